This design comes from an exercise in tuning for small area on the open sky130 flow, not from production work. At most, simulation tests tie the RTL to the original design; equivalence was not proved. The runs stand in the order in which they began. Some may have run side by side, so a run need not build on the results above it, and the first need not be the original design. The series may have gaps, and a smaller design here may also do less where the tests do not look. Only the layout flow was run in runs 2 and 4; the RTL was not checked for function there. The flow treats the clock pin as an ideal source, which a real chip does not have. No activity file was given, so power comes from the tool's default toggle rates.

==> design.v <==
`timescale 1ns / 1ps
module address_decoder(
    input we_i, req_i,
    input [31:0] addr_i,
    output reg req_m, we_m, 
    output reg [5:0] req,  
    output reg we_d, 
    output reg [2:0] RDsel_o       
    );
  always @(*) begin
  {req_m, we_m, req, we_d, RDsel_o} = 'b0;
  if (req_i)
    case(addr_i[31:12])
      20'h80000: begin  
        req = 6'h01;
        RDsel_o = 3'd1;
        we_d = we_i;
      end
      20'h80001: begin  
        req = 6'h02;
        RDsel_o = 3'd2;
        we_d = we_i;
      end
      20'h80002: begin  
        req = 6'h04;
        RDsel_o = 3'd3;
        we_d = we_i;
      end
      20'h80003: begin  
        req = 6'h08;
        RDsel_o = 3'd4;
        we_d = we_i;
      end
      20'h80004: begin  
        req = 6'h10;
        RDsel_o = 3'd5;
        we_d = we_i;
      end
      20'h80005: begin  
        req = 6'h20;
        RDsel_o = 3'd6;
        we_d = we_i;
      end
      default: begin
        req_m = 'b1;
        we_m = we_i;
        RDsel_o = 3'b0;
      end
    endcase
  end
endmodule
`timescale 1ns / 1ps
module regs_leds(
    input req_i, we_i, CLK100, resetn,
    input [31:0] wdata, addr_i,
    output reg [31:0] out,
    output [15:0] LED
  );
  reg        clk_strb;
  reg [31:0] strb_buf;
  reg [15:0] data_strb;
  reg [15:0] LED_reg;
  assign LED = clk_strb? LED_reg | data_strb: LED_reg & ~data_strb;
  always @(posedge CLK100) begin
    if(!resetn) begin
      strb_buf  <= 'b0;
      clk_strb  <= 'b0;
      data_strb <= 'b0;
      LED_reg   <= 'b0;
      out       <= 'b0;
    end else begin
      if (strb_buf == 10**6) begin 
        clk_strb <= ~clk_strb;
        strb_buf <= 'b0;
      end else 
        strb_buf <= strb_buf + 1'b1;
      if(req_i) begin
        if(addr_i[11:0] == 12'h800) begin
          if(we_i) LED_reg <= wdata[31:16]? LED_reg: wdata[15:0];
          out <= 'b0 | LED_reg;
        end
        if(addr_i[11:0] == 12'hf00) begin
          if(we_i) data_strb <= wdata[31:16]? data_strb: wdata[15:0];
          out <= 'b0 | data_strb;
        end
      end
    end
  end
endmodule
`timescale 1ns / 1ps
module regs_semseg(
    input req_i, we_i, CLK100, resetn,
    input [31:0] wdata_i, addr_i,
    output reg [31:0] out,  
    output CA, CB, CC, CD, CE, CF, CG, 
    output [7:0] AN
  );
  reg [9:0] counter;
  reg [7:0] semseg;
  reg [7:0] ANreg;
  reg CAr, CBr, CCr, CDr, CEr, CFr, CGr;
  reg [31:0] wdata_seg;
  reg [7:0]  select_seg;
  reg        clk_strb;
  reg [31:0] strb_buf;
  reg [7:0]  strb_sel;
  assign AN = ANreg | ~(select_seg | (strb_sel & {8{clk_strb}}));
  assign {CA, CB, CC, CD, CE, CF, CG} = {CAr, CBr, CCr, CDr, CEr, CFr, CGr};
  always @(posedge CLK100) begin
    if (!resetn) begin
      counter <= 'b0;
      ANreg[7:0] <= 8'b11111111;
      {CAr, CBr, CCr, CDr, CEr, CFr, CGr} <= 7'b1111111;
      select_seg <= 'b0;
      clk_strb <= 'b0;
      strb_buf <= 'b0;
      strb_sel <= 'b0;
      out      <= 'b0;
      wdata_seg <= 'b0;
      semseg   <= 'b0;
    end
    else begin
      if(req_i)
        case (addr_i[11:0])
          12'h000: begin
            if(we_i) wdata_seg[3:0] <= wdata_i[31:4]? wdata_seg[3:0]: wdata_i[3:0];
            out <= wdata_seg;
          end
          12'h004: begin
            if(we_i) wdata_seg[7:4] <= wdata_i[31:4]? wdata_seg[7:4]: wdata_i[3:0];
            out <= wdata_seg;
          end
          12'h008: begin
            if(we_i) wdata_seg[11:8] <= wdata_i[31:4]? wdata_seg[11:8]: wdata_i[3:0];
            out <= wdata_seg;
          end
          12'h00C: begin
            if(we_i) wdata_seg[15:12] <= wdata_i[31:4]? wdata_seg[15:12]: wdata_i[3:0];
            out <= wdata_seg;
          end
          12'h010: begin
            if(we_i) wdata_seg[19:16] <= wdata_i[31:4]? wdata_seg[19:16]: wdata_i[3:0];
            out <= wdata_seg;
          end
          12'h014: begin
            if(we_i) wdata_seg[23:20] <= wdata_i[31:4]? wdata_seg[23:20]: wdata_i[3:0];
            out <= wdata_seg;
          end
          12'h018: begin
            if(we_i) wdata_seg[27:24] <= wdata_i[31:4]? wdata_seg[27:24]: wdata_i[3:0];
            out <= wdata_seg;
          end
          12'h01C: begin
            if(we_i) wdata_seg[31:28] <= wdata_i[31:4]? wdata_seg[31:28]: wdata_i[3:0];
            out <= wdata_seg;
          end
          12'h020: begin
            if(we_i) select_seg <= wdata_i[31:8]? select_seg: wdata_i[7:0];
            out <= 'b0 | select_seg;
          end
          12'h024: begin
            if(we_i) 
              if (&wdata_i[7:0])  
                strb_sel <= 'b0;  
              else if (&(~wdata_i[7:4]))  
                  strb_sel <= 8'b1 << wdata_i[3:0];
            out <= 'b0 | strb_sel;
          end
          12'h028: begin
            if(we_i) begin
              wdata_seg <= 'b0;
              select_seg <= 8'hFF;
              strb_sel <= 'b0;
            end
            out <= 'b0;
          end
          default: out <= 'b0;
        endcase
      if (strb_buf == 10**6) begin 
        clk_strb <= ~clk_strb;
        strb_buf <= 'b0;
      end else 
        strb_buf <= strb_buf + 1'b1;
      if (counter < 1000) counter <= counter + 'b1;
      else begin
        counter <= 'b0;
        ANreg[1] <= ANreg[0];
        ANreg[2] <= ANreg[1];
        ANreg[3] <= ANreg[2];
        ANreg[4] <= ANreg[3];
        ANreg[5] <= ANreg[4];
        ANreg[6] <= ANreg[5];
        ANreg[7] <= ANreg[6];
        ANreg[0] <= !(ANreg[6:0] == 7'b1111111);
      end
      case (1'b0)
        ANreg[0]: semseg <= wdata_seg[3 : 0];
        ANreg[1]: semseg <= wdata_seg[7 : 4];
        ANreg[2]: semseg <= wdata_seg[11: 8];
        ANreg[3]: semseg <= wdata_seg[15:12];
        ANreg[4]: semseg <= wdata_seg[19:16];
        ANreg[5]: semseg <= wdata_seg[23:20];
        ANreg[6]: semseg <= wdata_seg[27:24];
        ANreg[7]: semseg <= wdata_seg[31:28];
      endcase
      case (semseg)
          4'h0: {CAr, CBr, CCr, CDr, CEr, CFr, CGr} <= 7'b0000001;
          4'h1: {CAr, CBr, CCr, CDr, CEr, CFr, CGr} <= 7'b1001111;
          4'h2: {CAr, CBr, CCr, CDr, CEr, CFr, CGr} <= 7'b0010010;
          4'h3: {CAr, CBr, CCr, CDr, CEr, CFr, CGr} <= 7'b0000110;
          4'h4: {CAr, CBr, CCr, CDr, CEr, CFr, CGr} <= 7'b1001100;
          4'h5: {CAr, CBr, CCr, CDr, CEr, CFr, CGr} <= 7'b0100100;
          4'h6: {CAr, CBr, CCr, CDr, CEr, CFr, CGr} <= 7'b0100000;
          4'h7: {CAr, CBr, CCr, CDr, CEr, CFr, CGr} <= 7'b0001111;
          4'h8: {CAr, CBr, CCr, CDr, CEr, CFr, CGr} <= 7'b0000000;
          4'h9: {CAr, CBr, CCr, CDr, CEr, CFr, CGr} <= 7'b0000100;
          4'hA: {CAr, CBr, CCr, CDr, CEr, CFr, CGr} <= 7'b0001000;
          4'hB: {CAr, CBr, CCr, CDr, CEr, CFr, CGr} <= 7'b1100000;
          4'hC: {CAr, CBr, CCr, CDr, CEr, CFr, CGr} <= 7'b0110001;
          4'hD: {CAr, CBr, CCr, CDr, CEr, CFr, CGr} <= 7'b1000010;
          4'hE: {CAr, CBr, CCr, CDr, CEr, CFr, CGr} <= 7'b0110000;
          4'hF: {CAr, CBr, CCr, CDr, CEr, CFr, CGr} <= 7'b0111000;
          default: {CAr,CBr,CCr,CDr, CEr, CFr, CGr} <= 7'b1111111;
      endcase
    end
  end
endmodule
`timescale 1ns / 1ps
module regs_sw(
    input req_i, CLK100, resetn,
    input [31:0] addr_i,
    input [15:0] SW,
    input BTNU, BTNL, BTNC, BTNR, BTND,
    output reg [31:0] out
    );
  always @(posedge CLK100) begin
    if(!resetn) 
      out <= 'b0;
    else begin
      if(req_i) begin
        if(addr_i[11:0] == 12'h000)
          out <= 'b0 | SW;
        if(addr_i[11:0] == 12'h004)
          out <= 'b0 | {BTNU, BTNL, BTNC, BTNR, BTND};
      end
    end
  end
endmodule
`timescale 1ns / 1ps
module periph_top(
    input         clk,
    input         resetn,
    input         req_i,
    input         we_i,
    input  [31:0] addr_i,
    input  [31:0] wdata_i,
    input  [15:0] SW,
    input         BTNU, BTNL, BTNC, BTNR, BTND,
    output        req_m,
    output        we_m,
    output [5:0]  req,
    output        we_d,
    output [2:0]  RDsel_o,
    output [31:0] led_rdata,
    output [31:0] seg_rdata,
    output [31:0] sw_rdata,
    output [15:0] LED,
    output        CA, CB, CC, CD, CE, CF, CG,
    output [7:0]  AN
  );
  address_decoder u_dec (
    .we_i(we_i), .req_i(req_i), .addr_i(addr_i),
    .req_m(req_m), .we_m(we_m), .req(req), .we_d(we_d), .RDsel_o(RDsel_o)
  );
  regs_leds u_leds (
    .req_i(req[0]), .we_i(we_d), .CLK100(clk), .resetn(resetn),
    .wdata(wdata_i), .addr_i(addr_i), .out(led_rdata), .LED(LED)
  );
  regs_semseg u_seg (
    .req_i(req[1]), .we_i(we_d), .CLK100(clk), .resetn(resetn),
    .wdata_i(wdata_i), .addr_i(addr_i), .out(seg_rdata),
    .CA(CA), .CB(CB), .CC(CC), .CD(CD), .CE(CE), .CF(CF), .CG(CG), .AN(AN)
  );
  regs_sw u_sw (
    .req_i(req[2]), .CLK100(clk), .resetn(resetn), .addr_i(addr_i),
    .SW(SW), .BTNU(BTNU), .BTNL(BTNL), .BTNC(BTNC), .BTNR(BTNR), .BTND(BTND),
    .out(sw_rdata)
  );
endmodule
==> run.sh <==
#!/bin/bash
# synth_recipe.tcl (not shown) runs the flow's synth.tcl, then flattens the netlist and writes it again
# the make line also repeats each setting of config.mk as NAME=value (left out here)
make -C /OpenROAD-flow-scripts/flow DESIGN_CONFIG=/design/flow/config.mk WORK_HOME=/design/flow/orfs CLKGATE_MAP_FILE= SYNTH_SCRIPT=/design/flow/synth_recipe.tcl finish
==> config.mk <==
export PLATFORM = sky130hd
export DESIGN_NAME = periph_top
export DESIGN_NICKNAME = periph_top
export VERILOG_FILES = /design/flow/design.v
export SDC_FILE = /design/flow/constraint.sdc
export NUM_CORES = 4
export LEC_CHECK = 0
export CAP_MARGIN = 20
export CORE_MARGIN = 2
export CORE_UTILIZATION = 40
export SLEW_MARGIN = 20
==> constraint.sdc <==
create_clock -name core_clock -period 10.0 [get_ports {clk}]
set_input_delay 2.0000 -clock core_clock [delete_from_list [all_inputs] [get_ports {clk}]]
set_output_delay 2.0000 -clock core_clock [all_outputs]
set_load 0.01 [all_outputs]
==> run notes, run 1 <==
outcome - finished clean
hold buffers post-CTS - 0
Critical Path End Type - output port
Remaining Overflow, GRT - 0
CP Launch Type - input port
total power - 0.00203 W
Die W - 173 um
Vias/cell - 5.41
Site Rows - 61
GRT met2 Usage - 37.1%
maximum number of pins on one net before global-route repair - 61
Power Density - 141 nW/um2
clock transition at the registers of the reported paths - 0.06 ns
Final Hold Fails - 0
H-tree depth - 1
endpoints failing setup - 0
gr usage total - 21.2%
switching pwr - 0.000453 W
Root Buffer - clkbuf_16
gr busiest metal - met2
syn_area_per_cell - 8.61 um2
TritonCTS clock tree - yes
Ant. Diodes - 0
Syn Std Cell Area - 11400 um2
gpl congestion - 0.881
Crit Path Category - input port to output port
1st-pass router iterations - 5
leakage power - 5.16 nW
DRT Wirelength - 32600 um
Num CTS Buffers - 26
commonest non-fill, non-tap cell in the layout - dfxtp_1
Final ANT Viol Nets - 0
Synth cell types - 58
top_reg_cell synth - dfxtp_1
# port buffers - 195
DRC Markers - 0
Tcrit/Tclk final - 66.7%
fin util - 51.4%
Layout area overhead - 26.1%
area of the core - 27900 um2
Async S/R FF share, synth - 0%
CTS Sinks - 239
vias in the first global route - 9696
minimum clock period - 6.67 ns
Fillers - 2695
most frequent cells in the layout - dfxtp_1 (239), clkdlybuf4s50_1 (194), nand2_1 (160), nand3_1 (118), nor2_1 (113)
switching share of total power - 22.3%
Max Cap Viol - 0
Mapped Cells - 1323
# IOs - 228
first-pass GRT wire length - 52400 um
initial core utilization - 40.8%
layout net count - 1583
worst-case clock buffer depth - 3
VDD IR max - 0.0973 mV
Post CTS Setup Buffer Count - 0
clk latency of the worst-skew pair - 0.53 ns
initial antenna violation count - 0
Clock power frac - 47.5%
WL per Instance - 17.3 um
Int Pwr - 0.00157 W
# resized after CTS - 0
Die Ht - 173 um
Data required, critical path - 8.00 ns
Place WS - 3.33 ns
final slew viol count - 0
initial DRC count - 633
PnR worst setup slack - 3.33 ns
setup TNS - 0 ns
Die ar. - 29800 um2
flops & latches, synth - 239
Clock Skew - 0.0187 ns
Min-Delay Path Class - flop to flop
GRT met3 Usage - 3.21%
yosys warns - 4
Seq/Total Area, Yosys - 42.0%
fmax - 150 MHz
Worst Path Arrival - 4.67 ns
Post-DP HPWL - 23800 um
worst-path fanout max - 7
met1 usage - 27.1%
Rel. slew slack - 22.8%
sequential share of power - 47.4%
combinational power share - 5.1%
Vias - 10200
RSZ-0062 raised after global routing - false
count of flip-flops with a built-in enable after synthesis - 0
Tightest Pin Transition - 1.15 ns
share of cells above drive strength 1 - 7.26%
==> power by group through the flow <==
| stage | sequential [W] | clock (W) | combinational (W) |
|---|---|---|---|
| after floorplan | 0.000981 | 0 | 0.0000525 |
| after global placement | 0.000982 | 0 | 0.000101 |
| after detailed placement | 0.000982 | 0 | 0.000102 |
| after CTS | 0.000961 | 0.000980 | 0.000103 |
| after global routing | 0.000961 | 0.00102 | 0.000112 |
| final | 0.000961 | 0.000963 | 0.000103 |
==> stage by stage <==
step           std cells  hold WS (ns)  instance area, um2
4_1_cts             1878         0.452               14300
5_1_grt             1879         0.461               14400
6_report            1879         0.448               14400
2_1_floorplan       1354         0.430               11500
3_5_place_dp        1832         0.444               13500
3_3_place_gp        1830         0.439               13500
==> per-layer routing <==
| metal | part of all wire (%) | vias up |
|---|---|---|
| met5 | 0 | - |
| met4 | 2.8 | 0 |
| met3 | 4.4 | 69 |
| met2 | 48 | 241 |
| met1 | 45 | 4833 |
| li1 | - | 5027 |
==> cell families after synthesis <==
logic type                 share of synthesized area [%]
adders and majority gates                           1.21
muxes                                               7.66
DFF                                                 42.0
AOI/OAI and AO/OA                                   12.2
xor gates and xnor gates                            4.61
other                                             0.0329
buffers and inverters                               5.59
and+or+nand+nor                                     26.7
==> critical path, stage by stage <==
cell and delay [ns]:
clkdlybuf4s50_1 0.41, nor4_1 0.52, nand3_1 0.46, nor2_1 0.33
nand2_1 0.17, nor4_1 0.20, clkdlybuf4s50_1 0.59
==> cell type report <==
class	instances	area (um2)	area share [%]
well taps	378	473	3.29
inverters	22	82.6	0.575
clock inverters	10	114	0.793
clock buffers	36	748	5.21
repair buffers	207	2040	14.2
flip-flops and latches	239	4780	33.3
multi-input cells	987	6120	42.6
==> synth_stat cells, types with 26 or more instances <==
master / n / area (um2)
o21ai_0: 32 / 160
buf_4: 35 / 263
xor2_1: 26 / 228
mux2i_1: 68 / 681
nor2_1: 113 / 424
a21oi_1: 70 / 350
nand2_1: 160 / 601
dfxtp_1: 239 / 4780
nor4_1: 34 / 213
xnor2_1: 34 / 298
nand4_1: 35 / 219
nand3_1: 118 / 591
clkbuf_1: 55 / 206
==> final timing paths <==
kind                                        from                       endpoint  slack, ns  depth (start not counted)
setup / recovery                      addr_i[23]                         req[3]       3.33                          7
hold / removal         u_sw.out[13]$_SDFFE_PN0P_      u_sw.out[13]$_SDFFE_PN0P_       0.45                          2
setup reg to reg  u_leds.strb_buf[11]$_SDFF_PP0_  u_leds.strb_buf[8]$_SDFF_PP0_       7.77                          5
hold reg to reg        u_sw.out[13]$_SDFFE_PN0P_      u_sw.out[13]$_SDFFE_PN0P_       0.45                          2
==> run 2, diff against run 1 <==
==> design.v (replaced) <==
`timescale 1ns / 1ps
module periph_top(
    input         clk,
    input         resetn,
    input         req_i,
    input         we_i,
    input  [31:0] addr_i,
    input  [31:0] wdata_i,
    input  [15:0] SW,
    input         BTNU, BTNL, BTNC, BTNR, BTND,
    output        req_m,
    output        we_m,
    output [5:0]  req,
    output        we_d,
    output [2:0]  RDsel_o,
    output [31:0] led_rdata,
    output [31:0] seg_rdata,
    output [31:0] sw_rdata,
    output [15:0] LED,
    output        CA, CB, CC, CD, CE, CF, CG,
    output [7:0]  AN
  );
  wire [2:0] win  = addr_i[14:12];
  wire       base = req_i & addr_i[31] & ~|addr_i[30:15];
  wire       dev  = base & ~(win[2] & win[1]);
  assign req_m   = req_i & ~dev;
  assign we_m    = req_m & we_i;
  assign we_d    = dev & we_i;
  assign req     = {6{dev}} & (6'b1 << win);
  assign RDsel_o = dev ? win + 3'd1 : 3'd0;
  wire [11:0] off = addr_i[11:0];
  reg  [19:0] bt;
  reg         clk_strb;
  wire        bt_tc  = (bt == 20'b01111101001101011001);
  wire        bt_clr = ~resetn | bt_tc;
  always @(posedge clk) begin
    bt       <= ~({bt[18:0], bt[19] ^ bt[16]} | {20{bt_clr}});
    clk_strb <= resetn & (clk_strb ^ bt_tc);
  end
  reg [15:0] LED_reg, data_strb, led_out;
  wire led_a = req[0] & (off == 12'h800);
  wire led_b = req[0] & (off == 12'hF00);
  wire led_wok = we_d & ~|wdata_i[31:16];
  always @(posedge clk) begin
    if (!resetn) begin
      LED_reg   <= 16'b0;
      data_strb <= 16'b0;
      led_out   <= 16'b0;
    end else begin
      if (led_a & led_wok) LED_reg <= wdata_i[15:0];
      if (led_b & led_wok) data_strb <= wdata_i[15:0];
      if (led_a) led_out <= LED_reg;
      else if (led_b) led_out <= data_strb;
    end
  end
  assign LED = clk_strb ? (LED_reg | data_strb) : (LED_reg & ~data_strb);
  assign led_rdata = {16'b0, led_out};
  reg [31:0] wseg;
  reg [7:0]  select_seg;
  reg        sv;           
  reg [2:0]  sidx;         
  reg [31:0] seg_out;
  wire [7:0] strb_sel = {8{sv}} & (8'b1 << sidx);
  wire sreq    = req[1];
  wire sw_e    = sreq & we_d;
  wire dig     = (off[11:5] == 7'b0) & (off[1:0] == 2'b0);
  wire o_sel   = (off == 12'h020);
  wire o_strb  = (off == 12'h024);
  wire o_res   = (off == 12'h028);
  wire w4z     = ~|wdata_i[31:4];
  wire w8z     = ~|wdata_i[31:8];
  wire wff     = &wdata_i[7:0];
  wire w74z    = ~|wdata_i[7:4];
  integer k;
  always @(posedge clk) begin
    if (!resetn) begin
      wseg       <= 32'b0;
      select_seg <= 8'b0;
      sv         <= 1'b0;
      seg_out    <= 32'b0;
    end else if (sreq) begin
      for (k = 0; k < 8; k = k + 1)
        if (sw_e & dig & (off[4:2] == k) & w4z) wseg[4*k +: 4] <= wdata_i[3:0];
      if (sw_e & o_sel & w8z) select_seg <= wdata_i[7:0];
      if (sw_e & o_strb & wff) sv <= 1'b0;
      else if (sw_e & o_strb & w74z) sv <= ~wdata_i[3];
      if (sw_e & o_res) begin
        wseg       <= 32'b0;
        select_seg <= 8'hFF;
        sv         <= 1'b0;
      end
      if (dig)         seg_out <= wseg;
      else if (o_sel)  seg_out <= {24'b0, select_seg};
      else if (o_strb) seg_out <= {24'b0, strb_sel};
      else             seg_out <= 32'b0;
    end
  end
  always @(posedge clk)
    if (sw_e & o_strb & w74z) sidx <= wdata_i[2:0];
  assign seg_rdata = seg_out;
  reg [9:0] sc;
  reg       av;            
  reg [2:0] aidx;          
  wire      sc_tc  = (sc == 10'b1100100011);
  wire      sc_clr = ~resetn | sc_tc;
  always @(posedge clk) begin
    sc <= ~({sc[8:0], sc[9] ^ sc[6]} | {10{sc_clr}});
    av <= resetn & (av | sc_tc);
    if (sc_tc) aidx <= {3{av}} & (aidx + 3'd1);
  end
  reg [3:0] cur, prv;
  reg       first;
  always @(posedge clk) begin
    cur   <= (resetn & av) ? wseg[4*aidx +: 4] : 4'b0;
    prv   <= cur;
    first <= ~resetn;
  end
  reg [6:0] pat;
  always @(*)
    case (prv)
      4'h0: pat = 7'b0000001;
      4'h1: pat = 7'b1001111;
      4'h2: pat = 7'b0010010;
      4'h3: pat = 7'b0000110;
      4'h4: pat = 7'b1001100;
      4'h5: pat = 7'b0100100;
      4'h6: pat = 7'b0100000;
      4'h7: pat = 7'b0001111;
      4'h8: pat = 7'b0000000;
      4'h9: pat = 7'b0000100;
      4'hA: pat = 7'b0001000;
      4'hB: pat = 7'b1100000;
      4'hC: pat = 7'b0110001;
      4'hD: pat = 7'b1000010;
      4'hE: pat = 7'b0110000;
      default: pat = 7'b0111000;
    endcase
  assign {CA, CB, CC, CD, CE, CF, CG} = pat | {7{first}};
  wire [7:0] anon = {8{av}} & (8'b1 << aidx);
  assign AN = ~(anon & (select_seg | (strb_sel & {8{clk_strb}})));
  reg [15:0] sw_out;
  always @(posedge clk) begin
    if (!resetn) sw_out <= 16'b0;
    else if (req[2] & (off == 12'h000)) sw_out <= SW;
    else if (req[2] & (off == 12'h004)) sw_out <= {11'b0, BTNU, BTNL, BTNC, BTNR, BTND};
  end
  assign sw_rdata = {16'b0, sw_out};
endmodule
==> run 2 against run 1 <==
Core utilization grew 1.5 points. Flip-flop and latch count fell by 52. Largest power group is now sequential cells. Sequential power fell by 21%. First-iteration DRC count fell by 31%. Highest routed layer unchanged. Still clean on timing, DRC and antenna.
==> run notes, run 2 <==
most common cell in the netlist - dfxtp_1
yosys warns - 1 (-3)
reg2reg start - sc[6]$_DFF_P_
gpl congestion - 0.906 (+2.8%)
endpoints failing setup - 0 (unchanged)
VDD IR max - 0.118 mV (+21%)
count of flip-flops with a built-in enable after synthesis - 6 (+6)
clk latency of the worst-skew pair - 0.43 ns (-0.10 ns)
mux contribution to synthesized area - 15.4% (+7.7 points)
share of cells above drive strength 1 - 9.57% (+2.3 points)
1st-pass router iterations - 6 (+1)
CP Launch Type - input port
initial core utilization - 40.6% (-0.15 points)
top_reg_cell synth - dfxtp_1
# port buffers - 195 (unchanged)
layout net count - 1180 (-25%)
area of the core - 21000 um2 (-25%)
largest cells by area after synthesis - dfxtp_1 (43%), mux2i_1 (10%), nand3_1 (4.8%)
Vias - 7097 (-30%)
DRC Markers - 0 (unchanged)
Most common cell on crit path - clkdlybuf4s50_1
Post-DP HPWL - 16200 um (-32%)
worst hold path depth - 1 (-1)
Post-DP Area - 10500 um2 (-22%)
Vias/cell - 5.21 (-3.7%)
Worst Hold End - bt[5]$_DFF_P_
hold path start - bt[4]$_DFF_P_
CP peak stage delay - 0.66 ns (+0.07 ns)
post-synthesis xor/xnor area fraction - 0.309% (-4.3 points)
Max Cap Viol - 0 (unchanged)
Critical R2R Capture - sc[3]$_DFF_P_
Final Cell Area - 11100 um2 (-23%)
Async S/R FF share, synth - 0% (unchanged)
Die Ht - 150 um (-13%)
outcome - finished clean
Syn Std Cell Area - 8510 um2 (-25%)
Synth cell types - 57 (-1.7%)
worst-path fanout max - 33 (+26)
initial antenna violation count - 0 (unchanged)
CTS Sinks - 187 (-22%)
maximum number of pins on one net before global-route repair - 104 (+70%)
Root Buffer - clkbuf_16
Critical Path End Type - output port
reg2reg setup slack - 7.94 ns (+0.17 ns)
Site Rows - 53 (-13%)
clock transition at the registers of the reported paths - 0.07 ns (about the same)
Mapped Cells - 914 (-31%)
minimum clock period - 6.88 ns (+0.205 ns)
commonest non-fill, non-tap cell in the layout - clkdlybuf4s50_1
Data required, critical path - 8.00 ns (about the same)
Ant. Diodes - 0 (unchanged)
initial DRC count - 439 (-31%)
Crit Path Category - input port to output port
Final ANT Viol Nets - 0 (unchanged)
Power Density - 138 nW/um2 (-2.0%)
leakage power - 4.19 nW (-19%)
fin util - 52.9% (+1.5 points)
TritonCTS clock tree - yes
Seq/Total Area, Yosys - 44.7% (+2.7 points)
Tightest Pin Transition - 0.976 ns (-0.171 ns)
# resized after CTS - 0 (unchanged)
simple-gate share of the synthesized area - 21.0% (-5.7 points)
DRT Wirelength - 22600 um (-31%)
main combinational cell family by area after synthesis - simple AND/OR/NAND/NOR gates
Tcrit/Tclk final - 68.8% (+2.0 points)
H-tree depth - 4 (+3)
adder-cell share of the synthesized area - 2.50% (+1.3 points)
fmax - 145 MHz (-3.0%)
flops & latches, synth - 187 (-22%)
FF-to-FF path depth - 5 (unchanged)
first-pass GRT wire length - 35900 um (-32%)
Die W - 150 um (-13%)
Min-Delay Path Class - flop to flop
Clock Skew - 0.0146 ns (-0.00407 ns)
Worst Path Arrival - 4.88 ns (+0.21 ns)
setup TNS - 0 ns (unchanged)
RSZ-0062 raised after global routing - false
Synth area leader - dfxtp_1
Synth Area in Compound Gates - 9.14% (-3.1 points)
Layout area overhead - 30.2%
WL per Instance - 16.6 um (-4.5%)
most frequent cells in the layout - clkdlybuf4s50_1 (194), dfxtp_1 (181), nand2_1 (93), mux2i_1 (87), nand3_1 (81)
hold buffers post-CTS - 0 (unchanged)
Top Registers - seg_out (32), wseg (32), bt (20)
final slew viol count - 0 (unchanged)
Rel. slew slack - 34.4% (+12 points)
Synth top cells by count - dfxtp_1 (181), nand2_1 (93), mux2i_1 (87)
Synth top area share - 42.6% (+0.56 points)
vias in the first global route - 6637 (-32%)
syn_area_per_cell - 9.31 um2 (+8.2%)
Remaining Overflow, GRT - 0 (unchanged)
worst-case clock buffer depth - 2 (-1)
# IOs - 228 (unchanged)
Critical-path top delay cell - clkdlybuf4s50_1
Die ar. - 22500 um2 (-25%)
crit path cell chain - clkdlybuf4s50_1 > or4_1 > nor2_1 > nand3_1 > buf_4 > inv_1 > clkdlybuf4s50_1
Post CTS Setup Buffer Count - 0 (unchanged)
Final Hold Fails - 0 (unchanged)
Num CTS Buffers - 17 (-35%)
gr usage total - 20.3% (-0.95 points)
## run 2: changes by cell type in the layout (fill, tap and decap cells not counted), moves of 19 or more
cell | before | now
nor4_1 | 34 | 14
xnor2_1 | 34 | 1
a211oi_1 | 22 | 0
nand4_1 | 35 | 14
dfxtp_1 | 239 | 181
nor2_1 | 113 | 53
mux2i_1 | 68 | 87
xor2_1 | 26 | 2
nand3_1 | 118 | 81
nand2_1 | 160 | 93
## run 2: cells by family after synthesis
logic type	count (synthesis)
AO/OA/AOI/OAI	131
buffers and inverters	114
multiplexers	117
adder cells (fa/ha/maj)	17
flip-flops	187
XOR/XNOR	3
AND/OR/NAND/NOR	344
other	1
## run 2: metal layers
metal / track usage, % / up-vias / wire length (um)
li1: - / 3514 / -
met2: 31.7 / 220 / 10200
met5: 0 / - / 0
met1: 28.0 / 3347 / 10700
met3: 4.63 / 16 / 1330
met4: 5.94 / 0 / 303
## run 2: how the worst max path moves through the flow
stage | end | depth (start not counted) | startpoint | slack, ns
6_report | req[1] | 7 | addr_i[18] | 3.12
5_1_grt | req[1] | 7 | addr_i[18] | 2.90
4_1_cts | req[1] | 7 | addr_i[18] | 3.09
3_5_place_dp | req[1] | 7 | addr_i[18] | 3.10
3_3_place_gp | req[1] | 7 | addr_i[18] | 3.12
2_1_floorplan | req[1] | 6 | addr_i[18] | 4.39
## run 2: where the power goes
| part | leakage, nW | internal, W | total, W | switching [W] |
|---|---|---|---|---|
| Sequential | 1.52 | 0.000757 | 0.000762 | 0.00000520 |
| Combinational | 2.37 | 0.0000457 | 0.0000901 | 0.0000444 |
| Clock | 0.296 | 0.000359 | 0.000681 | 0.000322 |
| Total | 4.19 | 0.00116 | 0.00153 | 0.000371 |
## run 2: final cells by class
class / count / area (um2)
sequential: 187 / 3800
timing repair buffer: 203 / 2010
multi-input combinational: 644 / 4260
inverter: 21 / 78.8
tap: 275 / 344
clock buffer: 17 / 425
clock inverter: 15 / 170
fill: 1965 / 9870
## run 2: metrics by stage
| stage | total power [W] | std cells | worst slack [ns] | hold WS (ns) |
|---|---|---|---|---|
| floorplan | 0.000827 | 945 | 4.39 | 0.378 |
| global placement | 0.000869 | 1330 | 3.12 | 0.387 |
| detailed placement | 0.000869 | 1330 | 3.10 | 0.389 |
| CTS | 0.00155 | 1362 | 3.09 | 0.400 |
| global route | 0.00160 | 1362 | 2.90 | 0.412 |
| finish | 0.00153 | 1362 | 3.12 | 0.400 |
## run 2: critical path, delay by kind of cell
family | cells | cell delay, ns
simple gates | 3 | 1.05
buf+inv | 4 | 1.81
==> run 3, diff against run 2 <==
--- a/design.v
+++ b/design.v
@@ -42,15 +42,10 @@
   wire led_b = req[0] & (off == 12'hF00);
   wire led_wok = we_d & ~|wdata_i[31:16];
+  wire        rst   = ~resetn;
+  wire [15:0] wd16  = wdata_i[15:0] & {16{resetn}};
   always @(posedge clk) begin
-    if (!resetn) begin
-      LED_reg   <= 16'b0;
-      data_strb <= 16'b0;
-      led_out   <= 16'b0;
-    end else begin
-      if (led_a & led_wok) LED_reg <= wdata_i[15:0];
-      if (led_b & led_wok) data_strb <= wdata_i[15:0];
-      if (led_a) led_out <= LED_reg;
-      else if (led_b) led_out <= data_strb;
-    end
+    if ((led_a & led_wok) | rst) LED_reg <= wd16;
+    if ((led_b & led_wok) | rst) data_strb <= wd16;
+    if (led_a | led_b | rst) led_out <= (led_a & resetn) ? LED_reg : (data_strb & {16{resetn}});
   end
   assign LED = clk_strb ? (LED_reg | data_strb) : (LED_reg & ~data_strb);
@@ -72,27 +67,15 @@
   wire wff     = &wdata_i[7:0];
   wire w74z    = ~|wdata_i[7:4];
+  wire [3:0] wd4   = wdata_i[3:0] & {4{resetn & ~(sw_e & o_res)}};
+  wire       clr   = rst | (sw_e & o_res);
   integer k;
   always @(posedge clk) begin
-    if (!resetn) begin
-      wseg       <= 32'b0;
-      select_seg <= 8'b0;
-      sv         <= 1'b0;
-      seg_out    <= 32'b0;
-    end else if (sreq) begin
-      for (k = 0; k < 8; k = k + 1)
-        if (sw_e & dig & (off[4:2] == k) & w4z) wseg[4*k +: 4] <= wdata_i[3:0];
-      if (sw_e & o_sel & w8z) select_seg <= wdata_i[7:0];
-      if (sw_e & o_strb & wff) sv <= 1'b0;
-      else if (sw_e & o_strb & w74z) sv <= ~wdata_i[3];
-      if (sw_e & o_res) begin
-        wseg       <= 32'b0;
-        select_seg <= 8'hFF;
-        sv         <= 1'b0;
-      end
-      if (dig)         seg_out <= wseg;
-      else if (o_sel)  seg_out <= {24'b0, select_seg};
-      else if (o_strb) seg_out <= {24'b0, strb_sel};
-      else             seg_out <= 32'b0;
-    end
+    for (k = 0; k < 8; k = k + 1)
+      if ((sw_e & dig & (off[4:2] == k) & w4z) | clr) wseg[4*k +: 4] <= wd4;
+    if ((sw_e & o_sel & w8z) | clr) select_seg <= (sw_e & o_res & resetn) ? 8'hFF : wdata_i[7:0] & {8{resetn}};
+    if ((sw_e & o_strb & (wff | w74z)) | clr) sv <= resetn & ~(sw_e & o_res) & ~wff & ~wdata_i[3];
+    if (sreq | rst) seg_out <= {32{resetn}} & (dig ? wseg :
+                                  o_sel  ? {24'b0, select_seg} :
+                                  o_strb ? {24'b0, strb_sel} : 32'b0);
   end
   always @(posedge clk)
@@ -140,9 +123,9 @@
   assign AN = ~(anon & (select_seg | (strb_sel & {8{clk_strb}})));
   reg [15:0] sw_out;
-  always @(posedge clk) begin
-    if (!resetn) sw_out <= 16'b0;
-    else if (req[2] & (off == 12'h000)) sw_out <= SW;
-    else if (req[2] & (off == 12'h004)) sw_out <= {11'b0, BTNU, BTNL, BTNC, BTNR, BTND};
-  end
+  wire sw_a = req[2] & (off == 12'h000);
+  wire sw_b = req[2] & (off == 12'h004);
+  always @(posedge clk)
+    if (sw_a | sw_b | rst)
+      sw_out <= {16{resetn}} & (sw_a ? SW : {11'b0, BTNU, BTNL, BTNC, BTNR, BTND});
   assign sw_rdata = {16'b0, sw_out};
 endmodule
==> flow/run.sh (new file) <==
#!/bin/bash
set -e
echo 'export BUFFER_PORTS_ARGS = -buffer_cell sky130_fd_sc_hd__buf_1' >> config.mk
bash standard.sh > standard.log 2>&1
==> standard.sh (new file) <==
#!/bin/bash
# synth_recipe.tcl (not shown) runs the flow's synth.tcl, then flattens the netlist and writes it again
# the make line also repeats each setting of config.mk as NAME=value (left out here)
make -C /OpenROAD-flow-scripts/flow DESIGN_CONFIG=/design/flow/config.mk WORK_HOME=/design/flow/orfs CLKGATE_MAP_FILE= SYNTH_SCRIPT=/design/flow/synth_recipe.tcl "${@:-finish}"
--- a/config.mk
+++ b/config.mk
@@ -8,4 +8,6 @@
 export CAP_MARGIN = 20
 export CORE_MARGIN = 2
-export CORE_UTILIZATION = 40
+export CORE_UTILIZATION = 60
+export CTS_BUF_LIST = sky130_fd_sc_hd__clkbuf_8
 export SLEW_MARGIN = 20
+export BUFFER_PORTS_ARGS = -buffer_cell sky130_fd_sc_hd__buf_1
removed: run.sh
==> run 3 against run 2 <==
Still clean. Clock power shrank 25%. Flip-flop and latch count stayed put. Fmax up 23%. Global-route usage up 5.5 points. Core utilization increased by 17 points. Total power shrank 0.44%. Cell count fell by 25%. Routed wire length decreased by 19%. Critical endpoint is now req[2]. Largest cell class is now sequential cells.
==> run notes, run 3 <==
Die W - 121 um (-19%)
# IOs - 228 (unchanged)
initial core utilization - 61.5% (+21 points)
flops & latches, synth - 187 (unchanged)
minimum clock period - 5.57 ns (-1.31 ns)
vias in the first global route - 5593 (-16%)
first-pass GRT wire length - 28200 um (-21%)
layout net count - 936 (-21%)
Worst Path Arrival - 3.57 ns (-1.31 ns)
CTS Sinks - 187 (unchanged)
# resized after CTS - 0 (unchanged)
initial antenna violation count - 0 (unchanged)
crit path launch - addr_i[23]
hold buffers post-CTS - 0 (unchanged)
Critical Path End Type - output port
Async S/R FF share, synth - 0% (unchanged)
Die ar. - 14600 um2 (-35%)
Data required, critical path - 8.00 ns (about the same)
H-tree depth - 4 (unchanged)
CP Launch Type - input port
Num CTS Buffers - 17 (unchanged)
Root Buffer - clkbuf_8
Ant. Diodes - 0 (unchanged)
Synth top area share - 52.5% (+9.9 points)
Remaining Overflow, GRT - 0 (unchanged)
Vias - 5693 (-20%)
Vias/cell - 5.59 (+7.2%)
count of flip-flops with a built-in enable after synthesis - 143 (+137)
largest cells by area after synthesis - edfxtp_1 (52%), dfxtp_1 (11%), buf_4 (3.1%)
setup TNS - 0 ns (unchanged)
DRT Wirelength - 18300 um (-19%)
Power Density - 163 nW/um2 (+18%)
Top Registers - seg_out (32), wseg (32), bt (20)
Synth area leader - edfxtp_1
Min-Delay Path Class - flop to flop
yosys warns - 1 (unchanged)
initial DRC count - 358 (-18%)
clk latency of the worst-skew pair - 0.45 ns (+0.02 ns)
1st-pass router iterations - 5 (-1)
Die Ht - 121 um (-19%)
WL per Instance - 18.0 um (+8.4%)
Final Hold Fails - 0 (unchanged)
TritonCTS clock tree - yes
Crit Path Category - input port to output port
RSZ-0062 raised after global routing - false
combinational power share - 7.4% (+1.5 points)
switching pwr - 0.000355 W (-4.3%)
leakage power - 3.50 nW (-16%)
Seq/Total Area, Yosys - 63.3% (+19 points)
top_reg_cell synth - edfxtp_1
Rel. slew slack - 39.9% (+5.6 points)
reg2reg start - sc[4]$_DFF_P_
Clock power frac - 33.4% (-11 points)
total power - 0.00153 W (-0.44%)
most common cell in the netlist - edfxtp_1
share of cells above drive strength 1 - 9.61% (+0.041 points)
Syn Std Cell Area - 8180 um2 (-3.9%)
endpoints failing setup - 0 (unchanged)
FF-to-FF path depth - 5 (unchanged)
outcome - finished clean
Post-DP HPWL - 13600 um (-16%)
most frequent cells in the layout - buf_1 (194), edfxtp_1 (143), nor2_1 (57), dfxtp_1 (44), nand2_1 (35)
Post-DP Area - 8940 um2 (-15%)
Synth cell types - 52 (-8.8%)
Synth top cells by count - edfxtp_1 (143), nor2_1 (57), dfxtp_1 (44)
worst-case clock buffer depth - 2 (unchanged)
Layout area overhead - 14.3%
Final Cell Area - 9350 um2 (-16%)
CP endpoint - req[2]
gpl congestion - 0.901 (-0.49%)
DRC Markers - 0 (unchanged)
switching share of total power - 23.3% (-0.95 points)
reg2reg setup slack - 7.97 ns (+0.03 ns)
final slew viol count - 0 (unchanged)
Clock Skew - 0.0107 ns (-0.00397 ns)
Final ANT Viol Nets - 0 (unchanged)
fmax - 180 MHz (+23%)
area of the core - 13300 um2 (-37%)
# port buffers - 195 (unchanged)
Site Rows - 42 (-21%)
Int Pwr - 0.00117 W (+0.82%)
Tightest Pin Transition - 0.898 ns (-0.0776 ns)
Post CTS Setup Buffer Count - 0 (unchanged)
Mapped Cells - 639 (-30%)
sequential share of power - 59.2% (+9.5 points)
commonest non-fill, non-tap cell in the layout - buf_1
clock transition at the registers of the reported paths - 0.09 ns (+0.02 ns)
worst-path fanout max - 7 (-79%)
Critical R2R Capture - sc[8]$_DFF_P_
maximum number of pins on one net before global-route repair - 64 (-38%)
Max Cap Viol - 0 (unchanged)
VDD IR max - 0.123 mV (+4.5%)
gr usage total - 25.7% (+5.5 points)
Tcrit/Tclk final - 55.7% (-13 points)
syn_area_per_cell - 12.8 um2 (+37%)
## run 3: cell count changes after synthesis, moves of 10 or more
cell	delta
a21oi_1	-37
and2_1	+24
and3_1	+28
clkbuf_1	-25
dfxtp_1	-137
edfxtp_1	+137
mux2i_1	-83
nand2_1	-58
nand3_1	-73
o21ai_0	-17
or2_2	-10
## run 3: how the worst min path moves through the flow
stage | start | depth (start not counted) | slack [ns] | endpoint
3_3_place_gp | bt[4]$_DFF_P_ | 1 | 0.39 | bt[5]$_DFF_P_
6_report | bt[4]$_DFF_P_ | 1 | 0.41 | bt[5]$_DFF_P_
4_1_cts | bt[11]$_DFF_P_ | 1 | 0.41 | bt[12]$_DFF_P_
3_5_place_dp | bt[3]$_DFF_P_ | 1 | 0.39 | bt[4]$_DFF_P_
2_1_floorplan | bt[3]$_DFF_P_ | 1 | 0.38 | bt[4]$_DFF_P_
5_1_grt | bt[0]$_DFF_P_ | 1 | 0.43 | bt[1]$_DFF_P_
## run 3: power by group through the flow
stage	Clock (W)	Combinational (W)	Sequential [W]
6_report	0.000509	0.000113	0.000904
5_1_grt	0.000548	0.000124	0.000909
3_3_place_gp	0	0.000110	0.000919
3_5_place_dp	0	0.000113	0.000922
2_1_floorplan	0	0.0000699	0.000921
4_1_cts	0.000517	0.000113	0.000904
## run 3: per-stage QoR
stage | hold slack [ns] | instances | util [%] | worst slack [ns]
detailed placement | 0.392 | 987 | 67.3 | 4.45
CTS | 0.410 | 1019 | 70.3 | 4.44
global route | 0.431 | 1019 | 70.3 | 4.31
finish | 0.413 | 1019 | 70.3 | 4.43
floorplan | 0.378 | 670 | - | 4.85
global placement | 0.388 | 987 | 67.3 | 4.50
## run 3: cell type report
cell class                      count  area [um2]
Timing Repair Buffer              202         786
Inverter                           20        75.1
Fill cell                         971        3940
Clock inverter                     15         174
Clock buffer                       17         234
Tap cell                          176         220
Multi-Input combinational cell    402        2690
Sequential cell                   187        5170
## run 3: logic make-up after synthesis
group                    synth area share, %
other                                 0.0458
buffers and inverters                   5.51
flip-flops                              63.3
adder cells (fa/ha/maj)                 2.60
AO/OA/AOI/OAI                           7.39
multiplexers                            5.31
XOR/XNOR                               0.321
AND/OR/NAND/NOR                         15.6
## run 3: worst max-delay path: stages
cell	delay, ns
buf_1	0.11
nor4_2	0.33
nand3_2	0.18
nor3_1	0.57
nand2_1	0.16
inv_1	0.08
buf_1	0.15
## run 3: layer usage
layer | vias up | part of all wire [%] | GRT usage [%]
met5 | - | 0 | 0
met4 | 0 | 1.5 | 7.27
met3 | 26 | 7.9 | 7.22
met2 | 254 | 50 | 41.9
met1 | 2726 | 41 | 34.0
li1 | 2687 | - | -
==> run 4, diff against run 3 <==
--- a/design.v
+++ b/design.v
@@ -92,8 +92,16 @@
     if (sc_tc) aidx <= {3{av}} & (aidx + 3'd1);
   end
+  wire [7:0] anon = {8{av}} & (8'b1 << aidx);
+  reg  [3:0] digsel;
+  integer j;
+  always @(*) begin
+    digsel = 4'b0;
+    for (j = 0; j < 8; j = j + 1)
+      digsel = digsel | ({4{anon[j]}} & wseg[4*j +: 4]);
+  end
   reg [3:0] cur, prv;
   reg       first;
   always @(posedge clk) begin
-    cur   <= (resetn & av) ? wseg[4*aidx +: 4] : 4'b0;
+    cur   <= {4{resetn}} & digsel;
     prv   <= cur;
     first <= ~resetn;
@@ -120,5 +128,4 @@
     endcase
   assign {CA, CB, CC, CD, CE, CF, CG} = pat | {7{first}};
-  wire [7:0] anon = {8{av}} & (8'b1 << aidx);
   assign AN = ~(anon & (select_seg | (strb_sel & {8{clk_strb}})));
   reg [15:0] sw_out;
==> flow/run.sh (replaced) <==
#!/bin/bash
set -e
cat >> config.mk <<'EOC'
export BUFFER_PORTS_ARGS = -buffer_cell sky130_fd_sc_hd__buf_1
export CTS_ARGS = -sink_clustering_enable -repair_clock_nets -dont_use_dummy_load -buf_list sky130_fd_sc_hd__clkbuf_8
EOC
bash standard.sh > standard.log 2>&1
--- a/config.mk
+++ b/config.mk
@@ -9,5 +9,5 @@
 export CORE_MARGIN = 2
 export CORE_UTILIZATION = 60
-export CTS_BUF_LIST = sky130_fd_sc_hd__clkbuf_8
 export SLEW_MARGIN = 20
 export BUFFER_PORTS_ARGS = -buffer_cell sky130_fd_sc_hd__buf_1
+export CTS_ARGS = -sink_clustering_enable -repair_clock_nets -dont_use_dummy_load -buf_list sky130_fd_sc_hd__clkbuf_8
==> run 4 against run 3 <==
Hold slack got worse by 0.0048 ns. First-iteration DRC count rose by 15%. Worst setup slack got worse by 0.089 ns. Sequential power barely moved. Synthesized area fell by 0.38%. Combinational power fell by 7%. Routed wire length fell by 5.8%. Die area fell by 0.37%. Core utilization fell by 1.6 points. Global-route usage fell by 1.6 points. Design area fell by 2.7%. Critical path type unchanged. Highest routed layer unchanged.
==> run notes, run 4 <==
outcome - finished clean
Seq/Total Area, Yosys - 63.5% (+0.24 points)
CTS Sinks - 187 (unchanged)
Async S/R FF share, synth - 0% (unchanged)
Syn Std Cell Area - 8150 um2 (-0.38%)
Tcrit/Tclk final - 56.6% (+0.89 points)
final slew viol count - 0 (unchanged)
Min-Delay Path Class - flop to flop
worst hold slack - 0.408 ns (-0.00483 ns)
hold path start - bt[6]$_DFF_P_
CP peak stage delay - 0.55 ns (-0.02 ns)
gr usage total - 24.1% (-1.6 points)
setup TNS - 0 ns (unchanged)
most common cell in the netlist - edfxtp_1
Num CTS Buffers - 17 (unchanged)
share of cells above drive strength 1 - 7.04% (-2.6 points)
Layout area overhead - 11.7%
Die ar. - 14500 um2 (-0.37%)
Placed Cells - 983 (-0.41%)
Top delay family on crit path - simple AND/OR/NAND/NOR gates
DRT Wirelength - 17200 um (-5.8%)
adder-cell share of the synthesized area - 2.61% (+0.010 points)
Root Buffer - clkbuf_8
Synth top area share - 52.7% (+0.20 points)
PnR worst setup slack - 4.34 ns (-0.0891 ns)
WP buf/inv - 2 (-1)
Post CTS Setup Buffer Count - 0 (unchanged)
simple-gate share of the synthesized area - 16.0% (+0.46 points)
Clock Skew - 0.0224 ns (+0.0117 ns)
mux contribution to synthesized area - 3.84% (-1.5 points)
Synth top cells by count - edfxtp_1 (143), nor2_1 (67), dfxtp_1 (44)
flops & latches, synth - 187 (unchanged)
hold buffers post-CTS - 0 (unchanged)
worst-path fanout max - 9 (+2)
fmax - 177 MHz (-1.6%)
DRC Markers - 0 (unchanged)
Tightest Pin Transition - 0.998 ns (+0.100 ns)
worst-case clock buffer depth - 2 (unchanged)
Data required, critical path - 8.00 ns (about the same)
H-tree depth - 4 (unchanged)
fin cells - 1000 (-1.9%)
Mapped Cells - 641 (+0.31%)
endpoints failing setup - 0 (unchanged)
top_reg_cell synth - edfxtp_1
WL per Instance - 17.2 um (-4.0%)
Remaining Overflow, GRT - 0 (unchanged)
leakage power - 3.31 nW (-5.5%)
Top Registers - seg_out (32), wseg (32), bt (20)
Vias/cell - 5.64 (+0.92%)
1st-pass router iterations - 7 (+2)
first-pass GRT wire length - 26700 um (-5.2%)
Die W - 121 um (-0.19%)
Worst Path Arrival - 3.66 ns (+0.09 ns)
main combinational cell family by area after synthesis - simple AND/OR/NAND/NOR gates
yosys warns - 1 (unchanged)
reg2reg start - bt[4]$_DFF_P_
Rel. slew slack - 32.9% (-7.0 points)
area of the core - 13200 um2 (-0.40%)
Final ANT Viol Nets - 0 (unchanged)
gpl congestion - 0.903 (+0.16%)
RSZ-0062 raised after global routing - false
syn_area_per_cell - 12.7 um2 (-0.69%)
Critical-path top delay cell - a211oi_1
most frequent cells in the layout - buf_1 (194), edfxtp_1 (143), nor2_1 (67), dfxtp_1 (44), conb_1 (32)
Ant. Diodes - 0 (unchanged)
Synth area leader - edfxtp_1
crit path launch - addr_i[22]
Vias - 5638 (-0.97%)
crit path cell chain - buf_1 > nor4_1 > nand3_1 > a211oi_1 > and2_1 > buf_1
TritonCTS clock tree - yes
Crit Path Category - input port to output port
largest cells by area after synthesis - edfxtp_1 (53%), dfxtp_1 (11%), nor2_1 (3.1%)
initial DRC count - 413 (+15%)
minimum clock period - 5.66 ns (+0.0891 ns)
Die Ht - 121 um (-0.19%)
Final Hold Fails - 0 (unchanged)
vias in the first global route - 5354 (-4.3%)
initial antenna violation count - 0 (unchanged)
commonest non-fill, non-tap cell in the layout - buf_1
VDD IR max - 0.0919 mV (-25%)
post-synthesis xor/xnor area fraction - 0.322% (+0.0012 points)
Synth Area in Compound Gates - 8.04% (+0.66 points)
Power Density - 151 nW/um2 (-7.3%)
CP Launch Type - input port
maximum number of pins on one net before global-route repair - 59 (-7.8%)
count of flip-flops with a built-in enable after synthesis - 143 (unchanged)
Max Cap Viol - 0 (unchanged)
reg2reg setup slack - 8.09 ns (+0.12 ns)
initial core utilization - 61.5% (about the same)
clk latency of the worst-skew pair - 0.46 ns (about the same)
Synth cell types - 61 (+17%)
# resized after CTS - 0 (unchanged)
clock transition at the registers of the reported paths - 0.08 ns (about the same)
Site Rows - 42 (unchanged)
layout net count - 932 (-0.43%)
# port buffers - 195 (unchanged)
Most common cell on crit path - buf_1
Place WS - 4.16 ns (-0.285 ns)
fin util - 68.7% (-1.6 points)
Post-DP HPWL - 13000 um (-4.5%)
# IOs - 228 (unchanged)
Critical Path End Type - output port
-- run 4: cell types whose count changed in the layout (fill, tap and decap cells not counted), sizes merged, moves of 6 or more --
cell,delta
nand2,-16
nor2,+12
mux4,-8
a21oi,-7
mux2,+7
a221oi,+6
a22o,+6
clkinv,-6
inv,-6
nor2b,+6
o2111a,-6
-- run 4: power by group --
group | internal, W | leakage, nW | switching (W)
Clock | 0.000150 | 0.122 | 0.000218
Combinational | 0.0000381 | 1.42 | 0.0000671
Sequential | 0.000882 | 1.77 | 0.0000221
-- run 4: per-stage QoR --
stage	total power (W)	area [um2]
global route	0.00143	9100
CTS	0.00139	9100
finish	0.00138	9100
floorplan	0.000986	8270
detailed placement	0.00103	8860
global placement	0.00102	8860
-- run 4: final timing paths --
kind | endpoint | cells after the start
worst max-delay path | we_d | 6
worst min-delay path | bt[7]$_DFF_P_ | 1
worst max register to register | bt[14]$_DFF_P_ | 5
worst min register to register | bt[7]$_DFF_P_ | 1
-- run 4: final cells by class --
class	count	area (um2)
inverter	18	68.8
fill	1010	4140
sequential	187	5170
multi-input combinational	403	2640
tap	176	220
timing repair buffer	199	763
clock buffer	17	234
-- run 4: routing by layer --
metal  vias to the layer above  wire (um)  GRT usage, %
li1                       2665          -             -
met1                      2689       7440          32.5
met2                       258       8340          39.6
met3                        26       1240          4.81
met4                         0        231          7.56
met5                         -          0             0
-- run 4: kinds of logic (layout without fill, tap and decap cells) --
family | Yosys count | count (layout)
mux | 27 | 27
flops | 187 | 187
xor+xnor | 3 | 3
compound gates | 89 | 89
other cells | 1 | 32
fa+ha+maj | 17 | 17
buf+inv | 82 | 234
simple gates | 235 | 235
==> run 5, diff against run 4 <==
--- a/design.v
+++ b/design.v
@@ -52,8 +52,12 @@
   assign led_rdata = {16'b0, led_out};
   reg [31:0] wseg;
+  reg        pv;
+  reg [2:0]  pidx;
+  reg [3:0]  pval;
   reg [7:0]  select_seg;
   reg        sv;           
   reg [2:0]  sidx;         
-  reg [31:0] seg_out;
+  reg        segw;         
+  reg [7:0]  seg_lo;       
   wire [7:0] strb_sel = {8{sv}} & (8'b1 << sidx);
   wire sreq    = req[1];
@@ -67,19 +71,27 @@
   wire wff     = &wdata_i[7:0];
   wire w74z    = ~|wdata_i[7:4];
-  wire [3:0] wd4   = wdata_i[3:0] & {4{resetn & ~(sw_e & o_res)}};
+  wire       dwr   = sw_e & dig & w4z;
   wire       clr   = rst | (sw_e & o_res);
+  wire [3:0] cd    = pval & {4{~clr}};
   integer k;
   always @(posedge clk) begin
     for (k = 0; k < 8; k = k + 1)
-      if ((sw_e & dig & (off[4:2] == k) & w4z) | clr) wseg[4*k +: 4] <= wd4;
+      if ((sreq & pv & (pidx == k)) | clr) wseg[4*k +: 4] <= cd;
+    if (sreq | rst) begin
+      pv     <= resetn & dwr;
+      segw   <= resetn & dig;
+      seg_lo <= {8{resetn}} & (o_sel ? select_seg : o_strb ? strb_sel : 8'b0);
+    end
     if ((sw_e & o_sel & w8z) | clr) select_seg <= (sw_e & o_res & resetn) ? 8'hFF : wdata_i[7:0] & {8{resetn}};
     if ((sw_e & o_strb & (wff | w74z)) | clr) sv <= resetn & ~(sw_e & o_res) & ~wff & ~wdata_i[3];
-    if (sreq | rst) seg_out <= {32{resetn}} & (dig ? wseg :
-                                  o_sel  ? {24'b0, select_seg} :
-                                  o_strb ? {24'b0, strb_sel} : 32'b0);
   end
-  always @(posedge clk)
+  always @(posedge clk) begin
+    if (dwr) begin
+      pidx <= off[4:2];
+      pval <= wdata_i[3:0];
+    end
     if (sw_e & o_strb & w74z) sidx <= wdata_i[2:0];
-  assign seg_rdata = seg_out;
+  end
+  assign seg_rdata = segw ? wseg : {24'b0, seg_lo};
   reg [9:0] sc;
   reg       av;            
@@ -103,28 +115,17 @@
   reg       first;
   always @(posedge clk) begin
-    cur   <= {4{resetn}} & digsel;
+    cur   <= {4{resetn}} & ((av & pv & (pidx == aidx)) ? pval : digsel);
     prv   <= cur;
     first <= ~resetn;
   end
-  reg [6:0] pat;
-  always @(*)
-    case (prv)
-      4'h0: pat = 7'b0000001;
-      4'h1: pat = 7'b1001111;
-      4'h2: pat = 7'b0010010;
-      4'h3: pat = 7'b0000110;
-      4'h4: pat = 7'b1001100;
-      4'h5: pat = 7'b0100100;
-      4'h6: pat = 7'b0100000;
-      4'h7: pat = 7'b0001111;
-      4'h8: pat = 7'b0000000;
-      4'h9: pat = 7'b0000100;
-      4'hA: pat = 7'b0001000;
-      4'hB: pat = 7'b1100000;
-      4'hC: pat = 7'b0110001;
-      4'hD: pat = 7'b1000010;
-      4'hE: pat = 7'b0110000;
-      default: pat = 7'b0111000;
-    endcase
+  wire [15:0] dhot = 16'b1 << prv;
+  wire [6:0]  pat;
+  assign pat[6] = |(dhot & 16'b0010100000010010);   
+  assign pat[5] = |(dhot & 16'b1101100001100000);   
+  assign pat[4] = |(dhot & 16'b1101000000000100);   
+  assign pat[3] = |(dhot & 16'b1000010010010010);   
+  assign pat[2] = |(dhot & 16'b0000001010111010);   
+  assign pat[1] = |(dhot & 16'b0010000010001110);   
+  assign pat[0] = |(dhot & 16'b0001000010000011);   
   assign {CA, CB, CC, CD, CE, CF, CG} = pat | {7{first}};
   assign AN = ~(anon & (select_seg | (strb_sel & {8{clk_strb}})));
==> flow/run.sh (replaced) <==
#!/bin/bash
# Layout flow: the standard flow (standard.sh) with three changes.
#  - Synthesis is the standard flow's own script, except that its abc call maps the logic
#    with an area-oriented script (flow/area.abc). Every pass before abc,
#    flip-flop mapping included, is the standard one, so the registers are the
#    standard synthesis's.
#  - The port buffers are the smallest buffer cell.
#  - Clock tree synthesis adds no dummy loads.
set -euo pipefail
W=$PWD
cat >> config.mk <<'EOC'
export BUFFER_PORTS_ARGS = -buffer_cell sky130_fd_sc_hd__buf_1
export CTS_ARGS = -sink_clustering_enable -repair_clock_nets -dont_use_dummy_load -buf_list sky130_fd_sc_hd__clkbuf_16 -sink_clustering_size 30 -sink_clustering_max_diameter 60
EOC
{
  cat <<'EOT'
proc abc {args} {
  set i [lsearch -exact $args -script]
  if { $i >= 0 } { lset args [expr {$i + 1}] $::env(AREA_ABC_SCRIPT) }
  yosys abc {*}$args
}
EOT
  cat synth_recipe.tcl
} > area_synth.tcl
sed "s|SYNTH_SCRIPT=[^ ]*|SYNTH_SCRIPT=$W/area_synth.tcl|" standard.sh > area_standard.sh
export AREA_ABC_SCRIPT=$W/flow/area.abc
bash area_standard.sh > standard.log 2>&1
==> flow/area.abc (new file) <==
strash
balance
rewrite
refactor
balance
rewrite
rewrite -z
balance
refactor -z
rewrite -z
balance
balance
rewrite
refactor
balance
rewrite
rewrite -z
balance
refactor -z
rewrite -z
balance
dch -f
amap
mfs2
strash
dch -f
amap
topo
--- a/config.mk
+++ b/config.mk
@@ -11,3 +11,3 @@
 export SLEW_MARGIN = 20
 export BUFFER_PORTS_ARGS = -buffer_cell sky130_fd_sc_hd__buf_1
-export CTS_ARGS = -sink_clustering_enable -repair_clock_nets -dont_use_dummy_load -buf_list sky130_fd_sc_hd__clkbuf_8
+export CTS_ARGS = -sink_clustering_enable -repair_clock_nets -dont_use_dummy_load -buf_list sky130_fd_sc_hd__clkbuf_16 -sink_clustering_size 30 -sink_clustering_max_diameter 60
==> run 5 against run 4 <==
Hold slack lost 0.085 ns. Global-route usage grew 2.1 points. Fmax shrank 7.9%. Register-to-register slack lost 0.51 ns. Combinational power grew 11%. Design area shrank 4.0%. First-iteration DRC count grew 8.0%. Non-clock buffer count grew 2. Sequential share of layout area shrank 3.5 points. Largest cell class unchanged. Highest routed layer unchanged.
==> run notes, run 5 <==
Die W - 115 um (-4.4%)
Post CTS Setup Buffer Count - 0 (unchanged)
most common cell in the netlist - edfxtp_1
share of cells above drive strength 1 - 2.88% (-4.2 points)
Rel. slew slack - 42.3% (+9.3 points)
gpl congestion - 0.889 (-1.5%)
Worst Path Arrival - 4.14 ns (+0.48 ns)
Synth cell types - 38 (-38%)
syn_area_per_cell - 10.8 um2 (-15%)
setup TNS - 0 ns (unchanged)
Crit Path Category - input port to output port
VDD IR max - 0.119 mV (+30%)
hold path start - cur[2]$_DFF_P_
hold buffers post-CTS - 0 (unchanged)
final slew viol count - 0 (unchanged)
Tightest Pin Transition - 0.859 ns (-0.139 ns)
Die ar. - 13300 um2 (-8.6%)
TritonCTS clock tree - yes
Data required, critical path - 8.00 ns (about the same)
outcome - finished clean
worst hold path depth - 0 (-1)
fin util - 72.4% (+3.7 points)
Remaining Overflow, GRT - 0 (unchanged)
Post-DP HPWL - 13100 um (+0.78%)
Synth top cells by count - edfxtp_1 (128), nor2_1 (120), clkinv_1 (98)
FF-to-FF path depth - 7 (+2)
Clock Skew - 0.0120 ns (-0.0104 ns)
reg2reg start - pidx[0]$_DFFE_PP_
Ant. Diodes - 0 (unchanged)
Worst Hold End - prv[2]$_DFF_P_
Mapped Cells - 686 (+7.0%)
worst-path fanout max - 10 (+1)
Vias - 5854 (+3.8%)
Vias/cell - 5.47 (-3.0%)
commonest non-fill, non-tap cell in the layout - buf_1
DRT Wirelength - 17200 um (-0.19%)
CTS Sinks - 169 (-9.6%)
Synth top area share - 51.8% (-0.91 points)
initial antenna violation count - 0 (unchanged)
WL per Instance - 16.1 um (-6.7%)
Largest register FFs - 32
Place WS - 3.82 ns (-0.349 ns)
largest cells by area after synthesis - edfxtp_1 (52%), dfxtp_1 (11%), nor2_1 (6.1%)
endpoints failing setup - 0 (unchanged)
Final ANT Viol Nets - 0 (unchanged)
clock transition at the registers of the reported paths - 0.05 ns (-0.03 ns)
most frequent cells in the layout - buf_1 (195), edfxtp_1 (128), nor2_1 (120), clkinv_1 (98), o22ai_1 (46)
# port buffers - 195 (unchanged)
PnR worst setup slack - 3.86 ns (-0.482 ns)
count of flip-flops with a built-in enable after synthesis - 128 (-10%)
Critical Path End Type - output port
Num CTS Buffers - 17 (unchanged)
Top Registers - wseg (32), bt (20)
minimum clock period - 6.14 ns (+0.482 ns)
yosys warns - 1 (unchanged)
Final Hold Fails - 0 (unchanged)
Syn Std Cell Area - 7420 um2 (-8.9%)
clk latency of the worst-skew pair - 0.42 ns (-0.04 ns)
Critical R2R Capture - cur[2]$_DFF_P_
Power Density - 166 nW/um2 (+9.5%)
Site Rows - 40 (-4.8%)
Root Buffer - clkbuf_16
vias in the first global route - 5412 (+1.1%)
# IOs - 228 (unchanged)
flops & latches, synth - 169 (-9.6%)
gr usage total - 26.2% (+2.1 points)
maximum number of pins on one net before global-route repair - 51 (-14%)
Synth area leader - edfxtp_1
DRC Markers - 0 (unchanged)
fmax - 163 MHz (-7.9%)
RSZ-0062 raised after global routing - false
Seq/Total Area, Yosys - 62.8% (-0.66 points)
total power - 0.00145 W (+5.1%)
1st-pass router iterations - 5 (-2)
Max Cap Viol - 0 (unchanged)
Die Ht - 115 um (-4.4%)
Min-Delay Path Class - flop to flop
Biggest register - wseg
Async S/R FF share, synth - 0% (unchanged)
first-pass GRT wire length - 26000 um (-2.6%)
initial core utilization - 61.5% (about the same)
# resized after CTS - 0 (unchanged)
Fillers - 889 (-12%)
worst-case clock buffer depth - 2 (unchanged)
CP Launch Type - input port
area of the core - 12100 um2 (-8.9%)
reg2reg setup slack - 7.58 ns (-0.51 ns)
worst hold slack - 0.322 ns (-0.0855 ns)
Layout area overhead - 17.7%
initial DRC count - 446 (+8.0%)
Tcrit/Tclk final - 61.4% (+4.8 points)
H-tree depth - 4 (unchanged)
top_reg_cell synth - edfxtp_1
layout net count - 1004 (+7.7%)
leakage power - 3.03 nW (-8.4%)
run 5: kinds of logic (layout without fill, tap and decap cells):
logic type	Yosys count	after routing	share of synthesized area, %
and+or+nand+nor	257	257	16.7
DFF	169	169	62.8
buffers and inverters	131	316	8.29
AOI/OAI and AO/OA	117	117	10.3
adders and majority gates	11	11	1.85
other	1	32	0.0505
run 5: how the worst max path moves through the flow:
stage | start | cells after the start | end
6_report | addr_i[24] | 6 | req[1]
5_1_grt | addr_i[24] | 6 | req[1]
4_1_cts | addr_i[20] | 6 | req[1]
3_5_place_dp | addr_i[20] | 6 | req[1]
3_3_place_gp | addr_i[24] | 6 | req[1]
2_1_floorplan | addr_i[24] | 8 | sw_out[0]$_DFFE_PP_
run 5: report_power, final:
| part | internal (W) | switching (W) | total [W] |
|---|---|---|---|
| sequential | 0.000796 | 0.0000169 | 0.000813 |
| clock | 0.000294 | 0.000224 | 0.000519 |
| combinational | 0.0000385 | 0.0000784 | 0.000117 |
run 5: layout make-up:
cell class,count,area (um2),area share [%]
clock buffer,17,425,4.87
inverter,98,368,4.21
multi-input combinational,417,2290,26.2
sequential,169,4660,53.4
tap,168,210,2.41
timing repair buffer,201,777,8.89
run 5: layer usage:
metal  track usage, %  vias up  part of all wire, %
met3             6.27       20                  7.5
li1                 -     2817                    -
met4             9.40        0                  1.4
met2             45.8      298                   51
met5                0        -                    0
met1             31.7     2719                   40
run 5: stage by stage:
step / cell area (um2) / instances
after floorplan: 7540 / 717
after global placement: 8290 / 1052
after detailed placement: 8290 / 1053
after CTS: 8720 / 1070
after global routing: 8740 / 1070
final: 8740 / 1070
run 5: critical path, stage by stage:
cell and delay, ns:
buf_1 0.07, or4_1 0.50, nor3_1 0.20, nand4_1 0.36
nor3_1 0.79, buf_1 0.23
==> run 6, diff against run 5 <==
--- a/flow/run.sh
+++ b/flow/run.sh
@@ -11,5 +11,5 @@
 cat >> config.mk <<'EOC'
 export BUFFER_PORTS_ARGS = -buffer_cell sky130_fd_sc_hd__buf_1
-export CTS_ARGS = -sink_clustering_enable -repair_clock_nets -dont_use_dummy_load -buf_list sky130_fd_sc_hd__clkbuf_16 -sink_clustering_size 30 -sink_clustering_max_diameter 60
+export CTS_ARGS = -sink_clustering_enable -repair_clock_nets -dont_use_dummy_load -buf_list sky130_fd_sc_hd__clkbuf_8
 EOC
 {
--- a/config.mk
+++ b/config.mk
@@ -11,3 +11,3 @@
 export SLEW_MARGIN = 20
 export BUFFER_PORTS_ARGS = -buffer_cell sky130_fd_sc_hd__buf_1
-export CTS_ARGS = -sink_clustering_enable -repair_clock_nets -dont_use_dummy_load -buf_list sky130_fd_sc_hd__clkbuf_16 -sink_clustering_size 30 -sink_clustering_max_diameter 60
+export CTS_ARGS = -sink_clustering_enable -repair_clock_nets -dont_use_dummy_load -buf_list sky130_fd_sc_hd__clkbuf_8
==> run 6 against run 5 <==
Total power down 11%. Register-to-register slack about the same. Combinational power about the same. Global-route usage down 0.26 points. Non-clock buffer count unchanged. Largest cell class unchanged.
==> run notes, run 6 <==
# resized after CTS - 0 (unchanged)
Async S/R FF share, synth - 0% (unchanged)
Ant. Diodes - 0 (unchanged)
top_reg_cell synth - edfxtp_1
commonest non-fill, non-tap cell in the layout - buf_1
Die Ht - 115 um (unchanged)
minimum clock period - 6.20 ns (+0.0586 ns)
layout net count - 1004 (unchanged)
RSZ-0062 raised after global routing - false
Final ANT Viol Nets - 0 (unchanged)
1st-pass router iterations - 5 (unchanged)
Int Pwr - 0.000983 W (-13%)
Post CTS Setup Buffer Count - 0 (unchanged)
gr usage total - 25.9% (-0.26 points)
clock transition at the registers of the reported paths - 0.07 ns (+0.02 ns)
Syn Std Cell Area - 7420 um2 (unchanged)
DRC Markers - 0 (unchanged)
Num CTS Buffers - 17 (unchanged)
yosys warns - 1 (unchanged)
switching pwr - 0.000301 W (-5.8%)
TritonCTS clock tree - yes
Seq/Total Area, Yosys - 62.8% (unchanged)
initial core utilization - 61.5% (unchanged)
routed wl met2 - 8710 um (-1.4%)
Clock Skew - 0.0252 ns (+0.0133 ns)
outcome - finished clean
metal3 WL - 1420 um (+11%)
Data required, critical path - 8.00 ns (about the same)
Place WS - 3.82 ns (unchanged)
vias in the first global route - 5399 (-0.24%)
# port buffers - 195 (unchanged)
fmax - 161 MHz (-0.95%)
VDD IR max - 0.107 mV (-10%)
Worst Path Arrival - 4.20 ns (+0.06 ns)
Root Buffer - clkbuf_8
share of cells above drive strength 1 - 2.88% (unchanged)
Layout area overhead - 15.1%
initial DRC count - 412 (-7.6%)
most frequent cells in the layout - buf_1 (195), edfxtp_1 (128), nor2_1 (120), clkinv_1 (98), o22ai_1 (46)
Rel. slew slack - 37.9% (-4.4 points)
worst-case clock buffer depth - 2 (unchanged)
CP Launch Type - input port
Power Density - 150 nW/um2 (-9.4%)
Clock power frac - 27.7% (-8.1 points)
Post-Route M1 WL - 6680 um (-2.5%)
Synth area leader - edfxtp_1
combinational power share - 9.1% (+1.0 points)
reg2reg setup slack - 7.59 ns (about the same)
syn_area_per_cell - 10.8 um2 (unchanged)
hold buffers post-CTS - 0 (unchanged)
crit path launch - addr_i[24]
Placed Cells - 1053 (unchanged)
hold path start - cur[2]$_DFF_P_
Max Cap Viol - 0 (unchanged)
Largest register FFs - 32 (unchanged)
highest routed layer - met4
Crit Path Category - input port to output port
flops & latches, synth - 169 (unchanged)
Vias - 5875 (+0.36%)
Synth top area share - 51.8% (unchanged)
initial antenna violation count - 0 (unchanged)
Critical Path End Type - output port
largest cells by area after synthesis - edfxtp_1 (52%), dfxtp_1 (11%), nor2_1 (6.1%)
WL per Instance - 16.1 um (-0.21%)
Tightest Pin Transition - 0.925 ns (+0.0655 ns)
Synth top cells by count - edfxtp_1 (128), nor2_1 (120), clkinv_1 (98)
Remaining Overflow, GRT - 0 (unchanged)
leakage power - 2.94 nW (-2.9%)
Post-DP HPWL - 13100 um (unchanged)
Biggest register - wseg
DRT Wirelength - 17200 um (-0.21%)
maximum number of pins on one net before global-route repair - 51 (unchanged)
Synth cell types - 38 (unchanged)
fin cells - 1070 (unchanged)
gpl congestion - 0.889 (unchanged)
Die ar. - 13300 um2 (unchanged)
area of the core - 12100 um2 (unchanged)
final slew viol count - 0 (unchanged)
Tcrit/Tclk final - 62.0% (+0.59 points)
worst-path fanout max - 10 (unchanged)
Top Registers - wseg (32), bt (20)
switching share of total power - 23.4% (+1.4 points)
Final Hold Fails - 0 (unchanged)
setup TNS - 0 ns (unchanged)
Site Rows - 40 (unchanged)
Min-Delay Path Class - flop to flop
PnR worst setup slack - 3.80 ns (-0.0586 ns)
count of flip-flops with a built-in enable after synthesis - 128 (unchanged)
first-pass GRT wire length - 25900 um (-0.74%)
most common cell in the netlist - edfxtp_1
CTS Sinks - 169 (unchanged)
# IOs - 228 (unchanged)
Mapped Cells - 686 (unchanged)
reg2reg start - pidx[0]$_DFFE_PP_
H-tree depth - 4 (unchanged)
Vias/cell - 5.49 (+0.36%)
Die W - 115 um (unchanged)
clk latency of the worst-skew pair - 0.47 ns (+0.05 ns)
sequential share of power - 63.2% (+7.1 points)
endpoints failing setup - 0 (unchanged)
## run 6: cell counts after synthesis
Identical to the previous run, type by type.
## run 6: cells by family after synthesis
| kind of cell | after synthesis | synth area share (%) |
|---|---|---|
| AOI/OAI and AO/OA | 117 | 10.3 |
| and+or+nand+nor | 257 | 16.7 |
| DFF | 169 | 62.8 |
| other | 1 | 0.0505 |
| buffers and inverters | 131 | 8.29 |
| adders and majority gates | 11 | 1.85 |
## run 6: critical path: stages
cell	delay, ns
buf_1	0.07
or4_1	0.50
nor3_1	0.20
nand4_1	0.36
nor3_1	0.84
buf_1	0.23
## run 6: routing by layer
metal / track usage [%] / up-vias
li1: - / 2810
met1: 31.5 / 2705
met2: 45.4 / 331
met3: 5.27 / 29
met4: 10.4 / 0
met5: 0 / -
## run 6: power groups by stage
stage	Combinational, W	Clock (W)	Sequential [W]
final	0.000117	0.000356	0.000812
after global routing	0.000131	0.000383	0.000815
after CTS	0.000117	0.000361	0.000812
after detailed placement	0.000117	0	0.000827
after global placement	0.000113	0	0.000825
after floorplan	0.0000712	0	0.000828
## run 6: stage by stage
step	area, um2	hold WS [ns]	utilization [%]	power, W
after floorplan	7540	0.310	-	0.000899
after global placement	8290	0.320	68.7	0.000938
after detailed placement	8290	0.318	68.8	0.000944
after CTS	8530	0.327	70.7	0.00129
after global routing	8540	0.334	70.8	0.00133
final	8540	0.329	70.8	0.00128
## run 6: final timing paths
kind	end	cells after the start
worst max-delay path	req[1]	6
worst min-delay path	prv[2]$_DFF_P_	0
worst max register to register	cur[1]$_DFF_P_	7
worst min register to register	prv[2]$_DFF_P_	0
## run 6: cell type report
cell class	instances	area [um2]
flip-flops and latches	169	4660
fillers	916	3520
well taps	168	210
clock buffers	17	234
inverters	98	368
multi-input cells	417	2290
repair buffers	201	777
==> run 7, diff against run 6 <==
--- a/flow/run.sh
+++ b/flow/run.sh
@@ -11,4 +11,5 @@
 cat >> config.mk <<'EOC'
 export BUFFER_PORTS_ARGS = -buffer_cell sky130_fd_sc_hd__buf_1
+export SKIP_REPAIR_TIE_FANOUT = 1
 export CTS_ARGS = -sink_clustering_enable -repair_clock_nets -dont_use_dummy_load -buf_list sky130_fd_sc_hd__clkbuf_8
 EOC
--- a/config.mk
+++ b/config.mk
@@ -11,3 +11,4 @@
 export SLEW_MARGIN = 20
 export BUFFER_PORTS_ARGS = -buffer_cell sky130_fd_sc_hd__buf_1
+export SKIP_REPAIR_TIE_FANOUT = 1
 export CTS_ARGS = -sink_clustering_enable -repair_clock_nets -dont_use_dummy_load -buf_list sky130_fd_sc_hd__clkbuf_8
==> run 7 against run 6 <==
Fmax decreased by 1.3%. Highest routed layer unchanged. Non-clock buffer count decreased by 2. Register-to-register slack got worse by 0.06 ns. Routed wire length about the same. Synthesized cell count unchanged. Synthesized area unchanged. Still clean. Cell count decreased by 3.1%. Via count decreased by 2.1%.
==> run notes, run 7 <==
Data required, critical path - 8.00 ns (about the same)
maximum number of pins on one net before global-route repair - 50 (-2.0%)
Worst Path Arrival - 4.28 ns (+0.08 ns)
GRT met2 Usage - 45.5% (+0.078 points)
flops & latches, synth - 169 (unchanged)
Critical-path top delay cell - nor3_1
Crit Path Category - input port to output port
layout net count - 971 (-3.3%)
gr busiest metal - met2
Top Registers - wseg (32), bt (20)
worst-path fanout max - 10 (unchanged)
Remaining Overflow, GRT - 0 (unchanged)
CP Launch Type - input port
Final ANT Viol Nets - 0 (unchanged)
Synth area leader - edfxtp_1
VDD IR max - 0.0965 mV (-9.9%)
Power Density - 152 nW/um2 (+1.1%)
share of cells above drive strength 1 - 2.88% (-0.0056 points)
most common cell in the netlist - edfxtp_1
area of the core - 12100 um2 (unchanged)
Rel. slew slack - 31.3% (-6.6 points)
Critical R2R Capture - cur[1]$_DFF_P_
total power - 0.00128 W (-0.39%)
Max Cap Viol - 0 (unchanged)
Die Ht - 115 um (unchanged)
setup TNS - 0 ns (unchanged)
Top delay family on crit path - simple AND/OR/NAND/NOR gates
fin util - 69.8% (-1.1 points)
reg2reg start - aidx[1]$_DFFE_PP_
crit path cell chain - buf_1 > or4_1 > nor3_1 > nand4_1 > nor3_1 > buf_1
DRT Wirelength - 17200 um (about the same)
clock transition at the registers of the reported paths - 0.07 ns (about the same)
Final Hold Fails - 0 (unchanged)
Synth top cells by count - edfxtp_1 (128), nor2_1 (120), clkinv_1 (98)
initial core utilization - 61.5% (unchanged)
Tcrit/Tclk final - 62.8% (+0.79 points)
commonest non-fill, non-tap cell in the layout - buf_1
initial DRC count - 465 (+13%)
GRT met3 Usage - 4.80% (-0.47 points)
Root Buffer - clkbuf_8
Clock Skew - 0.0251 ns (-0.000183 ns)
met1 usage - 32.9% (+1.4 points)
Async S/R FF share, synth - 0% (unchanged)
vias in the first global route - 5538 (+2.6%)
Biggest register - wseg
first-pass GRT wire length - 26400 um (+2.2%)
Layout area overhead - 13.4%
FF-to-FF path depth - 7 (unchanged)
most frequent cells in the layout - buf_1 (195), edfxtp_1 (128), nor2_1 (120), clkinv_1 (98), o22ai_1 (46)
DRC Markers - 0 (unchanged)
Critical Path End Type - output port
Die W - 115 um (unchanged)
minimum clock period - 6.28 ns (+0.0791 ns)
Post CTS Setup Buffer Count - 0 (unchanged)
yosys warns - 1 (unchanged)
initial antenna violation count - 0 (unchanged)
gr usage total - 26.2% (+0.26 points)
Syn Std Cell Area - 7420 um2 (unchanged)
Min-Delay Path Class - flop to flop
Die ar. - 13300 um2 (unchanged)
WP buf/inv - 2 (unchanged)
# IOs - 228 (unchanged)
Post-DP HPWL - 13000 um (-0.84%)
reg2reg setup slack - 7.53 ns (-0.06 ns)
syn_area_per_cell - 10.8 um2 (unchanged)
Num CTS Buffers - 17 (unchanged)
Synth cell types - 38 (unchanged)
crit path launch - addr_i[24]
gpl congestion - 0.924 (+3.9%)
Vias/cell - 5.55 (+1.1%)
worst hold path depth - 0 (unchanged)
# resized after CTS - 0 (unchanged)
Largest register FFs - 32 (unchanged)
CP endpoint - req[1]
Ant. Diodes - 0 (unchanged)
Site Rows - 40 (unchanged)
fmax - 159 MHz (-1.3%)
endpoints failing setup - 0 (unchanged)
1st-pass router iterations - 7 (+2)
# port buffers - 195 (unchanged)
hold path start - cur[3]$_DFF_P_
Synth top area share - 51.8% (unchanged)
final slew viol count - 0 (unchanged)
count of flip-flops with a built-in enable after synthesis - 128 (unchanged)
worst-case clock buffer depth - 2 (unchanged)
hold buffers post-CTS - 0 (unchanged)
RSZ-0062 raised after global routing - false
H-tree depth - 4 (unchanged)
Vias - 5754 (-2.1%)
leakage power - 2.83 nW (-3.7%)
Levels on crit path - 6 (unchanged)
outcome - finished clean
clk latency of the worst-skew pair - 0.45 ns (-0.02 ns)
top_reg_cell synth - edfxtp_1
Mapped Cells - 686 (unchanged)
Seq/Total Area, Yosys - 62.8% (unchanged)
WL per Instance - 16.6 um (+3.1%)
CP peak stage delay - 0.88 ns (+0.04 ns)
TritonCTS clock tree - yes
Tightest Pin Transition - 1.03 ns (+0.106 ns)
largest cells by area after synthesis - edfxtp_1 (52%), dfxtp_1 (11%), nor2_1 (6.1%)
CTS Sinks - 169 (unchanged)
## run 7: cell counts after synthesis
No cell type changed its count.
## run 7: final cells by class
class,instances,area (um2)
Sequential cell,169,4660
Fill cell,920,3640
Multi-Input combinational cell,386,2180
Timing Repair Buffer,199,762
Inverter,98,368
Clock buffer,17,234
Tap cell,168,210
## run 7: report_power, final
| group | switching (W) | internal, W | total, W |
|---|---|---|---|
| combinational | 0.0000790 | 0.0000381 | 0.000117 |
| sequential | 0.0000163 | 0.000795 | 0.000811 |
| clock | 0.000201 | 0.000150 | 0.000351 |
## run 7: worst min path at each step
stage / end / slack, ns
2_1_floorplan: prv[0]$_DFF_P_ / 0.31
3_3_place_gp: prv[3]$_DFF_P_ / 0.31
3_5_place_dp: prv[2]$_DFF_P_ / 0.31
4_1_cts: prv[3]$_DFF_P_ / 0.32
5_1_grt: prv[1]$_DFF_P_ / 0.32
6_report: prv[3]$_DFF_P_ / 0.32
## run 7: stage by stage
step	hold WS [ns]	cells	instance area (um2)	worst slack, ns
finish	0.316	1037	8420	3.72
CTS	0.318	1037	8400	3.71
floorplan	0.310	686	7420	4.32
global placement	0.314	1020	8170	3.85
detailed placement	0.313	1020	8170	3.72
global route	0.325	1037	8420	3.56
## run 7: kinds of logic (layout without fill, tap and decap cells)
logic type      count (synthesis)  after routing  share of synthesized area [%]
simple gates                  257            257                           16.7
flops                         169            169                           62.8
other cells                     1              1                         0.0505
fa+ha+maj                      11             11                           1.85
buf+inv                       131            314                           8.29
compound gates                117            117                           10.3
## run 7: routing by layer
metal	share of wire, %	wire length (um)
met3	7.0	1200
met1	41	7050
met4	2.0	338
met2	50	8580
met5	0	0
==> run 8, diff against run 7 <==
--- a/flow/run.sh
+++ b/flow/run.sh
@@ -1,9 +1,11 @@
 #!/bin/bash
-# Layout flow: the standard flow (standard.sh) with three changes.
+# Layout flow: the standard flow (standard.sh) with these changes.
 #  - Synthesis is the standard flow's own script, except that its abc call maps the logic
-#    with an area-oriented script (flow/area.abc). Every pass before abc,
-#    flip-flop mapping included, is the standard one, so the registers are the
-#    standard synthesis's.
+#    with an area-oriented script (flow/area.abc) and the extract_fa pass (which
+#    makes half/full-adder cells of small xor/and groups) is skipped. Every
+#    other pass, flip-flop mapping included, is the standard one, so the
+#    registers are the standard synthesis's.
 #  - The port buffers are the smallest buffer cell.
+#  - One tie cell drives all the constant outputs (no tie fanout repair).
 #  - Clock tree synthesis adds no dummy loads.
 set -euo pipefail
@@ -16,4 +18,5 @@
 {
   cat <<'EOT'
+proc extract_fa {args} { puts "extract_fa skipped" }
 proc abc {args} {
   set i [lsearch -exact $args -script]
==> run 8 against run 7 <==
Worst setup slack gained 0.10 ns. Fmax rose by 1.6%. Clock-buffer cell count unchanged. Die area fell by 0.91%. Global-route usage up 0.62 points. Sequential power about the same. Hold slack gained 0.012 ns. Non-clock buffer count is 3 higher. Clock power about the same. Critical path type unchanged.
==> run notes, run 8 <==
hold buffers post-CTS - 0 (unchanged)
WL per Instance - 16.9 um (+1.8%)
Syn Std Cell Area - 7350 um2 (-0.94%)
Vias/cell - 5.70 (+2.8%)
Mapped Cells - 703 (+2.5%)
# port buffers - 195 (unchanged)
Layout area overhead - 13.3% (about the same)
DRC Markers - 0 (unchanged)
final slew viol count - 0 (unchanged)
WP buf/inv - 2 (unchanged)
count of flip-flops with a built-in enable after synthesis - 128 (unchanged)
1st-pass router iterations - 5 (-2)
Largest register FFs - 32 (unchanged)
H-tree depth - 4 (unchanged)
Final ANT Viol Nets - 0 (unchanged)
# IOs - 228 (unchanged)
yosys warns - 1 (unchanged)
worst-case clock buffer depth - 2 (unchanged)
Synth cell types - 38 (unchanged)
Tcrit/Tclk final - 61.8% (-1.0 points)
commonest non-fill, non-tap cell in the layout - buf_1
most frequent cells in the layout - buf_1 (195), nor2_1 (150), edfxtp_1 (128), clkinv_1 (111), dfxtp_1 (41)
Seq/Total Area, Yosys - 63.4% (+0.60 points)
CP Launch Type - input port
syn_area_per_cell - 10.5 um2 (-3.3%)
Max Cap Viol - 0 (unchanged)
area of the core - 12000 um2 (-0.42%)
leakage power - 2.81 nW (-0.89%)
initial DRC count - 429 (-7.7%)
endpoints failing setup - 0 (unchanged)
Synth top cells by count - nor2_1 (150), edfxtp_1 (128), clkinv_1 (111)
Die ar. - 13200 um2 (-0.91%)
Critical-path top delay cell - nor3_1
maximum number of pins on one net before global-route repair - 48 (-4.0%)
Crit Path Category - input port to output port
Ant. Diodes - 0 (unchanged)
layout net count - 980 (+0.93%)
Power Density - 153 nW/um2 (+0.81%)
Final Hold Fails - 0 (unchanged)
DRT Wirelength - 17500 um (+1.7%)
flops & latches, synth - 169 (unchanged)
share of cells above drive strength 1 - 3.04% (+0.16 points)
Top delay family on crit path - simple AND/OR/NAND/NOR gates
gpl congestion - 0.887 (-4.0%)
Post CTS Setup Buffer Count - 0 (unchanged)
first-pass GRT wire length - 26400 um (about the same)
Top Registers - wseg (32), bt (20)
initial core utilization - 61.2% (-0.33 points)
largest cells by area after synthesis - edfxtp_1 (52%), dfxtp_1 (11%), nor2_1 (7.7%)
fmax - 162 MHz (+1.6%)
Clock Skew - 0.0161 ns (-0.00893 ns)
clock transition at the registers of the reported paths - 0.07 ns (about the same)
# resized after CTS - 0 (unchanged)
RSZ-0062 raised after global routing - false
minimum clock period - 6.18 ns (-0.101 ns)
initial antenna violation count - 0 (unchanged)
outcome - finished clean
Die W - 115 um (-0.46%)
gr usage total - 26.8% (+0.62 points)
Rel. slew slack - 27.4% (-3.8 points)
worst-path fanout max - 8 (-2)
VDD IR max - 0.0871 mV (-9.7%)
Worst Path Arrival - 4.18 ns (-0.10 ns)
crit path cell chain - buf_1 > or4_1 > nor3_1 > nand4_1 > nor3_1 > buf_1
clk latency of the worst-skew pair - 0.45 ns (about the same)
Tightest Pin Transition - 1.08 ns (+0.0493 ns)
Die Ht - 115 um (-0.46%)
Data required, critical path - 8.00 ns (about the same)
Site Rows - 40 (unchanged)
CTS Sinks - 169 (unchanged)
fin cells - 1036 (-0.096%)
Remaining Overflow, GRT - 0 (unchanged)
CP peak stage delay - 0.87 ns (about the same)
Synth top area share - 52.3% (+0.49 points)
TritonCTS clock tree - yes
most common cell in the netlist - nor2_1
Synth area leader - edfxtp_1
Num CTS Buffers - 17 (unchanged)
Post-DP HPWL - 13200 um (+1.7%)
Min-Delay Path Class - flop to flop
setup TNS - 0 ns (unchanged)
Placed Cells - 1019 (-0.098%)
Async S/R FF share, synth - 0% (unchanged)
top_reg_cell synth - edfxtp_1
Biggest register - wseg
vias in the first global route - 5666 (+2.3%)
Critical Path End Type - output port
Root Buffer - clkbuf_8
Fillers - 937 (+1.8%)
Vias - 5908 (+2.7%)
## run 8: worst register-to-register path, cell delays in order (launching register included)
cell     delay [ns]
dfxtp_1        0.33
nor2_1         0.08
nand3_1        0.08
or4b_1         0.54
nor4_1         0.36
or2_0          0.82
nor2_1         0.10
## run 8: routing by layer
layer	share of wire [%]	GRT usage (%)
met1	40	31.9
met2	50	46.4
met3	7.5	7.15
met4	2.2	10.8
met5	0	0
## run 8: per-stage QoR
| step | total power, W | util (%) | hold slack, ns | cell area (um2) | setup slack (ns) |
|---|---|---|---|---|---|
| after global placement | 0.000932 | 67.4 | 0.312 | 8090 | 3.94 |
| final | 0.00128 | 69.3 | 0.328 | 8330 | 3.82 |
| after CTS | 0.00128 | 69.3 | 0.331 | 8320 | 3.81 |
| after global routing | 0.00132 | 69.3 | 0.345 | 8330 | 3.67 |
| after detailed placement | 0.000937 | 67.4 | 0.315 | 8090 | 3.81 |
| after floorplan | 0.000894 | - | 0.310 | 7350 | 3.52 |
## run 8: cell type report
type / count / area (um2) / area share (%)
clock buffer: 17 / 234 / 2.81
inverter: 111 / 417 / 5.00
multi-input combinational: 390 / 2050 / 24.6
sequential: 169 / 4660 / 56.0
tap: 147 / 184 / 2.21
timing repair buffer: 202 / 785 / 9.42
## run 8: cells by family (layout without fill, tap and decap cells)
family	count (synthesis)	count (layout)	share of synthesized area, %
DFF	169	169	63.4
buffers and inverters	144	330	9.04
other	1	1	0.0510
and+or+nand+nor	278	278	17.6
AOI/OAI and AO/OA	111	111	9.87
## run 8: where the power goes
part	switching (W)	leakage [nW]	total [W]	internal, W
Combinational	0.0000769	1.11	0.000112	0.0000353
Clock	0.000205	0.122	0.000354	0.000150
Sequential	0.0000163	1.57	0.000809	0.000793
Total	0.000298	2.81	0.00128	0.000978
## run 8: worst paths after layout
kind / start / end / slack (ns) / cells after the start
worst max-delay path: addr_i[24] / req[1] / 3.82 / 6
worst max register to register: bt[5]$_DFF_P_ / bt[14]$_DFF_P_ / 7.53 / 6
worst min register to register: cur[2]$_DFF_P_ / prv[2]$_DFF_P_ / 0.33 / 0
worst min-delay path: cur[2]$_DFF_P_ / prv[2]$_DFF_P_ / 0.33 / 0
==> run 9, diff against run 8 <==
--- a/design.v
+++ b/design.v
@@ -105,15 +105,8 @@
   end
   wire [7:0] anon = {8{av}} & (8'b1 << aidx);
-  reg  [3:0] digsel;
-  integer j;
-  always @(*) begin
-    digsel = 4'b0;
-    for (j = 0; j < 8; j = j + 1)
-      digsel = digsel | ({4{anon[j]}} & wseg[4*j +: 4]);
-  end
   reg [3:0] cur, prv;
   reg       first;
   always @(posedge clk) begin
-    cur   <= {4{resetn}} & ((av & pv & (pidx == aidx)) ? pval : digsel);
+    cur   <= {4{resetn}} & ((av & pv & (pidx == aidx)) ? pval : (av ? wseg[4*aidx +: 4] : 4'b0));
     prv   <= cur;
     first <= ~resetn;
--- a/flow/run.sh
+++ b/flow/run.sh
@@ -8,5 +8,7 @@
 #  - The port buffers are the smallest buffer cell.
 #  - One tie cell drives all the constant outputs (no tie fanout repair).
-#  - Clock tree synthesis adds no dummy loads.
+#  - Clock tree synthesis adds no dummy loads, and afterwards each clock buffer
+#    is made a clkbuf_4 where the flip-flop clock slew stays under 110 ps
+#    (flow/shrink_clk.tcl).
 set -euo pipefail
 W=$PWD
@@ -16,4 +18,5 @@
 export CTS_ARGS = -sink_clustering_enable -repair_clock_nets -dont_use_dummy_load -buf_list sky130_fd_sc_hd__clkbuf_8
 EOC
+echo "export POST_CTS_TCL = $W/flow/shrink_clk.tcl" >> config.mk
 {
   cat <<'EOT'
==> flow/shrink_clk.tcl (new file) <==
set clk_bufs {sky130_fd_sc_hd__clkbuf_4}
set slew_cap 0.110
proc clk_max_slew {} {
  set m 0.0
  foreach p [get_pins -hierarchical */CLK] {
    set s [get_property $p slew_max]
    if { $s > $m } { set m $s }
  }
  return $m
}
estimate_parasitics -placement
puts "clock buffer resize: max flip-flop clock slew before [clk_max_slew]"
foreach inst [get_cells -hierarchical clkbuf_*] {
  set name [get_property $inst full_name]
  set orig [get_property [get_property $inst liberty_cell] name]
  foreach cell $clk_bufs {
    replace_cell $inst $cell
    estimate_parasitics -placement
    if { [clk_max_slew] <= $slew_cap } {
      puts "clock buffer resize: $name $orig -> $cell"
      break
    }
    replace_cell $inst $orig
  }
}
estimate_parasitics -placement
puts "clock buffer resize: max flip-flop clock slew after [clk_max_slew]"
--- a/config.mk
+++ b/config.mk
@@ -13,2 +13,3 @@
 export SKIP_REPAIR_TIE_FANOUT = 1
 export CTS_ARGS = -sink_clustering_enable -repair_clock_nets -dont_use_dummy_load -buf_list sky130_fd_sc_hd__clkbuf_8
+export POST_CTS_TCL = /design/flow/flow/shrink_clk.tcl
==> run 9 against run 8 <==
Core utilization fell by 0.65 points. Die area fell by 1.1%. Via count fell by 1.0%. First-iteration DRC count rose by 21%. Synthesized area fell by 1.1%. Hold slack improved by 0.0022 ns. Sequential share of layout area rose by 1.0 points. Cell count fell by 2.8%. Clock skew rose by 0.025 ns. Critical endpoint unchanged. Largest power group unchanged.
==> run notes, run 9 <==
share of cells above drive strength 1 - 2.91% (-0.13 points)
worst-path fanout max - 6 (-2)
DRT Wirelength - 18400 um (+5.1%)
reg2reg setup slack - 7.60 ns (+0.07 ns)
clock transition at the registers of the reported paths - 0.07 ns (about the same)
Synth area leader - edfxtp_1
final slew viol count - 0 (unchanged)
Syn Std Cell Area - 7270 um2 (-1.1%)
Die W - 114 um (-0.53%)
CP Launch Type - input port
Place WS - 4.07 ns (+0.259 ns)
Reg area - 4660 um2 (unchanged)
Max Cap Viol - 0 (unchanged)
Vias - 5848 (-1.0%)
top_reg_cell synth - edfxtp_1
Fillers - 932 (-0.53%)
Synth cell types - 37 (-2.6%)
PnR worst setup slack - 4.06 ns (+0.235 ns)
fin cells - 1007 (-2.8%)
Int Pwr - 0.000945 W (-3.4%)
leakage power - 2.73 nW (-2.7%)
Clock Skew - 0.0412 ns (+0.0251 ns)
vias in the first global route - 5585 (-1.4%)
gr usage total - 28.2% (+1.4 points)
count of flip-flops with a built-in enable after synthesis - 128 (unchanged)
combinational power share - 9.1% (+0.3 points)
reg2reg start - bt[2]$_DFF_P_
Remaining Overflow, GRT - 0 (unchanged)
largest cells by area after synthesis - edfxtp_1 (53%), dfxtp_1 (11%), nor2_1 (6.6%)
Power Density - 151 nW/um2 (-1.4%)
fmax - 168 MHz (+4.0%)
Async S/R FF share, synth - 0% (unchanged)
first-pass GRT wire length - 27700 um (+4.7%)
initial antenna violation count - 1 (+1)
clk latency of the worst-skew pair - 0.58 ns (+0.13 ns)
FF-to-FF path depth - 6 (unchanged)
Site Rows - 40 (unchanged)
crit path cell chain - buf_1 > or4_1 > nor3_1 > nand4_1 > clkinv_1 > nand2_1 > nor2_1 > buf_1
yosys warns - 1 (unchanged)
layout net count - 950 (-3.1%)
Seq/Total Area, Yosys - 64.1% (+0.70 points)
sequential share of power - 65.5% (+2.1 points)
Min-Delay Path Class - flop to flop
DRC Markers - 0 (unchanged)
Tightest Pin Transition - 1.04 ns (-0.0440 ns)
switching share of total power - 23.6% (+0.23 points)
outcome - finished clean
Post-DP HPWL - 13900 um (+5.1%)
Largest register FFs - 32 (unchanged)
Crit Path Category - input port to output port
Die ar. - 13000 um2 (-1.1%)
1st-pass router iterations - 5 (unchanged)
CTS Sinks - 169 (unchanged)
Layout area overhead - 12.5%
Final Hold Fails - 0 (unchanged)
commonest non-fill, non-tap cell in the layout - buf_1
area of the core - 11900 um2 (-0.83%)
most common cell in the netlist - edfxtp_1
Data required, critical path - 8.00 ns (about the same)
crit path launch - addr_i[20]
Die Ht - 114 um (-0.53%)
syn_area_per_cell - 10.8 um2 (+3.3%)
setup TNS - 0 ns (unchanged)
VDD IR max - 0.0897 mV (+3.0%)
total power - 0.00124 W (-3.1%)
# IOs - 228 (unchanged)
Top Registers - wseg (32), bt (20)
maximum number of pins on one net before global-route repair - 56 (+17%)
CP peak stage delay - 0.53 ns (-0.34 ns)
Clock power frac - 25.3% (-2.5 points)
Most common cell on crit path - buf_1
# port buffers - 195 (unchanged)
initial DRC count - 518 (+21%)
RSZ-0062 raised after global routing - false
Tcrit/Tclk final - 59.4% (-2.4 points)
switching pwr - 0.000291 W (-2.1%)
area of the multi-input gates - 2040 um2 (-0.49%)
Critical-path top delay cell - or4_1
Rel. slew slack - 30.4% (+3.0 points)
WL per Instance - 18.2 um (+8.2%)
Synth top cells by count - edfxtp_1 (128), nor2_1 (127), clkinv_1 (88)
CP endpoint - req[1]
Vias/cell - 5.81 (+1.8%)
gpl congestion - 0.926 (+4.3%)
TritonCTS clock tree - yes
endpoints failing setup - 0 (unchanged)
initial core utilization - 61.1% (-0.16 points)
Final ANT Viol Nets - 0 (unchanged)
Critical R2R Capture - bt[0]$_DFF_P_
Critical Path End Type - output port
minimum clock period - 5.94 ns (-0.235 ns)
most frequent cells in the layout - buf_1 (195), edfxtp_1 (128), nor2_1 (127), clkinv_1 (88), o22ai_1 (43)
Placed Cells - 988 (-3.0%)
Worst Path Arrival - 3.94 ns (-0.24 ns)
Mapped Cells - 673 (-4.3%)
Synth top area share - 52.8% (+0.58 points)
Biggest register - wseg
flops & latches, synth - 169 (unchanged)
==> run 9: changes by cell type in the layout (fill, tap and decap cells not counted), sizes merged, moves of 6 or more <==
cell / delta
o22a: +7
nand2: +10
o21bai: -8
nor2: -23
nor2b: +9
nor3: -6
clkinv: -23
==> run 9: metrics by stage <==
| step | instance area, um2 | hold slack, ns | util [%] |
|---|---|---|---|
| final | 8180 | 0.330 | 68.7 |
| after global routing | 8180 | 0.338 | 68.7 |
| after detailed placement | 7990 | 0.312 | 67.0 |
| after global placement | 7990 | 0.311 | 67.0 |
| after floorplan | 7270 | 0.310 | - |
==> run 9: area by class of cell <==
cell class	count	area share, %
antenna	1	0.0306
clock buffer	17	2.25
inverter	88	4.04
multi-input combinational	383	24.9
sequential	169	57.0
tap	147	2.25
timing repair buffer	202	9.56
==> run 9: worst min path at each step <==
stage	startpoint	to	slack (ns)	cells past startpoint
5_1_grt	cur[1]$_DFF_P_	prv[1]$_DFF_P_	0.34	0
6_report	cur[1]$_DFF_P_	prv[1]$_DFF_P_	0.33	0
2_1_floorplan	cur[0]$_DFF_P_	prv[0]$_DFF_P_	0.31	0
3_3_place_gp	cur[0]$_DFF_P_	prv[0]$_DFF_P_	0.31	0
3_5_place_dp	cur[1]$_DFF_P_	prv[1]$_DFF_P_	0.31	0
==> run 9: cell families (layout without fill, tap and decap cells) <==
| group | count (synthesis) | after routing | synth area share (%) |
|---|---|---|---|
| flip-flops | 169 | 169 | 64.1 |
| other | 1 | 2 | 0.0516 |
| AO/OA/AOI/OAI | 124 | 124 | 11.2 |
| buffers and inverters | 121 | 307 | 7.95 |
| AND/OR/NAND/NOR | 258 | 258 | 16.7 |
==> run 9: power groups by stage <==
stage / clock network (W) / logic [W] / registers, W
2_1_floorplan: 0 / 0.0000690 / 0.000826
3_3_place_gp: 0 / 0.000109 / 0.000825
3_5_place_dp: 0 / 0.000112 / 0.000826
5_1_grt: 0.000341 / 0.000125 / 0.000814
6_report: 0.000313 / 0.000113 / 0.000810
==> run 9: critical path, delay by kind of cell <==
| family | cells | cell delay [ns] |
|---|---|---|
| AND/OR/NAND/NOR | 5 | 1.52 |
| buffers and inverters | 3 | 0.41 |
==> run 9: per-layer routing <==
metal	track usage (%)	vias to the layer above	share of wire [%]
li1	-	2764	-
met4	11.5	0	2.1
met5	0	-	0
met2	47.3	297	50
met3	7.25	26	8.4
met1	35.1	2761	39
==> run 10, diff against run 9 <==
--- a/config.mk
+++ b/config.mk
@@ -8,5 +8,5 @@
 export CAP_MARGIN = 20
 export CORE_MARGIN = 2
-export CORE_UTILIZATION = 60
+export CORE_UTILIZATION = 75
 export SLEW_MARGIN = 20
 export BUFFER_PORTS_ARGS = -buffer_cell sky130_fd_sc_hd__buf_1
==> run 10 against run 9 <==
Sequential share of layout area up 0.37 points. Critical path type unchanged. Clock-buffer cell count unchanged. Combinational power about the same. Cell count shrank 2.1%. Critical path depth up 2. Flip-flop and latch count did not move. First-iteration DRC count increased by 2.7%. Non-clock buffer count is 3 lower. Still clean.
==> run notes, run 10 <==
outcome - finished clean
Final Hold Fails - 0 (unchanged)
Clock Skew - 0.0342 ns (-0.00696 ns)
area of the core - 9330 um2 (-22%)
most common cell in the netlist - edfxtp_1
Top Registers - wseg (32), bt (20)
DRT Wirelength - 18800 um (+2.3%)
reg2reg start - aidx[2]$_DFFE_PP_
Critical-path top delay cell - or4_1
VDD IR max - 0.0934 mV (+4.1%)
maximum number of pins on one net before global-route repair - 55 (-1.8%)
Die Ht - 102 um (-10%)
FF-to-FF path depth - 8 (+2)
Post-DP Area - 7950 um2 (-0.42%)
first-pass GRT wire length - 27800 um (+0.35%)
CTS Sinks - 169 (unchanged)
WL per Instance - 19.1 um (+4.5%)
Critical R2R Capture - cur[0]$_DFF_P_
Syn Std Cell Area - 7270 um2 (unchanged)
Max Cap Viol - 0 (unchanged)
worst hold path depth - 0 (unchanged)
Min-Delay Path Class - flop to flop
endpoints failing setup - 0 (unchanged)
Synth top area share - 52.8% (unchanged)
sequential share of power - 66.2% (+0.7 points)
CP Launch Type - input port
Tightest Pin Transition - 1.06 ns (+0.0243 ns)
top_reg_cell synth - edfxtp_1
leakage power - 2.71 nW (-0.76%)
1st-pass router iterations - 6 (+1)
gpl congestion - 0.930 (+0.50%)
Site Rows - 35 (-13%)
Post-DP HPWL - 13500 um (-2.7%)
fmax - 166 MHz (-1.3%)
switching pwr - 0.000294 W (+1.0%)
Clock power frac - 24.5% (-0.8 points)
WP buf/inv - 4 (+1)
worst-path fanout max - 6 (unchanged)
Power Density - 151 nW/um2 (-0.15%)
initial DRC count - 532 (+2.7%)
Crit Path Category - input port to output port
vias in the first global route - 5937 (+6.3%)
Async S/R FF share, synth - 0% (unchanged)
Seq/Total Area, Yosys - 64.1% (unchanged)
Remaining Overflow, GRT - 0 (unchanged)
Mapped Cells - 673 (unchanged)
Biggest register - wseg
initial antenna violation count - 0 (-1)
clock transition at the registers of the reported paths - 0.10 ns (+0.03 ns)
share of cells above drive strength 1 - 2.80% (-0.11 points)
setup TNS - 0 ns (unchanged)
hold path start - cur[0]$_DFF_P_
Worst Hold End - prv[0]$_DFF_P_
Synth top cells by count - edfxtp_1 (128), nor2_1 (127), clkinv_1 (88)
crit path cell chain - buf_1 > or4_1 > nor3_1 > nand4_1 > nor2_1 > clkinv_1 > nor2_1 > clkinv_1 > o21ai_0 > buf_1
Rel. slew slack - 28.5% (-1.8 points)
Data required, critical path - 8.00 ns (about the same)
initial core utilization - 78.0% (+17 points)
switching share of total power - 24.0% (+0.42 points)
Worst Path Arrival - 4.02 ns (+0.08 ns)
Place WS - 4.02 ns (-0.0514 ns)
Final Cell Area - 8130 um2 (-0.64%)
most frequent cells in the layout - buf_1 (195), edfxtp_1 (128), nor2_1 (127), clkinv_1 (88), o22ai_1 (43)
combinational power share - 9.2% (about the same)
count of flip-flops with a built-in enable after synthesis - 128 (unchanged)
layout net count - 947 (-0.32%)
Critical Path End Type - output port
Top delay family on crit path - simple AND/OR/NAND/NOR gates
DRC Markers - 0 (unchanged)
minimum clock period - 6.02 ns (+0.0775 ns)
Vias - 6218 (+6.3%)
Synth cell types - 37 (unchanged)
Layout area overhead - 11.8%
clk latency of the worst-skew pair - 0.56 ns (-0.02 ns)
PnR worst setup slack - 3.98 ns (-0.0775 ns)
Synth area leader - edfxtp_1
CP peak stage delay - 0.53 ns (about the same)
Vias/cell - 6.31 (+8.6%)
Final ANT Viol Nets - 0 (unchanged)
TritonCTS clock tree - yes
syn_area_per_cell - 10.8 um2 (unchanged)
RSZ-0062 raised after global routing - false
Tcrit/Tclk final - 60.2% (+0.78 points)
worst hold slack - 0.339 ns (+0.00833 ns)
flops & latches, synth - 169 (unchanged)
gr usage total - 35.8% (+7.6 points)
largest cells by area after synthesis - edfxtp_1 (53%), dfxtp_1 (11%), nor2_1 (6.6%)
Die ar. - 10500 um2 (-19%)
final slew viol count - 0 (unchanged)
Int Pwr - 0.000932 W (-1.3%)
reg2reg setup slack - 7.44 ns (-0.16 ns)
Die W - 102 um (-10%)
# port buffers - 195 (unchanged)
commonest non-fill, non-tap cell in the layout - buf_1
# IOs - 228 (unchanged)
total power - 0.00123 W (-0.79%)
Largest register FFs - 32 (unchanged)
yosys warns - 1 (unchanged)
-- run 10: cell type report --
| cell class | instances | area (um2) |
|---|---|---|
| fillers | 471 | 1200 |
| inverters | 88 | 330 |
| repair buffers | 199 | 762 |
| flip-flops and latches | 169 | 4660 |
| well taps | 129 | 161 |
| clock buffers | 17 | 165 |
| multi-input cells | 383 | 2040 |
| diodes | 1 | 2.50 |
-- run 10: how the worst max path moves through the flow --
stage,end,start,slack [ns],cells past startpoint
after global placement,RDsel_o[1],addr_i[24],4.16,10
after detailed placement,RDsel_o[1],addr_i[20],4.02,10
after global routing,RDsel_o[1],addr_i[20],3.89,10
final,RDsel_o[1],addr_i[20],3.98,10
after floorplan,RDsel_o[1],addr_i[24],4.20,8
-- run 10: layer usage --
metal | GRT usage, % | vias to the layer above | share of wire (%)
met1 | 40.9 | 2809 | 33
met5 | 0 | - | 0
li1 | - | 2749 | -
met4 | 16.8 | 0 | 4.4
met2 | 64.0 | 538 | 52
met3 | 7.73 | 122 | 11
-- run 10: stage by stage --
step                      util (%)  instances
after floorplan                  -        673
after global placement        85.2        968
after detailed placement      85.3        968
after global routing          87.1        985
final                         87.2        986
-- run 10: logic make-up after synthesis --
| logic type | after synthesis | synth area share [%] |
|---|---|---|
| other | 1 | 0.0516 |
| AOI/OAI and AO/OA | 124 | 11.2 |
| and+or+nand+nor | 258 | 16.7 |
| buffers and inverters | 121 | 7.95 |
| DFF | 169 | 64.1 |
-- run 10: power groups by stage --
stage | combinational [W] | clock [W] | sequential [W]
global placement | 0.000105 | 0 | 0.000824
finish | 0.000113 | 0.000301 | 0.000812
detailed placement | 0.000111 | 0 | 0.000827
global route | 0.000125 | 0.000317 | 0.000815
floorplan | 0.0000690 | 0 | 0.000826
==> run 11, diff against run 10 <==
--- a/flow/area.abc
+++ b/flow/area.abc
@@ -24,5 +24,7 @@
 mfs2
 strash
-dch -f
-amap
+&get -n
+&dch -f
+&nf -a -R 2000 -E 50
+&put
 topo
--- a/config.mk
+++ b/config.mk
@@ -8,5 +8,5 @@
 export CAP_MARGIN = 20
 export CORE_MARGIN = 2
-export CORE_UTILIZATION = 75
+export CORE_UTILIZATION = 60
 export SLEW_MARGIN = 20
 export BUFFER_PORTS_ARGS = -buffer_cell sky130_fd_sc_hd__buf_1
==> run 11 against run 10 <==
Still clean. Cell count fell by 5.4%. Critical path depth shrank 3. First-iteration DRC count increased by 30%. Combinational power down 8%. Critical endpoint is now req[1].
==> run notes, run 11 <==
outcome - finished clean
# port buffers - 195 (unchanged)
area of the core - 11900 um2 (+27%)
Biggest register - wseg
share of cells above drive strength 1 - 3.18% (+0.38 points)
count of flip-flops with a built-in enable after synthesis - 128 (unchanged)
initial DRC count - 692 (+30%)
Post-DP Area - 7940 um2 (-0.22%)
syn_area_per_cell - 12.0 um2 (+11%)
clk latency of the worst-skew pair - 0.57 ns (about the same)
clock transition at the registers of the reported paths - 0.09 ns (about the same)
initial antenna violation count - 0 (unchanged)
commonest non-fill, non-tap cell in the layout - buf_1
Synth area leader - edfxtp_1
endpoints failing setup - 0 (unchanged)
Tcrit/Tclk final - 59.4% (-0.81 points)
gr usage total - 27.3% (-8.4 points)
Tightest Pin Transition - 1.10 ns (+0.0387 ns)
Synth cell types - 44 (+19%)
most common cell in the netlist - edfxtp_1
Rel. slew slack - 26.0% (-2.5 points)
flops & latches, synth - 169 (unchanged)
Synth top area share - 53.4% (+0.52 points)
Worst Path Arrival - 3.94 ns (-0.08 ns)
Die W - 114 um (+11%)
Final ANT Viol Nets - 0 (unchanged)
setup TNS - 0 ns (unchanged)
Syn Std Cell Area - 7200 um2 (-0.98%)
gpl congestion - 0.988 (+6.3%)
Post-DP HPWL - 12900 um (-4.3%)
top_reg_cell synth - edfxtp_1
CP Launch Type - input port
Vias/cell - 5.90 (-6.4%)
Final Hold Fails - 0 (unchanged)
fmax - 168 MHz (+1.4%)
final slew viol count - 0 (unchanged)
largest cells by area after synthesis - edfxtp_1 (53%), dfxtp_1 (11%), and2_0 (5.1%)
VDD IR max - 0.0807 mV (-14%)
most frequent cells in the layout - buf_1 (195), edfxtp_1 (128), nor2_1 (81), and2_0 (59), dfxtp_1 (41)
initial core utilization - 60.7% (-17 points)
Final Cell Area - 8110 um2 (-0.22%)
WL per Instance - 18.5 um (-2.7%)
Data required, critical path - 8.00 ns (about the same)
leakage power - 2.75 nW (+1.4%)
Top Registers - wseg (32), bt (20)
CTS Sinks - 169 (unchanged)
Min-Delay Path Class - flop to flop
Remaining Overflow, GRT - 0 (unchanged)
Power Density - 151 nW/um2 (about the same)
Ant. Diodes - 0 (-1)
Seq/Total Area, Yosys - 64.8% (+0.64 points)
Largest register FFs - 32 (unchanged)
DRT Wirelength - 17300 um (-7.9%)
minimum clock period - 5.94 ns (-0.0811 ns)
Die Ht - 114 um (+11%)
Die ar. - 12900 um2 (+23%)
Synth top cells by count - edfxtp_1 (128), nor2_1 (81), and2_0 (59)
maximum number of pins on one net before global-route repair - 33 (-40%)
Clock Skew - 0.0321 ns (-0.00213 ns)
first-pass GRT wire length - 26600 um (-4.2%)
Critical Path End Type - output port
Crit Path Category - input port to output port
RSZ-0062 raised after global routing - false
Vias - 5509 (-11%)
Mapped Cells - 601 (-11%)
Site Rows - 40 (+14%)
total power - 0.00122 W (-0.31%)
Layout area overhead - 12.6%
worst-path fanout max - 8 (+2)
1st-pass router iterations - 6 (unchanged)
vias in the first global route - 5305 (-11%)
layout net count - 877 (-7.4%)
# IOs - 228 (unchanged)
Max Cap Viol - 0 (unchanged)
DRC Markers - 0 (unchanged)
Async S/R FF share, synth - 0% (unchanged)
TritonCTS clock tree - yes
yosys warns - 1 (unchanged)
==> run 11: cell types whose count changed after synthesis, sizes merged, moves of 11 or more <==
| cell | change |
|---|---|
| and2 | +59 |
| or3 | -12 |
| o22ai | -42 |
| nand2b | +12 |
| a21oi | +11 |
| clkinv | -77 |
| nor2 | -46 |
| a22o | +22 |
==> run 11: final cells by class <==
cell class,instances,area (um2)
inverters,11,41.3
well taps,147,184
fillers,929,3750
clock buffers,17,178
multi-input cells,388,2270
flip-flops and latches,169,4660
repair buffers,201,777
==> run 11: worst paths after layout <==
path                startpoint              to  slack (ns)  cells past startpoint
max                 addr_i[22]          req[1]        4.06                      7
min             cur[2]$_DFF_P_  prv[2]$_DFF_P_        0.34                      0
min reg2reg     cur[2]$_DFF_P_  prv[2]$_DFF_P_        0.34                      0
max reg2reg  aidx[0]$_DFFE_PP_  cur[2]$_DFF_P_        7.70                      7
==> run 11: through the flow <==
step	worst slack (ns)	hold slack [ns]	utilization [%]	instances
finish	4.06	0.342	68.4	933
global placement	4.21	0.320	66.8	916
global route	3.89	0.349	68.4	933
detailed placement	4.11	0.319	66.9	916
floorplan	4.72	0.310	-	601
==> run 11: worst max-delay path, cell delays in order <==
cell and delay [ns]:
buf_1 0.13, nor4_1 0.26, nand3_1 0.21, nor2_1 0.37
nand2_1 0.12, nor3_1 0.61, buf_1 0.22
==> run 11: cells by family (layout without fill, tap and decap cells) <==
| kind of cell | count (synthesis) | after routing | synth area share, % |
|---|---|---|---|
| and+or+nand+nor | 273 | 273 | 19.8 |
| DFF | 169 | 169 | 64.8 |
| AOI/OAI and AO/OA | 105 | 105 | 9.97 |
| buffers and inverters | 44 | 229 | 4.01 |
| muxes | 8 | 8 | 1.25 |
| other | 1 | 1 | 0.0521 |
| xor gates and xnor gates | 1 | 1 | 0.122 |
==> run 11: where the power goes <==
group	switching, W	leakage [nW]	internal, W	total (W)
Clock	0.000194	0.0989	0.000111	0.000305
Combinational	0.0000672	1.05	0.0000371	0.000104
Sequential	0.0000200	1.60	0.000793	0.000814
Total	0.000281	2.75	0.000942	0.00122
==> run 11: per-layer routing <==
| layer | track usage, % | share of wire (%) | up-vias |
|---|---|---|---|
| li1 | - | - | 2578 |
| met1 | 33.6 | 39 | 2590 |
| met2 | 45.3 | 49 | 290 |
| met3 | 6.96 | 8.4 | 51 |
| met4 | 13.4 | 3.5 | 0 |
| met5 | 0 | 0 | - |
==> run 12, diff against run 11 <==
--- a/config.mk
+++ b/config.mk
@@ -8,5 +8,5 @@
 export CAP_MARGIN = 20
 export CORE_MARGIN = 2
-export CORE_UTILIZATION = 60
+export CORE_UTILIZATION = 72
 export SLEW_MARGIN = 20
 export BUFFER_PORTS_ARGS = -buffer_cell sky130_fd_sc_hd__buf_1
==> run 12 against run 11 <==
First-iteration DRC count fell by 19%. Hold slack got worse by 0.0076 ns. Critical path depth rose by 1. Synthesized cell count did not move. Design area fell by 0.28%. Die area fell by 16%. Flip-flop and latch count did not move. Combinational power barely moved. Non-clock buffer count fell by 1. Routed wire length fell by 3.2%. Worst setup slack improved by 0.29 ns. Synthesized area did not move.
==> run notes, run 12 <==
commonest non-fill, non-tap cell in the layout - buf_1
Tightest Pin Transition - 0.967 ns (-0.132 ns)
Worst Path Arrival - 3.65 ns (-0.29 ns)
count of flip-flops with a built-in enable after synthesis - 128 (unchanged)
layout net count - 876 (-0.11%)
WL per Instance - 18.2 um (-1.6%)
clock transition at the registers of the reported paths - 0.09 ns (about the same)
FF-to-FF path depth - 9 (+2)
final slew viol count - 0 (unchanged)
Largest register FFs - 32 (unchanged)
top_reg_cell synth - edfxtp_1
Ant. Diodes - 0 (unchanged)
share of cells above drive strength 1 - 3.31% (+0.13 points)
endpoints failing setup - 0 (unchanged)
Top Registers - wseg (32), bt (20)
leakage power - 2.74 nW (-0.26%)
Vias/cell - 6.15 (+4.2%)
crit path cell chain - buf_1 > nor4_1 > nand4_1 > nor2_1 > nor2b_1 > nand2_1 > o21ai_0 > buf_1
DRT Wirelength - 16700 um (-3.2%)
Die W - 104 um (-8.4%)
CP Launch Type - input port
Seq/Total Area, Yosys - 64.8% (unchanged)
# IOs - 228 (unchanged)
Die ar. - 10800 um2 (-16%)
largest cells by area after synthesis - edfxtp_1 (53%), dfxtp_1 (11%), and2_0 (5.1%)
Critical-path top delay cell - nor2_1
Crit Path Category - input port to output port
Die Ht - 104 um (-8.4%)
fmax - 177 MHz (+5.0%)
yosys warns - 1 (unchanged)
most common cell in the netlist - edfxtp_1
Rel. slew slack - 35.1% (+9.1 points)
Most common cell on crit path - buf_1
# port buffers - 195 (unchanged)
vias in the first global route - 5497 (+3.6%)
TritonCTS clock tree - yes
Final Hold Fails - 0 (unchanged)
initial core utilization - 74.0% (+13 points)
1st-pass router iterations - 7 (+1)
Tcrit/Tclk final - 56.5% (-2.9 points)
CP peak stage delay - 0.35 ns (-0.26 ns)
Async S/R FF share, synth - 0% (unchanged)
area of the core - 9730 um2 (-18%)
Synth top cells by count - edfxtp_1 (128), nor2_1 (81), and2_0 (59)
minimum clock period - 5.65 ns (-0.285 ns)
Clock Skew - 0.0267 ns (-0.00541 ns)
VDD IR max - 0.119 mV (+47%)
Fillers - 561 (-40%)
most frequent cells in the layout - buf_1 (195), edfxtp_1 (128), nor2_1 (80), and2_0 (59), dfxtp_1 (41)
Synth cell types - 44 (unchanged)
Max Cap Viol - 0 (unchanged)
syn_area_per_cell - 12.0 um2 (unchanged)
worst-path fanout max - 8 (unchanged)
flops & latches, synth - 169 (unchanged)
Min-Delay Path Class - flop to flop
gr usage total - 31.6% (+4.3 points)
worst hold path depth - 0 (unchanged)
Critical Path End Type - output port
CTS Sinks - 169 (unchanged)
Post-DP HPWL - 12500 um (-3.5%)
Site Rows - 36 (-10%)
Remaining Overflow, GRT - 0 (unchanged)
DRC Markers - 0 (unchanged)
total power - 0.00122 W (-0.46%)
outcome - finished clean
maximum number of pins on one net before global-route repair - 33 (unchanged)
Synth top area share - 53.4% (unchanged)
reg2reg setup slack - 7.74 ns (+0.04 ns)
Mapped Cells - 601 (unchanged)
Data required, critical path - 8.00 ns (about the same)
initial DRC count - 563 (-19%)
clk latency of the worst-skew pair - 0.54 ns (-0.03 ns)
Vias - 5647 (+2.5%)
setup TNS - 0 ns (unchanged)
Power Density - 150 nW/um2 (-0.19%)
first-pass GRT wire length - 26600 um (about the same)
Synth area leader - edfxtp_1
Biggest register - wseg
initial antenna violation count - 0 (unchanged)
Layout area overhead - 12.3%
gpl congestion - 1.00 (+1.5%)
RSZ-0062 raised after global routing - false
Syn Std Cell Area - 7200 um2 (unchanged)
Final ANT Viol Nets - 0 (unchanged)
## run 12: stage by stage
| step | cell area (um2) | util [%] | hold WS [ns] | cells | setup slack [ns] |
|---|---|---|---|---|---|
| 6_report | 8090 | 83.2 | 0.335 | 918 | 4.35 |
| 3_5_place_dp | 7900 | 81.2 | 0.330 | 901 | 4.43 |
| 2_1_floorplan | 7200 | - | 0.310 | 601 | 4.72 |
| 3_3_place_gp | 7900 | 81.2 | 0.341 | 901 | 4.46 |
| 5_1_grt | 8090 | 83.2 | 0.331 | 918 | 4.04 |
## run 12: metal layers
layer / share of wire [%] / vias up / routed length, um / global-route usage [%]
li1: - / 2583 / - / -
met3: 10 / 42 / 1680 / 8.08
met2: 51 / 377 / 8490 / 54.3
met1: 37 / 2645 / 6190 / 38.7
met5: 0 / - / 0 / 0
met4: 2.3 / 0 / 388 / 12.0
## run 12: final timing paths
check / startpoint / end
setup reg to reg: aidx[2]$_DFFE_PP_ / cur[0]$_DFF_P_
hold / removal: cur[1]$_DFF_P_ / prv[1]$_DFF_P_
setup / recovery: addr_i[16] / RDsel_o[1]
hold reg to reg: cur[1]$_DFF_P_ / prv[1]$_DFF_P_
## run 12: cell families (layout without fill, tap and decap cells)
kind of cell / after synthesis / in the layout / synth area share (%)
other: 1 / 1 / 0.0521
buffers and inverters: 44 / 228 / 4.01
muxes: 8 / 8 / 1.25
AOI/OAI and AO/OA: 105 / 105 / 9.97
DFF: 169 / 169 / 64.8
and+or+nand+nor: 273 / 273 / 19.8
xor gates and xnor gates: 1 / 1 / 0.122
## run 12: power by group
group	internal [W]	total [W]	switching, W
clock network	0.000107	0.000298	0.000191
logic	0.0000369	0.000104	0.0000675
registers	0.000793	0.000815	0.0000211
total	0.000937	0.00122	0.000280
## run 12: area by class of cell
cell class              count  area [um2]  area share [%]
flip-flops and latches    169        4660            57.7
multi-input cells         388        2280            28.1
repair buffers            200         769            9.51
clock buffers              17         171            2.12
well taps                 133         166            2.06
inverters                  11        41.3           0.510
## run 12: worst max-delay path, delay by kind of cell
| kind | cells | cell delay, ns |
|---|---|---|
| buffers and inverters | 2 | 0.25 |
| AND/OR/NAND/NOR | 5 | 1.26 |
| AO/OA/AOI/OAI | 1 | 0.14 |
==> run 13, diff against run 12 <==
--- a/flow/run.sh
+++ b/flow/run.sh
@@ -9,6 +9,6 @@
 #  - One tie cell drives all the constant outputs (no tie fanout repair).
 #  - Clock tree synthesis adds no dummy loads, and afterwards each clock buffer
-#    is made a clkbuf_4 where the flip-flop clock slew stays under 110 ps
-#    (flow/shrink_clk.tcl).
+#    (the leaves first, the root last) is made a clkbuf_4 where the flip-flop
+#    clock slew stays under 110 ps (flow/shrink_clk.tcl).
 set -euo pipefail
 W=$PWD
==> flow/shrink_clk.tcl (replaced) <==
set small_buf sky130_fd_sc_hd__clkbuf_4
set slew_cap 0.110
proc clk_max_slew {} {
  set m 0.0
  foreach p [get_pins -hierarchical */CLK] {
    set s [get_property $p slew_max]
    if { $s > $m } { set m $s }
  }
  return $m
}
estimate_parasitics -placement
puts "clock buffer resize: max flip-flop clock slew before [clk_max_slew]"
set leaves {}
set roots {}
foreach inst [get_cells -hierarchical clkbuf_*] {
  if { [get_property $inst full_name] == "clkbuf_0_clk" } {
    lappend roots $inst
  } else {
    lappend leaves $inst
  }
}
foreach inst [concat $leaves $roots] {
  set name [get_property $inst full_name]
  set orig [get_property [get_property $inst liberty_cell] name]
  if { $orig == $small_buf } { continue }
  replace_cell $inst $small_buf
  estimate_parasitics -placement
  if { [clk_max_slew] <= $slew_cap } {
    puts "clock buffer resize: $name $orig -> $small_buf"
  } else {
    replace_cell $inst $orig
  }
}
estimate_parasitics -placement
puts "clock buffer resize: max flip-flop clock slew after [clk_max_slew]"
--- a/config.mk
+++ b/config.mk
@@ -8,5 +8,5 @@
 export CAP_MARGIN = 20
 export CORE_MARGIN = 2
-export CORE_UTILIZATION = 72
+export CORE_UTILIZATION = 60
 export SLEW_MARGIN = 20
 export BUFFER_PORTS_ARGS = -buffer_cell sky130_fd_sc_hd__buf_1
==> run 13 against run 12 <==
Sequential share of layout area decreased by 0.12 points. Total power increased by 0.36%. Sequential power is essentially flat. First-iteration DRC count grew 13%. Clock power rose by 2%. Core utilization fell by 15 points. Worst setup slack worse by 0.31 ns. Register-to-register slack got worse by 0.06 ns. Fmax decreased by 5.1%. Non-clock buffer count grew 1. Design area increased by 0.20%.
==> run notes, run 13 <==
count of flip-flops with a built-in enable after synthesis - 128 (unchanged)
fmax - 168 MHz (-5.1%)
Power Density - 151 nW/um2 (+0.16%)
CP Launch Type - input port
Place WS - 4.11 ns (-0.321 ns)
1st-pass router iterations - 6 (-1)
gpl congestion - 0.988 (-1.4%)
area of the core - 11900 um2 (+22%)
Mapped Cells - 601 (unchanged)
TritonCTS clock tree - yes
Synth cell types - 44 (unchanged)
Synth top area share - 53.4% (unchanged)
Die W - 114 um (+9.2%)
syn_area_per_cell - 12.0 um2 (unchanged)
Final ANT Viol Nets - 0 (unchanged)
WL per Instance - 18.6 um (+1.9%)
minimum clock period - 5.96 ns (+0.306 ns)
Seq/Total Area, Yosys - 64.8% (unchanged)
vias in the first global route - 5310 (-3.4%)
maximum number of pins on one net before global-route repair - 33 (unchanged)
yosys warns - 1 (unchanged)
Largest register FFs - 32 (unchanged)
# port buffers - 195 (unchanged)
Critical Path End Type - output port
Rel. slew slack - 22.0% (-13 points)
PnR worst setup slack - 4.04 ns (-0.306 ns)
Synth area leader - edfxtp_1
Tcrit/Tclk final - 59.6% (+3.1 points)
Vias/cell - 5.90 (-4.1%)
most frequent cells in the layout - buf_1 (195), edfxtp_1 (128), nor2_1 (81), and2_0 (59), dfxtp_1 (41)
outcome - finished clean
setup TNS - 0 ns (unchanged)
Min-Delay Path Class - flop to flop
VDD IR max - 0.0808 mV (-32%)
initial antenna violation count - 0 (unchanged)
# IOs - 228 (unchanged)
Die Ht - 114 um (+9.2%)
crit path launch - addr_i[22]
first-pass GRT wire length - 26600 um (+0.13%)
Remaining Overflow, GRT - 0 (unchanged)
Biggest register - wseg
Vias - 5504 (-2.5%)
Clock Skew - 0.0344 ns (+0.00774 ns)
Crit Path Category - input port to output port
clock transition at the registers of the reported paths - 0.09 ns (about the same)
CTS Sinks - 169 (unchanged)
Layout area overhead - 12.6%
Site Rows - 40 (+11%)
GRT met2 Usage - 45.4% (-8.9 points)
initial DRC count - 639 (+13%)
Ant. Diodes - 0 (unchanged)
RSZ-0062 raised after global routing - false
Worst Path Arrival - 3.96 ns (+0.31 ns)
final slew viol count - 0 (unchanged)
Synth top cells by count - edfxtp_1 (128), nor2_1 (81), and2_0 (59)
Syn Std Cell Area - 7200 um2 (unchanged)
most common cell in the netlist - edfxtp_1
largest cells by area after synthesis - edfxtp_1 (53%), dfxtp_1 (11%), and2_0 (5.1%)
layout net count - 877 (+0.11%)
clk latency of the worst-skew pair - 0.44 ns (-0.10 ns)
top_reg_cell synth - edfxtp_1
hold path start - cur[2]$_DFF_P_
Top Registers - wseg (32), bt (20)
share of cells above drive strength 1 - 3.18% (-0.13 points)
met1 usage - 33.9% (-4.8 points)
GRT met3 Usage - 6.54% (-1.5 points)
DRC Markers - 0 (unchanged)
reg2reg start - aidx[0]$_DFFE_PP_
gr usage total - 27.3% (-4.2 points)
gr busiest metal - met2
Die ar. - 12900 um2 (+19%)
leakage power - 2.75 nW (+0.16%)
Tightest Pin Transition - 1.16 ns (+0.192 ns)
Post-DP HPWL - 12900 um (+3.6%)
Async S/R FF share, synth - 0% (unchanged)
endpoints failing setup - 0 (unchanged)
commonest non-fill, non-tap cell in the layout - buf_1
DRT Wirelength - 17300 um (+3.6%)
worst-path fanout max - 8 (unchanged)
Final Hold Fails - 0 (unchanged)
Data required, critical path - 8.00 ns (about the same)
initial core utilization - 60.7% (-13 points)
Max Cap Viol - 0 (unchanged)
flops & latches, synth - 169 (unchanged)
[run 13: worst max-delay path: stages]
cell     delay (ns)
buf_1          0.13
nor4_1         0.26
nand3_1        0.21
nor2_1         0.37
nand2_1        0.12
nor3_1         0.63
buf_1          0.22
[run 13: path summary, 6_finish.rpt]
path                          to  slack (ns)  cells after the start
setup / recovery          req[1]        4.04                      7
hold / removal    prv[2]$_DFF_P_        0.34                      0
setup reg to reg  cur[2]$_DFF_P_        7.68                      7
hold reg to reg   prv[2]$_DFF_P_        0.34                      0
[run 13: cell type report]
type                            count  area [um2]
Inverter                           11        41.3
Clock buffer                       17         171
Multi-Input combinational cell    388        2270
Timing Repair Buffer              201         777
Sequential cell                   169        4660
Fill cell                         931        3750
Tap cell                          147         184
[run 13: routing by layer]
metal	routed length, um	vias to the layer above
met5	0	-
met4	573	0
met3	1490	46
met2	8520	301
met1	6760	2578
li1	-	2579
[run 13: logic make-up after synthesis]
| kind of cell | after synthesis | synth area share (%) |
|---|---|---|
| simple gates | 273 | 19.8 |
| flops | 169 | 64.8 |
| compound gates | 105 | 9.97 |
| buf+inv | 44 | 4.01 |
| mux | 8 | 1.25 |
| xor+xnor | 1 | 0.122 |
| other cells | 1 | 0.0521 |
[run 13: where the power goes]
part / internal, W / switching (W)
Sequential: 0.000793 / 0.0000202
Combinational: 0.0000371 / 0.0000672
Clock: 0.000109 / 0.000195
Total: 0.000939 / 0.000282
[run 13: through the flow]
stage          total power [W]  util [%]  cell area [um2]  hold WS [ns]  std cells
6_report               0.00122      68.3             8110         0.343        933
5_1_grt                0.00127      68.3             8110         0.349        933
3_5_place_dp          0.000934      66.9             7940         0.319        916
3_3_place_gp          0.000930      66.8             7930         0.320        916
2_1_floorplan         0.000891         -             7200         0.310        601
==> run 14, diff against run 13 <==
--- a/design.v
+++ b/design.v
@@ -55,5 +55,6 @@
   reg [2:0]  pidx;
   reg [3:0]  pval;
-  reg [7:0]  select_seg;
+  reg [7:0]  nsel;         
+  wire [7:0] select_seg = ~nsel;
   reg        sv;           
   reg [2:0]  sidx;         
@@ -83,5 +84,5 @@
       seg_lo <= {8{resetn}} & (o_sel ? select_seg : o_strb ? strb_sel : 8'b0);
     end
-    if ((sw_e & o_sel & w8z) | clr) select_seg <= (sw_e & o_res & resetn) ? 8'hFF : wdata_i[7:0] & {8{resetn}};
+    if ((sw_e & o_sel & w8z) | clr) nsel <= ~((sw_e & o_res & resetn) ? 8'hFF : wdata_i[7:0] & {8{resetn}});
     if ((sw_e & o_strb & (wff | w74z)) | clr) sv <= resetn & ~(sw_e & o_res) & ~wff & ~wdata_i[3];
   end
==> run 14 against run 13 <==
Synthesized area down 0.64%. Clock power shrank 1%. Synthesized cell count decreased by 1.3%. Still clean. Critical path depth unchanged. Cell count fell by 1.2%. Clock-buffer cell count unchanged. Largest cell class unchanged. Via count barely moved. Routed wire length up 2.1%. Design area is 0.71% lower.
==> run notes, run 14 <==
Largest register FFs - 32 (unchanged)
leakage power - 2.69 nW (-1.9%)
Vias/cell - 5.97 (+1.2%)
fin util - 69.9% (+1.5 points)
TritonCTS clock tree - yes
fmax - 169 MHz (+0.80%)
Critical Path End Type - output port
Worst Path Arrival - 3.91 ns (-0.05 ns)
sequential share of power - 66.7% (about the same)
Rel. slew slack - 35.1% (+13 points)
Mapped Cells - 593 (-1.3%)
Final Cell Area - 8050 um2 (-0.71%)
initial core utilization - 62.1% (+1.4 points)
switching share of total power - 23.1% (-0.038 points)
top_reg_cell synth - edfxtp_1
clk latency of the worst-skew pair - 0.44 ns (about the same)
Top delay family on crit path - simple AND/OR/NAND/NOR gates
CP peak stage delay - 0.53 ns (-0.10 ns)
switching pwr - 0.000282 W (-0.26%)
clock transition at the registers of the reported paths - 0.10 ns (about the same)
Crit Path Category - input port to output port
vias in the first global route - 5161 (-2.8%)
flops & latches, synth - 169 (unchanged)
Max Cap Viol - 0 (unchanged)
area of the core - 11500 um2 (-2.9%)
Remaining Overflow, GRT - 0 (unchanged)
reg2reg start - aidx[2]$_DFFE_PP_
count of flip-flops with a built-in enable after synthesis - 128 (unchanged)
yosys warns - 1 (unchanged)
setup TNS - 0 ns (unchanged)
Tcrit/Tclk final - 59.1% (-0.47 points)
Tightest Pin Transition - 0.973 ns (-0.185 ns)
gpl congestion - 0.895 (-9.5%)
Clock power frac - 24.6% (-0.3 points)
syn_area_per_cell - 12.1 um2 (+0.70%)
Vias - 5502 (-0.036%)
combinational power share - 8.7% (+0.2 points)
Most common cell on crit path - buf_1
Min-Delay Path Class - flop to flop
Placed Cells - 905 (-1.2%)
Final ANT Viol Nets - 0 (unchanged)
layout net count - 870 (-0.80%)
Syn Std Cell Area - 7160 um2 (-0.64%)
worst-path fanout max - 8 (unchanged)
Int Pwr - 0.000939 W (about the same)
Layout area overhead - 12.5% (about the same)
crit path cell chain - buf_1 > nor4_1 > nand4_1 > nor2_1 > nand2_1 > nor3_1 > buf_1
Die W - 113 um (-0.31%)
Ant. Diodes - 0 (unchanged)
endpoints failing setup - 0 (unchanged)
Synth cell types - 42 (-4.5%)
Post-DP HPWL - 13400 um (+3.6%)
Site Rows - 39 (-2.5%)
final slew viol count - 0 (unchanged)
Data required, critical path - 8.00 ns (about the same)
# port buffers - 195 (unchanged)
initial DRC count - 445 (-30%)
Async S/R FF share, synth - 0% (unchanged)
Clock Skew - 0.0396 ns (+0.00515 ns)
commonest non-fill, non-tap cell in the layout - buf_1
initial antenna violation count - 0 (unchanged)
fin cells - 922 (-1.2%)
Post-DP Area - 7870 um2 (-0.80%)
CTS Sinks - 169 (unchanged)
Synth top area share - 53.7% (+0.35 points)
most common cell in the netlist - edfxtp_1
Die Ht - 113 um (-0.31%)
Final Hold Fails - 0 (unchanged)
Seq/Total Area, Yosys - 65.2% (+0.42 points)
CP Launch Type - input port
Synth top cells by count - edfxtp_1 (128), nor2_1 (86), and2_0 (59)
DRC Markers - 0 (unchanged)
minimum clock period - 5.91 ns (-0.0472 ns)
Power Density - 152 nW/um2 (+0.63%)
DRT Wirelength - 17700 um (+2.1%)
most frequent cells in the layout - buf_1 (195), edfxtp_1 (128), nor2_1 (86), and2_0 (59), dfxtp_1 (41)
Synth area leader - edfxtp_1
hold path start - cur[1]$_DFF_P_
RSZ-0062 raised after global routing - false
Critical-path top delay cell - nor3_1
maximum number of pins on one net before global-route repair - 33 (unchanged)
WP buf/inv - 2 (unchanged)
Biggest register - wseg
Top Registers - wseg (32), bt (20)
# IOs - 228 (unchanged)
total power - 0.00122 W (about the same)
first-pass GRT wire length - 26900 um (+1.0%)
crit path launch - addr_i[16]
1st-pass router iterations - 24 (+18)
outcome - finished clean
share of cells above drive strength 1 - 3.21% (+0.029 points)
largest cells by area after synthesis - edfxtp_1 (54%), dfxtp_1 (11%), and2_0 (5.2%)
gr usage total - 27.6% (+0.27 points)
Die ar. - 12800 um2 (-0.62%)
WL per Instance - 19.2 um (+3.3%)
VDD IR max - 0.102 mV (+27%)
## run 14: cell types whose count changed in the layout (fill, tap and decap cells not counted), moves of 5 or more
cell	before	now
nor3_1	12	7
nand3_1	8	26
a31oi_1	7	2
o22a_1	0	6
a21oi_1	31	20
nor2_1	81	86
a22oi_1	8	0
nand4_1	9	14
nand2b_1	13	3
## run 14: metrics by stage
stage / hold WS [ns] / worst slack, ns
after detailed placement: 0.320 / 4.07
after floorplan: 0.310 / 4.72
final: 0.302 / 4.09
after global routing: 0.311 / 3.92
after global placement: 0.318 / 4.16
## run 14: layer usage
metal | share of wire (%) | track usage [%]
met1 | 41 | 36.6
met5 | 0 | 0
met3 | 7.2 | 5.68
met4 | 1.7 | 8.78
met2 | 50 | 46.2
## run 14: power groups by stage
stage / logic [W] / clock network (W) / registers [W]
2_1_floorplan: 0.0000621 / 0 / 0.000828
3_3_place_gp: 0.000104 / 0 / 0.000829
3_5_place_dp: 0.000106 / 0 / 0.000830
5_1_grt: 0.000117 / 0.000329 / 0.000819
6_report: 0.000106 / 0.000300 / 0.000814
## run 14: worst paths after layout
path | end | slack [ns] | depth (start not counted)
max | req[1] | 4.09 | 7
min | prv[1]$_DFF_P_ | 0.30 | 0
max reg2reg | cur[1]$_DFF_P_ | 7.40 | 6
min reg2reg | prv[1]$_DFF_P_ | 0.30 | 0
## run 14: area by class of cell
type / count / area [um2]
flip-flops and latches: 169 / 4660
fillers: 901 / 3470
multi-input cells: 383 / 2220
repair buffers: 202 / 785
well taps: 143 / 179
clock buffers: 17 / 171
inverters: 8 / 30.0
## run 14: kinds of logic after synthesis
family | Yosys count | share of synthesized area (%)
AOI/OAI and AO/OA | 96 | 9.70
xor gates and xnor gates | 1 | 0.122
buffers and inverters | 41 | 3.88
DFF | 169 | 65.2
muxes | 8 | 1.26
other | 1 | 0.0524
and+or+nand+nor | 277 | 19.8
==> run 15, diff against run 14 <==
--- a/config.mk
+++ b/config.mk
@@ -8,5 +8,5 @@
 export CAP_MARGIN = 20
 export CORE_MARGIN = 2
-export CORE_UTILIZATION = 60
+export CORE_UTILIZATION = 55
 export SLEW_MARGIN = 20
 export BUFFER_PORTS_ARGS = -buffer_cell sky130_fd_sc_hd__buf_1
==> run 15 against run 14 <==
Still clean on timing, DRC and antenna. Sequential power is essentially flat. Synthesized cell count unchanged. Total power is 1.1% higher. Clock skew down 0.0046 ns. Hold slack better by 0.030 ns. Core utilization down 6.0 points. Synthesized area is the same. Fmax grew 1.1%. Routed wire length up 1.5%. Worst setup slack better by 0.064 ns. Design area increased by 0.59%. Die area up 8.8%. Highest routed layer unchanged.
==> run notes, run 15 <==
Mapped Cells - 593 (unchanged)
clk latency of the worst-skew pair - 0.45 ns (about the same)
yosys warns - 1 (unchanged)
layout net count - 869 (-0.11%)
Die ar. - 13900 um2 (+8.8%)
setup TNS - 0 ns (unchanged)
first-pass GRT wire length - 28100 um (+4.4%)
initial antenna violation count - 0 (unchanged)
crit path launch - addr_i[16]
Vias/cell - 5.75 (-3.7%)
gr usage total - 26.2% (-1.4 points)
Die W - 118 um (+4.3%)
Tightest Pin Transition - 0.968 ns (-0.00553 ns)
vias in the first global route - 5286 (+2.4%)
commonest non-fill, non-tap cell in the layout - buf_1
DRT Wirelength - 18000 um (+1.5%)
CP endpoint - req[1]
outcome - finished clean
hold path start - cur[3]$_DFF_P_
top_reg_cell synth - edfxtp_1
Data required, critical path - 8.00 ns (about the same)
Synth area leader - edfxtp_1
initial DRC count - 495 (+11%)
syn_area_per_cell - 12.1 um2 (unchanged)
count of flip-flops with a built-in enable after synthesis - 128 (unchanged)
endpoints failing setup - 0 (unchanged)
Power Density - 152 nW/um2 (+0.53%)
Largest register FFs - 32 (unchanged)
Post-DP HPWL - 13500 um (+0.63%)
Site Rows - 41 (+5.1%)
share of cells above drive strength 1 - 3.21% (+0.0041 points)
Max Cap Viol - 0 (unchanged)
reg2reg setup slack - 7.51 ns (+0.11 ns)
TritonCTS clock tree - yes
Clock Skew - 0.0350 ns (-0.00458 ns)
Reg area - 4660 um2 (unchanged)
Seq/Total Area, Yosys - 65.2% (unchanged)
largest cells by area after synthesis - edfxtp_1 (54%), dfxtp_1 (11%), and2_0 (5.2%)
final slew viol count - 0 (unchanged)
Synth top cells by count - edfxtp_1 (128), nor2_1 (86), and2_0 (59)
clock transition at the registers of the reported paths - 0.08 ns (-0.02 ns)
leakage power - 2.69 nW (about the same)
CTS Sinks - 169 (unchanged)
# port buffers - 195 (unchanged)
Ant. Diodes - 0 (unchanged)
Async S/R FF share, synth - 0% (unchanged)
Rel. slew slack - 35.4% (+0.37 points)
Biggest register - wseg
initial core utilization - 56.5% (-5.7 points)
area of the core - 12700 um2 (+10%)
flops & latches, synth - 169 (unchanged)
Vias - 5459 (-0.78%)
most frequent cells in the layout - buf_1 (195), edfxtp_1 (128), nor2_1 (86), and2_0 (59), dfxtp_1 (41)
Final Hold Fails - 0 (unchanged)
most common cell in the netlist - edfxtp_1
minimum clock period - 5.85 ns (-0.0640 ns)
Layout area overhead - 13.1%
VDD IR max - 0.103 mV (+1.0%)
fmax - 171 MHz (+1.1%)
Final ANT Viol Nets - 0 (unchanged)
total power - 0.00123 W (+1.1%)
Synth cell types - 42 (unchanged)
RSZ-0062 raised after global routing - false
DRC Markers - 0 (unchanged)
Crit Path Category - input port to output port
Syn Std Cell Area - 7160 um2 (unchanged)
worst-path fanout max - 8 (unchanged)
1st-pass router iterations - 6 (-75%)
Top Registers - wseg (32), bt (20)
Critical Path End Type - output port
Min-Delay Path Class - flop to flop
CP Launch Type - input port
Fillers - 1077 (+20%)
FF-to-FF path depth - 6 (unchanged)
Critical R2R Capture - cur[2]$_DFF_P_
reg2reg start - aidx[2]$_DFFE_PP_
Remaining Overflow, GRT - 0 (unchanged)
gpl congestion - 0.888 (-0.70%)
# IOs - 228 (unchanged)
Tcrit/Tclk final - 58.5% (-0.64 points)
maximum number of pins on one net before global-route repair - 33 (unchanged)
Die Ht - 118 um (+4.3%)
Worst Path Arrival - 3.85 ns (-0.06 ns)
WL per Instance - 18.9 um (-1.5%)
Synth top area share - 53.7% (unchanged)
area of the multi-input gates - 2230 um2 (+0.28%)
==> run 15: cell counts after synthesis <==
Identical to the previous run, type by type.
==> run 15: final cells by class <==
type	instances	area share, %
Multi-Input combinational cell	383	27.5
Inverter	8	0.371
Clock buffer	17	2.27
Timing Repair Buffer	201	9.60
Sequential cell	169	57.6
Tap cell	172	2.66
==> run 15: cell families (layout without fill, tap and decap cells) <==
family	Yosys count	in the layout	synth area share, %
flip-flops	169	169	65.2
AO/OA/AOI/OAI	96	96	9.70
multiplexers	8	8	1.26
XOR/XNOR	1	1	0.122
AND/OR/NAND/NOR	277	277	19.8
buffers and inverters	41	226	3.88
other	1	1	0.0524
==> run 15: through the flow <==
step           std cells  worst slack [ns]  area [um2]  utilization (%)  hold slack (ns)
2_1_floorplan        593              4.72        7160                -            0.310
6_report             950              4.15        8100             63.9            0.332
3_5_place_dp         933              4.16        7900             62.3            0.313
5_1_grt              950              3.96        8100             63.9            0.352
3_3_place_gp         933              4.25        7900             62.3            0.317
==> run 15: critical path, cell delays in order <==
cell and delay (ns):
buf_1 0.09, nor4_1 0.32, nand4_1 0.13, nor2_1 0.40, nand2_1 0.13, nor3_1 0.51
buf_1 0.26
==> run 15: worst min-delay path by stage <==
stage / end / depth (start not counted) / slack, ns
floorplan: prv[0]$_DFF_P_ / 0 / 0.31
global placement: prv[1]$_DFF_P_ / 0 / 0.32
detailed placement: prv[3]$_DFF_P_ / 0 / 0.31
global route: prv[0]$_DFF_P_ / 0 / 0.35
finish: prv[3]$_DFF_P_ / 0 / 0.33
==> run 15: per-layer routing <==
metal,part of all wire [%],track usage [%],vias up
met5,0,0,-
met4,2.0,9.11,0
li1,-,-,2557
met2,50,44.1,252
met3,5.7,5.38,32
met1,42,33.8,2618
==> run 15: where the power goes <==
| group | internal [W] | leakage (nW) | switching (W) | total [W] |
|---|---|---|---|---|
| logic | 0.0000364 | 0.984 | 0.0000696 | 0.000106 |
| clock network | 0.000117 | 0.102 | 0.000196 | 0.000313 |
| registers | 0.000794 | 1.61 | 0.0000218 | 0.000815 |
==> run 16, diff against run 15 <==
--- a/design.v
+++ b/design.v
@@ -53,6 +53,4 @@
   reg [31:0] wseg;
   reg        pv;
-  reg [2:0]  pidx;
-  reg [3:0]  pval;
   reg [7:0]  nsel;         
   wire [7:0] select_seg = ~nsel;
@@ -61,4 +59,6 @@
   reg        segw;         
   reg [7:0]  seg_lo;       
+  wire [2:0] pidx = seg_lo[6:4];
+  wire [3:0] pval = seg_lo[3:0];
   wire [7:0] strb_sel = {8{sv}} & (8'b1 << sidx);
   wire sreq    = req[1];
@@ -82,16 +82,13 @@
       pv     <= resetn & dwr;
       segw   <= resetn & dig;
-      seg_lo <= {8{resetn}} & (o_sel ? select_seg : o_strb ? strb_sel : 8'b0);
+      seg_lo <= {8{resetn}} & (dig    ? {1'b0, off[4:2], wdata_i[3:0]} :
+                               o_sel  ? select_seg :
+                               o_strb ? strb_sel : 8'b0);
     end
     if ((sw_e & o_sel & w8z) | clr) nsel <= ~((sw_e & o_res & resetn) ? 8'hFF : wdata_i[7:0] & {8{resetn}});
     if ((sw_e & o_strb & (wff | w74z)) | clr) sv <= resetn & ~(sw_e & o_res) & ~wff & ~wdata_i[3];
   end
-  always @(posedge clk) begin
-    if (dwr) begin
-      pidx <= off[4:2];
-      pval <= wdata_i[3:0];
-    end
+  always @(posedge clk)
     if (sw_e & o_strb & w74z) sidx <= wdata_i[2:0];
-  end
   assign seg_rdata = segw ? wseg : {24'b0, seg_lo};
   reg [9:0] sc;
==> run 16 against run 15 <==
Total power fell by 3.6%. Worst setup slack got worse by 0.29 ns. Clock power down 6.7%. Sequential power is 3.3% lower.
==> run notes, run 16 <==
Biggest register - wseg
Fillers - 1074 (-0.28%)
hold path start - cur[3]$_DFF_P_
initial DRC count - 380 (-23%)
reg2reg start - aidx[2]$_DFFE_PP_
outcome - finished clean
Ant. Diodes - 0 (unchanged)
Rel. slew slack - 36.6% (+1.1 points)
Site Rows - 41 (unchanged)
clock transition at the registers of the reported paths - 0.09 ns (about the same)
Tcrit/Tclk final - 61.4% (+2.9 points)
worst-path fanout max - 8 (unchanged)
VDD IR max - 0.0847 mV (-18%)
Synth cell types - 41 (-2.4%)
DRT Wirelength - 17100 um (-4.6%)
top_reg_cell synth - edfxtp_1
Vias - 5365 (-1.7%)
clk latency of the worst-skew pair - 0.44 ns (about the same)
Die W - 117 um (-1.1%)
gpl congestion - 0.859 (-3.3%)
area of the multi-input gates - 2250 um2 (+1.0%)
first-pass GRT wire length - 25200 um (-10%)
RSZ-0062 raised after global routing - false
minimum clock period - 6.14 ns (+0.290 ns)
Power Density - 150 nW/um2 (-1.5%)
leakage power - 2.64 nW (-2.1%)
Remaining Overflow, GRT - 0 (unchanged)
Clock Skew - 0.0360 ns (+0.00104 ns)
Vias/cell - 5.61 (-2.3%)
Worst Path Arrival - 4.14 ns (+0.29 ns)
Largest register FFs - 32 (unchanged)
initial core utilization - 55.9% (-0.62 points)
Top Registers - wseg (32), bt (20)
gr usage total - 25.0% (-1.2 points)
most frequent cells in the layout - buf_1 (195), edfxtp_1 (121), nor2_1 (79), and2_0 (62), dfxtp_1 (41)
count of flip-flops with a built-in enable after synthesis - 121 (-5.5%)
Critical Path End Type - output port
setup TNS - 0 ns (unchanged)
share of cells above drive strength 1 - 3.44% (+0.23 points)
fmax - 163 MHz (-4.7%)
Mapped Cells - 597 (+0.67%)
Final ANT Viol Nets - 0 (unchanged)
# IOs - 228 (unchanged)
commonest non-fill, non-tap cell in the layout - buf_1
syn_area_per_cell - 11.7 um2 (-2.9%)
Async S/R FF share, synth - 0% (unchanged)
initial antenna violation count - 0 (unchanged)
vias in the first global route - 4753 (-10%)
crit path launch - addr_i[28]
Tightest Pin Transition - 0.951 ns (-0.0167 ns)
Synth area leader - edfxtp_1
CTS Sinks - 162 (-4.1%)
DRC Markers - 0 (unchanged)
Synth top cells by count - edfxtp_1 (121), nor2_1 (80), and2_0 (62)
yosys warns - 1 (unchanged)
Crit Path Category - input port to output port
Die ar. - 13600 um2 (-2.2%)
Final Hold Fails - 0 (unchanged)
largest cells by area after synthesis - edfxtp_1 (52%), dfxtp_1 (12%), and2_0 (5.5%)
1st-pass router iterations - 5 (-1)
TritonCTS clock tree - yes
layout net count - 875 (+0.69%)
WL per Instance - 17.9 um (-5.2%)
flops & latches, synth - 162 (-4.1%)
area of the core - 12500 um2 (-1.2%)
CP Launch Type - input port
Die Ht - 117 um (-1.1%)
Post-DP HPWL - 12700 um (-5.7%)
# port buffers - 195 (unchanged)
maximum number of pins on one net before global-route repair - 36 (+9.1%)
final slew viol count - 0 (unchanged)
endpoints failing setup - 0 (unchanged)
Min-Delay Path Class - flop to flop
most common cell in the netlist - edfxtp_1
Data required, critical path - 8.00 ns (about the same)
fin util - 63.3% (-0.59 points)
Max Cap Viol - 0 (unchanged)
Reg area - 4450 um2 (-4.5%)
Syn Std Cell Area - 6990 um2 (-2.3%)
Layout area overhead - 13.3%
Synth top area share - 52.0% (-1.7 points)
Seq/Total Area, Yosys - 63.7% (-1.5 points)
run 16: cell count changes after synthesis, moves of 3 or more:
cell and change:
edfxtp_1 -7, nor2_1 -6, o22a_1 -6, clkinv_1 +5
nand2_1 +4, o21ai_0 +4, o22ai_1 +4, and2_0 +3
and3_1 -3, o221ai_1 +3
run 16: worst max-delay path, cell delays in order:
cell and delay (ns):
buf_1 0.07, nor4_1 0.51, nand3_1 0.16, nor2_1 0.36
nand2_1 0.12, nor3_1 0.69, buf_1 0.22
run 16: metal layers:
| metal | track usage, % | wire [um] | vias to the layer above |
|---|---|---|---|
| li1 | - | - | 2582 |
| met1 | 33.6 | 7230 | 2511 |
| met3 | 6.33 | 1340 | 25 |
| met2 | 39.8 | 8270 | 247 |
| met5 | 0 | 0 | - |
| met4 | 8.86 | 293 | 0 |
run 16: worst paths after layout:
check	endpoint	cells past startpoint	slack, ns
worst min register to register	prv[3]$_DFF_P_	0	0.32
worst min-delay path	prv[3]$_DFF_P_	0	0.32
worst max register to register	cur[1]$_DFF_P_	7	7.86
worst max-delay path	req[1]	7	3.86
run 16: stage by stage:
stage               area (um2)  power [W]  std cells  setup slack, ns  hold slack [ns]
finish                    7920    0.00119        956             3.86            0.323
floorplan                 6990   0.000867        597             4.59            0.310
global route              7920    0.00124        956             3.70            0.338
global placement          7750   0.000910        939             3.94            0.313
detailed placement        7750   0.000914        939             3.81            0.317
run 16: cell families (layout without fill, tap and decap cells):
logic type / after synthesis / after routing / share of synthesized area (%)
XOR/XNOR: 1 / 1 / 0.125
other: 1 / 1 / 0.0536
AO/OA/AOI/OAI: 103 / 103 / 10.4
multiplexers: 7 / 7 / 1.13
flip-flops: 162 / 162 / 63.7
buffers and inverters: 46 / 233 / 4.24
AND/OR/NAND/NOR: 277 / 277 / 20.4
run 16: final cells by class:
cell class	instances	share of cell area (%)
tap	172	2.72
multi-input combinational	389	28.4
inverter	13	0.616
clock buffer	17	2.08
timing repair buffer	203	10.0
sequential	162	56.2
run 16: power breakdown:
group | switching, W | total (W) | internal [W]
clock network | 0.000187 | 0.000292 | 0.000105
logic | 0.0000719 | 0.000110 | 0.0000385
registers | 0.0000227 | 0.000788 | 0.000766
total | 0.000282 | 0.00119 | 0.000909
==> run 17, diff against run 16 <==
--- a/config.mk
+++ b/config.mk
@@ -8,5 +8,5 @@
 export CAP_MARGIN = 20
 export CORE_MARGIN = 2
-export CORE_UTILIZATION = 55
+export CORE_UTILIZATION = 60
 export SLEW_MARGIN = 20
 export BUFFER_PORTS_ARGS = -buffer_cell sky130_fd_sc_hd__buf_1
==> run 17 against run 16 <==
Still clean. Core utilization is 5.7 points higher. Cell count is 3.0% lower. Fmax is 6.8% higher. Synthesized area stayed put. Global-route usage is 2.7 points higher. Routed wire length is 1.4% higher. Sequential share of layout area is 0.29 points higher. Critical endpoint unchanged. Largest power group unchanged.
==> run notes, run 17 <==
DRC Markers - 0 (unchanged)
DRT Wirelength - 17400 um (+1.4%)
Power Density - 151 nW/um2 (+0.81%)
Max Cap Viol - 0 (unchanged)
initial antenna violation count - 1 (+1)
Post-Route M1 WL - 7380 um (+2.1%)
outcome - finished clean
Async S/R FF share, synth - 0% (unchanged)
worst-path fanout max - 8 (unchanged)
largest cells by area after synthesis - edfxtp_1 (52%), dfxtp_1 (12%), and2_0 (5.5%)
metal3 WL - 1530 um (+14%)
Tcrit/Tclk final - 57.5% (-3.9 points)
share of cells above drive strength 1 - 3.32% (-0.12 points)
Critical Path End Type - output port
Clock Skew - 0.0341 ns (-0.00193 ns)
Data required, critical path - 8.00 ns (about the same)
Worst Hold End - prv[1]$_DFF_P_
1st-pass router iterations - 5 (unchanged)
routed wl met2 - 8220 um (-0.59%)
Die Ht - 112 um (-4.1%)
Min-Delay Path Class - flop to flop
syn_area_per_cell - 11.7 um2 (unchanged)
Layout area overhead - 12.7%
clock transition at the registers of the reported paths - 0.08 ns (about the same)
reg2reg start - aidx[2]$_DFFE_PP_
minimum clock period - 5.75 ns (-0.390 ns)
Largest register FFs - 32 (unchanged)
Post-DP Area - 7710 um2 (-0.56%)
Synth cell types - 41 (unchanged)
flops & latches, synth - 162 (unchanged)
Critical R2R Capture - cur[1]$_DFF_P_
Mapped Cells - 597 (unchanged)
VDD IR max - 0.0890 mV (+5.0%)
initial DRC count - 401 (+5.5%)
final slew viol count - 0 (unchanged)
PnR worst setup slack - 4.25 ns (+0.390 ns)
clk latency of the worst-skew pair - 0.58 ns (+0.14 ns)
gpl congestion - 0.905 (+5.4%)
count of flip-flops with a built-in enable after synthesis - 121 (unchanged)
highest routed layer - met4
Placed Cells - 909 (-3.2%)
fin cells - 927 (-3.0%)
FF-to-FF path depth - 7 (unchanged)
Synth area leader - edfxtp_1
Final ANT Viol Nets - 0 (unchanged)
Synth top area share - 52.0% (unchanged)
Vias/cell - 5.90 (+5.2%)
Tightest Pin Transition - 1.01 ns (+0.0548 ns)
commonest non-fill, non-tap cell in the layout - buf_1
Site Rows - 39 (-4.9%)
Rel. slew slack - 32.7% (-3.9 points)
Place WS - 4.27 ns (+0.465 ns)
setup TNS - 0 ns (unchanged)
top_reg_cell synth - edfxtp_1
TritonCTS clock tree - yes
CP Launch Type - input port
Final Hold Fails - 0 (unchanged)
maximum number of pins on one net before global-route repair - 36 (unchanged)
leakage power - 2.63 nW (-0.19%)
hold path start - cur[1]$_DFF_P_
CTS Sinks - 162 (unchanged)
fmax - 174 MHz (+6.8%)
# IOs - 228 (unchanged)
Seq/Total Area, Yosys - 63.7% (unchanged)
Biggest register - wseg
Remaining Overflow, GRT - 0 (unchanged)
vias in the first global route - 5068 (+6.6%)
Post-DP HPWL - 12800 um (+0.91%)
Synth top cells by count - edfxtp_1 (121), nor2_1 (80), and2_0 (62)
gr usage total - 27.7% (+2.7 points)
# port buffers - 195 (unchanged)
initial core utilization - 61.2% (+5.4 points)
reg2reg setup slack - 7.83 ns (-0.03 ns)
worst hold slack - 0.333 ns (+0.0104 ns)
RSZ-0062 raised after global routing - false
Top Registers - wseg (32), bt (20)
WL per Instance - 18.8 um (+4.6%)
worst hold path depth - 0 (unchanged)
Worst Path Arrival - 3.75 ns (-0.39 ns)
Die ar. - 12500 um2 (-8.1%)
most frequent cells in the layout - buf_1 (195), edfxtp_1 (121), nor2_1 (79), and2_0 (62), dfxtp_1 (41)
Final Cell Area - 7880 um2 (-0.52%)
Syn Std Cell Area - 6990 um2 (unchanged)
Fillers - 911 (-15%)
area of the core - 11400 um2 (-8.8%)
Vias - 5472 (+2.0%)
Die W - 112 um (-4.1%)
Crit Path Category - input port to output port
endpoints failing setup - 0 (unchanged)
yosys warns - 1 (unchanged)
first-pass GRT wire length - 26500 um (+5.4%)
most common cell in the netlist - edfxtp_1
layout net count - 874 (-0.11%)
run 17: cell counts after synthesis:
Identical to the previous run, type by type.
run 17: cell type report:
| type | instances | area, um2 | area share (%) |
|---|---|---|---|
| sequential | 162 | 4450 | 56.5 |
| multi-input combinational | 389 | 2250 | 28.5 |
| timing repair buffer | 202 | 785 | 9.95 |
| tap | 143 | 179 | 2.27 |
| clock buffer | 17 | 165 | 2.10 |
| inverter | 13 | 48.8 | 0.619 |
| antenna | 1 | 2.50 | 0.0317 |
run 17: worst max-delay path by stage:
stage / startpoint / end / slack (ns) / cells past startpoint
2_1_floorplan: addr_i[16] / req[0] / 4.59 / 5
3_3_place_gp: addr_i[28] / req[1] / 4.36 / 7
3_5_place_dp: addr_i[28] / req[1] / 4.27 / 7
5_1_grt: addr_i[24] / req[1] / 4.07 / 7
6_report: addr_i[28] / req[1] / 4.25 / 7
run 17: cells by family after synthesis:
kind of cell	count (synthesis)	synth area share [%]
and+or+nand+nor	277	20.4
DFF	162	63.7
AOI/OAI and AO/OA	103	10.4
buffers and inverters	46	4.24
muxes	7	1.13
xor gates and xnor gates	1	0.125
other	1	0.0536
run 17: critical path: stages:
cell	delay [ns]
buf_1	0.10
nor4_1	0.27
nand3_1	0.13
nor2_1	0.34
nand2_1	0.13
nor3_1	0.54
buf_1	0.24
run 17: stage by stage:
step           power [W]  util (%)
6_report         0.00119      69.0
5_1_grt          0.00124      69.0
3_5_place_dp    0.000916      67.5
3_3_place_gp    0.000911      67.5
2_1_floorplan   0.000867         -
run 17: where the power goes:
| part | internal [W] | switching (W) |
|---|---|---|
| clock network | 0.000103 | 0.000189 |
| logic | 0.0000387 | 0.0000742 |
| registers | 0.000766 | 0.0000230 |
run 17: layer usage:
| metal | vias up | global-route usage (%) |
|---|---|---|
| met4 | 0 | 9.51 |
| met2 | 258 | 41.9 |
| met1 | 2614 | 38.6 |
| met5 | - | 0 |
| met3 | 25 | 8.60 |
| li1 | 2575 | - |
==> run 18, diff against run 17 <==
--- a/flow/area.abc
+++ b/flow/area.abc
@@ -24,7 +24,13 @@
 mfs2
 strash
+dch -f
 &get -n
-&dch -f
-&nf -a -R 2000 -E 50
+&nf -a -R 1000
+&put
+mfs2
+strash
+dch -f
+&get -n
+&nf -a -R 1000
 &put
 topo
==> run 18 against run 17 <==
Routed wire length shrank 7.5%. Clock-buffer cell count is the same. Sequential share of layout area grew 0.29 points. Total power shrank 3.3%. Combinational power shrank 9.7%. Clock power shrank 7.5%. Design area shrank 0.51%. First-iteration DRC count grew 16%. Worst setup slack lost 0.052 ns. Clock skew is essentially flat. Global-route usage shrank 1.9 points. Critical path type unchanged. Largest power group unchanged.
==> run notes, run 18 <==
final slew viol count - 0 (unchanged)
count of flip-flops with a built-in enable after synthesis - 121 (unchanged)
metal3 WL - 1170 um (-24%)
FF-to-FF path depth - 7 (unchanged)
maximum number of pins on one net before global-route repair - 33 (-8.3%)
Seq/Total Area, Yosys - 64.0% (+0.27 points)
most frequent cells in the layout - buf_1 (195), edfxtp_1 (121), nor2_1 (81), and2_0 (56), dfxtp_1 (41)
Clock Skew - 0.0340 ns (-0.000149 ns)
Largest register FFs - 32 (unchanged)
Async S/R FF share, synth - 0% (unchanged)
Worst Path Arrival - 3.80 ns (+0.05 ns)
crit path cell chain - buf_1 > nor4_1 > nand4_1 > nor2_1 > nand2_1 > nor3_1 > buf_1
Power Density - 147 nW/um2 (-2.8%)
worst-path fanout max - 6 (-2)
initial antenna violation count - 0 (-1)
initial core utilization - 61.2% (about the same)
routed wl met2 - 7980 um (-2.9%)
most common cell in the netlist - edfxtp_1
commonest non-fill, non-tap cell in the layout - buf_1
Syn Std Cell Area - 6960 um2 (-0.43%)
worst hold path depth - 0 (unchanged)
fin cells - 918 (-0.97%)
minimum clock period - 5.80 ns (+0.0523 ns)
share of cells above drive strength 1 - 3.49% (+0.17 points)
CTS Sinks - 162 (unchanged)
Final Hold Fails - 0 (unchanged)
leakage power - 2.60 nW (-1.0%)
highest routed layer - met4
gr usage total - 25.8% (-1.9 points)
endpoints failing setup - 0 (unchanged)
Die W - 112 um (-0.21%)
Remaining Overflow, GRT - 0 (unchanged)
# port buffers - 195 (unchanged)
RSZ-0062 raised after global routing - false
Data required, critical path - 8.00 ns (about the same)
outcome - finished clean
Top delay family on crit path - simple AND/OR/NAND/NOR gates
Synth cell types - 44 (+7.3%)
Fillers - 896 (-1.6%)
Synth top area share - 52.2% (+0.22 points)
Critical-path top delay cell - nor3_1
setup TNS - 0 ns (unchanged)
syn_area_per_cell - 11.9 um2 (+1.4%)
Layout area overhead - 12.7% (about the same)
Final ANT Viol Nets - 0 (unchanged)
Synth area leader - edfxtp_1
DRT Wirelength - 16100 um (-7.5%)
Die ar. - 12500 um2 (-0.42%)
TritonCTS clock tree - yes
Top Registers - wseg (32), bt (20)
Rel. slew slack - 38.9% (+6.3 points)
WP buf/inv - 2 (unchanged)
Tightest Pin Transition - 0.916 ns (-0.0902 ns)
fmax - 172 MHz (-0.90%)
area of the core - 11400 um2 (-0.43%)
layout net count - 865 (-1.0%)
Synth top cells by count - edfxtp_1 (121), nor2_1 (81), and2_0 (56)
Tcrit/Tclk final - 58.0% (+0.52 points)
Levels on crit path - 7 (unchanged)
gpl congestion - 0.892 (-1.4%)
first-pass GRT wire length - 25200 um (-4.9%)
Crit Path Category - input port to output port
CP peak stage delay - 0.57 ns (+0.03 ns)
clk latency of the worst-skew pair - 0.54 ns (-0.04 ns)
Mapped Cells - 586 (-1.8%)
WL per Instance - 17.5 um (-6.6%)
Most common cell on crit path - buf_1
Vias - 5328 (-2.6%)
CP Launch Type - input port
initial DRC count - 464 (+16%)
Critical Path End Type - output port
Vias/cell - 5.80 (-1.7%)
# IOs - 228 (unchanged)
VDD IR max - 0.105 mV (+18%)
Placed Cells - 900 (-0.99%)
Max Cap Viol - 0 (unchanged)
total power - 0.00115 W (-3.3%)
Biggest register - wseg
Post-Route M1 WL - 6720 um (-9.0%)
Die Ht - 112 um (-0.21%)
Post-DP HPWL - 11900 um (-7.3%)
largest cells by area after synthesis - edfxtp_1 (52%), dfxtp_1 (12%), and2_0 (5.0%)
Min-Delay Path Class - flop to flop
top_reg_cell synth - edfxtp_1
yosys warns - 1 (unchanged)
clock transition at the registers of the reported paths - 0.10 ns (+0.02 ns)
vias in the first global route - 5195 (+2.5%)
DRC Markers - 0 (unchanged)
Site Rows - 39 (unchanged)
flops & latches, synth - 162 (unchanged)
1st-pass router iterations - 5 (unchanged)
==> run 18: cell types whose count changed in the layout (fill, tap and decap cells not counted), sizes merged, moves of 4 or more <==
cell | previous run | this run
a21oi | 20 | 29
a22o | 22 | 26
and2 | 62 | 56
nand3 | 27 | 16
o221ai | 5 | 1
==> run 18: path summary, 6_finish.rpt <==
path	from	endpoint	slack (ns)
max	addr_i[16]	req[1]	4.20
max reg2reg	aidx[2]$_DFFE_PP_	cur[2]$_DFF_P_	7.81
min	cur[2]$_DFF_P_	prv[2]$_DFF_P_	0.31
min reg2reg	cur[2]$_DFF_P_	prv[2]$_DFF_P_	0.31
==> run 18: logic make-up (layout without fill, tap and decap cells) <==
kind of cell,Yosys count,in the layout,share of synthesized area (%)
AOI/OAI and AO/OA,113,113,11.2
buffers and inverters,43,231,4.10
other,1,2,0.0539
xor gates and xnor gates,2,2,0.252
DFF,162,162,64.0
muxes,9,9,1.46
and+or+nand+nor,256,256,19.0
==> run 18: layout make-up <==
cell class	count	area, um2	area share (%)
inverter	10	37.5	0.479
clock buffer	17	140	1.79
sequential	162	4450	56.8
timing repair buffer	204	800	10.2
multi-input combinational	381	2230	28.4
tap	143	179	2.28
antenna	1	2.50	0.0319
==> run 18: per-stage QoR <==
stage,hold WS [ns],utilization [%],instance area [um2],setup slack (ns)
floorplan,0.310,-,6960,4.77
global placement,0.312,67.7,7700,4.22
detailed placement,0.314,67.7,7700,4.17
global route,0.321,69.0,7840,3.93
finish,0.308,69.0,7840,4.20
==> run 18: where the power goes <==
group,switching [W],internal (W),leakage [nW],total (W)
Combinational,0.0000657,0.0000368,1.01,0.000102
Clock,0.000184,0.0000861,0.0834,0.000270
Sequential,0.0000203,0.000761,1.51,0.000782
Total,0.000270,0.000884,2.60,0.00115
==> run 18: metal layers <==
| layer | track usage, % | up-vias |
|---|---|---|
| met5 | 0 | - |
| met4 | 8.81 | 0 |
| met3 | 5.12 | 17 |
| met2 | 43.6 | 244 |
| met1 | 33.5 | 2515 |
| li1 | - | 2552 |
==> run 19, diff against run 18 <==
--- a/config.mk
+++ b/config.mk
@@ -6,8 +6,8 @@
 export NUM_CORES = 4
 export LEC_CHECK = 0
-export CAP_MARGIN = 20
+export CAP_MARGIN = 0
 export CORE_MARGIN = 2
 export CORE_UTILIZATION = 60
-export SLEW_MARGIN = 20
+export SLEW_MARGIN = 0
 export BUFFER_PORTS_ARGS = -buffer_cell sky130_fd_sc_hd__buf_1
 export SKIP_REPAIR_TIE_FANOUT = 1
==> run 19 against run 18 <==
Combinational power barely moved. Clock skew fell by 0.00068 ns. Fmax is essentially flat. Die area did not move. Via count increased by 0.64%. Critical path type unchanged. Design area unchanged.
==> run notes, run 19 <==
outcome - finished clean
worst-path fanout max - 6 (unchanged)
count of flip-flops with a built-in enable after synthesis - 121 (unchanged)
main combinational cell family by area after synthesis - simple AND/OR/NAND/NOR gates
Final Hold Fails - 0 (unchanged)
Die ar. - 12500 um2 (unchanged)
Seq/Total Area, Yosys - 64.0% (unchanged)
clock transition at the registers of the reported paths - 0.10 ns (about the same)
initial DRC count - 463 (-0.22%)
Layout area overhead - 12.7% (unchanged)
fmax - 172 MHz (about the same)
Crit Path Category - input port to output port
largest cells by area after synthesis - edfxtp_1 (52%), dfxtp_1 (12%), and2_0 (5.0%)
Synth top area share - 52.2% (unchanged)
CP Launch Type - input port
DRC Markers - 0 (unchanged)
Biggest register - wseg
Synth top cells by count - edfxtp_1 (121), nor2_1 (81), and2_0 (56)
layout net count - 865 (unchanged)
1st-pass router iterations - 6 (+1)
first-pass GRT wire length - 25200 um (unchanged)
Synth cell types - 44 (unchanged)
DRT Wirelength - 16100 um (about the same)
most frequent cells in the layout - buf_1 (195), edfxtp_1 (121), nor2_1 (81), and2_0 (56), dfxtp_1 (41)
area of the multi-input gates - 2230 um2 (unchanged)
area of the core - 11400 um2 (unchanged)
Site Rows - 39 (unchanged)
adder-cell share of the synthesized area - 0% (unchanged)
Critical Path End Type - output port
# port buffers - 195 (unchanged)
Vias/cell - 5.84 (+0.64%)
Worst Path Arrival - 3.80 ns (about the same)
Vias - 5362 (+0.64%)
Data required, critical path - 8.00 ns (about the same)
Rel. slew slack - 18.9% (-20 points)
TritonCTS clock tree - yes
syn_area_per_cell - 11.9 um2 (unchanged)
final slew viol count - 0 (unchanged)
Die Ht - 112 um (unchanged)
most common cell in the netlist - edfxtp_1
Top Registers - wseg (32), bt (20)
Power Density - 147 nW/um2 (about the same)
commonest non-fill, non-tap cell in the layout - buf_1
Die W - 112 um (unchanged)
gr usage total - 25.8% (unchanged)
post-synthesis xor/xnor area fraction - 0.252% (unchanged)
# IOs - 228 (unchanged)
Fillers - 896 (unchanged)
Synth area leader - edfxtp_1
worst hold slack - 0.305 ns (-0.00324 ns)
Syn Std Cell Area - 6960 um2 (unchanged)
CTS Sinks - 162 (unchanged)
VDD IR max - 0.105 mV (-0.21%)
gpl congestion - 0.892 (unchanged)
RSZ-0062 raised after global routing - false
yosys warns - 1 (unchanged)
simple-gate share of the synthesized area - 19.0% (unchanged)
WL per Instance - 17.5 um (about the same)
Post-DP HPWL - 11900 um (unchanged)
Async S/R FF share, synth - 0% (unchanged)
flops & latches, synth - 162 (unchanged)
maximum number of pins on one net before global-route repair - 33 (unchanged)
Final ANT Viol Nets - 0 (unchanged)
Place WS - 4.17 ns (unchanged)
Tightest Pin Transition - 1.20 ns (+0.287 ns)
top_reg_cell synth - edfxtp_1
endpoints failing setup - 0 (unchanged)
Mapped Cells - 586 (unchanged)
Clock Skew - 0.0333 ns (-0.000684 ns)
clk latency of the worst-skew pair - 0.54 ns (about the same)
leakage power - 2.60 nW (about the same)
setup TNS - 0 ns (unchanged)
initial antenna violation count - 0 (unchanged)
Max Cap Viol - 0 (unchanged)
Largest register FFs - 32 (unchanged)
vias in the first global route - 5195 (unchanged)
minimum clock period - 5.80 ns (+0.00142 ns)
Tcrit/Tclk final - 58.0% (about the same)
mux contribution to synthesized area - 1.46% (unchanged)
Remaining Overflow, GRT - 0 (unchanged)
Synth Area in Compound Gates - 11.2% (unchanged)
PnR worst setup slack - 4.20 ns (-0.00142 ns)
initial core utilization - 61.2% (unchanged)
share of cells above drive strength 1 - 3.49% (unchanged)
Min-Delay Path Class - flop to flop
Reg area - 4450 um2 (unchanged)
-- run 19: changes by cell type in the layout (fill, tap and decap cells not counted) --
cell / change
o21ai_0: +1
o21ai_1: -1
-- run 19: path summary, 6_finish.rpt --
kind | cells after the start | start | slack, ns | end
max | 7 | addr_i[16] | 4.20 | req[1]
min reg2reg | 0 | cur[2]$_DFF_P_ | 0.30 | prv[2]$_DFF_P_
max reg2reg | 7 | aidx[2]$_DFFE_PP_ | 7.81 | cur[2]$_DFF_P_
min | 0 | cur[2]$_DFF_P_ | 0.30 | prv[2]$_DFF_P_
-- run 19: cells by family after synthesis --
| logic type | Yosys count |
|---|---|
| other | 1 |
| XOR/XNOR | 2 |
| AO/OA/AOI/OAI | 113 |
| AND/OR/NAND/NOR | 256 |
| buffers and inverters | 43 |
| flip-flops | 162 |
| multiplexers | 9 |
-- run 19: cell type report --
class / count / share of cell area, %
diodes: 1 / 0.0319
clock buffers: 17 / 1.79
inverters: 10 / 0.479
multi-input cells: 381 / 28.4
flip-flops and latches: 162 / 56.8
well taps: 143 / 2.28
repair buffers: 204 / 10.2
-- run 19: layer usage --
metal,GRT usage [%],up-vias,wire length (um)
li1,-,2554,-
met1,33.5,2520,6660
met4,8.81,0,202
met5,0,-,0
met3,5.12,19,1250
met2,43.6,269,7960
-- run 19: metrics by stage --
| stage | power (W) | cell area (um2) | cells | utilization, % |
|---|---|---|---|---|
| 6_report | 0.00115 | 7840 | 918 | 69.0 |
| 5_1_grt | 0.00120 | 7840 | 917 | 69.0 |
| 3_5_place_dp | 0.000900 | 7700 | 900 | 67.7 |
| 3_3_place_gp | 0.000895 | 7700 | 900 | 67.7 |
| 2_1_floorplan | 0.000858 | 6960 | 586 | - |
-- run 19: critical path: stages --
cell,delay [ns]
buf_1,0.07
nor4_1,0.37
nand4_1,0.16
nor2_1,0.29
nand2_1,0.12
nor3_1,0.57
buf_1,0.22
-- run 19: power by group --
| group | switching (W) | internal (W) |
|---|---|---|
| clock network | 0.000184 | 0.0000861 |
| registers | 0.0000203 | 0.000761 |
| logic | 0.0000656 | 0.0000367 |
| total | 0.000269 | 0.000884 |

re-timing with driven ports:
In the flow no input, the clock included, has a driving cell. The finished layouts below were timed again as built, in two steps.
Step 1, drivers: a clkbuf_16 drives clk and a buf_2 each remaining input, both assumed.
Step 2 also shifts input and output timing later by t, the mid clock arrival at the registers, as if the neighbouring blocks saw the same clock.
Slacks: ideal ports / drivers / drivers and shift; pairs: ideal ports / drivers.
| run | shift t [ns] | setup slack, ns | pins driven straight from the clock port |
|---|---|---|---|
| run 1 | 0.574 | 3.328 / 3.299 / 3.299 | 1 |
| run 2 | 0.479 | 3.124 / 3.102 / 3.102 | 1 |
| run 3 | 0.485 | 4.431 / 4.402 / 4.402 | 1 |
| run 4 | 0.481 | 4.342 / 4.320 / 4.204 | 1 |
| run 5 | 0.462 | 3.859 / 3.833 / 3.833 | 1 |
| run 6 | 0.491 | 3.801 / 3.774 / 3.774 | 1 |
| run 7 | 0.475 | 3.722 / 3.703 / 3.703 | 1 |
| run 8 | 0.481 | 3.822 / 3.803 / 3.803 | 1 |
| run 9 | 0.595 | 4.058 / 4.038 / 4.038 | 1 |
| run 10 | 0.592 | 3.980 / 3.957 / 3.957 | 1 |
| run 11 | 0.583 | 4.061 / 4.040 / 4.040 | 1 |
| run 12 | 0.560 | 4.346 / 4.322 / 4.322 | 1 |
| run 13 | 0.460 | 4.041 / 4.020 / 4.020 | 1 |
| run 14 | 0.455 | 4.088 / 4.067 / 4.067 | 1 |
| run 15 | 0.468 | 4.152 / 4.127 / 4.127 | 1 |
| run 16 | 0.458 | 3.862 / 3.835 / 3.835 | 1 |
| run 17 | 0.601 | 4.252 / 4.230 / 4.230 | 1 |
| run 18 | 0.564 | 4.200 / 4.178 / 4.178 | 1 |
| run 19 | 0.560 | 4.199 / 4.177 / 4.177 | 1 |
After both steps setup and hold are still met in every run listed. For run 4, which loses most, drivers alone change the setup slack by -0.022 ns; drivers and shift together by -0.138 ns.
